From an optimization exercise on the open Yosys and OpenROAD flow, aimed at small area; shortcuts taken in it are not production practice. At most, simulation tests tie the RTL to the original design; equivalence was not proved. Runs are listed by start time; runs that overlapped did not see each other's results, and the first one shown may already differ from the original design. Some runs may be left out. An edit can pass the tests and still lose a function that they never use. For run 3, only the layout was checked, not whether the RTL still works. Power figures rest on the tool's default switching activity, not on a simulated workload.

`flow/config.mk`:
```
export PLATFORM = sky130hd
export DESIGN_NAME = top_leds
export DESIGN_NICKNAME = top_leds
export VERILOG_FILES = /design/flow/design.v
export SDC_FILE = /design/flow/constraint.sdc
export NUM_CORES = 4
export LEC_CHECK = 0
export CAP_MARGIN = 20
export CORE_MARGIN = 2
export CORE_UTILIZATION = 30
export SLEW_MARGIN = 20
export SYNTH_MEMORY_MAX_BITS = 65536
```
`flow/constraint.sdc`:
```
create_clock -name core_clock -period 10.0 [get_ports {clk}]
set_input_delay 2.0000 -clock core_clock [delete_from_list [all_inputs] [get_ports {clk}]]
set_output_delay 2.0000 -clock core_clock [all_outputs]
set_load 0.01 [all_outputs]
```
`flow/design.v`:
```
`timescale 1ns / 1ps
module top_leds(
  input         clk,
  input         reset,
  input  [76:0] str,
  input         new_string,
  output [15:0] ledsOut
);
  wire [6:0] efect = str[76:70];
  wire load_e = (efect == 7'd51);
  wire efect0 = !((efect == 7'd49) | (efect == 7'd50) | (efect == 7'd51) |
                  (efect == 7'd52) | (efect == 7'd53));
  reg [9:0] rc;
  wire r_idle  = (rc == 10'd0);
  wire r_check = &rc;
  always @(posedge clk) begin
    if (reset) rc <= 10'd0;
    else if (r_idle) begin
      if (new_string) rc <= 10'd495;
    end else if (r_check) begin
      if (new_string) rc <= 10'd0;
    end else rc <= rc + 1'b1;
  end
  wire run_efect = r_check;
  wire stable = r_check & ~new_string;    
  reg rendered, first_buf;
  always @(posedge clk) begin
    if (reset) rendered <= 1'b0;
    else if (rc == 10'd1022) rendered <= 1'b1;
  end
  always @(posedge clk) begin
    if (rc == 10'd1022) first_buf <= ~rendered;
  end
  localparam S_START = 3'd0, S_1 = 3'd1, S_2 = 3'd2, S_3 = 3'd3, S_4 = 3'd4,
             S_5 = 3'd5, S_3F = 3'd7;
  reg [2:0] cs, nst;
  reg add_1, add_2, reset_1, reset_2, load_crt, reset_new, load_led, rst;
  reg [2:0] vuelta;
  reg [3:0] T;
  reg new_col, done_crt;
  wire top_1 = (vuelta == 3'd5);
  always @(*) begin
    add_1 = 1'b0; add_2 = 1'b0; reset_1 = 1'b0; reset_2 = 1'b0;
    load_crt = 1'b0; reset_new = 1'b0; load_led = 1'b0; rst = 1'b0;
    nst = S_START;
    case (cs)
      S_START: begin
        reset_1 = 1'b1; reset_2 = 1'b1; reset_new = 1'b1; rst = 1'b1;
        nst = ((load_e | efect0) & run_efect) ? S_1 : S_START;
      end
      S_1: begin
        load_crt = 1'b1; reset_new = 1'b1;
        nst = S_2;
      end
      S_2: begin
        if (new_col) nst = efect0 ? S_3F : S_3;
        else if (done_crt) nst = efect0 ? S_1 : S_4;
        else nst = S_2;
      end
      S_3: begin
        reset_new = 1'b1; load_led = 1'b1;
        nst = done_crt ? S_4 : S_2;
      end
      S_3F: begin
        reset_1 = 1'b1; reset_2 = 1'b1; reset_new = 1'b1; load_led = 1'b1;
        nst = done_crt ? S_4 : S_2;
      end
      S_4: begin
        add_1 = 1'b1;
        nst = top_1 ? S_5 : S_1;
      end
      S_5: begin
        add_2 = 1'b1; reset_1 = 1'b1;
        nst = S_1;
      end
      default: nst = S_START;
    endcase
  end
  always @(posedge clk) begin
    if (reset) cs <= S_START;
    else cs <= nst;
  end
  always @(posedge clk) begin
    if (reset || reset_1) vuelta <= 3'd0;
    else if (add_1) vuelta <= vuelta + 1'b1;
  end
  always @(posedge clk) begin
    if (reset || reset_2) T <= 4'd0;
    else if (add_2) T <= T + 1'b1;
  end
  reg [4:0] dv;
  wire tick = &dv;
  always @(posedge clk) begin
    if (reset || rst) dv <= 5'd0;
    else dv <= dv + 1'b1;
  end
  reg [2:0] sl;
  reg [4:0] of;
  wire at79 = sl[2] & sl[0] & of[3] & of[1];
  wire of16 = of[4];
  wire [2:0] sl_inc = of16 ? sl + 1'b1 : sl;
  wire [4:0] of_inc = of16 ? 5'd0 : of + 1'b1;
  always @(posedge clk) begin
    if (reset || load_crt) begin
      sl <= 3'd0; of <= 5'd16; done_crt <= 1'b0;
    end else if (tick) begin
      if (!at79) begin sl <= sl_inc; of <= of_inc; end
      else done_crt <= 1'b1;
    end
  end
  always @(posedge clk) begin
    if (reset || reset_new) new_col <= 1'b0;
    else if (tick) new_col <= 1'b1;
  end
  wire tick1 = ~rst & (dv == 5'd30);
  reg [2:0] sl2;
  reg [4:0] of2;
  always @(*) begin
    if (nst == S_1) begin sl2 = 3'd0; of2 = 5'd16; end
    else if (load_crt) begin
      if (tick1) begin sl2 = 3'd1; of2 = 5'd0; end
      else begin sl2 = 3'd0; of2 = 5'd16; end
    end else if ((tick | tick1) & ~at79) begin sl2 = sl_inc; of2 = of_inc; end
    else begin sl2 = sl; of2 = of; end
  end
  reg [6:0] code2;
  always @(*) begin
    case (sl2)
      3'd0: code2 = 7'd0;
      3'd1: code2 = first_buf ? str[6:0] : 7'd0;
      3'd2: code2 = str[13:7];
      3'd3: code2 = str[20:14];
      3'd4: code2 = str[27:21];
      default: code2 = str[34:28];
    endcase
  end
  reg [10:0] rreg;
  always @(posedge clk) begin
    if (stable) rreg <= {code2, of2[3:0]};
  end
  wire [15:0] word;
  fontrom fr(.code(rreg[10:4]), .kk(rreg[3:0]), .q(word));
  reg [15:0] temp;
  reg [3:0] con_tem;
  always @(posedge clk) begin
    if (reset) begin
      temp <= 16'b0;
      con_tem <= 4'b0;
    end else if (load_led) begin
      temp <= word;
      con_tem <= 4'b0;
    end else if (con_tem < T) begin
      temp <= {temp[0], temp[15:1]};
      con_tem <= con_tem + 1'b1;
    end
  end
  assign ledsOut = (con_tem == T) ? temp : 16'b0;
endmodule
module fontrom(input [6:0] code, input [3:0] kk, output reg [15:0] q);
  always @(*) begin
    case ({code, kk})
      11'd481: q = 16'h3ffc;
      11'd482: q = 16'h3ffc;
      11'd483: q = 16'h3ffd;
      11'd484: q = 16'h3ffd;
      11'd485: q = 16'h03f1;
      11'd486: q = 16'h03f1;
      11'd487: q = 16'h0fc1;
      11'd488: q = 16'h0fc1;
      11'd489: q = 16'h3ffd;
      11'd490: q = 16'h3ffd;
      11'd491: q = 16'h3ffc;
      11'd492: q = 16'h3ffc;
      11'd497: q = 16'h3ff0;
      11'd498: q = 16'h3ff0;
      11'd499: q = 16'h3ff4;
      11'd500: q = 16'h3ff4;
      11'd501: q = 16'h0034;
      11'd502: q = 16'h0034;
      11'd503: q = 16'h0034;
      11'd504: q = 16'h0034;
      11'd505: q = 16'h3ff4;
      11'd506: q = 16'h3ff4;
      11'd507: q = 16'h3fc0;
      11'd508: q = 16'h3fc0;
      11'd533: q = 16'h33fc;
      11'd534: q = 16'h33fc;
      11'd535: q = 16'h33fc;
      11'd536: q = 16'h33fc;
      11'd547: q = 16'h00fc;
      11'd548: q = 16'h00fc;
      11'd553: q = 16'h00fc;
      11'd554: q = 16'h00fc;
      11'd561: q = 16'h0660;
      11'd562: q = 16'h0660;
      11'd563: q = 16'h1ff8;
      11'd564: q = 16'h1ff8;
      11'd565: q = 16'h0660;
      11'd566: q = 16'h0660;
      11'd567: q = 16'h0660;
      11'd568: q = 16'h0660;
      11'd569: q = 16'h1ff8;
      11'd570: q = 16'h1ff8;
      11'd571: q = 16'h0660;
      11'd572: q = 16'h0660;
      11'd577: q = 16'h1860;
      11'd578: q = 16'h1860;
      11'd579: q = 16'h1998;
      11'd580: q = 16'h1998;
      11'd581: q = 16'h799e;
      11'd582: q = 16'h799e;
      11'd583: q = 16'h799e;
      11'd584: q = 16'h799e;
      11'd585: q = 16'h1998;
      11'd586: q = 16'h1998;
      11'd587: q = 16'h0618;
      11'd588: q = 16'h0618;
      11'd592: q = 16'h6000;
      11'd593: q = 16'h6000;
      11'd594: q = 16'h781e;
      11'd595: q = 16'h781e;
      11'd596: q = 16'h1e1e;
      11'd597: q = 16'h1e1e;
      11'd598: q = 16'h0780;
      11'd599: q = 16'h0780;
      11'd600: q = 16'h01e0;
      11'd601: q = 16'h01e0;
      11'd602: q = 16'h7878;
      11'd603: q = 16'h7878;
      11'd604: q = 16'h781e;
      11'd605: q = 16'h781e;
      11'd608: q = 16'h0c00;
      11'd609: q = 16'h3f30;
      11'd610: q = 16'h3f30;
      11'd611: q = 16'h33fc;
      11'd612: q = 16'h33fc;
      11'd613: q = 16'h30cc;
      11'd614: q = 16'h30cc;
      11'd615: q = 16'h33fc;
      11'd616: q = 16'h33fc;
      11'd617: q = 16'h0f30;
      11'd618: q = 16'h0f30;
      11'd619: q = 16'h3fc0;
      11'd620: q = 16'h3fc0;
      11'd621: q = 16'h30c0;
      11'd627: q = 16'h00c0;
      11'd628: q = 16'h00c0;
      11'd629: q = 16'h00fc;
      11'd630: q = 16'h00fc;
      11'd631: q = 16'h003c;
      11'd632: q = 16'h003c;
      11'd644: q = 16'h0ff0;
      11'd645: q = 16'h0ff0;
      11'd646: q = 16'h3ffc;
      11'd647: q = 16'h3ffc;
      11'd648: q = 16'h300c;
      11'd649: q = 16'h300c;
      11'd660: q = 16'h300c;
      11'd661: q = 16'h300c;
      11'd662: q = 16'h3ffc;
      11'd663: q = 16'h3ffc;
      11'd664: q = 16'h0ff0;
      11'd665: q = 16'h0ff0;
      11'd674: q = 16'h1c38;
      11'd675: q = 16'h1e78;
      11'd676: q = 16'h1e78;
      11'd677: q = 16'h0ff0;
      11'd678: q = 16'h03c0;
      11'd679: q = 16'h03c0;
      11'd680: q = 16'h0ff0;
      11'd681: q = 16'h1e78;
      11'd682: q = 16'h1e78;
      11'd683: q = 16'h1c38;
      11'd689: q = 16'h0180;
      11'd690: q = 16'h0180;
      11'd691: q = 16'h0180;
      11'd692: q = 16'h0180;
      11'd693: q = 16'h1ff8;
      11'd694: q = 16'h1ff8;
      11'd695: q = 16'h1ff8;
      11'd696: q = 16'h1ff8;
      11'd697: q = 16'h0180;
      11'd698: q = 16'h0180;
      11'd699: q = 16'h0180;
      11'd700: q = 16'h0180;
      11'd707: q = 16'h3000;
      11'd708: q = 16'h3000;
      11'd709: q = 16'h3f00;
      11'd710: q = 16'h3f00;
      11'd711: q = 16'h0f00;
      11'd712: q = 16'h0f00;
      11'd721: q = 16'h0180;
      11'd722: q = 16'h0180;
      11'd723: q = 16'h0180;
      11'd724: q = 16'h0180;
      11'd725: q = 16'h0180;
      11'd726: q = 16'h0180;
      11'd727: q = 16'h0180;
      11'd728: q = 16'h0180;
      11'd729: q = 16'h0180;
      11'd730: q = 16'h0180;
      11'd731: q = 16'h0180;
      11'd732: q = 16'h0180;
      11'd741: q = 16'h3c00;
      11'd742: q = 16'h3c00;
      11'd743: q = 16'h3c00;
      11'd744: q = 16'h3c00;
      11'd754: q = 16'h1e00;
      11'd755: q = 16'h1e00;
      11'd756: q = 16'h0780;
      11'd757: q = 16'h0780;
      11'd758: q = 16'h01e0;
      11'd759: q = 16'h01e0;
      11'd760: q = 16'h0078;
      11'd761: q = 16'h0078;
      11'd762: q = 16'h0018;
      11'd763: q = 16'h0018;
      11'd769: q = 16'h0ff0;
      11'd770: q = 16'h0ff0;
      11'd771: q = 16'h3ffc;
      11'd772: q = 16'h3ffc;
      11'd773: q = 16'h330c;
      11'd774: q = 16'h330c;
      11'd775: q = 16'h30cc;
      11'd776: q = 16'h30cc;
      11'd777: q = 16'h3ffc;
      11'd778: q = 16'h3ffc;
      11'd779: q = 16'h0ff0;
      11'd780: q = 16'h0ff0;
      11'd787: q = 16'h3030;
      11'd788: q = 16'h3030;
      11'd789: q = 16'h3ffc;
      11'd790: q = 16'h3ffc;
      11'd791: q = 16'h3ffc;
      11'd792: q = 16'h3ffc;
      11'd793: q = 16'h3000;
      11'd794: q = 16'h3000;
      11'd801: q = 16'h3c30;
      11'd802: q = 16'h3c30;
      11'd803: q = 16'h3f3c;
      11'd804: q = 16'h3f3c;
      11'd805: q = 16'h330c;
      11'd806: q = 16'h330c;
      11'd807: q = 16'h330c;
      11'd808: q = 16'h330c;
      11'd809: q = 16'h33fc;
      11'd810: q = 16'h33fc;
      11'd811: q = 16'h30f0;
      11'd812: q = 16'h30f0;
      11'd817: q = 16'h0c30;
      11'd818: q = 16'h0c30;
      11'd819: q = 16'h3c3c;
      11'd820: q = 16'h3c3c;
      11'd821: q = 16'h300c;
      11'd822: q = 16'h300c;
      11'd823: q = 16'h30cc;
      11'd824: q = 16'h30cc;
      11'd825: q = 16'h3ffc;
      11'd826: q = 16'h3ffc;
      11'd827: q = 16'h0f30;
      11'd828: q = 16'h0f30;
      11'd833: q = 16'h03fc;
      11'd834: q = 16'h03fc;
      11'd835: q = 16'h03fc;
      11'd836: q = 16'h03fc;
      11'd837: q = 16'h0300;
      11'd838: q = 16'h0300;
      11'd839: q = 16'h3ff0;
      11'd840: q = 16'h3ff0;
      11'd841: q = 16'h3ff0;
      11'd842: q = 16'h3ff0;
      11'd843: q = 16'h0300;
      11'd844: q = 16'h0300;
      11'd849: q = 16'h0cfc;
      11'd850: q = 16'h0cfc;
      11'd851: q = 16'h3ccc;
      11'd852: q = 16'h3ccc;
      11'd853: q = 16'h30cc;
      11'd854: q = 16'h30cc;
      11'd855: q = 16'h30cc;
      11'd856: q = 16'h30cc;
      11'd857: q = 16'h3fcc;
      11'd858: q = 16'h3fcc;
      11'd859: q = 16'h0f0c;
      11'd860: q = 16'h0f0c;
      11'd865: q = 16'h0ff0;
      11'd866: q = 16'h0ff0;
      11'd867: q = 16'h3ffc;
      11'd868: q = 16'h3ffc;
      11'd869: q = 16'h30cc;
      11'd870: q = 16'h30cc;
      11'd871: q = 16'h30cc;
      11'd872: q = 16'h30cc;
      11'd873: q = 16'h3fcc;
      11'd874: q = 16'h3fcc;
      11'd875: q = 16'h0f00;
      11'd876: q = 16'h0f00;
      11'd881: q = 16'h000c;
      11'd882: q = 16'h000c;
      11'd883: q = 16'h000c;
      11'd884: q = 16'h000c;
      11'd885: q = 16'h3f0c;
      11'd886: q = 16'h3f0c;
      11'd887: q = 16'h3ffc;
      11'd888: q = 16'h3ffc;
      11'd889: q = 16'h00fc;
      11'd890: q = 16'h00fc;
      11'd891: q = 16'h000c;
      11'd892: q = 16'h000c;
      11'd897: q = 16'h0f30;
      11'd898: q = 16'h0f30;
      11'd899: q = 16'h3ffc;
      11'd900: q = 16'h3ffc;
      11'd901: q = 16'h30cc;
      11'd902: q = 16'h30cc;
      11'd903: q = 16'h30cc;
      11'd904: q = 16'h30cc;
      11'd905: q = 16'h3ffc;
      11'd906: q = 16'h3ffc;
      11'd907: q = 16'h0f30;
      11'd908: q = 16'h0f30;
      11'd913: q = 16'h00f0;
      11'd914: q = 16'h00f0;
      11'd915: q = 16'h33fc;
      11'd916: q = 16'h33fc;
      11'd917: q = 16'h330c;
      11'd918: q = 16'h330c;
      11'd919: q = 16'h330c;
      11'd920: q = 16'h330c;
      11'd921: q = 16'h3ffc;
      11'd922: q = 16'h3ffc;
      11'd923: q = 16'h0ff0;
      11'd924: q = 16'h0ff0;
      11'd933: q = 16'h1e78;
      11'd934: q = 16'h1e78;
      11'd935: q = 16'h1e78;
      11'd936: q = 16'h1e78;
      11'd949: q = 16'h3f3c;
      11'd950: q = 16'h3f3c;
      11'd951: q = 16'h0f3c;
      11'd952: q = 16'h0f3c;
      11'd963: q = 16'h0180;
      11'd964: q = 16'h0180;
      11'd965: q = 16'h07e0;
      11'd966: q = 16'h07e0;
      11'd967: q = 16'h1e78;
      11'd968: q = 16'h1e78;
      11'd969: q = 16'h1818;
      11'd970: q = 16'h1818;
      11'd978: q = 16'h0e70;
      11'd979: q = 16'h0e70;
      11'd980: q = 16'h0e70;
      11'd981: q = 16'h0e70;
      11'd982: q = 16'h0e70;
      11'd983: q = 16'h0e70;
      11'd984: q = 16'h0e70;
      11'd985: q = 16'h0e70;
      11'd986: q = 16'h0e70;
      11'd987: q = 16'h0e70;
      11'd995: q = 16'h1818;
      11'd996: q = 16'h1818;
      11'd997: q = 16'h1e78;
      11'd998: q = 16'h1e78;
      11'd999: q = 16'h07e0;
      11'd1000: q = 16'h07e0;
      11'd1001: q = 16'h0180;
      11'd1002: q = 16'h0180;
      11'd1009: q = 16'h0030;
      11'd1010: q = 16'h0030;
      11'd1011: q = 16'h003c;
      11'd1012: q = 16'h003c;
      11'd1013: q = 16'h330c;
      11'd1014: q = 16'h330c;
      11'd1015: q = 16'h330c;
      11'd1016: q = 16'h330c;
      11'd1017: q = 16'h03fc;
      11'd1018: q = 16'h03fc;
      11'd1019: q = 16'h00f0;
      11'd1020: q = 16'h00f0;
      11'd1025: q = 16'h0ff0;
      11'd1026: q = 16'h0ff0;
      11'd1027: q = 16'h3ffc;
      11'd1028: q = 16'h3ffc;
      11'd1029: q = 16'h300c;
      11'd1030: q = 16'h300c;
      11'd1031: q = 16'h33cc;
      11'd1032: q = 16'h33cc;
      11'd1033: q = 16'h33fc;
      11'd1034: q = 16'h33fc;
      11'd1035: q = 16'h30f0;
      11'd1036: q = 16'h30f0;
      11'd1041: q = 16'h3ff0;
      11'd1042: q = 16'h3ff0;
      11'd1043: q = 16'h3ffc;
      11'd1044: q = 16'h3ffc;
      11'd1045: q = 16'h030c;
      11'd1046: q = 16'h030c;
      11'd1047: q = 16'h030c;
      11'd1048: q = 16'h030c;
      11'd1049: q = 16'h3ffc;
      11'd1050: q = 16'h3ffc;
      11'd1051: q = 16'h3ff0;
      11'd1052: q = 16'h3ff0;
      11'd1057: q = 16'h3ffc;
      11'd1058: q = 16'h3ffc;
      11'd1059: q = 16'h3ffc;
      11'd1060: q = 16'h3ffc;
      11'd1061: q = 16'h30cc;
      11'd1062: q = 16'h30cc;
      11'd1063: q = 16'h30cc;
      11'd1064: q = 16'h30cc;
      11'd1065: q = 16'h3ffc;
      11'd1066: q = 16'h3ffc;
      11'd1067: q = 16'h0f30;
      11'd1068: q = 16'h0f30;
      11'd1073: q = 16'h0ff0;
      11'd1074: q = 16'h0ff0;
      11'd1075: q = 16'h3ffc;
      11'd1076: q = 16'h3ffc;
      11'd1077: q = 16'h300c;
      11'd1078: q = 16'h300c;
      11'd1079: q = 16'h300c;
      11'd1080: q = 16'h300c;
      11'd1081: q = 16'h3c3c;
      11'd1082: q = 16'h3c3c;
      11'd1083: q = 16'h0c30;
      11'd1084: q = 16'h0c30;
      11'd1089: q = 16'h3ffc;
      11'd1090: q = 16'h3ffc;
      11'd1091: q = 16'h3ffc;
      11'd1092: q = 16'h3ffc;
      11'd1093: q = 16'h300c;
      11'd1094: q = 16'h300c;
      11'd1095: q = 16'h300c;
      11'd1096: q = 16'h300c;
      11'd1097: q = 16'h3ffc;
      11'd1098: q = 16'h3ffc;
      11'd1099: q = 16'h0ff0;
      11'd1100: q = 16'h0ff0;
      11'd1105: q = 16'h3ffc;
      11'd1106: q = 16'h3ffc;
      11'd1107: q = 16'h3ffc;
      11'd1108: q = 16'h3ffc;
      11'd1109: q = 16'h30cc;
      11'd1110: q = 16'h30cc;
      11'd1111: q = 16'h30cc;
      11'd1112: q = 16'h30cc;
      11'd1113: q = 16'h300c;
      11'd1114: q = 16'h300c;
      11'd1115: q = 16'h300c;
      11'd1116: q = 16'h300c;
      11'd1121: q = 16'h3ffc;
      11'd1122: q = 16'h3ffc;
      11'd1123: q = 16'h3ffc;
      11'd1124: q = 16'h3ffc;
      11'd1125: q = 16'h00cc;
      11'd1126: q = 16'h00cc;
      11'd1127: q = 16'h00cc;
      11'd1128: q = 16'h00cc;
      11'd1129: q = 16'h000c;
      11'd1130: q = 16'h000c;
      11'd1131: q = 16'h000c;
      11'd1132: q = 16'h000c;
      11'd1137: q = 16'h0ff0;
      11'd1138: q = 16'h0ff0;
      11'd1139: q = 16'h3ffc;
      11'd1140: q = 16'h3ffc;
      11'd1141: q = 16'h300c;
      11'd1142: q = 16'h300c;
      11'd1143: q = 16'h330c;
      11'd1144: q = 16'h330c;
      11'd1145: q = 16'h3f3c;
      11'd1146: q = 16'h3f3c;
      11'd1147: q = 16'h0f30;
      11'd1148: q = 16'h0f30;
      11'd1153: q = 16'h3ffc;
      11'd1154: q = 16'h3ffc;
      11'd1155: q = 16'h3ffc;
      11'd1156: q = 16'h3ffc;
      11'd1157: q = 16'h00c0;
      11'd1158: q = 16'h00c0;
      11'd1159: q = 16'h00c0;
      11'd1160: q = 16'h00c0;
      11'd1161: q = 16'h3ffc;
      11'd1162: q = 16'h3ffc;
      11'd1163: q = 16'h3ffc;
      11'd1164: q = 16'h3ffc;
      11'd1171: q = 16'h300c;
      11'd1172: q = 16'h300c;
      11'd1173: q = 16'h3ffc;
      11'd1174: q = 16'h3ffc;
      11'd1175: q = 16'h3ffc;
      11'd1176: q = 16'h3ffc;
      11'd1177: q = 16'h300c;
      11'd1178: q = 16'h300c;
      11'd1185: q = 16'h0c00;
      11'd1186: q = 16'h0c00;
      11'd1187: q = 16'h3c0c;
      11'd1188: q = 16'h3c0c;
      11'd1189: q = 16'h300c;
      11'd1190: q = 16'h300c;
      11'd1191: q = 16'h3ffc;
      11'd1192: q = 16'h3ffc;
      11'd1193: q = 16'h0ffc;
      11'd1194: q = 16'h0ffc;
      11'd1195: q = 16'h000c;
      11'd1196: q = 16'h000c;
      11'd1201: q = 16'h3ffc;
      11'd1202: q = 16'h3ffc;
      11'd1203: q = 16'h3ffc;
      11'd1204: q = 16'h3ffc;
      11'd1205: q = 16'h03c0;
      11'd1206: q = 16'h03c0;
      11'd1207: q = 16'h0ff0;
      11'd1208: q = 16'h0ff0;
      11'd1209: q = 16'h3c3c;
      11'd1210: q = 16'h3c3c;
      11'd1211: q = 16'h300c;
      11'd1212: q = 16'h300c;
      11'd1218: q = 16'h3ffc;
      11'd1219: q = 16'h3ffc;
      11'd1220: q = 16'h3ffc;
      11'd1221: q = 16'h3ffc;
      11'd1222: q = 16'h3000;
      11'd1223: q = 16'h3000;
      11'd1224: q = 16'h3000;
      11'd1225: q = 16'h3000;
      11'd1226: q = 16'h3000;
      11'd1227: q = 16'h3000;
      11'd1232: q = 16'h3ffc;
      11'd1233: q = 16'h3ffc;
      11'd1234: q = 16'h3ffc;
      11'd1235: q = 16'h3ffc;
      11'd1236: q = 16'h00f0;
      11'd1237: q = 16'h00f0;
      11'd1238: q = 16'h03c0;
      11'd1239: q = 16'h03c0;
      11'd1240: q = 16'h00f0;
      11'd1241: q = 16'h00f0;
      11'd1242: q = 16'h3ffc;
      11'd1243: q = 16'h3ffc;
      11'd1244: q = 16'h3ffc;
      11'd1245: q = 16'h3ffc;
      11'd1249: q = 16'h3ffc;
      11'd1250: q = 16'h3ffc;
      11'd1251: q = 16'h3ffc;
      11'd1252: q = 16'h3ffc;
      11'd1253: q = 16'h03f0;
      11'd1254: q = 16'h03f0;
      11'd1255: q = 16'h0fc0;
      11'd1256: q = 16'h0fc0;
      11'd1257: q = 16'h3ffc;
      11'd1258: q = 16'h3ffc;
      11'd1259: q = 16'h3ffc;
      11'd1260: q = 16'h3ffc;
      11'd1265: q = 16'h0ff0;
      11'd1266: q = 16'h0ff0;
      11'd1267: q = 16'h3ffc;
      11'd1268: q = 16'h3ffc;
      11'd1269: q = 16'h300c;
      11'd1270: q = 16'h300c;
      11'd1271: q = 16'h300c;
      11'd1272: q = 16'h300c;
      11'd1273: q = 16'h3ffc;
      11'd1274: q = 16'h3ffc;
      11'd1275: q = 16'h0ff0;
      11'd1276: q = 16'h0ff0;
      11'd1281: q = 16'h3ffc;
      11'd1282: q = 16'h3ffc;
      11'd1283: q = 16'h3ffc;
      11'd1284: q = 16'h3ffc;
      11'd1285: q = 16'h030c;
      11'd1286: q = 16'h030c;
      11'd1287: q = 16'h030c;
      11'd1288: q = 16'h030c;
      11'd1289: q = 16'h03fc;
      11'd1290: q = 16'h03fc;
      11'd1291: q = 16'h00f0;
      11'd1292: q = 16'h00f0;
      11'd1297: q = 16'h0ff0;
      11'd1298: q = 16'h0ff0;
      11'd1299: q = 16'h3ffc;
      11'd1300: q = 16'h3ffc;
      11'd1301: q = 16'h300c;
      11'd1302: q = 16'h300c;
      11'd1303: q = 16'h3c0c;
      11'd1304: q = 16'h3c0c;
      11'd1305: q = 16'h0ffc;
      11'd1306: q = 16'h0ffc;
      11'd1307: q = 16'h33f0;
      11'd1308: q = 16'h33f0;
      11'd1313: q = 16'h3ffc;
      11'd1314: q = 16'h3ffc;
      11'd1315: q = 16'h3ffc;
      11'd1316: q = 16'h3ffc;
      11'd1317: q = 16'h030c;
      11'd1318: q = 16'h030c;
      11'd1319: q = 16'h030c;
      11'd1320: q = 16'h030c;
      11'd1321: q = 16'h3ffc;
      11'd1322: q = 16'h3ffc;
      11'd1323: q = 16'h3cf0;
      11'd1324: q = 16'h3cf0;
      11'd1329: q = 16'h0c78;
      11'd1330: q = 16'h0c78;
      11'd1331: q = 16'h3dfc;
      11'd1332: q = 16'h3dfc;
      11'd1333: q = 16'h318c;
      11'd1334: q = 16'h318c;
      11'd1335: q = 16'h318c;
      11'd1336: q = 16'h318c;
      11'd1337: q = 16'h3fbc;
      11'd1338: q = 16'h3fbc;
      11'd1339: q = 16'h0f30;
      11'd1340: q = 16'h0f30;
      11'd1345: q = 16'h000c;
      11'd1346: q = 16'h000c;
      11'd1347: q = 16'h000c;
      11'd1348: q = 16'h000c;
      11'd1349: q = 16'h3ffc;
      11'd1350: q = 16'h3ffc;
      11'd1351: q = 16'h3ffc;
      11'd1352: q = 16'h3ffc;
      11'd1353: q = 16'h000c;
      11'd1354: q = 16'h000c;
      11'd1355: q = 16'h000c;
      11'd1356: q = 16'h000c;
      11'd1361: q = 16'h0ffc;
      11'd1362: q = 16'h0ffc;
      11'd1363: q = 16'h3ffc;
      11'd1364: q = 16'h3ffc;
      11'd1365: q = 16'h3000;
      11'd1366: q = 16'h3000;
      11'd1367: q = 16'h3000;
      11'd1368: q = 16'h3000;
      11'd1369: q = 16'h3ffc;
      11'd1370: q = 16'h3ffc;
      11'd1371: q = 16'h0ffc;
      11'd1372: q = 16'h0ffc;
      11'd1377: q = 16'h03fc;
      11'd1378: q = 16'h03fc;
      11'd1379: q = 16'h0ffc;
      11'd1380: q = 16'h0ffc;
      11'd1381: q = 16'h3c00;
      11'd1382: q = 16'h3c00;
      11'd1383: q = 16'h3c00;
      11'd1384: q = 16'h3c00;
      11'd1385: q = 16'h0ffc;
      11'd1386: q = 16'h0ffc;
      11'd1387: q = 16'h03fc;
      11'd1388: q = 16'h03fc;
      11'd1392: q = 16'h3ffc;
      11'd1393: q = 16'h3ffc;
      11'd1394: q = 16'h3ffc;
      11'd1395: q = 16'h3ffc;
      11'd1396: q = 16'h0f00;
      11'd1397: q = 16'h0f00;
      11'd1398: q = 16'h03c0;
      11'd1399: q = 16'h03c0;
      11'd1400: q = 16'h0f00;
      11'd1401: q = 16'h0f00;
      11'd1402: q = 16'h3ffc;
      11'd1403: q = 16'h3ffc;
      11'd1404: q = 16'h3ffc;
      11'd1405: q = 16'h3ffc;
      11'd1409: q = 16'h3c0c;
      11'd1410: q = 16'h3c0c;
      11'd1411: q = 16'h0f3c;
      11'd1412: q = 16'h0f3c;
      11'd1413: q = 16'h03f0;
      11'd1414: q = 16'h03f0;
      11'd1415: q = 16'h03f0;
      11'd1416: q = 16'h03f0;
      11'd1417: q = 16'h0f3c;
      11'd1418: q = 16'h0f3c;
      11'd1419: q = 16'h3c0c;
      11'd1420: q = 16'h3c0c;
      11'd1425: q = 16'h003c;
      11'd1426: q = 16'h003c;
      11'd1427: q = 16'h00fc;
      11'd1428: q = 16'h00fc;
      11'd1429: q = 16'h3fc0;
      11'd1430: q = 16'h3fc0;
      11'd1431: q = 16'h3fc0;
      11'd1432: q = 16'h3fc0;
      11'd1433: q = 16'h00fc;
      11'd1434: q = 16'h00fc;
      11'd1435: q = 16'h003c;
      11'd1436: q = 16'h003c;
      11'd1441: q = 16'h3c0c;
      11'd1442: q = 16'h3c0c;
      11'd1443: q = 16'h3f0c;
      11'd1444: q = 16'h3f0c;
      11'd1445: q = 16'h33cc;
      11'd1446: q = 16'h33cc;
      11'd1447: q = 16'h30fc;
      11'd1448: q = 16'h30fc;
      11'd1449: q = 16'h303c;
      11'd1450: q = 16'h303c;
      11'd1451: q = 16'h300c;
      11'd1452: q = 16'h300c;
      11'd1460: q = 16'h3ffc;
      11'd1461: q = 16'h3ffc;
      11'd1462: q = 16'h3ffc;
      11'd1463: q = 16'h3ffc;
      11'd1464: q = 16'h300c;
      11'd1465: q = 16'h300c;
      11'd1474: q = 16'h0018;
      11'd1475: q = 16'h0018;
      11'd1476: q = 16'h0078;
      11'd1477: q = 16'h0078;
      11'd1478: q = 16'h01e0;
      11'd1479: q = 16'h01e0;
      11'd1480: q = 16'h0780;
      11'd1481: q = 16'h0780;
      11'd1482: q = 16'h1e00;
      11'd1483: q = 16'h1e00;
      11'd1493: q = 16'h300c;
      11'd1494: q = 16'h300c;
      11'd1495: q = 16'h3ffc;
      11'd1496: q = 16'h3ffc;
      11'd1497: q = 16'h3ffc;
      11'd1498: q = 16'h3ffc;
      11'd1506: q = 16'h0030;
      11'd1507: q = 16'h0030;
      11'd1508: q = 16'h003c;
      11'd1509: q = 16'h003c;
      11'd1510: q = 16'h000e;
      11'd1511: q = 16'h000e;
      11'd1512: q = 16'h000e;
      11'd1513: q = 16'h003c;
      11'd1514: q = 16'h003c;
      11'd1515: q = 16'h0030;
      11'd1516: q = 16'h0030;
      11'd1521: q = 16'h3000;
      11'd1522: q = 16'h3000;
      11'd1523: q = 16'h3000;
      11'd1524: q = 16'h3000;
      11'd1525: q = 16'h3000;
      11'd1526: q = 16'h3000;
      11'd1527: q = 16'h3000;
      11'd1528: q = 16'h3000;
      11'd1529: q = 16'h3000;
      11'd1530: q = 16'h3000;
      11'd1531: q = 16'h3000;
      11'd1532: q = 16'h3000;
      11'd1539: q = 16'h003c;
      11'd1540: q = 16'h003c;
      11'd1541: q = 16'h00fc;
      11'd1542: q = 16'h00fc;
      11'd1543: q = 16'h00c0;
      11'd1544: q = 16'h00c0;
      11'd1552: q = 16'h0fc0;
      11'd1553: q = 16'h0fc0;
      11'd1554: q = 16'h3ff0;
      11'd1555: q = 16'h3ff0;
      11'd1556: q = 16'h3030;
      11'd1557: q = 16'h3030;
      11'd1558: q = 16'h3030;
      11'd1559: q = 16'h3030;
      11'd1560: q = 16'h0ff0;
      11'd1561: q = 16'h0ff0;
      11'd1562: q = 16'h3ff0;
      11'd1563: q = 16'h3ff0;
      11'd1564: q = 16'h3000;
      11'd1565: q = 16'h3000;
      11'd1569: q = 16'h3fff;
      11'd1570: q = 16'h3fff;
      11'd1571: q = 16'h3fff;
      11'd1572: q = 16'h3fff;
      11'd1573: q = 16'h3030;
      11'd1574: q = 16'h3030;
      11'd1575: q = 16'h3030;
      11'd1576: q = 16'h3030;
      11'd1577: q = 16'h3ff0;
      11'd1578: q = 16'h3ff0;
      11'd1579: q = 16'h0fc0;
      11'd1580: q = 16'h0fc0;
      11'd1585: q = 16'h0fc0;
      11'd1586: q = 16'h0fc0;
      11'd1587: q = 16'h3ff0;
      11'd1588: q = 16'h3ff0;
      11'd1589: q = 16'h3030;
      11'd1590: q = 16'h3030;
      11'd1591: q = 16'h3030;
      11'd1592: q = 16'h3030;
      11'd1593: q = 16'h3cf0;
      11'd1594: q = 16'h3cf0;
      11'd1595: q = 16'h0cc0;
      11'd1596: q = 16'h0cc0;
      11'd1601: q = 16'h0fc0;
      11'd1602: q = 16'h0fc0;
      11'd1603: q = 16'h3ff0;
      11'd1604: q = 16'h3ff0;
      11'd1605: q = 16'h3030;
      11'd1606: q = 16'h3030;
      11'd1607: q = 16'h3030;
      11'd1608: q = 16'h3030;
      11'd1609: q = 16'h3fff;
      11'd1610: q = 16'h3fff;
      11'd1611: q = 16'h3fff;
      11'd1612: q = 16'h3fff;
      11'd1617: q = 16'h0fc0;
      11'd1618: q = 16'h0fc0;
      11'd1619: q = 16'h3ff0;
      11'd1620: q = 16'h3ff0;
      11'd1621: q = 16'h3330;
      11'd1622: q = 16'h3330;
      11'd1623: q = 16'h3330;
      11'd1624: q = 16'h3330;
      11'd1625: q = 16'h33f0;
      11'd1626: q = 16'h33f0;
      11'd1627: q = 16'h30c0;
      11'd1628: q = 16'h30c0;
      11'd1634: q = 16'h00c0;
      11'd1635: q = 16'h00c0;
      11'd1636: q = 16'h3ff0;
      11'd1637: q = 16'h3ff0;
      11'd1638: q = 16'h3ffc;
      11'd1639: q = 16'h3ffc;
      11'd1640: q = 16'h00cc;
      11'd1641: q = 16'h00cc;
      11'd1642: q = 16'h000c;
      11'd1643: q = 16'h000c;
      11'd1649: q = 16'h03c0;
      11'd1650: q = 16'h03c0;
      11'd1651: q = 16'hcff0;
      11'd1652: q = 16'hcff0;
      11'd1653: q = 16'hcc30;
      11'd1654: q = 16'hcc30;
      11'd1655: q = 16'hcc30;
      11'd1656: q = 16'hcc30;
      11'd1657: q = 16'hfff0;
      11'd1658: q = 16'hfff0;
      11'd1659: q = 16'h3ff0;
      11'd1660: q = 16'h3ff0;
      11'd1665: q = 16'h3fff;
      11'd1666: q = 16'h3fff;
      11'd1667: q = 16'h3fff;
      11'd1668: q = 16'h3fff;
      11'd1669: q = 16'h0030;
      11'd1670: q = 16'h0030;
      11'd1671: q = 16'h0030;
      11'd1672: q = 16'h0030;
      11'd1673: q = 16'h3ff0;
      11'd1674: q = 16'h3ff0;
      11'd1675: q = 16'h3fc0;
      11'd1676: q = 16'h3fc0;
      11'd1685: q = 16'h3ff3;
      11'd1686: q = 16'h3ff3;
      11'd1687: q = 16'h3ff3;
      11'd1688: q = 16'h3ff3;
      11'd1698: q = 16'h3000;
      11'd1699: q = 16'h3000;
      11'd1700: q = 16'hf000;
      11'd1701: q = 16'hf000;
      11'd1702: q = 16'hc000;
      11'd1703: q = 16'hc000;
      11'd1704: q = 16'hfff3;
      11'd1705: q = 16'hfff3;
      11'd1706: q = 16'h3ff3;
      11'd1707: q = 16'h3ff3;
      11'd1713: q = 16'h3fff;
      11'd1714: q = 16'h3fff;
      11'd1715: q = 16'h3fff;
      11'd1716: q = 16'h3fff;
      11'd1717: q = 16'h03c0;
      11'd1718: q = 16'h03c0;
      11'd1719: q = 16'h0fc0;
      11'd1720: q = 16'h0fc0;
      11'd1721: q = 16'h3cf0;
      11'd1722: q = 16'h3cf0;
      11'd1723: q = 16'h3030;
      11'd1724: q = 16'h3030;
      11'd1731: q = 16'h0fff;
      11'd1732: q = 16'h0fff;
      11'd1733: q = 16'h3fff;
      11'd1734: q = 16'h3fff;
      11'd1735: q = 16'h3000;
      11'd1736: q = 16'h3000;
      11'd1737: q = 16'h3000;
      11'd1738: q = 16'h3000;
      11'd1744: q = 16'h3ff0;
      11'd1745: q = 16'h3ff0;
      11'd1746: q = 16'h3ff0;
      11'd1747: q = 16'h3ff0;
      11'd1748: q = 16'h0030;
      11'd1749: q = 16'h0030;
      11'd1750: q = 16'h3fc0;
      11'd1751: q = 16'h3fc0;
      11'd1752: q = 16'h0030;
      11'd1753: q = 16'h0030;
      11'd1754: q = 16'h3ff0;
      11'd1755: q = 16'h3ff0;
      11'd1756: q = 16'h3fc0;
      11'd1757: q = 16'h3fc0;
      11'd1761: q = 16'h3ff0;
      11'd1762: q = 16'h3ff0;
      11'd1763: q = 16'h3ff0;
      11'd1764: q = 16'h3ff0;
      11'd1765: q = 16'h0030;
      11'd1766: q = 16'h0030;
      11'd1767: q = 16'h0030;
      11'd1768: q = 16'h0030;
      11'd1769: q = 16'h3ff0;
      11'd1770: q = 16'h3ff0;
      11'd1771: q = 16'h3fc0;
      11'd1772: q = 16'h3fc0;
      11'd1777: q = 16'h0fc0;
      11'd1778: q = 16'h0fc0;
      11'd1779: q = 16'h3ff0;
      11'd1780: q = 16'h3ff0;
      11'd1781: q = 16'h3030;
      11'd1782: q = 16'h3030;
      11'd1783: q = 16'h3030;
      11'd1784: q = 16'h3030;
      11'd1785: q = 16'h3ff0;
      11'd1786: q = 16'h3ff0;
      11'd1787: q = 16'h0fc0;
      11'd1788: q = 16'h0fc0;
      11'd1793: q = 16'hfff0;
      11'd1794: q = 16'hfff0;
      11'd1795: q = 16'hfff0;
      11'd1796: q = 16'hfff0;
      11'd1797: q = 16'h0c30;
      11'd1798: q = 16'h0c30;
      11'd1799: q = 16'h0c30;
      11'd1800: q = 16'h0c30;
      11'd1801: q = 16'h0ff0;
      11'd1802: q = 16'h0ff0;
      11'd1803: q = 16'h03c0;
      11'd1804: q = 16'h03c0;
      11'd1808: q = 16'h03c0;
      11'd1809: q = 16'h03c0;
      11'd1810: q = 16'h0ff0;
      11'd1811: q = 16'h0ff0;
      11'd1812: q = 16'h0c30;
      11'd1813: q = 16'h0c30;
      11'd1814: q = 16'h0c30;
      11'd1815: q = 16'h0c30;
      11'd1816: q = 16'hfff0;
      11'd1817: q = 16'hfff0;
      11'd1818: q = 16'hfff0;
      11'd1819: q = 16'hfff0;
      11'd1820: q = 16'h3000;
      11'd1821: q = 16'h3000;
      11'd1825: q = 16'h3ff0;
      11'd1826: q = 16'h3ff0;
      11'd1827: q = 16'h3ff0;
      11'd1828: q = 16'h3ff0;
      11'd1829: q = 16'h00c0;
      11'd1830: q = 16'h00c0;
      11'd1831: q = 16'h0030;
      11'd1832: q = 16'h0030;
      11'd1833: q = 16'h00f0;
      11'd1834: q = 16'h00f0;
      11'd1835: q = 16'h00c0;
      11'd1836: q = 16'h00c0;
      11'd1841: q = 16'h30c0;
      11'd1842: q = 16'h30c0;
      11'd1843: q = 16'h33f0;
      11'd1844: q = 16'h33f0;
      11'd1845: q = 16'h3330;
      11'd1846: q = 16'h3330;
      11'd1847: q = 16'h3330;
      11'd1848: q = 16'h3330;
      11'd1849: q = 16'h3f30;
      11'd1850: q = 16'h3f30;
      11'd1851: q = 16'h0c00;
      11'd1852: q = 16'h0c00;
      11'd1857: q = 16'h0030;
      11'd1858: q = 16'h0030;
      11'd1859: q = 16'h0ffc;
      11'd1860: q = 16'h0ffc;
      11'd1861: q = 16'h3ffc;
      11'd1862: q = 16'h3ffc;
      11'd1863: q = 16'h3030;
      11'd1864: q = 16'h3030;
      11'd1865: q = 16'h3c30;
      11'd1866: q = 16'h3c30;
      11'd1867: q = 16'h0c00;
      11'd1868: q = 16'h0c00;
      11'd1872: q = 16'h0ff0;
      11'd1873: q = 16'h0ff0;
      11'd1874: q = 16'h3ff0;
      11'd1875: q = 16'h3ff0;
      11'd1876: q = 16'h3000;
      11'd1877: q = 16'h3000;
      11'd1878: q = 16'h3000;
      11'd1879: q = 16'h3000;
      11'd1880: q = 16'h0ff0;
      11'd1881: q = 16'h0ff0;
      11'd1882: q = 16'h3ff0;
      11'd1883: q = 16'h3ff0;
      11'd1884: q = 16'h3000;
      11'd1885: q = 16'h3000;
      11'd1889: q = 16'h03f0;
      11'd1890: q = 16'h03f0;
      11'd1891: q = 16'h0ff0;
      11'd1892: q = 16'h0ff0;
      11'd1893: q = 16'h3c00;
      11'd1894: q = 16'h3c00;
      11'd1895: q = 16'h3c00;
      11'd1896: q = 16'h3c00;
      11'd1897: q = 16'h0ff0;
      11'd1898: q = 16'h0ff0;
      11'd1899: q = 16'h03f0;
      11'd1900: q = 16'h03f0;
      11'd1904: q = 16'h0ff0;
      11'd1905: q = 16'h0ff0;
      11'd1906: q = 16'h3ff0;
      11'd1907: q = 16'h3ff0;
      11'd1908: q = 16'h3000;
      11'd1909: q = 16'h3000;
      11'd1910: q = 16'h0ff0;
      11'd1911: q = 16'h0ff0;
      11'd1912: q = 16'h3000;
      11'd1913: q = 16'h3000;
      11'd1914: q = 16'h3ff0;
      11'd1915: q = 16'h3ff0;
      11'd1916: q = 16'h3ff0;
      11'd1917: q = 16'h3ff0;
      11'd1921: q = 16'h3030;
      11'd1922: q = 16'h3030;
      11'd1923: q = 16'h38f0;
      11'd1924: q = 16'h1cf0;
      11'd1925: q = 16'h0fc0;
      11'd1926: q = 16'h0780;
      11'd1927: q = 16'h0780;
      11'd1928: q = 16'h0fc0;
      11'd1929: q = 16'h1cf0;
      11'd1930: q = 16'h38f0;
      11'd1931: q = 16'h3030;
      11'd1932: q = 16'h3030;
      11'd1937: q = 16'h03f0;
      11'd1938: q = 16'h03f0;
      11'd1939: q = 16'hcff0;
      11'd1940: q = 16'hcff0;
      11'd1941: q = 16'hcc00;
      11'd1942: q = 16'hcc00;
      11'd1943: q = 16'hcc00;
      11'd1944: q = 16'hcc00;
      11'd1945: q = 16'hfff0;
      11'd1946: q = 16'hfff0;
      11'd1947: q = 16'h3ff0;
      11'd1948: q = 16'h3ff0;
      11'd1953: q = 16'h3030;
      11'd1954: q = 16'h3030;
      11'd1955: q = 16'h3c30;
      11'd1956: q = 16'h3c30;
      11'd1957: q = 16'h3f30;
      11'd1958: q = 16'h3f30;
      11'd1959: q = 16'h33f0;
      11'd1960: q = 16'h33f0;
      11'd1961: q = 16'h30f0;
      11'd1962: q = 16'h30f0;
      11'd1963: q = 16'h3030;
      11'd1964: q = 16'h3030;
      11'd1970: q = 16'h0180;
      11'd1971: q = 16'h0180;
      11'd1972: q = 16'h0180;
      11'd1973: q = 16'h0180;
      11'd1974: q = 16'h0ff0;
      11'd1975: q = 16'h0ff0;
      11'd1976: q = 16'h3e7c;
      11'd1977: q = 16'h3e7c;
      11'd1978: q = 16'h300c;
      11'd1979: q = 16'h300c;
      11'd1989: q = 16'h3ffc;
      11'd1990: q = 16'h3ffc;
      11'd1991: q = 16'h3ffc;
      11'd1992: q = 16'h3ffc;
      11'd2002: q = 16'h300c;
      11'd2003: q = 16'h300c;
      11'd2004: q = 16'h3e7c;
      11'd2005: q = 16'h3e7c;
      11'd2006: q = 16'h0ff0;
      11'd2007: q = 16'h0ff0;
      11'd2008: q = 16'h0180;
      11'd2009: q = 16'h0180;
      11'd2010: q = 16'h0180;
      11'd2011: q = 16'h0180;
      11'd2017: q = 16'h0180;
      11'd2018: q = 16'h0180;
      11'd2019: q = 16'h0060;
      11'd2020: q = 16'h0060;
      11'd2021: q = 16'h01e0;
      11'd2022: q = 16'h01e0;
      11'd2023: q = 16'h0780;
      11'd2024: q = 16'h0780;
      11'd2025: q = 16'h0600;
      11'd2026: q = 16'h0600;
      11'd2027: q = 16'h0180;
      11'd2028: q = 16'h0180;
      default: q = 16'h0000;
    endcase
  end
endmodule
```
`flow/run.sh`:
```
#!/bin/bash
# synth_recipe.tcl (not shown) runs the flow's synth.tcl, then flattens the netlist and writes it again
# the make line also repeats each setting of config.mk as NAME=value (left out here)
make -C /OpenROAD-flow-scripts/flow DESIGN_CONFIG=/design/flow/config.mk WORK_HOME=/design/flow/orfs CLKGATE_MAP_FILE= SYNTH_SCRIPT=/design/flow/synth_recipe.tcl finish
```
==> results of run 1 <==
[registers in the layout, indices dropped and copies added (netlist names)]
signal	count
temp	16
rreg	11
rc	10
dv	5
of	5
T	4
con_tem	4
cs	3
sl	3
vuelta	3
done_crt	1
first_buf	1
new_col	1
rendered	1
[report_power, final]
group | leakage, nW | internal [W] | switching [W] | total, W
clock network | 0.147 | 0.000188 | 0.000138 | 0.000325
logic | 2.67 | 0.0000439 | 0.0000457 | 0.0000896
registers | 0.572 | 0.000290 | 0.0000189 | 0.000309
[stage by stage]
| stage | utilization [%] | cell area (um^2) |
|---|---|---|
| final | 33.6 | 10500 |
| after global routing | 33.6 | 10500 |
| after CTS | 33.6 | 10500 |
| after detailed placement | 32.6 | 10200 |
| after global placement | 32.6 | 10200 |
| after floorplan | - | 9470 |
[cells in the mapped netlist (9+ instances only)]
cell type  number  area (um^2)
o311ai_0       10         87.6
a211o_1         9         78.8
o211ai_1       27          203
a221oi_1       17          149
a211oi_1       31          233
a21o_1          9         67.6
o22ai_1        11         68.8
nand4_1        15         93.8
clkbuf_1       63          236
o31ai_1        17          128
o21ai_0       115          576
nor3_1         39          195
dfxtp_1        56         1120
inv_1          29          109
a22oi_1        12         90.1
buf_4          13         97.6
nand3_1        37          185
a21oi_1       137          686
o221ai_1       13          114
mux2i_1        23          230
a311oi_1       13          114
nor2_1        118          443
buf_2          41          205
nand2b_1       22          138
or3_1           9         56.3
nand2_1       120          450
a31oi_1        37          231
buf_6          10          113
and2_1         27          169
edfxtp_1       12          360
ha_1           30          375
nor2b_1        27          169
[path summary, 6_finish.rpt]
path,slack (ps),end,cells after the start
worst max-delay path,4540,temp[7]$_SDFFE_PP0P_,11
worst min-delay path,450,first_buf$_DFFE_PN_,1
worst max register to register,4540,temp[7]$_SDFFE_PP0P_,11
worst min register to register,450,first_buf$_DFFE_PN_,1
[worst max-delay path, delay by kind of cell, from the launching register on]
| kind | cells | cell delay (ps) |
|---|---|---|
| buffers and inverters | 3 | 900 |
| AOI/OAI and AO/OA | 4 | 2610 |
| adders and majority gates | 1 | 530 |
| and+or+nand+nor | 3 | 920 |
| DFF | 1 | 320 |
[metal layers]
metal / vias up / wire length [um] / GRT usage [%] / part of all wire [%]
met1: 5736 / 21500 / 41.3 / 39
met2: 902 / 23800 / 50.9 / 43
met5: - / 9 / 0 / 0.016
met4: 2 / 3600 / 19.0 / 6.6
met3: 199 / 5870 / 7.52 / 11
li1: 5169 / - / - / -
[placed cells by master, fill, tap and decap left out, types with 7 or more instances in the layout]
cell and instances:
a211o_1 9, a211oi_1 31, a21o_1 9, a21oi_1 137, a221oi_1 17, a22o_1 8, a22oi_1 12, a311oi_1 13
a31oi_1 37, and2_1 27, and3_1 7, buf_4 38, clkbuf_16 10, clkdlybuf4s50_1 60, dfxtp_1 56, edfxtp_1 12
ha_1 30, inv_1 29, mux2i_1 23, nand2_1 120, nand2b_1 22, nand3_1 37, nand4_1 15, nor2_1 118
nor2b_1 27, nor3_1 39, o211ai_1 27, o21ai_0 115, o21ai_1 7, o221ai_1 13, o22a_1 8, o22ai_1 11
o311ai_0 10, o31ai_1 17, or3_1 9, xor2_1 7
[logic make-up after synthesis]
group | share of synthesized area [%]
AO/OA/AOI/OAI | 41.6
buffers and inverters | 8.48
flip-flops | 15.6
multiplexers | 3.29
adder cells (fa/ha/maj) | 3.96
XOR/XNOR | 1.47
AND/OR/NAND/NOR | 25.5
[cell type report]
class                      instances  area, um^2
sequential                        68        1480
inverter                          31         116
clock buffer                      10         250
fill                            3389       20800
clock inverter                     6        51.3
tap                              402         503
timing repair buffer              99         906
multi-input combinational       1126        7210
==> flow_summary.json, run 1 <==
{
  "p_total_w": 0.000724,
  "cp_slowest_cell": "a2111oi_0",
  "holdWs_ps": 454,
  "maxSlewHeadroom_pct": 17.7,
  "hpwl_mm": 38.2,
  "synth_fp_nets": 1468,
  "die_h_um": 182,
  "drv_cap": 0,
  "ys.flop_type": "dfxtp_1",
  "wire_per_inst_um": 31.4,
  "yosysSeqAreaShare_pct": 15.6,
  "cts.sinks": 68,
  "drc": 0,
  "drt-vias-per-instance": 6.89,
  "cts_tree": "built",
  "dp_cells": 1726,
  "r2r_start": "rreg[2]$_SDFFCE_PP0P_",
  "drive_gt1_share_pct": 8.06,
  "rows": 65,
  "required_ps": 10180,
  "grt_pass1_wl_mm": 79.9,
  "crit_type": "reg2reg",
  "max_stage_delay_ps": 1200,
  "ios": 96,
  "grt_max_degree": 110,
  "yosys_warnings": 2,
  "crit_top_cell": "buf_4",
  "htreeDepth": 3,
  "finalHoldViolations": 0,
  "worst_slack_ps": 4540,
  "syn_to_final_growth_pct": 11.0,
  "fin_nets": 1445,
  "overflow": 0,
  "start_util_pct": 30.2,
  "cts_setup_buffers": 0,
  "synth-seq-cells": 68,
  "grt_setup_unrepaired": "false",
  "port_buffers": 60,
  "gp_congestion": 1.04,
  "hp-start": "rendered$_SDFFE_PP0N_",
  "die_area_um2": 33000,
  "finalSetupTns_ps": 0,
  "first_pass_iters": 6,
  "critPathMaxFanout": 52,
  "chipWidth_um": 182,
  "antenna_found_initial": 2,
  "vias": 12000,
  "worstPathArrival_ps": 5640,
  "cts_buffers": 9,
  "slew_violations": 0,
  "cts_root_buffer": "clkbuf_16",
  "crit_start": "rreg[2]$_SDFFCE_PP0P_",
  "hold_buffers": 0,
  "synth-edff-count": 12,
  "path_cells": "buf_4 -> inv_1 -> buf_4 -> ha_1 -> nand2b_1 -> nand3_1 -> nand2_1 -> o211ai_1 -> o2111ai_1 -> a2111oi_0 -> o22ai_1",
  "fin_crit_sh_pct": 54.6,
  "power_leakage_nw": 3.39,
  "wirelength_mm": 54.7,
  "status": "no timing/DRC/antenna violations",
  "layout_min_cycle_time_ps": 5460,
  "grt_pass1_vias": 11500,
  "setup_viol": 0,
  "syn-cell-area_um2": 9470,
  "final_cells": 1742,
  "skew_ps": 10.3,
  "antenna_left": 0,
  "endpoint_kind": "flop",
  "max_freq_ghz": 0.183,
  "clk_latency_ps": 350,
  "diodes": 0,
  "syn_area_per_cell_um2": 6.97,
  "drt_iter0_drc": 1676,
  "cts_buffer_depth": 2,
  "synth.distinct_cells": 106,
  "grt_usage_pct": 32.7,
  "hp-class": "reg2reg",
  "core_um2": 31300,
  "async_reset_ff_share_pct": 0,
  "postCtsResizedCells": 0,
  "power_density_nw_per_um2": 68.9,
  "syn_inst": 1358,
  "ir_drop_uv": 91.8,
  "preCtsSetupSlack_ps": 5060,
  "tightest_slew_ps": 1200,
  "critPathLaunchType": "flop",
  "cts.clk_slew.worst_paths_ps": 60
}
==> inputs of run 2 (changes only) <==
--- a/flow/config.mk
+++ b/flow/config.mk
@@ -5,6 +5,7 @@
 export SDC_FILE = /design/flow/constraint.sdc
 export NUM_CORES = 4
 export LEC_CHECK = 0
+export ABC_AREA = 1
 export CAP_MARGIN = 20
 export CORE_MARGIN = 2
 export CORE_UTILIZATION = 30
==> flow_summary.json, run 2 <==
{
  "status": "no timing/DRC/antenna violations",
  "grt_setup_unrepaired": "false",
  "postCtsResizedCells": 0,
  "dp_cells": 1919,
  "required_ps": 8000,
  "tightest_slew_ps": 986,
  "synth-seq-cells": 68,
  "fin_nets": 1662,
  "cts_setup_buffers": 0,
  "overflow": 0,
  "mostFrequentLayoutCell": "nand2_1",
  "layout_common_cells": "nand2_1 (489), nor2_1 (156), inv_1 (150)",
  "drt_iter0_drc": 1343,
  "design_area_um2": 9610,
  "largest_reg_flops": 16,
  "max_freq_ghz": 0.233,
  "finish.utilization_pct": 34.6,
  "cts.sinks": 68,
  "endpoint_kind": "output pin",
  "antenna_left": 0,
  "r2r_start": "rreg[2]$_SDFFCE_PP0P_",
  "chipWidth_um": 172,
  "yosys_warnings": 2,
  "die_area_um2": 29600,
  "vias": 11000,
  "hp-start": "rendered$_SDFFE_PP0N_",
  "grt_pass1_vias": 10500,
  "num-fill-cells": 3134,
  "cts_buffer_depth": 2,
  "hold_end": "first_buf$_DFFE_PN_",
  "syn_inst": 1535,
  "core_um2": 27800,
  "drv_cap": 0,
  "reg2reg_to": "temp[9]$_SDFFE_PP0P_",
  "die_h_um": 172,
  "syn_area_per_cell_um2": 5.52,
  "worstPathArrival_ps": 2290,
  "syn_to_final_growth_pct": 13.5,
  "top_register": "temp",
  "power_leakage_nw": 4.57,
  "clk_latency_ps": 340,
  "synth_top_area_share_pct": 21.7,
  "cts.clk_slew.worst_paths_ps": 60,
  "finalSetupTns_ps": 0,
  "rows": 61,
  "drt-vias-per-instance": 5.67,
  "skew_ps": 9.90,
  "reg_top3": "temp: 16 flops, rreg: 11 flops, rc: 10 flops",
  "final_cells": 1936,
  "rr_worst_depth": 18,
  "slew_violations": 0,
  "fin_crit_sh_pct": 42.9,
  "yosys.area.top_type": "nand2_1",
  "hold_path_depth": 1,
  "ios": 96,
  "r2r_slack_ps": 5790,
  "synth_fp_nets": 1645,
  "cts_tree": "built",
  "antenna_found_initial": 3,
  "syn-cell-area_um2": 8470,
  "synth.most_common_cell": "nand2_1",
  "yosysSeqAreaShare_pct": 17.5,
  "layout_min_cycle_time_ps": 4290,
  "hp-class": "reg2reg",
  "ys.flop_type": "dfxtp_1",
  "crit_type": "reg2out",
  "start_util_pct": 30.5,
  "critPathLaunchType": "flop",
  "ir_drop_uv": 110,
  "synth-edff-count": 12,
  "cts_buffers": 9,
  "holdWs_ps": 457,
  "drc": 0,
  "power_density_nw_per_um2": 77.9,
  "yosys-top-cells-area": "nand2_1 (22%), dfxtp_1 (13%), nand3_1 (8.7%), a21oi_1 (7.5%), nor2_1 (7.0%)",
  "setup_viol": 0,
  "wire_per_inst_um": 21.9,
  "cts_root_buffer": "clkbuf_16",
  "critPathMaxFanout": 16,
  "port_buffers": 60,
  "htreeDepth": 3,
  "maxSlewHeadroom_pct": 34.2,
  "wirelength_mm": 42.5,
  "finalHoldViolations": 0,
  "synth_common_cells": "nand2_1 (489), nor2_1 (157), inv_1 (150)",
  "gp_congestion": 1.00,
  "grt_usage_pct": 29.0,
  "placed_area_um2": 9280,
  "hold_buffers": 0,
  "grt_pass1_wl_mm": 63.7,
  "drive_gt1_share_pct": 5.72,
  "synth.distinct_cells": 56,
  "async_reset_ff_share_pct": 0,
  "first_pass_iters": 5,
  "hpwl_mm": 32.0,
  "grt_max_degree": 56
}
==> run 2: cells by family (layout without fill, tap and decap cells) <==
logic type	count (synthesis)	in the layout	share of synthesized area, %
AO/OA/AOI/OAI	304	304	19.6
XOR/XNOR	12	12	1.24
adder cells (fa/ha/maj)	30	30	4.43
buffers and inverters	232	254	11.6
flip-flops	68	68	17.5
multiplexers	1	1	0.118
other	0	1	0
AND/OR/NAND/NOR	888	888	45.4
==> run 2: cell type report <==
type                            instances  area [um^2]  share of cell area, %
Antenna cell                            1         2.50                 0.0260
Multi-Input combinational cell       1235         6000                   62.5
Timing Repair Buffer                   73          698                   7.27
Sequential cell                        68         1480                   15.4
Clock inverter                          4         50.0                  0.521
Tap cell                              378          473                   4.92
Inverter                              165          622                   6.47
Clock buffer                           12          279                   2.90
==> run 2: worst max-delay path by stage <==
stage / from / end / slack (ps)
floorplan: str[73] / rreg[10]$_DFFE_PP_ / 6500
global placement: str[74] / rreg[9]$_DFFE_PP_ / 5720
detailed placement: str[74] / rreg[10]$_DFFE_PP_ / 5670
CTS: T[2]$_SDFFE_PP0P_ / ledsOut[8] / 5650
global route: T[2]$_SDFFE_PP0P_ / ledsOut[12] / 5430
finish: T[2]$_SDFFE_PP0P_ / ledsOut[2] / 5710
==> run 2: report_power, final <==
group          internal [W]  switching (W)
combinational     0.0000439      0.0000529
clock              0.000224       0.000122
sequential         0.000293      0.0000135
==> run 2: metal layers <==
layer | routed length [um] | GRT usage [%] | share of wire (%) | vias to the layer above
met5 | 26 | 0 | 0.061 | -
met4 | 3430 | 21.0 | 8.1 | 4
met3 | 4120 | 5.84 | 9.7 | 180
met2 | 18300 | 45.3 | 43 | 657
met1 | 16500 | 35.4 | 39 | 5047
li1 | - | - | - | 5097
==> run 2: through the flow <==
| stage | setup slack, ps | total power, W |
|---|---|---|
| 2_1_floorplan | 6500 | 0.000373 |
| 3_3_place_gp | 5720 | 0.000406 |
| 3_5_place_dp | 5670 | 0.000409 |
| 4_1_cts | 5650 | 0.000756 |
| 5_1_grt | 5430 | 0.000786 |
| 6_report | 5710 | 0.000749 |
==> run 2: worst max-delay path, cell delays in order (launching register included) <==
cell             delay, ps
dfxtp_1                340
inv_1                   80
ha_1                   280
nand2_1                 50
inv_1                   60
nand3_1                360
nor2_1                 210
clkdlybuf4s50_1        560
==> inputs of run 3 (changes only) <==
==> flow/design.v (replaced) <==
`timescale 1ns / 1ps
module top_leds(
  input         clk,
  input         reset,
  input  [76:0] str,
  input         new_string,
  output [15:0] ledsOut
);
  wire [6:0] efect = str[76:70];
  wire load_e = (efect == 7'd51);
  wire efect0 = !((efect == 7'd49) | (efect == 7'd50) | (efect == 7'd51) |
                  (efect == 7'd52) | (efect == 7'd53));
  reg [9:0] rc;
  wire r_idle  = ~|rc;
  wire r_check = &rc;
  always @(posedge clk) begin
    if (reset) rc <= 10'd0;
    else if (r_check) begin
      if (new_string) rc <= 10'd0;
    end else if (r_idle & new_string) rc <= 10'h135;
    else rc <= {rc[8:0], rc[9] ^ rc[6]};
  end
  wire run_efect = r_check;
  wire stable = r_check & ~new_string;    
  reg started, first_buf;
  always @(posedge clk) begin
    if (reset) started <= 1'b0;
    else if (r_idle & new_string) started <= 1'b1;
  end
  always @(posedge clk) begin
    if (r_idle & new_string) first_buf <= ~started;
  end
  localparam S_START = 3'd0, S_1 = 3'd1, S_2 = 3'd2, S_3 = 3'd3, S_4 = 3'd4,
             S_5 = 3'd5, S_3F = 3'd7;
  reg [2:0] cs, nst;
  reg add_1, add_2, reset_1, reset_2, load_crt, reset_new, load_led, rst;
  reg [2:0] vuelta;
  reg [3:0] T;
  reg new_col, done_crt;
  wire top_1 = (vuelta == 3'd5);
  always @(*) begin
    add_1 = 1'b0; add_2 = 1'b0; reset_1 = 1'b0; reset_2 = 1'b0;
    load_crt = 1'b0; reset_new = 1'b0; load_led = 1'b0; rst = 1'b0;
    nst = S_START;
    case (cs)
      S_START: begin
        reset_1 = 1'b1; reset_2 = 1'b1; reset_new = 1'b1; rst = 1'b1;
        nst = ((load_e | efect0) & run_efect) ? S_1 : S_START;
      end
      S_1: begin
        load_crt = 1'b1; reset_new = 1'b1;
        nst = S_2;
      end
      S_2: begin
        if (new_col) nst = efect0 ? S_3F : S_3;
        else if (done_crt) nst = efect0 ? S_1 : S_4;
        else nst = S_2;
      end
      S_3: begin
        reset_new = 1'b1; load_led = 1'b1;
        nst = done_crt ? S_4 : S_2;
      end
      S_3F: begin
        reset_1 = 1'b1; reset_2 = 1'b1; reset_new = 1'b1; load_led = 1'b1;
        nst = done_crt ? S_4 : S_2;
      end
      S_4: begin
        add_1 = 1'b1;
        nst = top_1 ? S_5 : S_1;
      end
      S_5: begin
        add_2 = 1'b1; reset_1 = 1'b1;
        nst = S_1;
      end
      default: nst = S_START;
    endcase
  end
  always @(posedge clk) begin
    if (reset) cs <= S_START;
    else cs <= nst;
  end
  always @(posedge clk) begin
    if (reset || reset_1) vuelta <= 3'd0;
    else if (add_1) vuelta <= vuelta + 1'b1;
  end
  always @(posedge clk) begin
    if (reset || reset_2) T <= 4'd0;
    else if (add_2) T <= T + 1'b1;
  end
  reg [4:0] dv;
  wire tick = &dv;
  always @(posedge clk) begin
    if (reset || rst) dv <= 5'd0;
    else dv <= dv + 1'b1;
  end
  reg [2:0] sl;
  reg [4:0] u;
  wire at79 = sl[2] & sl[0] & u[3] & u[1] & u[0];
  wire u17 = u[4] & u[0];
  wire [2:0] sl_inc = u17 ? sl + 1'b1 : sl;
  wire [4:0] u_inc = u17 ? 5'd1 : u + 1'b1;
  always @(posedge clk) begin
    if (reset || load_crt) begin
      sl <= 3'd0; u <= 5'd17; done_crt <= 1'b0;
    end else if (tick) begin
      if (!at79) begin sl <= sl_inc; u <= u_inc; end
      else done_crt <= 1'b1;
    end
  end
  always @(posedge clk) begin
    if (reset || reset_new) new_col <= 1'b0;
    else if (tick) new_col <= 1'b1;
  end
  wire tick1 = (dv == 5'd30);
  reg [2:0] sl2;
  reg [4:0] u2;
  always @(*) begin
    if ((nst == S_1) | load_crt) begin sl2 = 3'd0; u2 = 5'd17; end
    else if ((tick | tick1) & ~at79) begin sl2 = sl_inc; u2 = u_inc; end
    else begin sl2 = sl; u2 = u; end
  end
  reg [6:0] code2;
  always @(*) begin
    case (sl2)
      3'd0: code2 = 7'd0;
      3'd1: code2 = first_buf ? str[6:0] : 7'd0;
      3'd2: code2 = str[13:7];
      3'd3: code2 = str[20:14];
      3'd4: code2 = str[27:21];
      default: code2 = str[34:28];
    endcase
  end
  reg [10:0] rreg;
  always @(posedge clk) begin
    if (stable) rreg <= {code2, u2[3:0]};
  end
  wire [15:0] word;
  fontrom fr(.code(rreg[10:4]), .col(rreg[3:0]), .q(word));
  reg [15:0] temp;
  reg [3:0] con_tem;
  always @(posedge clk) begin
    if (reset) con_tem <= 4'hf;
    else if (load_led) con_tem <= 4'b0;
    else if (con_tem < T) con_tem <= con_tem + 1'b1;
  end
  always @(posedge clk) begin
    if (load_led) temp <= word;
    else if (con_tem < T) temp <= {temp[0], temp[15:1]};
  end
  assign ledsOut = (con_tem == T) ? temp : 16'b0;
endmodule
module fontrom(input [6:0] code, input [3:0] col, output [15:0] q);
  reg ox, oy; reg [7:0] base; reg [15:0] res;
  always @(*) begin case (code)
    7'd35: {ox,oy} = 2'b01;
    7'd36: {ox,oy} = 2'b01;
    7'd37: {ox,oy} = 2'b11;
    7'd40: {ox,oy} = 2'b10;
    7'd41: {ox,oy} = 2'b10;
    7'd42: {ox,oy} = 2'b01;
    7'd43: {ox,oy} = 2'b01;
    7'd45: {ox,oy} = 2'b01;
    7'd47: {ox,oy} = 2'b11;
    7'd58: {ox,oy} = 2'b01;
    7'd60: {ox,oy} = 2'b01;
    7'd61: {ox,oy} = 2'b10;
    7'd62: {ox,oy} = 2'b01;
    7'd76: {ox,oy} = 2'b10;
    7'd77: {ox,oy} = 2'b10;
    7'd87: {ox,oy} = 2'b10;
    7'd91: {ox,oy} = 2'b10;
    7'd92: {ox,oy} = 2'b11;
    7'd97: {ox,oy} = 2'b10;
    7'd102: {ox,oy} = 2'b10;
    7'd106: {ox,oy} = 2'b10;
    7'd109: {ox,oy} = 2'b10;
    7'd113: {ox,oy} = 2'b10;
    7'd117: {ox,oy} = 2'b10;
    7'd119: {ox,oy} = 2'b10;
    7'd123: {ox,oy} = 2'b10;
    7'd125: {ox,oy} = 2'b10;
    7'd126: {ox,oy} = 2'b01;
    default: {ox,oy} = 2'b00; endcase end
  wire [2:0] m = (ox & ~col[0]) ? col[3:1] - 1'b1 : col[3:1];
  always @(*) begin case ({code,m})
    10'd241: base = 8'h7e;
    10'd242: base = 8'h7e;
    10'd243: base = 8'h1c;
    10'd244: base = 8'h38;
    10'd245: base = 8'h7e;
    10'd246: base = 8'h7e;
    10'd249: base = 8'h7c;
    10'd250: base = 8'h7c;
    10'd251: base = 8'h04;
    10'd252: base = 8'h04;
    10'd253: base = 8'h7c;
    10'd254: base = 8'h78;
    10'd267: base = 8'h5e;
    10'd268: base = 8'h5e;
    10'd274: base = 8'h0e;
    10'd277: base = 8'h0e;
    10'd281: base = 8'h14;
    10'd282: base = 8'h3e;
    10'd283: base = 8'h14;
    10'd284: base = 8'h14;
    10'd285: base = 8'h3e;
    10'd286: base = 8'h14;
    10'd289: base = 8'h24;
    10'd290: base = 8'h2a;
    10'd291: base = 8'h6b;
    10'd292: base = 8'h6b;
    10'd293: base = 8'h2a;
    10'd294: base = 8'h12;
    10'd296: base = 8'h40;
    10'd297: base = 8'h63;
    10'd298: base = 8'h33;
    10'd299: base = 8'h18;
    10'd300: base = 8'h0c;
    10'd301: base = 8'h66;
    10'd302: base = 8'h63;
    10'd305: base = 8'h74;
    10'd306: base = 8'h5e;
    10'd307: base = 8'h4a;
    10'd308: base = 8'h5e;
    10'd309: base = 8'h34;
    10'd310: base = 8'h78;
    10'd314: base = 8'h08;
    10'd315: base = 8'h0e;
    10'd316: base = 8'h06;
    10'd322: base = 8'h3c;
    10'd323: base = 8'h7e;
    10'd324: base = 8'h42;
    10'd330: base = 8'h42;
    10'd331: base = 8'h7e;
    10'd332: base = 8'h3c;
    10'd338: base = 8'h36;
    10'd339: base = 8'h08;
    10'd340: base = 8'h08;
    10'd341: base = 8'h36;
    10'd345: base = 8'h08;
    10'd346: base = 8'h08;
    10'd347: base = 8'h3e;
    10'd348: base = 8'h3e;
    10'd349: base = 8'h08;
    10'd350: base = 8'h08;
    10'd354: base = 8'h40;
    10'd355: base = 8'h70;
    10'd356: base = 8'h30;
    10'd361: base = 8'h08;
    10'd362: base = 8'h08;
    10'd363: base = 8'h08;
    10'd364: base = 8'h08;
    10'd365: base = 8'h08;
    10'd366: base = 8'h08;
    10'd371: base = 8'h60;
    10'd372: base = 8'h60;
    10'd377: base = 8'h30;
    10'd378: base = 8'h18;
    10'd379: base = 8'h0c;
    10'd380: base = 8'h06;
    10'd381: base = 8'h02;
    10'd385: base = 8'h3c;
    10'd386: base = 8'h7e;
    10'd387: base = 8'h52;
    10'd388: base = 8'h4a;
    10'd389: base = 8'h7e;
    10'd390: base = 8'h3c;
    10'd394: base = 8'h44;
    10'd395: base = 8'h7e;
    10'd396: base = 8'h7e;
    10'd397: base = 8'h40;
    10'd401: base = 8'h64;
    10'd402: base = 8'h76;
    10'd403: base = 8'h52;
    10'd404: base = 8'h52;
    10'd405: base = 8'h5e;
    10'd406: base = 8'h4c;
    10'd409: base = 8'h24;
    10'd410: base = 8'h66;
    10'd411: base = 8'h42;
    10'd412: base = 8'h4a;
    10'd413: base = 8'h7e;
    10'd414: base = 8'h34;
    10'd417: base = 8'h1e;
    10'd418: base = 8'h1e;
    10'd419: base = 8'h10;
    10'd420: base = 8'h7c;
    10'd421: base = 8'h7c;
    10'd422: base = 8'h10;
    10'd425: base = 8'h2e;
    10'd426: base = 8'h6a;
    10'd427: base = 8'h4a;
    10'd428: base = 8'h4a;
    10'd429: base = 8'h7a;
    10'd430: base = 8'h32;
    10'd433: base = 8'h3c;
    10'd434: base = 8'h7e;
    10'd435: base = 8'h4a;
    10'd436: base = 8'h4a;
    10'd437: base = 8'h7a;
    10'd438: base = 8'h30;
    10'd441: base = 8'h02;
    10'd442: base = 8'h02;
    10'd443: base = 8'h72;
    10'd444: base = 8'h7e;
    10'd445: base = 8'h0e;
    10'd446: base = 8'h02;
    10'd449: base = 8'h34;
    10'd450: base = 8'h7e;
    10'd451: base = 8'h4a;
    10'd452: base = 8'h4a;
    10'd453: base = 8'h7e;
    10'd454: base = 8'h34;
    10'd457: base = 8'h0c;
    10'd458: base = 8'h5e;
    10'd459: base = 8'h52;
    10'd460: base = 8'h52;
    10'd461: base = 8'h7e;
    10'd462: base = 8'h3c;
    10'd467: base = 8'h36;
    10'd468: base = 8'h36;
    10'd475: base = 8'h76;
    10'd476: base = 8'h36;
    10'd482: base = 8'h08;
    10'd483: base = 8'h1c;
    10'd484: base = 8'h36;
    10'd485: base = 8'h22;
    10'd489: base = 8'h24;
    10'd490: base = 8'h24;
    10'd491: base = 8'h24;
    10'd492: base = 8'h24;
    10'd493: base = 8'h24;
    10'd498: base = 8'h22;
    10'd499: base = 8'h36;
    10'd500: base = 8'h1c;
    10'd501: base = 8'h08;
    10'd505: base = 8'h04;
    10'd506: base = 8'h06;
    10'd507: base = 8'h52;
    10'd508: base = 8'h52;
    10'd509: base = 8'h1e;
    10'd510: base = 8'h0c;
    10'd513: base = 8'h3c;
    10'd514: base = 8'h7e;
    10'd515: base = 8'h42;
    10'd516: base = 8'h5a;
    10'd517: base = 8'h5e;
    10'd518: base = 8'h4c;
    10'd521: base = 8'h7c;
    10'd522: base = 8'h7e;
    10'd523: base = 8'h12;
    10'd524: base = 8'h12;
    10'd525: base = 8'h7e;
    10'd526: base = 8'h7c;
    10'd529: base = 8'h7e;
    10'd530: base = 8'h7e;
    10'd531: base = 8'h4a;
    10'd532: base = 8'h4a;
    10'd533: base = 8'h7e;
    10'd534: base = 8'h34;
    10'd537: base = 8'h3c;
    10'd538: base = 8'h7e;
    10'd539: base = 8'h42;
    10'd540: base = 8'h42;
    10'd541: base = 8'h66;
    10'd542: base = 8'h24;
    10'd545: base = 8'h7e;
    10'd546: base = 8'h7e;
    10'd547: base = 8'h42;
    10'd548: base = 8'h42;
    10'd549: base = 8'h7e;
    10'd550: base = 8'h3c;
    10'd553: base = 8'h7e;
    10'd554: base = 8'h7e;
    10'd555: base = 8'h4a;
    10'd556: base = 8'h4a;
    10'd557: base = 8'h42;
    10'd558: base = 8'h42;
    10'd561: base = 8'h7e;
    10'd562: base = 8'h7e;
    10'd563: base = 8'h0a;
    10'd564: base = 8'h0a;
    10'd565: base = 8'h02;
    10'd566: base = 8'h02;
    10'd569: base = 8'h3c;
    10'd570: base = 8'h7e;
    10'd571: base = 8'h42;
    10'd572: base = 8'h52;
    10'd573: base = 8'h76;
    10'd574: base = 8'h34;
    10'd577: base = 8'h7e;
    10'd578: base = 8'h7e;
    10'd579: base = 8'h08;
    10'd580: base = 8'h08;
    10'd581: base = 8'h7e;
    10'd582: base = 8'h7e;
    10'd586: base = 8'h42;
    10'd587: base = 8'h7e;
    10'd588: base = 8'h7e;
    10'd589: base = 8'h42;
    10'd593: base = 8'h20;
    10'd594: base = 8'h62;
    10'd595: base = 8'h42;
    10'd596: base = 8'h7e;
    10'd597: base = 8'h3e;
    10'd598: base = 8'h02;
    10'd601: base = 8'h7e;
    10'd602: base = 8'h7e;
    10'd603: base = 8'h18;
    10'd604: base = 8'h3c;
    10'd605: base = 8'h66;
    10'd606: base = 8'h42;
    10'd609: base = 8'h7e;
    10'd610: base = 8'h7e;
    10'd611: base = 8'h40;
    10'd612: base = 8'h40;
    10'd613: base = 8'h40;
    10'd616: base = 8'h7e;
    10'd617: base = 8'h7e;
    10'd618: base = 8'h0c;
    10'd619: base = 8'h18;
    10'd620: base = 8'h0c;
    10'd621: base = 8'h7e;
    10'd622: base = 8'h7e;
    10'd625: base = 8'h7e;
    10'd626: base = 8'h7e;
    10'd627: base = 8'h1c;
    10'd628: base = 8'h38;
    10'd629: base = 8'h7e;
    10'd630: base = 8'h7e;
    10'd633: base = 8'h3c;
    10'd634: base = 8'h7e;
    10'd635: base = 8'h42;
    10'd636: base = 8'h42;
    10'd637: base = 8'h7e;
    10'd638: base = 8'h3c;
    10'd641: base = 8'h7e;
    10'd642: base = 8'h7e;
    10'd643: base = 8'h12;
    10'd644: base = 8'h12;
    10'd645: base = 8'h1e;
    10'd646: base = 8'h0c;
    10'd649: base = 8'h3c;
    10'd650: base = 8'h7e;
    10'd651: base = 8'h42;
    10'd652: base = 8'h62;
    10'd653: base = 8'h3e;
    10'd654: base = 8'h5c;
    10'd657: base = 8'h7e;
    10'd658: base = 8'h7e;
    10'd659: base = 8'h12;
    10'd660: base = 8'h12;
    10'd661: base = 8'h7e;
    10'd662: base = 8'h6c;
    10'd665: base = 8'h24;
    10'd666: base = 8'h6e;
    10'd667: base = 8'h42;
    10'd668: base = 8'h42;
    10'd669: base = 8'h76;
    10'd670: base = 8'h34;
    10'd673: base = 8'h02;
    10'd674: base = 8'h02;
    10'd675: base = 8'h7e;
    10'd676: base = 8'h7e;
    10'd677: base = 8'h02;
    10'd678: base = 8'h02;
    10'd681: base = 8'h3e;
    10'd682: base = 8'h7e;
    10'd683: base = 8'h40;
    10'd684: base = 8'h40;
    10'd685: base = 8'h7e;
    10'd686: base = 8'h3e;
    10'd689: base = 8'h1e;
    10'd690: base = 8'h3e;
    10'd691: base = 8'h60;
    10'd692: base = 8'h60;
    10'd693: base = 8'h3e;
    10'd694: base = 8'h1e;
    10'd696: base = 8'h7e;
    10'd697: base = 8'h7e;
    10'd698: base = 8'h30;
    10'd699: base = 8'h18;
    10'd700: base = 8'h30;
    10'd701: base = 8'h7e;
    10'd702: base = 8'h7e;
    10'd705: base = 8'h62;
    10'd706: base = 8'h36;
    10'd707: base = 8'h1c;
    10'd708: base = 8'h1c;
    10'd709: base = 8'h36;
    10'd710: base = 8'h62;
    10'd713: base = 8'h06;
    10'd714: base = 8'h0e;
    10'd715: base = 8'h78;
    10'd716: base = 8'h78;
    10'd717: base = 8'h0e;
    10'd718: base = 8'h06;
    10'd721: base = 8'h62;
    10'd722: base = 8'h72;
    10'd723: base = 8'h5a;
    10'd724: base = 8'h4e;
    10'd725: base = 8'h46;
    10'd726: base = 8'h42;
    10'd730: base = 8'h7e;
    10'd731: base = 8'h7e;
    10'd732: base = 8'h42;
    10'd737: base = 8'h02;
    10'd738: base = 8'h06;
    10'd739: base = 8'h0c;
    10'd740: base = 8'h18;
    10'd741: base = 8'h30;
    10'd747: base = 8'h42;
    10'd748: base = 8'h7e;
    10'd749: base = 8'h7e;
    10'd754: base = 8'h04;
    10'd755: base = 8'h02;
    10'd756: base = 8'h02;
    10'd757: base = 8'h06;
    10'd758: base = 8'h04;
    10'd761: base = 8'h40;
    10'd762: base = 8'h40;
    10'd763: base = 8'h40;
    10'd764: base = 8'h40;
    10'd765: base = 8'h40;
    10'd766: base = 8'h40;
    10'd770: base = 8'h06;
    10'd771: base = 8'h0e;
    10'd772: base = 8'h08;
    10'd776: base = 8'h38;
    10'd777: base = 8'h7c;
    10'd778: base = 8'h44;
    10'd779: base = 8'h44;
    10'd780: base = 8'h3c;
    10'd781: base = 8'h7c;
    10'd782: base = 8'h40;
    10'd785: base = 8'h7f;
    10'd786: base = 8'h7f;
    10'd787: base = 8'h44;
    10'd788: base = 8'h44;
    10'd789: base = 8'h7c;
    10'd790: base = 8'h38;
    10'd793: base = 8'h38;
    10'd794: base = 8'h7c;
    10'd795: base = 8'h44;
    10'd796: base = 8'h44;
    10'd797: base = 8'h6c;
    10'd798: base = 8'h28;
    10'd801: base = 8'h38;
    10'd802: base = 8'h7c;
    10'd803: base = 8'h44;
    10'd804: base = 8'h44;
    10'd805: base = 8'h7f;
    10'd806: base = 8'h7f;
    10'd809: base = 8'h38;
    10'd810: base = 8'h7c;
    10'd811: base = 8'h54;
    10'd812: base = 8'h54;
    10'd813: base = 8'h5c;
    10'd814: base = 8'h48;
    10'd817: base = 8'h08;
    10'd818: base = 8'h7c;
    10'd819: base = 8'h7e;
    10'd820: base = 8'h0a;
    10'd821: base = 8'h02;
    10'd825: base = 8'h18;
    10'd826: base = 8'hbc;
    10'd827: base = 8'ha4;
    10'd828: base = 8'ha4;
    10'd829: base = 8'hfc;
    10'd830: base = 8'h7c;
    10'd833: base = 8'h7f;
    10'd834: base = 8'h7f;
    10'd835: base = 8'h04;
    10'd836: base = 8'h04;
    10'd837: base = 8'h7c;
    10'd838: base = 8'h78;
    10'd843: base = 8'h7d;
    10'd844: base = 8'h7d;
    10'd849: base = 8'h40;
    10'd850: base = 8'hc0;
    10'd851: base = 8'h80;
    10'd852: base = 8'hfd;
    10'd853: base = 8'h7d;
    10'd857: base = 8'h7f;
    10'd858: base = 8'h7f;
    10'd859: base = 8'h18;
    10'd860: base = 8'h38;
    10'd861: base = 8'h6c;
    10'd862: base = 8'h44;
    10'd866: base = 8'h3f;
    10'd867: base = 8'h7f;
    10'd868: base = 8'h40;
    10'd869: base = 8'h40;
    10'd872: base = 8'h7c;
    10'd873: base = 8'h7c;
    10'd874: base = 8'h04;
    10'd875: base = 8'h78;
    10'd876: base = 8'h04;
    10'd877: base = 8'h7c;
    10'd878: base = 8'h78;
    10'd881: base = 8'h7c;
    10'd882: base = 8'h7c;
    10'd883: base = 8'h04;
    10'd884: base = 8'h04;
    10'd885: base = 8'h7c;
    10'd886: base = 8'h78;
    10'd889: base = 8'h38;
    10'd890: base = 8'h7c;
    10'd891: base = 8'h44;
    10'd892: base = 8'h44;
    10'd893: base = 8'h7c;
    10'd894: base = 8'h38;
    10'd897: base = 8'hfc;
    10'd898: base = 8'hfc;
    10'd899: base = 8'h24;
    10'd900: base = 8'h24;
    10'd901: base = 8'h3c;
    10'd902: base = 8'h18;
    10'd904: base = 8'h18;
    10'd905: base = 8'h3c;
    10'd906: base = 8'h24;
    10'd907: base = 8'h24;
    10'd908: base = 8'hfc;
    10'd909: base = 8'hfc;
    10'd910: base = 8'h40;
    10'd913: base = 8'h7c;
    10'd914: base = 8'h7c;
    10'd915: base = 8'h08;
    10'd916: base = 8'h04;
    10'd917: base = 8'h0c;
    10'd918: base = 8'h08;
    10'd921: base = 8'h48;
    10'd922: base = 8'h5c;
    10'd923: base = 8'h54;
    10'd924: base = 8'h54;
    10'd925: base = 8'h74;
    10'd926: base = 8'h20;
    10'd929: base = 8'h04;
    10'd930: base = 8'h3e;
    10'd931: base = 8'h7e;
    10'd932: base = 8'h44;
    10'd933: base = 8'h64;
    10'd934: base = 8'h20;
    10'd936: base = 8'h3c;
    10'd937: base = 8'h7c;
    10'd938: base = 8'h40;
    10'd939: base = 8'h40;
    10'd940: base = 8'h3c;
    10'd941: base = 8'h7c;
    10'd942: base = 8'h40;
    10'd945: base = 8'h1c;
    10'd946: base = 8'h3c;
    10'd947: base = 8'h60;
    10'd948: base = 8'h60;
    10'd949: base = 8'h3c;
    10'd950: base = 8'h1c;
    10'd952: base = 8'h3c;
    10'd953: base = 8'h7c;
    10'd954: base = 8'h40;
    10'd955: base = 8'h3c;
    10'd956: base = 8'h40;
    10'd957: base = 8'h7c;
    10'd958: base = 8'h7c;
    10'd961: base = 8'h44;
    10'd962: base = 8'h0c;
    10'd963: base = 8'h10;
    10'd964: base = 8'h10;
    10'd965: base = 8'h0c;
    10'd966: base = 8'h44;
    10'd969: base = 8'h1c;
    10'd970: base = 8'hbc;
    10'd971: base = 8'ha0;
    10'd972: base = 8'ha0;
    10'd973: base = 8'hfc;
    10'd974: base = 8'h7c;
    10'd977: base = 8'h44;
    10'd978: base = 8'h64;
    10'd979: base = 8'h74;
    10'd980: base = 8'h5c;
    10'd981: base = 8'h4c;
    10'd982: base = 8'h44;
    10'd987: base = 8'h3c;
    10'd988: base = 8'h66;
    10'd989: base = 8'h42;
    10'd995: base = 8'h7e;
    10'd996: base = 8'h7e;
    10'd1001: base = 8'h42;
    10'd1002: base = 8'h66;
    10'd1003: base = 8'h3c;
    10'd1009: base = 8'h08;
    10'd1010: base = 8'h04;
    10'd1011: base = 8'h0c;
    10'd1012: base = 8'h18;
    10'd1013: base = 8'h10;
    10'd1014: base = 8'h08;
    default: base = 8'h00; endcase end
  always @(*) begin case ({code,col})
    11'd484: res = 16'h0001;
    11'd485: res = 16'h0001;
    11'd486: res = 16'h0001;
    11'd487: res = 16'h0001;
    11'd488: res = 16'h0001;
    11'd489: res = 16'h0001;
    11'd490: res = 16'h0001;
    11'd491: res = 16'h0001;
    11'd500: res = 16'h0004;
    11'd501: res = 16'h0004;
    11'd502: res = 16'h0004;
    11'd503: res = 16'h0004;
    11'd504: res = 16'h0004;
    11'd505: res = 16'h0004;
    11'd506: res = 16'h0004;
    11'd507: res = 16'h0004;
    11'd609: res = 16'h0c00;
    11'd622: res = 16'h30c0;
    11'd675: res = 16'h1c38;
    11'd678: res = 16'h0e70;
    11'd679: res = 16'h0240;
    11'd680: res = 16'h0240;
    11'd681: res = 16'h0e70;
    11'd684: res = 16'h1c38;
    11'd979: res = 16'h0240;
    11'd980: res = 16'h0240;
    11'd981: res = 16'h0240;
    11'd982: res = 16'h0240;
    11'd983: res = 16'h0240;
    11'd984: res = 16'h0240;
    11'd985: res = 16'h0240;
    11'd986: res = 16'h0240;
    11'd987: res = 16'h0240;
    11'd988: res = 16'h0240;
    11'd1330: res = 16'h0048;
    11'd1331: res = 16'h0048;
    11'd1332: res = 16'h0100;
    11'd1333: res = 16'h0100;
    11'd1334: res = 16'h0180;
    11'd1335: res = 16'h0180;
    11'd1336: res = 16'h0180;
    11'd1337: res = 16'h0180;
    11'd1338: res = 16'h0080;
    11'd1339: res = 16'h0080;
    11'd1507: res = 16'h0030;
    11'd1509: res = 16'h000c;
    11'd1510: res = 16'h0030;
    11'd1511: res = 16'h0002;
    11'd1512: res = 16'h0002;
    11'd1513: res = 16'h0002;
    11'd1924: res = 16'h3800;
    11'd1925: res = 16'h1c00;
    11'd1926: res = 16'h0cc0;
    11'd1927: res = 16'h0480;
    11'd1928: res = 16'h0480;
    11'd1929: res = 16'h0cc0;
    11'd1930: res = 16'h1c00;
    11'd1931: res = 16'h3800;
    11'd1971: res = 16'h0180;
    11'd1972: res = 16'h0180;
    11'd1973: res = 16'h0180;
    11'd1974: res = 16'h0180;
    11'd1977: res = 16'h0240;
    11'd1978: res = 16'h0240;
    11'd2005: res = 16'h0240;
    11'd2006: res = 16'h0240;
    11'd2009: res = 16'h0180;
    11'd2010: res = 16'h0180;
    11'd2011: res = 16'h0180;
    11'd2012: res = 16'h0180;
    default: res = 16'h0000; endcase end
  wire [15:0] dbl = {base[7],base[7],base[6],base[6],base[5],base[5],base[4],base[4],base[3],base[3],base[2],base[2],base[1],base[1],base[0],base[0]};
  assign q = (oy ? {dbl[14:0],1'b0} : dbl) ^ res;
endmodule
==> flow/flow/run.sh (new file) <==
#!/bin/bash
# Own layout flow: the standard flow (standard.sh) with two changes.
#  1. Synthesis is the standard synthesis script, except that its one
#     technology-mapping ABC call runs flow/abc_area_deep.script (deep AIG
#     optimisation, then area-only mapping) instead of ORFS's abc_area.script.
#     Registers come from the same Yosys steps, so they are the standard ones.
#  2. Port buffers use the smallest buffer cell, sky130_fd_sc_hd__buf_1.
# Each step's output goes to a log file of its own in the work folder (and
# ORFS's own per-step logs stay under orfs/logs/).
set -euo pipefail
W=$(pwd)
F=$W/flow
{
  echo "proc abc {args} {"
  echo "  set i [lsearch -exact \$args -script]"
  echo "  if {\$i >= 0} { lset args [expr {\$i + 1}] {$F/abc_area_deep.script} }"
  echo "  yosys abc {*}\$args"
  echo "}"
  cat "$W/synth_recipe.tcl"
} > "$W/own_synth.tcl"
bash "$W/standard.sh" SYNTH_SCRIPT="$W/own_synth.tcl" synth > "$W/log_1_synth.txt" 2>&1
export BUFFER_PORTS_ARGS="-buffer_cell sky130_fd_sc_hd__buf_1"
bash "$W/standard.sh" finish > "$W/log_2_layout.txt" 2>&1
==> flow/flow/abc_area_deep.script (new file) <==
strash
&get -n
&deepsyn -T 240
&put
dch
amap
topo
==> flow/standard.sh (new file) <==
#!/bin/bash
# synth_recipe.tcl (not shown) runs the flow's synth.tcl, then flattens the netlist and writes it again
# the make line also repeats each setting of config.mk as NAME=value (left out here)
make -C /OpenROAD-flow-scripts/flow DESIGN_CONFIG=/design/flow/config.mk WORK_HOME=/design/flow/orfs CLKGATE_MAP_FILE= SYNTH_SCRIPT=/design/flow/synth_recipe.tcl "${@:-finish}"
--- a/flow/config.mk
+++ b/flow/config.mk
@@ -8,6 +8,6 @@
 export ABC_AREA = 1
 export CAP_MARGIN = 20
 export CORE_MARGIN = 2
-export CORE_UTILIZATION = 30
+export CORE_UTILIZATION = 40
 export SLEW_MARGIN = 20
 export SYNTH_MEMORY_MAX_BITS = 65536
removed: flow/run.sh
==> flow_summary.json, run 3 <==
{
  "status": "no timing/DRC/antenna violations",
  "multi_input_area_um2": 4250,
  "skew_ps": 8.95,
  "first_pass_iters": 6,
  "p_int_w": 0.000593,
  "grt_usage_pct": 39.8,
  "drive_gt1_share_pct": 3.13,
  "drv_cap": 0,
  "syn_area_per_cell_um2": 6.55,
  "finalSetupTns_ps": 0,
  "cts.sinks": 70,
  "die_area_um2": 17300,
  "clockPowerShare_pct": 37.4,
  "power_leakage_nw": 2.54,
  "reg_top3": "temp: 16 flops, rreg: 11 flops, rc: 10 flops",
  "postCtsResizedCells": 0,
  "top_register": "temp",
  "drt_iter0_drc": 1557,
  "synth-seq-cells": 70,
  "max_freq_ghz": 0.143,
  "use_met3_pct": 12.5,
  "hpwl_mm": 26.4,
  "cts_setup_buffers": 0,
  "antenna_found_initial": 0,
  "endpoint_kind": "flop",
  "synth.most_common_cell": "nor2_1",
  "cts_root_buffer": "clkbuf_16",
  "tightest_slew_ps": 1030,
  "port_buffers": 60,
  "setup_viol": 0,
  "worstPathArrival_ps": 7050,
  "synth_fp_nets": 1095,
  "clk_latency_ps": 340,
  "power.share.sequential_pct": 45.8,
  "grt_max_degree": 24,
  "syn_inst": 992,
  "gp_congestion": 1.09,
  "vias": 8817,
  "synth_common_cells": "nor2_1 (243), clkinv_1 (152), o21ai_0 (78)",
  "p_total_w": 0.000850,
  "cts_buffers": 9,
  "layout_common_cells": "nor2_1 (243), clkinv_1 (152), o21ai_0 (77)",
  "num-fill-cells": 1642,
  "syn_to_final_growth_pct": 14.2,
  "antenna_left": 0,
  "cts_buffer_depth": 2,
  "wirelength_mm": 35.1,
  "grt_setup_unrepaired": "false",
  "die_h_um": 131,
  "cts_tree": "built",
  "rows": 46,
  "critPathLaunchType": "flop",
  "pwr-share-comb_pct": 16.8,
  "htreeDepth": 3,
  "use_met2_pct": 60.4,
  "mostFrequentLayoutCell": "nor2_1",
  "hold_buffers": 0,
  "start_util_pct": 40.9,
  "fin_nets": 1184,
  "ir_drop_uv": 130,
  "worst_slack_ps": 3010,
  "yosysSeqAreaShare_pct": 25.9,
  "grt_pass1_vias": 8126,
  "ff_latch_area_um2": 1680,
  "synth.distinct_cells": 48,
  "power_density_nw_per_um2": 115,
  "largest_reg_flops": 16,
  "ys.flop_type": "dfxtp_1",
  "drc": 0,
  "ios": 96,
  "hp-class": "reg2reg",
  "grt_pass1_wl_mm": 51.4,
  "synth-edff-count": 28,
  "use_met1_pct": 50.2,
  "crit_type": "reg2reg",
  "layout_min_cycle_time_ps": 6990,
  "yosys.area.top_type": "nor2_1",
  "drt-vias-per-instance": 6.77,
  "core_um2": 15900,
  "netSwitchingFraction_pct": 30.2,
  "p_switching_w": 0.000257,
  "overflow": 0,
  "synth_top_area_share_pct": 14.0,
  "maxSlewHeadroom_pct": 30.8,
  "preCtsSetupSlack_ps": 3440,
  "wire_per_inst_um": 26.9,
  "fin_crit_sh_pct": 69.9,
  "top_usage_layer": "met2",
  "yosys-top-cells-area": "nor2_1 (14%), dfxtp_1 (13%), edfxtp_1 (13%), clkinv_1 (8.8%), o21ai_0 (6.0%)",
  "async_reset_ff_share_pct": 0,
  "syn-cell-area_um2": 6500,
  "yosys_warnings": 2,
  "required_ps": 10060,
  "chipWidth_um": 131,
  "cts.clk_slew.worst_paths_ps": 70,
  "slew_violations": 0,
  "critPathMaxFanout": 13,
  "finalHoldViolations": 0,
  "diodes": 0
}
run 3: cell count changes after synthesis, moves of 29 or more:
| cell | previous run | this run |
|---|---|---|
| nand2_1 | 489 | 75 |
| o22ai_1 | 4 | 33 |
| a21oi_1 | 127 | 59 |
| inv_1 | 150 | 0 |
| nand3_1 | 148 | 14 |
| clkinv_1 | 2 | 152 |
| nor2_1 | 157 | 243 |
run 3: path summary, 6_finish.rpt:
path,cells past startpoint,from,endpoint,slack (ps)
worst max-delay path,22,rreg[0]$_SDFFCE_PP1P_,temp[6]$_DFFE_PP_,3010
worst min-delay path,2,rc[0]$_SDFFE_PP0N_,rc[1]$_SDFFE_PP0N_,450
worst max register to register,22,rreg[0]$_SDFFCE_PP1P_,temp[6]$_DFFE_PP_,3010
worst min register to register,2,rc[0]$_SDFFE_PP0N_,rc[1]$_SDFFE_PP0N_,450
run 3: critical path, cell delays in order, from the launching register on:
cell and delay, ps:
edfxtp_1 490, nor2b_1 300, clkinv_1 140, o22ai_1 130
buf_4 210, clkinv_1 130, ha_1 680, clkinv_1 610
nor2_1 830, clkinv_1 520, o21ai_0 230, nor2_1 90
nor2_1 120, a21oi_1 110, a31oi_1 250, o21ai_0 150
o311a_1 120, nor4_1 720, clkinv_1 280, o22ai_1 240
nor2_1 70, o21ai_0 160, o21ai_0 100
run 3: per-stage QoR:
step / area [um^2] / hold WS, ps / instances / util [%]
2_1_floorplan: 6500 / 411 / 992 / -
3_3_place_gp: 7130 / 425 / 1286 / 44.9
3_5_place_dp: 7130 / 433 / 1286 / 44.9
4_1_cts: 7420 / 443 / 1302 / 46.7
5_1_grt: 7420 / 475 / 1302 / 46.7
6_report: 7420 / 446 / 1302 / 46.7
run 3: area by class of cell:
class                           instances  share of cell area, %
Clock inverter                          7                  0.877
Sequential cell                        70                   22.7
Tap cell                              216                   3.64
Timing Repair Buffer                   78                   4.86
Inverter                              152                   7.69
Clock buffer                            9                   3.04
Multi-Input combinational cell        770                   57.2
run 3: layer usage:
| metal | vias to the layer above | part of all wire [%] |
|---|---|---|
| met5 | - | 0 |
| met4 | 0 | 6.4 |
| met3 | 168 | 14 |
| met2 | 761 | 42 |
| met1 | 4070 | 38 |
| li1 | 3818 | - |
run 3: cells by family (layout without fill, tap and decap cells):
| group | after synthesis | count (layout) | synth area share (%) |
|---|---|---|---|
| AND/OR/NAND/NOR | 433 | 433 | 28.7 |
| AO/OA/AOI/OAI | 313 | 313 | 32.1 |
| buffers and inverters | 152 | 246 | 8.78 |
| flip-flops | 70 | 70 | 25.9 |
| adder cells (fa/ha/maj) | 23 | 23 | 4.43 |
| XOR/XNOR | 1 | 1 | 0.135 |
run 3: power groups by stage:
stage	registers, W	clock network [W]	logic [W]
after CTS	0.000389	0.000319	0.000143
final	0.000389	0.000318	0.000143
after global routing	0.000395	0.000332	0.000164
after global placement	0.000391	0	0.000129
after detailed placement	0.000394	0	0.000142
after floorplan	0.000385	0	0.000105
==> inputs of run 4 (changes only) <==
--- a/flow/design.v
+++ b/flow/design.v
@@ -30,13 +30,15 @@
   always @(posedge clk) begin
     if (r_idle & new_string) first_buf <= ~started;
   end
+  reg [4:0] dv;
+  wire tick = &dv;
+  wire done_crt, new_col;
   localparam S_START = 3'd0, S_1 = 3'd1, S_2 = 3'd2, S_3 = 3'd3, S_4 = 3'd4,
              S_5 = 3'd5, S_3F = 3'd7;
   reg [2:0] cs, nst;
   reg add_1, add_2, reset_1, reset_2, load_crt, reset_new, load_led, rst;
   reg [2:0] vuelta;
   reg [3:0] T;
-  reg new_col, done_crt;
   wire top_1 = (vuelta == 3'd5);
   always @(*) begin
     add_1 = 1'b0; add_2 = 1'b0; reset_1 = 1'b0; reset_2 = 1'b0;
@@ -87,8 +89,6 @@
     if (reset || reset_2) T <= 4'd0;
     else if (add_2) T <= T + 1'b1;
   end
-  reg [4:0] dv;
-  wire tick = &dv;
   always @(posedge clk) begin
     if (reset || rst) dv <= 5'd0;
     else dv <= dv + 1'b1;
@@ -96,21 +96,19 @@
   reg [2:0] sl;
   reg [4:0] u;
   wire at79 = sl[2] & sl[0] & u[3] & u[1] & u[0];
-  wire u17 = u[4] & u[0];
+  wire u17 = u[4] & u[0] & ~u[1];
   wire [2:0] sl_inc = u17 ? sl + 1'b1 : sl;
   wire [4:0] u_inc = u17 ? 5'd1 : u + 1'b1;
   always @(posedge clk) begin
     if (reset || load_crt) begin
-      sl <= 3'd0; u <= 5'd17; done_crt <= 1'b0;
+      sl <= 3'd0; u <= 5'd17;
     end else if (tick) begin
       if (!at79) begin sl <= sl_inc; u <= u_inc; end
-      else done_crt <= 1'b1;
+      else u[4] <= 1'b1;
     end
   end
-  always @(posedge clk) begin
-    if (reset || reset_new) new_col <= 1'b0;
-    else if (tick) new_col <= 1'b1;
-  end
+  assign done_crt = sl[2] & sl[0] & u[4];
+  assign new_col = ~|dv;
   wire tick1 = (dv == 5'd30);
   reg [2:0] sl2;
   reg [4:0] u2;
--- a/flow/flow/run.sh
+++ b/flow/flow/run.sh
@@ -4,6 +4,8 @@
 #     technology-mapping ABC call runs flow/abc_area_deep.script (deep AIG
 #     optimisation, then area-only mapping) instead of ORFS's abc_area.script.
 #     Registers come from the same Yosys steps, so they are the standard ones.
+#     Yosys's extract_fa is skipped too, so ABC maps the few counters as
+#     plain logic instead of fixed half-adder cells.
 #  2. Port buffers use the smallest buffer cell, sky130_fd_sc_hd__buf_1.
 # Each step's output goes to a log file of its own in the work folder (and
 # ORFS's own per-step logs stay under orfs/logs/).
@@ -16,6 +18,7 @@
   echo "  if {\$i >= 0} { lset args [expr {\$i + 1}] {$F/abc_area_deep.script} }"
   echo "  yosys abc {*}\$args"
   echo "}"
+  echo "proc extract_fa {args} {}"
   cat "$W/synth_recipe.tcl"
 } > "$W/own_synth.tcl"
 bash "$W/standard.sh" SYNTH_SCRIPT="$W/own_synth.tcl" synth > "$W/log_1_synth.txt" 2>&1
--- a/flow/config.mk
+++ b/flow/config.mk
@@ -9,5 +9,7 @@
 export CAP_MARGIN = 20
 export CORE_MARGIN = 2
 export CORE_UTILIZATION = 40
+export CTS_BUF_LIST = sky130_fd_sc_hd__clkbuf_8
+export CTS_CLUSTER_SIZE = 24
 export SLEW_MARGIN = 20
 export SYNTH_MEMORY_MAX_BITS = 65536
==> flow_summary.json, run 4 <==
{
  "cts_buffers": 9,
  "synth_top_area_share_pct": 14.4,
  "status": "no timing/DRC/antenna violations",
  "max_stage_delay_ps": 640,
  "critPathBufInv": 7,
  "critPathTopFamily": "simple AND/OR/NAND/NOR gates",
  "wire_per_inst_um": 23.9,
  "overflow": 0,
  "syn_to_final_growth_pct": 13.3,
  "yosysSeqAreaShare_pct": 27.4,
  "hold_buffers": 0,
  "drt_iter0_drc": 1127,
  "critPathMaxFanout": 13,
  "ir_drop_uv": 137,
  "top_register": "temp",
  "yosys-top-cells-area": "nor2_1 (14%), edfxtp_1 (14%), dfxtp_1 (13%), clkinv_1 (9.2%), nand2_1 (4.7%)",
  "cts.sinks": 68,
  "htreeDepth": 3,
  "grt_setup_unrepaired": "false",
  "power_leakage_nw": 2.19,
  "synth_common_cells": "nor2_1 (230), clkinv_1 (147), nand2_1 (75)",
  "power_density_nw_per_um2": 103,
  "port_buffers": 60,
  "design_area_um2": 6790,
  "mostFrequentLayoutCell": "nor2_1",
  "synth-seq-cells": 68,
  "ys.flop_type": "dfxtp_1",
  "ios": 96,
  "synth.distinct_cells": 48,
  "antenna_left": 0,
  "clk_latency_ps": 370,
  "syn_area_per_cell_um2": 6.47,
  "fin_crit_sh_pct": 75.2,
  "skew_ps": 18.3,
  "chipWidth_um": 126,
  "gp_congestion": 1.17,
  "finish.utilization_pct": 46.5,
  "first_pass_iters": 10,
  "cts_tree": "built",
  "layout_common_cells": "nor2_1 (230), clkinv_1 (147), nand2_1 (75)",
  "wirelength_mm": 28.7,
  "synth.most_common_cell": "nor2_1",
  "synth-edff-count": 28,
  "drc": 0,
  "grt_usage_pct": 35.1,
  "async_reset_ff_share_pct": 0,
  "crit_top_cell": "nor2_1",
  "required_ps": 10110,
  "yosys.area.top_type": "nor2_1",
  "max_freq_ghz": 0.133,
  "cts.clk_slew.worst_paths_ps": 90,
  "largest_reg_flops": 16,
  "finalHoldViolations": 0,
  "placed_area_um2": 6580,
  "drt-vias-per-instance": 6.70,
  "layout_min_cycle_time_ps": 7520,
  "cts_setup_buffers": 0,
  "diodes": 0,
  "grt_max_degree": 26,
  "antenna_found_initial": 0,
  "yosys_warnings": 2,
  "syn_inst": 926,
  "drv_cap": 0,
  "cp_slowest_cell": "clkinv_1",
  "die_area_um2": 16000,
  "syn-cell-area_um2": 5990,
  "tightest_slew_ps": 974,
  "maxSlewHeadroom_pct": 34.9,
  "finalSetupTns_ps": 0,
  "worstPathArrival_ps": 7620,
  "fin_nets": 1095,
  "hp-class": "reg2reg",
  "die_h_um": 126,
  "vias": 8070,
  "grt_pass1_wl_mm": 42.9,
  "slew_violations": 0,
  "cts_root_buffer": "clkbuf_8",
  "start_util_pct": 41.1,
  "critPathLaunchType": "flop",
  "setup_viol": 0,
  "rows": 44,
  "hpwl_mm": 21.6,
  "drive_gt1_share_pct": 3.33,
  "postCtsResizedCells": 0,
  "reg_top3": "temp: 16 flops, rreg: 11 flops, rc: 10 flops",
  "grt_pass1_vias": 7318,
  "endpoint_kind": "flop",
  "synth_fp_nets": 1006,
  "core_um2": 14600,
  "crit_type": "reg2reg",
  "cts_buffer_depth": 2
}
run 4: routing by layer:
layer  up-vias  track usage [%]  wire length [um]
met1      3610             43.3             10900
met2       668             51.7             11600
met3       206             13.2              3920
met4         0             21.5              2310
li1       3586                -                 -
met5         -                0                 0
run 4: final cells by class:
type / count / area, um^2
clock buffers: 9 / 124
clock inverters: 7 / 80.1
flip-flops and latches: 68 / 1640
multi-input cells: 711 / 3800
well taps: 184 / 230
fillers: 1523 / 7800
repair buffers: 78 / 360
inverters: 147 / 552
run 4: cells by family after synthesis:
group                  after synthesis  share of synthesized area [%]
AND/OR/NAND/NOR                    429                           31.1
AO/OA/AOI/OAI                      282                           32.3
flip-flops                          68                           27.4
buffers and inverters              147                           9.21
run 4: worst min-delay path: cells and delay by family (launching register included):
kind	cells	cell delay, ps
AOI/OAI and AO/OA	1	50
buffers and inverters	1	40
DFF	1	310
run 4: through the flow:
step,hold WS [ps],std cells,total power [W],setup slack (ps)
final,443,1204,0.000696,2480
after global placement,426,1188,0.000454,2810
after CTS,450,1204,0.000700,2950
after floorplan,411,926,0.000424,4390
after global routing,479,1204,0.000733,2300
after detailed placement,437,1188,0.000456,3020
run 4: worst paths after layout:
kind	from	endpoint	slack (ps)	cells after the start
max	rreg[1]$_SDFFCE_PP0P_	temp[4]$_DFFE_PP_	2480	30
min	started$_SDFFE_PP0P_	started$_SDFFE_PP0P_	440	2
max reg2reg	rreg[1]$_SDFFCE_PP0P_	temp[4]$_DFFE_PP_	2480	30
min reg2reg	started$_SDFFE_PP0P_	started$_SDFFE_PP0P_	440	2
run 4: power breakdown:
group | total [W] | switching (W) | leakage (nW) | internal [W]
logic | 0.000109 | 0.0000696 | 1.50 | 0.0000395
clock network | 0.000244 | 0.000124 | 0.107 | 0.000120
registers | 0.000343 | 0.0000225 | 0.579 | 0.000321
total | 0.000696 | 0.000216 | 2.19 | 0.000480
==> inputs of run 5 (changes only) <==
--- a/flow/config.mk
+++ b/flow/config.mk
@@ -8,8 +8,9 @@
 export ABC_AREA = 1
 export CAP_MARGIN = 20
 export CORE_MARGIN = 2
-export CORE_UTILIZATION = 40
+export CORE_UTILIZATION = 50
 export CTS_BUF_LIST = sky130_fd_sc_hd__clkbuf_8
 export CTS_CLUSTER_SIZE = 24
+export GPL_TIMING_DRIVEN = 0
 export SLEW_MARGIN = 20
 export SYNTH_MEMORY_MAX_BITS = 65536
==> flow_summary.json, run 5 <==
{
  "die_h_um": 113,
  "drive_gt1_share_pct": 2.19,
  "synth-seq-cells": 68,
  "grt_setup_unrepaired": "false",
  "grt_usage_pct": 44.2,
  "cts_tree": "built",
  "max_stage_delay_ps": 760,
  "yosys-top-cells-area": "nor2_1 (14%), edfxtp_1 (14%), dfxtp_1 (13%), clkinv_1 (9.2%), nand2_1 (4.7%)",
  "design_area_um2": 6630,
  "critPathLaunchType": "flop",
  "wire_per_inst_um": 25.0,
  "crit_top_cell": "nor2_1",
  "reg2reg_to": "temp[4]$_DFFE_PP_",
  "drv_cap": 0,
  "hp-class": "reg2reg",
  "antenna_found_initial": 0,
  "core_um2": 11600,
  "drt-vias-per-instance": 7.39,
  "clockPowerShare_pct": 33.8,
  "pwr-share-comb_pct": 16.7,
  "rows": 39,
  "ys.flop_type": "dfxtp_1",
  "reg_top3": "temp: 16 flops, rreg: 11 flops, rc: 10 flops",
  "finalSetupTns_ps": 0,
  "hold_end": "started$_SDFFE_PP0P_",
  "cp_slowest_cell": "nor2_1",
  "htreeDepth": 3,
  "required_ps": 10100,
  "fin_nets": 1080,
  "syn_to_final_growth_pct": 10.6,
  "netSwitchingFraction_pct": 31.7,
  "endpoint_kind": "flop",
  "placed_area_um2": 6440,
  "synth_top_family_by_area": "compound AO/OA/AOI/OAI gates",
  "hold_path_depth": 2,
  "synthMuxAreaShare_pct": 0,
  "synth.distinct_cells": 48,
  "synth-compound-area-share_pct": 32.3,
  "top_register": "temp",
  "grt_max_degree": 26,
  "num-fill-cells": 1058,
  "largest_reg_flops": 16,
  "finalHoldViolations": 0,
  "slew_violations": 0,
  "p_int_w": 0.000477,
  "ir_drop_uv": 183,
  "synth_fp_nets": 1006,
  "skew_ps": 15.2,
  "grt_pass1_wl_mm": 43.6,
  "cts_buffer_depth": 2,
  "layout_min_cycle_time_ps": 8730,
  "power_density_nw_per_um2": 105,
  "cts.clk_slew.worst_paths_ps": 90,
  "overflow": 0,
  "maxSlewHeadroom_pct": 16.6,
  "p_switching_w": 0.000221,
  "synth-edff-count": 28,
  "syn-cell-area_um2": 5990,
  "gp_congestion": 1.19,
  "hpwl_mm": 20.7,
  "worstPathArrival_ps": 8830,
  "first_pass_iters": 16,
  "async_reset_ff_share_pct": 0,
  "yosys.area.top_type": "nor2_1",
  "cts_root_buffer": "clkbuf_8",
  "cts.sinks": 68,
  "port_buffers": 60,
  "critPathMaxFanout": 13,
  "yosysSeqAreaShare_pct": 27.4,
  "synth_xor_area_share_pct": 0,
  "crit_type": "reg2reg",
  "r2r_start": "rreg[1]$_SDFFCE_PP0P_",
  "cts_setup_buffers": 0,
  "fin_crit_sh_pct": 87.3,
  "cts_buffers": 9,
  "synth_top_area_share_pct": 14.4,
  "chipWidth_um": 113,
  "power.share.sequential_pct": 49.5,
  "die_area_um2": 12900,
  "tightest_slew_ps": 1250,
  "yosys_warnings": 2,
  "ios": 96,
  "setup_viol": 0,
  "mostFrequentLayoutCell": "nor2_1",
  "drc": 0,
  "rr_worst_depth": 29,
  "power_leakage_nw": 2.11,
  "layout_common_cells": "nor2_1 (227), clkinv_1 (147), nand2_1 (75)",
  "syn_inst": 926,
  "status": "no timing/DRC/antenna violations",
  "r2r_slack_ps": 1270,
  "diodes": 0,
  "max_freq_ghz": 0.115,
  "vias": 8484,
  "syn_area_per_cell_um2": 6.47,
  "synth.most_common_cell": "nor2_1",
  "postCtsResizedCells": 0,
  "clk_latency_ps": 370,
  "hold_buffers": 0,
  "yosys.area_share.adder_pct": 0,
  "synthSimpleGateAreaFrac_pct": 31.1,
  "hp-start": "started$_SDFFE_PP0P_",
  "p_total_w": 0.000699,
  "drt_iter0_drc": 1808,
  "synth_common_cells": "nor2_1 (230), clkinv_1 (147), nand2_1 (75)",
  "grt_pass1_vias": 7890,
  "wirelength_mm": 28.7,
  "antenna_left": 0,
  "start_util_pct": 51.8
}
==> run 5: cell types whose count changed in the layout (fill, tap and decap cells not counted) <==
cell | previous run | this run
inv_4 | 2 | 3
nor2_1 | 230 | 227
inv_6 | 3 | 2
buf_4 | 18 | 1
inv_8 | 1 | 0
buf_6 | 0 | 2
clkinv_2 | 0 | 1
a2111oi_0 | 10 | 9
nor2_2 | 0 | 3
a2111oi_1 | 0 | 1
==> run 5: metrics by stage <==
| step | util, % | cells | worst slack [ps] | hold WS (ps) |
|---|---|---|---|---|
| floorplan | - | 926 | 4390 | 411 |
| global placement | 55.3 | 1129 | 1030 | 426 |
| detailed placement | 55.7 | 1132 | 2140 | 443 |
| CTS | 57.3 | 1148 | 2100 | 467 |
| global route | 57.3 | 1148 | 1410 | 496 |
| finish | 57.3 | 1148 | 1270 | 468 |
==> run 5: layout make-up <==
class	instances	area, um^2	share of cell area, %
Inverter	147	552	8.32
Tap cell	143	179	2.70
Timing Repair Buffer	63	255	3.85
Multi-Input combinational cell	711	3810	57.4
Clock inverter	7	71.3	1.08
Sequential cell	68	1640	24.8
Clock buffer	9	124	1.87
==> run 5: how the worst max path moves through the flow <==
stage / startpoint / endpoint / slack [ps] / depth (start not counted)
finish: rreg[1]$_SDFFCE_PP0P_ / temp[4]$_DFFE_PP_ / 1270 / 29
floorplan: str[71] / fr.oy$_DFF_P_ / 4390 / 20
global placement: rreg[1]$_SDFFCE_PP0P_ / temp[8]$_DFFE_PP_ / 1030 / 19
detailed placement: rreg[1]$_SDFFCE_PP0P_ / temp[4]$_DFFE_PP_ / 2140 / 29
global route: rreg[1]$_SDFFCE_PP0P_ / temp[4]$_DFFE_PP_ / 1410 / 29
CTS: rreg[1]$_SDFFCE_PP0P_ / temp[4]$_DFFE_PP_ / 2100 / 29
==> run 5: layer usage <==
layer	up-vias	global-route usage (%)	wire [um]
met1	3746	51.7	9780
met2	904	68.2	12000
met5	-	0.784	0
met4	0	25.3	2490
li1	3553	-	-
met3	281	18.6	4480
==> run 5: kinds of logic (layout without fill, tap and decap cells) <==
logic type	Yosys count	in the layout
DFF	68	68
AOI/OAI and AO/OA	282	282
and+or+nand+nor	429	429
buffers and inverters	147	226
==> run 5: worst max-delay path, delay by kind of cell (launching register included) <==
kind / cells / cell delay (ps)
buffers and inverters: 6 / 2290
and+or+nand+nor: 12 / 3270
AOI/OAI and AO/OA: 11 / 2450
DFF: 1 / 430
==> run 5: power by group through the flow <==
stage | registers (W) | logic [W] | clock network, W
finish | 0.000346 | 0.000116 | 0.000236
global route | 0.000348 | 0.000128 | 0.000248
CTS | 0.000344 | 0.000113 | 0.000235
detailed placement | 0.000350 | 0.000110 | 0
global placement | 0.000347 | 0.000101 | 0
floorplan | 0.000342 | 0.0000816 | 0
==> inputs of run 6 (changes only) <==
--- a/flow/design.v
+++ b/flow/design.v
@@ -39,7 +39,7 @@
   reg add_1, add_2, reset_1, reset_2, load_crt, reset_new, load_led, rst;
   reg [2:0] vuelta;
   reg [3:0] T;
-  wire top_1 = (vuelta == 3'd5);
+  wire top_1 = vuelta[2] & ~vuelta[1];    
   always @(*) begin
     add_1 = 1'b0; add_2 = 1'b0; reset_1 = 1'b0; reset_2 = 1'b0;
     load_crt = 1'b0; reset_new = 1'b0; load_led = 1'b0; rst = 1'b0;
@@ -83,7 +83,7 @@
   end
   always @(posedge clk) begin
     if (reset || reset_1) vuelta <= 3'd0;
-    else if (add_1) vuelta <= vuelta + 1'b1;
+    else if (add_1) vuelta <= {vuelta[1:0], ~vuelta[2]};    
   end
   always @(posedge clk) begin
     if (reset || reset_2) T <= 4'd0;
@@ -95,46 +95,41 @@
   end
   reg [2:0] sl;
   reg [4:0] u;
-  wire at79 = sl[2] & sl[0] & u[3] & u[1] & u[0];
+  wire sl5 = sl[2] & ~sl[1];
+  wire at79 = sl5 & u[3] & u[1] & u[0];
   wire u17 = u[4] & u[0] & ~u[1];
-  wire [2:0] sl_inc = u17 ? sl + 1'b1 : sl;
+  wire [2:0] sl_inc = u17 ? {sl[1:0], ~sl[2]} : sl;
   wire [4:0] u_inc = u17 ? 5'd1 : u + 1'b1;
   always @(posedge clk) begin
     if (reset || load_crt) begin
-      sl <= 3'd0; u <= 5'd17;
+      sl <= 3'b000; u <= 5'd17;
     end else if (tick) begin
       if (!at79) begin sl <= sl_inc; u <= u_inc; end
       else u[4] <= 1'b1;
     end
   end
-  assign done_crt = sl[2] & sl[0] & u[4];
+  assign done_crt = sl5 & u[4];
   assign new_col = ~|dv;
   wire tick1 = (dv == 5'd30);
   reg [2:0] sl2;
   reg [4:0] u2;
   always @(*) begin
-    if ((nst == S_1) | load_crt) begin sl2 = 3'd0; u2 = 5'd17; end
+    if ((nst == S_1) | load_crt) begin sl2 = 3'b000; u2 = 5'd17; end
     else if ((tick | tick1) & ~at79) begin sl2 = sl_inc; u2 = u_inc; end
     else begin sl2 = sl; u2 = u; end
   end
-  reg [6:0] code2;
-  always @(*) begin
-    case (sl2)
-      3'd0: code2 = 7'd0;
-      3'd1: code2 = first_buf ? str[6:0] : 7'd0;
-      3'd2: code2 = str[13:7];
-      3'd3: code2 = str[20:14];
-      3'd4: code2 = str[27:21];
-      default: code2 = str[34:28];
-    endcase
-  end
+  wire [6:0] code2 = ({7{sl2[0] & ~sl2[1] & first_buf}} & str[6:0])
+                   | ({7{sl2[1] & ~sl2[2]}} & str[13:7])
+                   | ({7{sl2[2] & sl2[0]}} & str[20:14])
+                   | ({7{sl2[1] & ~sl2[0]}} & str[27:21])
+                   | ({7{sl2[2] & ~sl2[1]}} & str[34:28]);
   reg [10:0] rreg;
   always @(posedge clk) begin
     if (stable) rreg <= {code2, u2[3:0]};
   end
   wire [15:0] word;
   fontrom fr(.code(rreg[10:4]), .col(rreg[3:0]), .q(word));
-  reg [15:0] temp;
+  reg [15:0] tempn;
   reg [3:0] con_tem;
   always @(posedge clk) begin
     if (reset) con_tem <= 4'hf;
@@ -142,10 +137,10 @@
     else if (con_tem < T) con_tem <= con_tem + 1'b1;
   end
   always @(posedge clk) begin
-    if (load_led) temp <= word;
-    else if (con_tem < T) temp <= {temp[0], temp[15:1]};
+    if (load_led) tempn <= ~word;
+    else if (con_tem < T) tempn <= {tempn[0], tempn[15:1]};
   end
-  assign ledsOut = (con_tem == T) ? temp : 16'b0;
+  assign ledsOut = ~(tempn | {16{con_tem != T}});
 endmodule
 module fontrom(input [6:0] code, input [3:0] col, output [15:0] q);
   reg ox, oy; reg [7:0] base; reg [15:0] res;
@@ -155,7 +150,7 @@
     7'd37: {ox,oy} = 2'b11;
     7'd40: {ox,oy} = 2'b10;
     7'd41: {ox,oy} = 2'b10;
-    7'd42: {ox,oy} = 2'b01;
+    7'd42: {ox,oy} = 2'b11;
     7'd43: {ox,oy} = 2'b01;
     7'd45: {ox,oy} = 2'b01;
     7'd47: {ox,oy} = 2'b11;
@@ -182,16 +177,16 @@
   wire [2:0] m = (ox & ~col[0]) ? col[3:1] - 1'b1 : col[3:1];
   always @(*) begin case ({code,m})
     10'd241: base = 8'h7e;
-    10'd242: base = 8'h7e;
-    10'd243: base = 8'h1c;
-    10'd244: base = 8'h38;
-    10'd245: base = 8'h7e;
+    10'd242: base = 8'h7f;
+    10'd243: base = 8'h1d;
+    10'd244: base = 8'h39;
+    10'd245: base = 8'h7f;
     10'd246: base = 8'h7e;
     10'd249: base = 8'h7c;
-    10'd250: base = 8'h7c;
-    10'd251: base = 8'h04;
-    10'd252: base = 8'h04;
-    10'd253: base = 8'h7c;
+    10'd250: base = 8'h7e;
+    10'd251: base = 8'h06;
+    10'd252: base = 8'h06;
+    10'd253: base = 8'h7e;
     10'd254: base = 8'h78;
     10'd267: base = 8'h5e;
     10'd268: base = 8'h5e;
@@ -216,12 +211,14 @@
     10'd300: base = 8'h0c;
     10'd301: base = 8'h66;
     10'd302: base = 8'h63;
+    10'd304: base = 8'h20;
     10'd305: base = 8'h74;
     10'd306: base = 8'h5e;
     10'd307: base = 8'h4a;
     10'd308: base = 8'h5e;
     10'd309: base = 8'h34;
     10'd310: base = 8'h78;
+    10'd311: base = 8'h48;
     10'd314: base = 8'h08;
     10'd315: base = 8'h0e;
     10'd316: base = 8'h06;
@@ -231,9 +228,10 @@
     10'd330: base = 8'h42;
     10'd331: base = 8'h7e;
     10'd332: base = 8'h3c;
-    10'd338: base = 8'h36;
-    10'd339: base = 8'h08;
-    10'd340: base = 8'h08;
+    10'd337: base = 8'h36;
+    10'd338: base = 8'h3e;
+    10'd339: base = 8'h1c;
+    10'd340: base = 8'h3e;
     10'd341: base = 8'h36;
     10'd345: base = 8'h08;
     10'd346: base = 8'h08;
@@ -323,11 +321,11 @@
     10'd483: base = 8'h1c;
     10'd484: base = 8'h36;
     10'd485: base = 8'h22;
-    10'd489: base = 8'h24;
-    10'd490: base = 8'h24;
-    10'd491: base = 8'h24;
-    10'd492: base = 8'h24;
-    10'd493: base = 8'h24;
+    10'd489: base = 8'h3c;
+    10'd490: base = 8'h3c;
+    10'd491: base = 8'h3c;
+    10'd492: base = 8'h3c;
+    10'd493: base = 8'h3c;
     10'd498: base = 8'h22;
     10'd499: base = 8'h36;
     10'd500: base = 8'h1c;
@@ -450,11 +448,11 @@
     10'd660: base = 8'h12;
     10'd661: base = 8'h7e;
     10'd662: base = 8'h6c;
-    10'd665: base = 8'h24;
-    10'd666: base = 8'h6e;
-    10'd667: base = 8'h42;
-    10'd668: base = 8'h42;
-    10'd669: base = 8'h76;
+    10'd665: base = 8'h2e;
+    10'd666: base = 8'h7e;
+    10'd667: base = 8'h5a;
+    10'd668: base = 8'h5a;
+    10'd669: base = 8'h7e;
     10'd670: base = 8'h34;
     10'd673: base = 8'h02;
     10'd674: base = 8'h02;
@@ -510,9 +508,10 @@
     10'd747: base = 8'h42;
     10'd748: base = 8'h7e;
     10'd749: base = 8'h7e;
-    10'd754: base = 8'h04;
-    10'd755: base = 8'h02;
-    10'd756: base = 8'h02;
+    10'd753: base = 8'h04;
+    10'd754: base = 8'h06;
+    10'd755: base = 8'h06;
+    10'd756: base = 8'h03;
     10'd757: base = 8'h06;
     10'd758: base = 8'h04;
     10'd761: base = 8'h40;
@@ -660,10 +659,10 @@
     10'd957: base = 8'h7c;
     10'd958: base = 8'h7c;
     10'd961: base = 8'h44;
-    10'd962: base = 8'h0c;
-    10'd963: base = 8'h10;
-    10'd964: base = 8'h10;
-    10'd965: base = 8'h0c;
+    10'd962: base = 8'h6c;
+    10'd963: base = 8'h38;
+    10'd964: base = 8'h38;
+    10'd965: base = 8'h6c;
     10'd966: base = 8'h44;
     10'd969: base = 8'h1c;
     10'd970: base = 8'hbc;
@@ -677,14 +676,18 @@
     10'd980: base = 8'h5c;
     10'd981: base = 8'h4c;
     10'd982: base = 8'h44;
+    10'd985: base = 8'h18;
+    10'd986: base = 8'h18;
     10'd987: base = 8'h3c;
-    10'd988: base = 8'h66;
+    10'd988: base = 8'h7e;
     10'd989: base = 8'h42;
     10'd995: base = 8'h7e;
     10'd996: base = 8'h7e;
     10'd1001: base = 8'h42;
-    10'd1002: base = 8'h66;
+    10'd1002: base = 8'h7e;
     10'd1003: base = 8'h3c;
+    10'd1004: base = 8'h18;
+    10'd1005: base = 8'h18;
     10'd1009: base = 8'h08;
     10'd1010: base = 8'h04;
     10'd1011: base = 8'h0c;
@@ -692,78 +695,81 @@
     10'd1013: base = 8'h10;
     10'd1014: base = 8'h08;
     default: base = 8'h00; endcase end
+  reg [15:0] rset, rclr;
+  always @(*) begin case ({code,col})
+    11'd1511: rset = 16'h0002;
+    default: rset = 16'h0000; endcase end
   always @(*) begin case ({code,col})
-    11'd484: res = 16'h0001;
-    11'd485: res = 16'h0001;
-    11'd486: res = 16'h0001;
-    11'd487: res = 16'h0001;
-    11'd488: res = 16'h0001;
-    11'd489: res = 16'h0001;
-    11'd490: res = 16'h0001;
-    11'd491: res = 16'h0001;
-    11'd500: res = 16'h0004;
-    11'd501: res = 16'h0004;
-    11'd502: res = 16'h0004;
-    11'd503: res = 16'h0004;
-    11'd504: res = 16'h0004;
-    11'd505: res = 16'h0004;
-    11'd506: res = 16'h0004;
-    11'd507: res = 16'h0004;
-    11'd609: res = 16'h0c00;
-    11'd622: res = 16'h30c0;
-    11'd675: res = 16'h1c38;
-    11'd678: res = 16'h0e70;
-    11'd679: res = 16'h0240;
-    11'd680: res = 16'h0240;
-    11'd681: res = 16'h0e70;
-    11'd684: res = 16'h1c38;
-    11'd979: res = 16'h0240;
-    11'd980: res = 16'h0240;
-    11'd981: res = 16'h0240;
-    11'd982: res = 16'h0240;
-    11'd983: res = 16'h0240;
-    11'd984: res = 16'h0240;
-    11'd985: res = 16'h0240;
-    11'd986: res = 16'h0240;
-    11'd987: res = 16'h0240;
-    11'd988: res = 16'h0240;
-    11'd1330: res = 16'h0048;
-    11'd1331: res = 16'h0048;
-    11'd1332: res = 16'h0100;
-    11'd1333: res = 16'h0100;
-    11'd1334: res = 16'h0180;
-    11'd1335: res = 16'h0180;
-    11'd1336: res = 16'h0180;
-    11'd1337: res = 16'h0180;
-    11'd1338: res = 16'h0080;
-    11'd1339: res = 16'h0080;
-    11'd1507: res = 16'h0030;
-    11'd1509: res = 16'h000c;
-    11'd1510: res = 16'h0030;
-    11'd1511: res = 16'h0002;
-    11'd1512: res = 16'h0002;
-    11'd1513: res = 16'h0002;
-    11'd1924: res = 16'h3800;
-    11'd1925: res = 16'h1c00;
-    11'd1926: res = 16'h0cc0;
-    11'd1927: res = 16'h0480;
-    11'd1928: res = 16'h0480;
-    11'd1929: res = 16'h0cc0;
-    11'd1930: res = 16'h1c00;
-    11'd1931: res = 16'h3800;
-    11'd1971: res = 16'h0180;
-    11'd1972: res = 16'h0180;
-    11'd1973: res = 16'h0180;
-    11'd1974: res = 16'h0180;
-    11'd1977: res = 16'h0240;
-    11'd1978: res = 16'h0240;
-    11'd2005: res = 16'h0240;
-    11'd2006: res = 16'h0240;
-    11'd2009: res = 16'h0180;
-    11'd2010: res = 16'h0180;
-    11'd2011: res = 16'h0180;
-    11'd2012: res = 16'h0180;
-    default: res = 16'h0000; endcase end
+    11'd484: rclr = 16'h0002;
+    11'd485: rclr = 16'h0002;
+    11'd486: rclr = 16'h0002;
+    11'd487: rclr = 16'h0002;
+    11'd488: rclr = 16'h0002;
+    11'd489: rclr = 16'h0002;
+    11'd490: rclr = 16'h0002;
+    11'd491: rclr = 16'h0002;
+    11'd500: rclr = 16'h0008;
+    11'd501: rclr = 16'h0008;
+    11'd502: rclr = 16'h0008;
+    11'd503: rclr = 16'h0008;
+    11'd504: rclr = 16'h0008;
+    11'd505: rclr = 16'h0008;
+    11'd506: rclr = 16'h0008;
+    11'd507: rclr = 16'h0008;
+    11'd608: rclr = 16'h0c00;
+    11'd623: rclr = 16'h30c0;
+    11'd675: rclr = 16'h0240;
+    11'd677: rclr = 16'h0180;
+    11'd678: rclr = 16'h1008;
+    11'd679: rclr = 16'h0420;
+    11'd680: rclr = 16'h0420;
+    11'd681: rclr = 16'h1008;
+    11'd682: rclr = 16'h0180;
+    11'd684: rclr = 16'h0240;
+    11'd979: rclr = 16'h0180;
+    11'd980: rclr = 16'h0180;
+    11'd981: rclr = 16'h0180;
+    11'd982: rclr = 16'h0180;
+    11'd983: rclr = 16'h0180;
+    11'd984: rclr = 16'h0180;
+    11'd985: rclr = 16'h0180;
+    11'd986: rclr = 16'h0180;
+    11'd987: rclr = 16'h0180;
+    11'd988: rclr = 16'h0180;
+    11'd1330: rclr = 16'h0084;
+    11'd1331: rclr = 16'h0084;
+    11'd1332: rclr = 16'h0200;
+    11'd1333: rclr = 16'h0200;
+    11'd1334: rclr = 16'h0240;
+    11'd1335: rclr = 16'h0240;
+    11'd1336: rclr = 16'h0240;
+    11'd1337: rclr = 16'h0240;
+    11'd1338: rclr = 16'h0040;
+    11'd1339: rclr = 16'h0040;
+    11'd1506: rclr = 16'h0030;
+    11'd1508: rclr = 16'h000c;
+    11'd1511: rclr = 16'h0030;
+    11'd1512: rclr = 16'h0001;
+    11'd1513: rclr = 16'h0001;
+    11'd1924: rclr = 16'h0400;
+    11'd1925: rclr = 16'h2000;
+    11'd1927: rclr = 16'h0840;
+    11'd1928: rclr = 16'h0840;
+    11'd1930: rclr = 16'h2000;
+    11'd1931: rclr = 16'h0400;
+    11'd1971: rclr = 16'h0240;
+    11'd1972: rclr = 16'h0240;
+    11'd1973: rclr = 16'h0240;
+    11'd1974: rclr = 16'h0240;
+    11'd1977: rclr = 16'h0180;
+    11'd1978: rclr = 16'h0180;
+    11'd2005: rclr = 16'h0180;
+    11'd2006: rclr = 16'h0180;
+    11'd2009: rclr = 16'h0240;
+    11'd2010: rclr = 16'h0240;
+    11'd2011: rclr = 16'h0240;
+    11'd2012: rclr = 16'h0240;
+    default: rclr = 16'h0000; endcase end
   wire [15:0] dbl = {base[7],base[7],base[6],base[6],base[5],base[5],base[4],base[4],base[3],base[3],base[2],base[2],base[1],base[1],base[0],base[0]};
-  assign q = (oy ? {dbl[14:0],1'b0} : dbl) ^ res;
+  assign q = ((oy ? {dbl[14:0],1'b0} : dbl) & ~rclr) | rset;
 endmodule
--- a/flow/flow/run.sh
+++ b/flow/flow/run.sh
@@ -7,6 +7,7 @@
 #     Yosys's extract_fa is skipped too, so ABC maps the few counters as
 #     plain logic instead of fixed half-adder cells.
 #  2. Port buffers use the smallest buffer cell, sky130_fd_sc_hd__buf_1.
+#  3. Clock tree synthesis uses clkbuf_8 buffers and no dummy loads.
 # Each step's output goes to a log file of its own in the work folder (and
 # ORFS's own per-step logs stay under orfs/logs/).
 set -euo pipefail
@@ -23,4 +24,5 @@
 } > "$W/own_synth.tcl"
 bash "$W/standard.sh" SYNTH_SCRIPT="$W/own_synth.tcl" synth > "$W/log_1_synth.txt" 2>&1
 export BUFFER_PORTS_ARGS="-buffer_cell sky130_fd_sc_hd__buf_1"
+export CTS_ARGS="-sink_clustering_enable -repair_clock_nets -buf_list sky130_fd_sc_hd__clkbuf_8 -sink_clustering_size 24 -dont_use_dummy_load"
 bash "$W/standard.sh" finish > "$W/log_2_layout.txt" 2>&1
==> flow/flow/abc_area_deep.script (replaced) <==
strash
&get -n
&deepsyn -T 600
&put
dch
amap
topo
==> flow_summary.json, run 6 <==
{
  "num-fill-cells": 1024,
  "layout_common_cells": "nor2_1 (226), clkinv_1 (130), o21ai_0 (61)",
  "p_switching_w": 0.000151,
  "postCtsResizedCells": 0,
  "pwr-share-comb_pct": 11.4,
  "skew_ps": 27.7,
  "crit_type": "reg2reg",
  "drv_cap": 0,
  "maxSlewHeadroom_pct": 25.2,
  "clockPowerShare_pct": 31.3,
  "grt_usage_pct": 41.3,
  "grt_pass1_vias": 7231,
  "finalSetupTns_ps": 0,
  "tightest_slew_ps": 1120,
  "cts.sinks": 68,
  "cts.clk_slew.worst_paths_ps": 70,
  "power_leakage_nw": 1.99,
  "fin_crit_sh_pct": 90.0,
  "hold_buffers": 0,
  "mostFrequentLayoutCell": "nor2_1",
  "port_buffers": 60,
  "endpoint_kind": "flop",
  "antenna_left": 0,
  "setup_viol": 0,
  "synth_fp_nets": 950,
  "chipWidth_um": 111,
  "synth-seq-cells": 68,
  "syn-cell-area_um2": 5720,
  "synth-edff-count": 28,
  "reg_top3": "tempn: 16 flops, rreg: 11 flops, rc: 10 flops",
  "yosysSeqAreaShare_pct": 28.7,
  "slew_violations": 0,
  "start_util_pct": 50.7,
  "htreeDepth": 3,
  "placed_area_um2": 6160,
  "power_density_nw_per_um2": 89.7,
  "ys.flop_type": "dfxtp_1",
  "synth.most_common_cell": "nor2_1",
  "largest_reg_flops": 16,
  "critPathMaxFanout": 23,
  "drive_gt1_share_pct": 1.70,
  "wire_per_inst_um": 23.8,
  "yosys-top-cells-area": "nor2_1 (15%), edfxtp_1 (15%), dfxtp_1 (14%), clkinv_1 (8.5%), o21ai_0 (5.3%)",
  "async_reset_ff_share_pct": 0,
  "p_int_w": 0.000414,
  "syn_inst": 870,
  "yosys.area.top_type": "nor2_1",
  "gp_congestion": 1.13,
  "first_pass_iters": 10,
  "layout_min_cycle_time_ps": 9000,
  "cts_buffers": 9,
  "diodes": 0,
  "critPathLaunchType": "flop",
  "drt_iter0_drc": 1452,
  "die_area_um2": 12300,
  "design_area_um2": 6290,
  "hp-class": "reg2reg",
  "drt-vias-per-instance": 7.18,
  "fin_nets": 1023,
  "cts_buffer_depth": 2,
  "grt_setup_unrepaired": "false",
  "syn_area_per_cell_um2": 6.57,
  "wirelength_mm": 25.8,
  "overflow": 0,
  "vias": 7784,
  "max_freq_ghz": 0.111,
  "worstPathArrival_ps": 9220,
  "clk_latency_ps": 380,
  "grt_max_degree": 26,
  "ir_drop_uv": 175,
  "top_register": "tempn",
  "yosys_warnings": 2,
  "required_ps": 10230,
  "drc": 0,
  "finalHoldViolations": 0,
  "cts_tree": "built",
  "rows": 39,
  "grt_pass1_wl_mm": 39.7,
  "cts_setup_buffers": 0,
  "power.share.sequential_pct": 57.3,
  "netSwitchingFraction_pct": 26.7,
  "antenna_found_initial": 0,
  "synth_top_area_share_pct": 15.0,
  "status": "no timing/DRC/antenna violations",
  "hpwl_mm": 18.8,
  "ios": 96,
  "cts_root_buffer": "clkbuf_8",
  "synth_common_cells": "nor2_1 (228), clkinv_1 (130), o21ai_0 (61)",
  "syn_to_final_growth_pct": 10.0,
  "synth.distinct_cells": 44,
  "die_h_um": 111,
  "core_um2": 11300
}
-- run 6: worst max-delay path, stage by stage, from the launching register on --
cell       delay, ps
edfxtp_1         620
clkinv_1         300
o22ai_4          720
clkinv_1         780
nor2_1           950
clkinv_1         550
nor2_1           280
nor2_1           260
clkinv_1         160
nor2_1            60
nor3_1           290
nor2_1            70
o22ai_1          320
clkinv_1         250
o32a_1           390
o21ai_0          370
o221ai_1         320
o22ai_1          460
nand2_1          220
a21oi_1          220
nor2_1            90
a2111oi_0        510
a31oi_1          210
o221ai_1         250
o21a_1           170
-- run 6: area by class of cell --
class | instances | area (um^2) | share of cell area (%)
flip-flops and latches | 68 | 1640 | 26.1
multi-input cells | 672 | 3620 | 57.5
repair buffers | 62 | 238 | 3.78
clock buffers | 9 | 124 | 1.97
inverters | 130 | 488 | 7.76
well taps | 143 | 179 | 2.84
-- run 6: path summary, 6_finish.rpt --
| path | startpoint | endpoint | slack, ps | cells after the start |
|---|---|---|---|---|
| max reg2reg | rreg[2]$_SDFFCE_PP0P_ | tempn[10]$_DFFE_PP_ | 1000 | 24 |
| max | rreg[2]$_SDFFCE_PP0P_ | tempn[10]$_DFFE_PP_ | 1000 | 24 |
| min | started$_SDFFE_PP0P_ | first_buf$_DFFE_PP_ | 450 | 1 |
| min reg2reg | started$_SDFFE_PP0P_ | first_buf$_DFFE_PP_ | 450 | 1 |
-- run 6: routing by layer --
| metal | part of all wire [%] | wire, um | up-vias | GRT usage, % |
|---|---|---|---|---|
| met2 | 42 | 10800 | 781 | 64.3 |
| li1 | - | - | 3349 | - |
| met5 | 0 | 0 | - | 0 |
| met1 | 35 | 8900 | 3404 | 49.3 |
| met3 | 14 | 3740 | 250 | 12.5 |
| met4 | 9.2 | 2370 | 0 | 26.8 |
-- run 6: logic make-up after synthesis --
family                 share of synthesized area [%]
buffers and inverters                           8.53
AOI/OAI and AO/OA                               34.6
DFF                                             28.7
and+or+nand+nor                                 28.1
-- run 6: through the flow --
step           total power, W  util, %  hold WS, ps  cells  worst slack (ps)
3_3_place_gp         0.000384     54.3          432   1073              12.9
3_5_place_dp         0.000390     54.6          442   1075              1910
4_1_cts              0.000559     55.7          458   1084              1850
2_1_floorplan        0.000368        -          425    870              4070
6_report             0.000564     55.8          455   1084              1000
5_1_grt              0.000582     55.8          466   1084              1120
-- run 6: power by group through the flow --
stage                     sequential, W  clock, W  combinational (W)
after floorplan                0.000323         0          0.0000450
after global placement         0.000326         0          0.0000575
after detailed placement       0.000328         0          0.0000622
after CTS                      0.000323  0.000173          0.0000635
after global routing           0.000325  0.000186          0.0000719
final                          0.000324  0.000176          0.0000644
==> inputs of run 7 (changes only) <==
==> flow/flow/abc_area_deep.script (replaced) <==
strash
&get -n
&deepsyn -T 900
&put
dch
amap
topo
==> flow_summary.json, run 7 <==
{
  "clk_latency_ps": 350,
  "wirelength_mm": 25.3,
  "synth.most_common_cell": "nor2_1",
  "r2r_slack_ps": 1620,
  "critPathBufInv": 3,
  "gp_congestion": 1.22,
  "async_reset_ff_share_pct": 0,
  "layout_common_cells": "nor2_1 (220), clkinv_1 (130), nand2_1 (73)",
  "cts_buffers": 9,
  "rr_worst_depth": 22,
  "path_cells": "clkinv_1 -> o21ai_0 -> nor2_1 -> nor2_2 -> clkinv_1 -> nor2_1 -> a31oi_1 -> a21o_1 -> a31oi_1 -> nand2_1 -> o22ai_1 -> o21ai_0 -> clkinv_1 -> o211ai_1 -> nor2_1 -> a21oi_1 -> o21a_1 -> nor3_1 -> nor3_1 -> a31oi_1 -> nor2_1 -> o32a_1",
  "largest_reg_flops": 16,
  "antenna_found_initial": 0,
  "drive_gt1_share_pct": 1.69,
  "syn_inst": 878,
  "drt_iter0_drc": 1625,
  "skew_ps": 17.6,
  "finalHoldViolations": 0,
  "cts_buffer_depth": 2,
  "htreeDepth": 3,
  "ir_drop_uv": 173,
  "worstPathArrival_ps": 8490,
  "start_util_pct": 51.9,
  "overflow": 0,
  "final_cells": 1089,
  "first_pass_iters": 14,
  "fin_crit_sh_pct": 83.8,
  "die_area_um2": 12300,
  "top_register": "tempn",
  "max_freq_ghz": 0.119,
  "finish.utilization_pct": 56.9,
  "finalSetupTns_ps": 0,
  "synth-seq-cells": 68,
  "grt_usage_pct": 40.4,
  "num-fill-cells": 1041,
  "syn_area_per_cell_um2": 6.49,
  "mostFrequentLayoutCell": "nor2_1",
  "path_depth": 22,
  "critPathLaunchType": "flop",
  "grt_pass1_wl_mm": 39.3,
  "yosys.area.top_type": "edfxtp_1",
  "chipWidth_um": 111,
  "vias": 7878,
  "power_leakage_nw": 1.97,
  "core_um2": 11000,
  "crit_top_cell": "nor2_1",
  "layout_min_cycle_time_ps": 8380,
  "status": "no timing/DRC/antenna violations",
  "maxSlewHeadroom_pct": 22.0,
  "hold_buffers": 0,
  "syn_to_final_growth_pct": 9.73,
  "synth_top_area_share_pct": 14.8,
  "tightest_slew_ps": 1170,
  "fin_nets": 1031,
  "hold_path_depth": 1,
  "hpwl_mm": 18.4,
  "multi_input_area_um2": 3590,
  "yosys-top-cells-area": "edfxtp_1 (15%), nor2_1 (15%), dfxtp_1 (14%), clkinv_1 (8.6%), o21ai_0 (5.7%)",
  "reg_top3": "tempn: 16 flops, rreg: 11 flops, rc: 10 flops",
  "wire_per_inst_um": 23.3,
  "cts.sinks": 68,
  "syn-cell-area_um2": 5700,
  "drv_cap": 0,
  "required_ps": 10110,
  "max_stage_delay_ps": 940,
  "critPathTopFamily": "compound AO/OA/AOI/OAI gates",
  "critPathMaxFanout": 16,
  "rows": 38,
  "synth_fp_nets": 958,
  "cp_slowest_cell": "o21ai_0",
  "cts_setup_buffers": 0,
  "cts.clk_slew.worst_paths_ps": 70,
  "crit_type": "reg2reg",
  "placed_area_um2": 6120,
  "cts_tree": "built",
  "grt_max_degree": 25,
  "port_buffers": 60,
  "ff_latch_area_um2": 1640,
  "ys.flop_type": "dfxtp_1",
  "grt_pass1_vias": 7303,
  "setup_viol": 0,
  "ios": 96,
  "dp_cells": 1080,
  "cts_root_buffer": "clkbuf_8",
  "yosysSeqAreaShare_pct": 28.8,
  "slew_violations": 0,
  "die_h_um": 111,
  "drt-vias-per-instance": 7.23,
  "grt_setup_unrepaired": "false",
  "synth.distinct_cells": 45,
  "design_area_um2": 6250,
  "synth-edff-count": 28,
  "postCtsResizedCells": 0,
  "synth_common_cells": "nor2_1 (223), clkinv_1 (130), nand2_1 (73)",
  "drc": 0,
  "power_density_nw_per_um2": 89.6,
  "hp-class": "reg2reg",
  "yosys_warnings": 2,
  "diodes": 0,
  "endpoint_kind": "flop",
  "antenna_left": 0
}
==> run 7: changes by cell type after synthesis, sizes merged, moves of 6 or more <==
cell and delta:
nand2 +17, o211ai +7, a211oi -7, o22ai -8
o21a -6
==> run 7: path summary, 6_finish.rpt <==
path	endpoint	from
min	first_buf$_DFFE_PP_	started$_SDFFE_PP0P_
max reg2reg	tempn[6]$_DFFE_PP_	rreg[1]$_SDFFCE_PP0P_
max	tempn[6]$_DFFE_PP_	rreg[1]$_SDFFCE_PP0P_
min reg2reg	first_buf$_DFFE_PP_	started$_SDFFE_PP0P_
==> run 7: layout make-up <==
class	count	share of cell area [%]
Tap cell	140	2.80
Multi-Input combinational cell	680	57.4
Sequential cell	68	26.3
Timing Repair Buffer	62	3.76
Clock buffer	9	1.98
Inverter	130	7.80
==> run 7: per-stage QoR <==
stage / worst slack [ps] / hold slack [ps] / power, W
2_1_floorplan: 3870 / 425 / 0.000369
3_3_place_gp: 1550 / 431 / 0.000385
3_5_place_dp: 2530 / 439 / 0.000391
4_1_cts: 2520 / 456 / 0.000559
5_1_grt: 1820 / 475 / 0.000584
6_report: 1620 / 455 / 0.000560
==> run 7: metal layers <==
metal	up-vias	wire length (um)	track usage, %
li1	3346	-	-
met1	3440	8660	47.0
met2	820	10400	60.7
met3	272	3910	17.3
met4	0	2390	26.3
met5	-	0	0
==> run 7: cell families after synthesis <==
logic type / Yosys count / share of synthesized area (%)
AOI/OAI and AO/OA: 278 / 32.6
buffers and inverters: 130 / 8.56
DFF: 68 / 28.8
and+or+nand+nor: 402 / 30.0
==> run 7: report_power, final <==
part           total (W)  switching [W]  internal (W)
Clock           0.000169      0.0000894     0.0000799
Sequential      0.000325      0.0000173      0.000308
Combinational  0.0000657      0.0000390     0.0000267
Total           0.000560       0.000146      0.000414
==> inputs of run 8 (changes only) <==
--- a/flow/flow/run.sh
+++ b/flow/flow/run.sh
@@ -7,7 +7,8 @@
 #     Yosys's extract_fa is skipped too, so ABC maps the few counters as
 #     plain logic instead of fixed half-adder cells.
 #  2. Port buffers use the smallest buffer cell, sky130_fd_sc_hd__buf_1.
-#  3. Clock tree synthesis uses clkbuf_8 buffers and no dummy loads.
+#  3. Clock tree synthesis uses a clkbuf_8 root, clkbuf_4 buffers below it
+#     and no dummy loads.
 # Each step's output goes to a log file of its own in the work folder (and
 # ORFS's own per-step logs stay under orfs/logs/).
 set -euo pipefail
@@ -24,5 +25,5 @@
 } > "$W/own_synth.tcl"
 bash "$W/standard.sh" SYNTH_SCRIPT="$W/own_synth.tcl" synth > "$W/log_1_synth.txt" 2>&1
 export BUFFER_PORTS_ARGS="-buffer_cell sky130_fd_sc_hd__buf_1"
-export CTS_ARGS="-sink_clustering_enable -repair_clock_nets -buf_list sky130_fd_sc_hd__clkbuf_8 -sink_clustering_size 24 -dont_use_dummy_load"
+export CTS_ARGS="-sink_clustering_enable -repair_clock_nets -root_buf sky130_fd_sc_hd__clkbuf_8 -buf_list sky130_fd_sc_hd__clkbuf_4 -sink_clustering_size 24 -dont_use_dummy_load"
 bash "$W/standard.sh" finish > "$W/log_2_layout.txt" 2>&1
==> flow_summary.json, run 8 <==
{
  "num-fill-cells": 1041,
  "die_area_um2": 12300,
  "cts_tree": "built",
  "yosysSeqAreaShare_pct": 28.8,
  "ys.flop_type": "dfxtp_1",
  "cts.clk_slew.worst_paths_ps": 70,
  "crit_start": "rreg[1]$_SDFFCE_PP0P_",
  "synth_top_area_share_pct": 14.8,
  "fin_crit_sh_pct": 83.8,
  "first_pass_iters": 14,
  "critPathLaunchType": "flop",
  "grt_pass1_wl_mm": 39.3,
  "worstSetupEndpoint": "tempn[6]$_DFFE_PP_",
  "hpwl_mm": 18.4,
  "synth.most_common_cell": "nor2_1",
  "pwr-share-comb_pct": 11.7,
  "rr_worst_depth": 22,
  "yosys-top-cells-area": "edfxtp_1 (15%), nor2_1 (15%), dfxtp_1 (14%), clkinv_1 (8.6%), o21ai_0 (5.7%)",
  "synth-edff-count": 28,
  "htreeDepth": 3,
  "diodes": 0,
  "drv_cap": 0,
  "largest_reg_flops": 16,
  "start_util_pct": 51.9,
  "antenna_found_initial": 0,
  "p_switching_w": 0.000146,
  "reg2reg_to": "tempn[6]$_DFFE_PP_",
  "rows": 38,
  "die_h_um": 111,
  "finalHoldViolations": 0,
  "power_leakage_nw": 1.97,
  "skew_ps": 17.6,
  "netSwitchingFraction_pct": 26.0,
  "preCtsSetupSlack_ps": 2530,
  "setup_viol": 0,
  "wirelength_mm": 25.3,
  "grt_usage_pct": 40.4,
  "syn-cell-area_um2": 5700,
  "grt_max_degree": 25,
  "overflow": 0,
  "hold_buffers": 0,
  "dp_cells": 1080,
  "synth-seq-cells": 68,
  "worstPathArrival_ps": 8490,
  "gp_congestion": 1.22,
  "wire_per_inst_um": 23.3,
  "maxSlewHeadroom_pct": 22.0,
  "critPathMaxFanout": 16,
  "mostFrequentLayoutCell": "nor2_1",
  "r2r_start": "rreg[1]$_SDFFCE_PP0P_",
  "drc": 0,
  "grt_setup_unrepaired": "false",
  "power_density_nw_per_um2": 89.6,
  "p_int_w": 0.000414,
  "top_register": "tempn",
  "ir_drop_uv": 173,
  "endpoint_kind": "flop",
  "cts.sinks": 68,
  "holdWs_ps": 455,
  "ios": 96,
  "syn_inst": 878,
  "drt-vias-per-instance": 7.23,
  "reg_top3": "tempn: 16 flops, rreg: 11 flops, rc: 10 flops",
  "worst_slack_ps": 1620,
  "synth.distinct_cells": 45,
  "cts_setup_buffers": 0,
  "core_um2": 11000,
  "async_reset_ff_share_pct": 0,
  "syn_area_per_cell_um2": 6.49,
  "cts_buffers": 9,
  "max_freq_ghz": 0.119,
  "chipWidth_um": 111,
  "syn_to_final_growth_pct": 9.73,
  "fin_nets": 1031,
  "grt_pass1_vias": 7303,
  "synth_fp_nets": 958,
  "vias": 7878,
  "yosys_warnings": 2,
  "crit_type": "reg2reg",
  "yosys.area.top_type": "edfxtp_1",
  "clk_latency_ps": 350,
  "hold_path_depth": 1,
  "slew_violations": 0,
  "layout_min_cycle_time_ps": 8380,
  "finalSetupTns_ps": 0,
  "hp-class": "reg2reg",
  "layout_common_cells": "nor2_1 (220), clkinv_1 (130), nand2_1 (73)",
  "clockPowerShare_pct": 30.2,
  "antenna_left": 0,
  "cts_buffer_depth": 2,
  "required_ps": 10110,
  "port_buffers": 60,
  "drive_gt1_share_pct": 1.69,
  "r2r_slack_ps": 1620,
  "finish.utilization_pct": 56.9,
  "synth_common_cells": "nor2_1 (223), clkinv_1 (130), nand2_1 (73)",
  "cts_root_buffer": "clkbuf_8",
  "postCtsResizedCells": 0,
  "status": "no timing/DRC/antenna violations",
  "drt_iter0_drc": 1625,
  "tightest_slew_ps": 1170,
  "power.share.sequential_pct": 58.0,
  "final_cells": 1089
}
## run 8: cell counts after synthesis
Identical to the previous run, type by type.
## run 8: worst min path at each step
| stage | slack (ps) | start | endpoint |
|---|---|---|---|
| final | 450 | started$_SDFFE_PP0P_ | first_buf$_DFFE_PP_ |
| after global routing | 470 | started$_SDFFE_PP0P_ | first_buf$_DFFE_PP_ |
| after global placement | 430 | started$_SDFFE_PP0P_ | first_buf$_DFFE_PP_ |
| after detailed placement | 440 | started$_SDFFE_PP0P_ | first_buf$_DFFE_PP_ |
| after CTS | 460 | started$_SDFFE_PP0P_ | first_buf$_DFFE_PP_ |
| after floorplan | 420 | started$_SDFFE_PP0P_ | first_buf$_DFFE_PP_ |
## run 8: cells by family after synthesis
| family | share of synthesized area (%) |
|---|---|
| AO/OA/AOI/OAI | 32.6 |
| AND/OR/NAND/NOR | 30.0 |
| buffers and inverters | 8.56 |
| flip-flops | 28.8 |
## run 8: power groups by stage
| stage | clock network, W | registers (W) | logic, W |
|---|---|---|---|
| finish | 0.000169 | 0.000325 | 0.0000657 |
| floorplan | 0 | 0.000324 | 0.0000454 |
| detailed placement | 0 | 0.000329 | 0.0000620 |
| CTS | 0.000170 | 0.000324 | 0.0000649 |
| global route | 0.000183 | 0.000326 | 0.0000740 |
| global placement | 0 | 0.000327 | 0.0000583 |
## run 8: layout make-up
class                      count  area, um^2  share of cell area (%)
multi-input combinational    680        3590                    57.4
sequential                    68        1640                    26.3
inverter                     130         488                    7.80
timing repair buffer          62         235                    3.76
tap                          140         175                    2.80
clock buffer                   9         124                    1.98
## run 8: stage by stage
stage	area, um^2	power, W
6_report	6250	0.000560
5_1_grt	6250	0.000584
4_1_cts	6240	0.000559
3_5_place_dp	6120	0.000391
3_3_place_gp	6100	0.000385
2_1_floorplan	5700	0.000369
## run 8: worst max-delay path: stages, from the launching register on
cell and delay, ps:
edfxtp_1 470, clkinv_1 210, o21ai_0 940, nor2_1 310, nor2_2 810, clkinv_1 850, nor2_1 810, a31oi_1 280
a21o_1 320, a31oi_1 370, nand2_1 110, o22ai_1 280, o21ai_0 170, clkinv_1 80, o211ai_1 120, nor2_1 170
a21oi_1 160, o21a_1 270, nor3_1 330, nor3_1 120, a31oi_1 470, nor2_1 110, o32a_1 360
## run 8: metal layers
layer	GRT usage [%]	vias to the layer above	part of all wire, %	routed length [um]
li1	-	3346	-	-
met1	47.0	3440	34	8660
met2	60.7	820	41	10400
met3	17.3	272	15	3910
met4	26.3	0	9.4	2390
met5	0	-	0	0

==> static timing again, ports no longer ideal <==
No port has a modelled driver above. Below, the same layouts with a new extraction and two added sets of constraints.
Step 1 (the two cells are an assumption about what drives the block):
set clk [get_ports {clk}]
set_driving_cell -lib_cell sky130_fd_sc_hd__clkbuf_16 $clk
set_driving_cell -lib_cell sky130_fd_sc_hd__buf_2 [delete_from_list [all_inputs] $clk]
Step 2 moves the port delays by t, midway between the first and last clock arrival at a register: inputs arrive t later, outputs are due t later. That takes back most of the time a late clock gives input paths.
Slacks: ideal ports / drivers / drivers and shift; pairs: ideal ports / drivers.
run	shift t [ns]	setup WS [ns]	cell pins on the clock port's net
run 1	0.380	4.540 / 4.540 / 4.540	1
run 2	0.373	5.713 / 5.675 / 5.626	1
run 3	0.381	3.010 / 3.010 / 3.010	1
run 4	0.397	2.484 / 2.484 / 2.484	1
run 5	0.404	1.271 / 1.271 / 1.271	1
run 6	0.406	1.003 / 1.003 / 1.003	1
run 7	0.375	1.620 / 1.620 / 1.620	1
run 8	0.375	1.620 / 1.620 / 1.620	1
After both steps setup and hold are still met in every run listed. For run 2, which loses most, drivers alone change the setup slack by -0.038 ns; drivers and shift together by -0.087 ns.
